What follows belongs to an exercise in optimizing a design on an open flow for small area, a short achievable clock period and few clock cycles per item; a production flow would make more cautious choices. In this exercise RTL edits were held to simulation tests only and were not proved equivalent to the original. The runs stand in the order in which they began. Some may have run side by side, so a run need not build on the results above it, and the first need not be the original design. The series may have gaps, and a smaller design here may also do less where the tests do not look. Power and IR drop assume default switching activity.

==> flow/design.v <==
module fifo #(parameter DATA_WIDTH=32, ADDR_WIDTH=2, VECTOR_LEN=1)
            (clk, reset, rd, wr, empty, full, w_data, r_data);
	input  logic clk, reset, rd, wr;
	output logic empty, full;
	input  logic [DATA_WIDTH-1:0] w_data;
	output logic [DATA_WIDTH-1:0] r_data;
	logic [ADDR_WIDTH-1:0] w_addr, r_addr;
	logic w_en;
	assign w_en = wr & (~full | rd);
	fifo_ctrl #(ADDR_WIDTH, VECTOR_LEN) c_unit (.*);
	reg_file #(DATA_WIDTH, ADDR_WIDTH) r_unit (.*);
endmodule   
module fifo_ctrl #(parameter ADDR_WIDTH=4, VECTOR_LEN=1)
                 (clk, reset, rd, wr, empty, full, w_addr, r_addr);
	input  logic clk, reset, rd, wr;
	output logic empty, full;
	output logic [ADDR_WIDTH-1:0] w_addr, r_addr;
	logic [ADDR_WIDTH-1:0] rd_ptr, rd_ptr_next;
	logic [ADDR_WIDTH-1:0] wr_ptr, wr_ptr_next;
	logic empty_next, full_next;
	assign w_addr = wr_ptr;
	assign r_addr = rd_ptr;
	always_ff @(posedge clk) begin
		if (reset)
			begin
				wr_ptr <= 0;
				rd_ptr <= 0;
				full   <= 0;
				empty  <= 1;
			end
		else
			begin
				wr_ptr <= wr_ptr_next;
				rd_ptr <= rd_ptr_next;
				full   <= full_next;
				empty  <= empty_next;
			end
	end   
	always_comb begin
		rd_ptr_next = rd_ptr;
		wr_ptr_next = wr_ptr;
		empty_next = empty;
		full_next = full;
		case ({rd, wr})
			2'b11:   
				begin
					rd_ptr_next = rd_ptr + 1'b1;
					wr_ptr_next = wr_ptr + 1'b1;
				end
			2'b10:   
				if (~empty)
					begin
						rd_ptr_next = rd_ptr + 1'b1;
						if (rd_ptr_next == wr_ptr)
							empty_next = 1;
						full_next = 0;
					end
			2'b01:   
				if (~full)
					begin
						wr_ptr_next = wr_ptr + 1'b1;
						empty_next = 0;
						if (wr_ptr_next == rd_ptr)
							full_next = 1;
					end
			2'b00: ;  
		endcase
	end   
endmodule   
module reg_file #(parameter DATA_WIDTH=8, ADDR_WIDTH=2)
                (clk, w_data, w_en, w_addr, r_addr, r_data);
	input  logic clk, w_en;
	input  logic [ADDR_WIDTH-1:0] w_addr, r_addr;
	input  logic [DATA_WIDTH-1:0] w_data;
	output logic [DATA_WIDTH-1:0] r_data;
	logic [DATA_WIDTH-1:0] array_reg [0:2**ADDR_WIDTH-1];
	always_ff @(posedge clk)
	   if (w_en)
		   array_reg[w_addr] <= w_data;
	assign r_data = array_reg[r_addr];
endmodule   
module counter(input clk, reset,enable ,output[3:0] counter
    );
reg [3:0] counter_up;
always_ff @(posedge clk)
begin
if(reset)
 counter_up <= 4'd0;
else
 if(enable)
 counter_up <= counter_up + 4'd1;
 else
 counter_up <= 0;
end 
assign counter = counter_up;
endmodule
module oc_ic_counter(input clk, reset,enable ,output[3:0] counter
    );
logic [3:0] counter_up;
always_ff @(posedge clk)
begin
 if(reset)
 begin
   counter_up <= 0;
 end
 else
   begin
   if(enable)
   counter_up <= counter_up + 4'd1;
   else
   counter_up <= counter_up;
   end
end
assign counter = counter_up;
endmodule
module SqrtCORDIC(input         Start,
                  input         clk,
                  input         rst,
                  input  [31:0] InpNum,
                  output [15:0] Result,
                  output reg    Stop);
wire        init;
wire        gatedClk;
wire        le;
wire [15:0] added;
wire [15:0] addOrNot;
wire [47:0] squared;
wire [31:0] squaredRestr;
reg [15:0] OneShReg;
reg [15:0] Sqrt;
reg [31:0] InputReg;
reg [4:0] ctr;
assign added        = OneShReg + Sqrt;
assign squared      = added * added;
assign squaredRestr = squared >> 8;
assign le           = (squaredRestr <= InputReg) ? 1'b1  : 1'b0;
assign addOrNot     = (le == 1)                  ? added : Sqrt;
assign Result       = Sqrt>>4;
always @(posedge clk) begin
    if (rst) begin
   OneShReg <=16'b0;
Sqrt <=16'b0;
InputReg<=32'b0;
end else if (Start) begin
OneShReg<=16'b1<<15;
Sqrt<=16'b0;
InputReg<=InpNum;
end else if (~Stop) begin
OneShReg<=OneShReg>>1;
Sqrt<=addOrNot;
end
end
assign init = Start;
always@(posedge clk) begin
if (rst) begin
   ctr<= 5'b0;
 Stop<=1'b0;
end
else if (Start == 1'b1)
   begin
   ctr  <= 5'b0;
   Stop <= 1'b0;
   end
else
   if (ctr > 5'd15)
   begin
   ctr  <= ctr;
   Stop <= 1'b1;
   end
   else
   begin
   ctr  <= ctr + 5'b1;
   Stop <= 1'b0;
   end
end
endmodule 
module qdiv #(
    parameter Q = 8,
    parameter N = 16
)
(
    input [N-1:0] i_dividend,
    input [N-1:0] i_divisor,
    input i_start,
    input i_clk,
    input i_reset,  
    output [N-1:0] o_quotient_out,
    output o_complete,
    output o_overflow
);
reg [2*N+Q-3:0] reg_working_quotient;
reg [N-1:0] reg_quotient;
reg [N-2+Q:0] reg_working_dividend;
reg [2*N+Q-3:0] reg_working_divisor;
reg [N-1:0] reg_count;
reg reg_done;
reg reg_start;
reg reg_sign;
reg reg_overflow;
assign o_quotient_out[N-2:0] = reg_quotient[N-2:0];
assign o_quotient_out[N-1] = reg_sign;
assign o_complete = reg_done;
assign o_overflow = reg_overflow;
always @(posedge i_clk) begin
    if (i_reset) begin
        reg_done <= 1'b0;
        reg_start <= 1'b1;
        reg_overflow <= 1'b0;
        reg_sign <= 1'b0;
        reg_working_quotient <= 0;
        reg_quotient <= 0;
        reg_working_dividend <= 0;
        reg_working_divisor <= 0;
        reg_count <= 0;
    end else begin
        if (i_start && reg_start) begin
	    reg_start <= 1'b0;
            reg_count <= N+Q-1;
            reg_working_quotient <= 0;
            reg_working_dividend <= 0;  
            reg_working_divisor <= 0;    
            reg_overflow<=1'b0;										
			  reg_working_dividend[N+Q-2:Q] <=  i_dividend[N-2:0];				
			  reg_working_divisor[2*N+Q-3:N+Q-1] <= i_divisor[N-2:0];	
            reg_sign <= i_dividend[N-1] ^ i_divisor[N-1];
        end 
        else if (~reg_start) begin
            reg_working_divisor <= reg_working_divisor >> 1;
            reg_count <= reg_count - 1;
            if (reg_working_dividend >= reg_working_divisor) begin
                reg_working_quotient[reg_count] <= 1'b1;
                reg_working_dividend <= reg_working_dividend - reg_working_divisor;
            end
            if (reg_count == 0) begin
                reg_done <= 1'b1;
                reg_quotient <= reg_working_quotient;
                if (reg_working_quotient[2*N+Q-3:N] != 0)
                    reg_overflow <= 1'b1;
            end else begin
		  reg_count <= reg_count - 1;	
     end
     end
    end
end
endmodule
module norm
  ( input               clk_i
  , input               reset_i
  , input               done_acc
  , input        [15:0] A
  , input               v_i
  , output              ready_o
  , output logic [15:0] data_o
  , output        v_o
  , input               yumi_i
  );
  typedef enum logic [1:0] {eWAIT, eBUSY, eDONE} state_e;
  state_e  state_n, state_r;
  logic        v_o_norm;
  logic [15:0] A_n, A_r;
  logic [31:0] accum;
  assign ready_o = state_r == eWAIT;
  assign     v_o_norm = state_r == eDONE;
  assign accum = A_r;
  always_comb
    begin
      state_n = state_r;
      if (ready_o & v_i) begin
        state_n = eBUSY;
      end else if ((state_r == eBUSY & done_acc == 1'b1)) begin
        state_n = eDONE;
      end else if (v_o_norm & yumi_i) begin
        state_n = eWAIT;
      end
    end
  always_ff @(posedge clk_i)
    begin
      if (reset_i)
          state_r <= eWAIT;
      else
          state_r <= state_n;
    end
    assign A_n = ((state_r == eBUSY))? A_r+ A*A: A_r;
   always_ff@(posedge clk_i)
     begin
       if (reset_i)
           A_r<=0;
       else
           A_r <= A_n;
end
logic [31:0]in;
assign in= accum << 16;
SqrtCORDIC s1 (.Start(v_o_norm), .clk(clk_i), .InpNum(in), .rst(reset_i), .Result(data_o), .Stop(v_o));
endmodule
module normalization
  ( input               clk_i
  , input               reset_i
  , input        [15:0] A
  , input               v_i
  , output              ready_norm
  , output logic [15:0] data_out, data_norm
  , output logic        v_o, v_o_norm
  , input               yumi_i_norm
 , input               done_acc,
   output	o_overflow
  );
  logic [7:0] int_bits, fract_bits;
  logic [15:0] data_in_div;
  norm n1 (.clk_i( clk_i), .reset_i(reset_i), .done_acc(done_acc), .A(A), .v_i(v_i), 
             .ready_o(ready_norm), .data_o(data_norm), .v_o(v_o_norm), .yumi_i(1'b1));
				 assign int_bits=data_norm[15:8];
				 assign fract_bits= data_norm[7:0];
				 always @* begin
				 if (fract_bits >= 8'b10000000)  
            data_in_div = int_bits + 1;  
        else
            data_in_div = int_bits;  
    end
  qdiv #(.Q(8), .N(16)) d1 (.i_dividend(16'b0000000000000001), .i_divisor(data_in_div), .i_start(v_o_norm), .i_clk(clk_i),
 .i_reset(reset_i),
         .o_quotient_out(data_out), .o_complete(v_o), .o_overflow(o_overflow));
endmodule
module buffer_3 #(parameter DATA_WIDTH=16, ADDR_WIDTH=2)(
input [DATA_WIDTH-1:0] A_i,
input clk,reset,
input start_write,
input start_read,
output done_load,
output done_read_vector,
output [DATA_WIDTH-1:0] A_o
    );
 logic rd,wr; 
 logic [0:1] count_read;
 logic [0:1] count_write;
 logic [DATA_WIDTH-1:0] r_data, w_data;
 logic full, empty, done_temp_read, done_temp_write;  
assign w_data = A_i;
assign A_o = r_data;
assign done_read_vector = done_temp_read;
assign done_load = done_temp_write;
always_ff @(posedge clk)
begin
if(reset)
  begin
  done_temp_read <=0;
  done_temp_write <=0;
  count_read <=0;
  count_write <= 0;
 wr<=0;
  rd<=0;
  end
else
 begin
if (~start_write)
begin
count_write<= 0;
wr<=0;
done_temp_write <=0;
end
else if (count_write == 2'b11) 
  begin
  done_temp_write <= 1'b1;   
  wr<=1'b0;
  end
else if (start_write)  
 begin                  
 count_write <= count_write+ 1'b1;
 wr<=1'b1;
 end
else      
 begin
 count_write<= 0;
 wr<=0;
 end
if (~start_read)
 begin
 count_read<= 0;
 rd<=0;
 done_temp_read <=0;
 end
else if (count_read == 2'b10)
  begin
  done_temp_read <= 1'b1;
  count_read <= count_read+ 1'b1;
  rd <= 1'b1;
  end
else if (count_read ==3)  
  begin                   
   done_temp_read <= 1'b1;
   rd <= 0;
   end
else if (start_read && count_read !=2'b11)   
  begin                 
 count_read <= count_read+ 1'b1;
  rd <= 1'b1;
 end
else  
 begin
 count_read <= 0;
 rd <= 0;
 done_temp_read <=0;
 end
end
end
fifo   #(DATA_WIDTH,ADDR_WIDTH) in_buffer (.*);
endmodule
module input_buffer #(parameter DATA_WIDTH=16, ADDR_WIDTH=4)(
input [DATA_WIDTH-1:0] A_i,
input clk,reset,
input start_write,
input start_read,
output done_load,
output done_read_vector,
output [DATA_WIDTH-1:0] A_o,
output wr_o
    );
 logic rd,wr; 
 logic [0:1] count_read;
 logic [0:3] count_write;
 logic [DATA_WIDTH-1:0] r_data, w_data;
 logic full, empty, done_temp_read, done_temp_write;  
assign w_data = A_i;
assign A_o = r_data;
assign done_read_vector = done_temp_read;
assign done_load = done_temp_write;
assign wr_o = wr;
always_ff @(posedge clk)
begin
if(reset)
  begin
  done_temp_read <=0;
  done_temp_write <=0;
  count_read <=0;
  count_write <= 0;
   wr<=0;
  rd<=0;
  end
else
 begin
if (~start_write)
 begin
 count_write<= 0;
 wr<=0;
 done_temp_write <=0;
 end
else if (count_write == 4'b1001) 
  begin
  done_temp_write <= 1'b1;   
  wr<=1'b0;
  end
else if (start_write)  
 begin                  
 count_write <= count_write+ 1'b1;
 wr<=1'b1;
 done_temp_write <=0;
 end
else      
 begin
 count_write<= 0;
 wr<=0;
 done_temp_write <=0;
 end
if (~start_read)
 begin
 count_read<= 0;
 rd<=0;
 done_temp_read <=0;
 end
else if (count_read == 2'b10)
  begin
  done_temp_read <= 1'b1;
  count_read <= count_read+ 1'b1;
  rd <= 1'b1;
  end
else if (count_read ==3)  
  begin                   
   done_temp_read <= 1'b1;
   rd <= 0;
   count_read <=count_read;
   end
else if (start_read && count_read !=2'b11)   
  begin                 
 count_read <= count_read+ 1'b1;
  rd <= 1'b1;
  done_temp_read <=0;
 end
else  
 begin
 count_read <= 0;
 rd <= 0;
 done_temp_read <=0;
 end
end
end
fifo  #(DATA_WIDTH,ADDR_WIDTH) in_buffer (.*);
endmodule
module modified_buffer #(parameter DATA_WIDTH=16, ADDR_WIDTH=4)(
input [DATA_WIDTH-1:0] A_i,
input clk,reset,
input start_write,
input start_read,
output done_load,
output done_read_vector,
output [DATA_WIDTH-1:0] A_o
    );
 logic rd,wr; 
 logic [0:1] count_read;
 logic [0:1] count_write;
 logic [DATA_WIDTH-1:0] r_data, w_data;
 logic full, empty, done_temp_read, done_temp_write;  
assign w_data = A_i;
assign A_o = r_data;
assign done_read_vector = done_temp_read;
assign done_load = done_temp_write;
always_ff @(posedge clk)
begin
if(reset)
  begin
  done_temp_read <=0;
  done_temp_write <=0;
  count_read <=0;
  count_write <= 0;
  wr<=0;
  rd<=0;
  end
else
 begin
if (~start_write)
begin
count_write<= 0;
wr<=0;
done_temp_write <=0;
end
else if (count_write == 2'b11) 
  begin
  done_temp_write <= 1'b1;   
  wr<=1'b0;
  end
else if (start_write)  
 begin                  
 count_write <= count_write+ 1'b1;
 wr<=1'b1;
 done_temp_write <= 0;
 end
else      
 begin
 count_write<= 0;
 wr<=0;
 done_temp_write<=0;
 end
if (~start_read)
 begin
 count_read<= 0;
 rd<=0;
 done_temp_read <=0;
 end
else if (count_read == 2'b10)
  begin
  done_temp_read <= 1'b1;
  count_read <= count_read+ 1'b1;
  rd <= 1'b1;
  end
else if (count_read ==3)  
  begin                   
   done_temp_read <= 1'b1;
   rd <= 0;
   end
else if (start_read && count_read !=2'b11)   
  begin                 
 count_read <= count_read+ 1'b1;
  rd <= 1'b1;
  done_temp_read <=0;
 end
else  
 begin
 count_read <= 0;
 rd <= 0;
 done_temp_read <=0;
 end
end
end
fifo  #(DATA_WIDTH,ADDR_WIDTH) mod_buf (.*);
endmodule
module multiplier_b(
input [15:0] i_multiplier,
input [15:0] i_multiplicand,
input i_start,
input i_clk,
input i_reset,
output o_stop,
output [15:0] q1out,
output [15:0] q2out,
output [15:0] q3out
    );
logic stop_temp;   
logic [3:0] count_m;
counter cm(.clk(i_clk),
             .reset(i_reset),
             .enable(i_start & (~stop_temp)),
             .counter(count_m));
logic [15:0] q1out_temp, q2out_temp, q3out_temp;
assign q1out = q1out_temp;
assign q2out = q2out_temp;
assign q3out = q3out_temp;
assign o_stop =stop_temp;
always_ff @(posedge i_clk)
begin
  if(i_reset)
  begin
  q1out_temp <= 0;
  q2out_temp <= 0;
  q3out_temp <= 0;
  stop_temp<=0;
  end
  else
  begin
  case(count_m)
      4'b0001: q1out_temp <= i_multiplier * i_multiplicand;
      4'b0010: q2out_temp <= i_multiplier * i_multiplicand;
      4'b0011: begin
              q3out_temp <= i_multiplier * i_multiplicand;
              stop_temp <= 1'b1;
              end
	    4'b0000: stop_temp <= 0;
	   default: begin
		        q1out_temp <= q1out_temp;
               q2out_temp <= q2out_temp;
               q3out_temp <= q3out_temp;
               stop_temp <= stop_temp;
              end
   endcase
  end
end
endmodule
module load_q(
input [15:0] q1,
input [15:0] q2,
input [15:0] q3,
output [15:0] q1_l,
output [15:0] q2_l,
output [15:0] q3_l,
input clk,
input start,
input reset,
output stop
    );
logic stop_r, stop_n;
logic [15:0] q1_l_r, q2_l_r, q3_l_r;
logic [15:0] q1_l_n, q2_l_n, q3_l_n;
assign q1_l = q1_l_r;
assign q2_l = q2_l_r;
assign q3_l = q3_l_r;
assign stop = stop_r;
always_ff @(posedge clk)
begin
if(reset)
   begin
   q1_l_r <= 0;
   q2_l_r <= 0;
   q3_l_r <= 0;
   stop_r <= 0;
   end
else
   begin
    q1_l_r <= q1_l_n;
    q2_l_r <= q2_l_n;
    q3_l_r <= q3_l_n;
    stop_r <= stop_n;
    end
end
always_comb
   begin
     if (start)
     begin
     q1_l_n = q1;
     q2_l_n = q2;
     q3_l_n = q3;
     stop_n = 1;
     end
     else
     begin
     q1_l_n = q1_l_r;
     q2_l_n = q2_l_r;
     q3_l_n = q3_l_r;
     stop_n = 0;
     end
   end
endmodule
module o_q_i_dot(
input start,
input reset,
input clk,
input [15:0] q1_l, q2_l, q3_l,
output [15:0] q_i_dot,
output stop
    );
logic stop_temp;  
logic [15:0] q_i_dot_temp; 
assign stop = stop_temp;
assign q_i_dot = q_i_dot_temp;
logic [3:0] count;
counter cd(.clk(clk),
             .reset(reset),
             .enable(start & (~stop_temp)),
             .counter(count));
always_ff @(posedge clk)
begin
if (reset)
  begin
  stop_temp <= 0;
  q_i_dot_temp <= 0;
  end 
else
  begin
  case(count)
      4'b0000: q_i_dot_temp <= q1_l;
      4'b0001: q_i_dot_temp <= q2_l;
      4'b0010: begin
              q_i_dot_temp <= q3_l;
              stop_temp <= 1'b1;
              end
      default: stop_temp<=0;
   endcase
  end
end       
endmodule
module dot_product
  ( input               clk_i
  , input               reset_i
  , input               done_acc
  , input        [15:0] A
  , input        [15:0] B
  , input               A_v_i
  , input               B_v_i
  , output              ready_o
  , output logic [15:0] accum
  , output logic        v_o
  , input               yumi_i
  );
  typedef enum logic [1:0] {eWAIT, eBUSY, eDONE} state_e;
  state_e  state_n, state_r;
  logic [15:0] As;
  logic [31:0] A_n, A_r;
  assign ready_o = state_r == eWAIT;
  assign     v_o = state_r == eDONE;
  assign accum = A_r[23:8];
  always_comb
    begin
      state_n = state_r;
      if (ready_o & A_v_i & B_v_i) begin
        state_n = eBUSY;
      end else if ((state_r == eBUSY & done_acc==1'b1)) begin
        state_n = eDONE;
      end else if (v_o & yumi_i) begin
        state_n = eWAIT;
      end
    end
  always_ff @(posedge clk_i)
    begin
      if (reset_i)
       state_r <= eWAIT;
     else
        state_r <= state_n;
   end
    assign A_n = (state_r == eBUSY)? A_r+ A*B: A_r;
   always_ff@(posedge clk_i)
     begin
      if (reset_i)
           A_r<=0;
      else
           A_r <= A_n;
end
endmodule
module mul_dot(
input start,
input clk,
input reset,
input [15:0] q1_l, q2_l, q3_l,
input [15:0] dot_val,
output [31:0] d1_mul, d2_mul, d3_mul,
output stop  );
logic [31:0] d1_mul_temp, d2_mul_temp, d3_mul_temp;
logic stop_temp;
assign stop = stop_temp;
assign d1_mul = d1_mul_temp;
assign d2_mul = d2_mul_temp;
assign d3_mul = d3_mul_temp;
always_ff @(posedge clk)
begin
  if(reset)
    begin
    stop_temp <= 0;
    d1_mul_temp <=0;
    d2_mul_temp <=0;
    d3_mul_temp <=0;   
    end
  else if (start)
    begin 
    d1_mul_temp <= dot_val * q1_l;
    d2_mul_temp <= dot_val * q2_l;
    d3_mul_temp <= dot_val * q3_l;
    stop_temp <= 1'b1;
    end
  else
   begin
    stop_temp <= 0;
   end
end
endmodule
module sub(
   input start,
   output stop,
   input reset,
   input clk,
   input [15:0] sub1,
   input [15:0] d1_mul, d2_mul, d3_mul,
   output [15:0] sub_o,
   output start_w
    );
logic stop_temp; 
logic start_w_temp; 
logic [15:0] sub_o_temp; 
assign stop = stop_temp;
assign sub_o = sub_o_temp;
assign start_w = start_w_temp;
logic [3:0] count;
counter cd(.clk(clk),
             .reset(reset),
             .enable(start & (~stop_temp)),
             .counter(count));
always_ff @(posedge clk)
begin
if (reset)
  begin
  stop_temp <=  0;
  sub_o_temp <= 0;
  start_w_temp <= 0;
  end 
else
  begin
  case(count)
      4'b0000: begin
               start_w_temp <= start;
               end
      4'b0001: begin
               sub_o_temp <= sub1 - d1_mul;
               start_w_temp <= 1'b1;
               end
      4'b0010: begin
              sub_o_temp <= sub1 - d2_mul;
              start_w_temp <= 1'b1;
              end
      4'b0011: begin
              sub_o_temp <= sub1 - d3_mul;
              stop_temp <= 1'b1;
              start_w_temp<=1;
              end
      default: begin
              sub_o_temp <=0;
              stop_temp <=0;
              start_w_temp <=0;
             end
   endcase
  end
end       
endmodule
module controller(
    input start,
    input clk,
    input reset,
    output load_input,
    input done_load,
    input done_norm_state,
    input oc_eq_zero,
    output incr_oc,
    input oc_lt_n,
    input ic_eq_zero,
    output load_q,
    input oc_eq_one,
    input done_dot,
    input done_dot_mul ,
    input done_sub,
    output dot,
    output dot_mul,
    output sub,
    output incr_ic,
    input ic_eq_one,
    input ic_lt_n_minus_oc,
    input done_load_buff_sub_dot,
    output norm,
    output ic_eq_0,
    output read_input,  
    output read_modified ,   
    output read_modified_ds,
    output read_input_ds,
    output s_norm,
    output s_dot,
    output s_sub,
    output s_done
    );
    enum logic [3:0] {S_idle,S_load_reg,S_norm, S_wait_1 ,S_incr_oc,S_wait_2, S_dot, S_dot_mul, S_incr_ic,S_load_buff_sub_dot,S_wait_3, S_done, S_eq_0, S_sub} ps,ns;
    always_ff @(posedge clk)
    if (reset)
       ps <= S_idle;
    else
       ps <= ns;
    always_comb
       case(ps)
           S_idle: ns = start ? S_load_reg:S_idle;
           S_load_reg: ns = done_load ? S_norm:S_load_reg;
           S_norm: ns = done_norm_state? S_wait_1:S_norm;
           S_wait_1: ns = (ic_eq_one & ic_lt_n_minus_oc)? S_load_buff_sub_dot:S_incr_oc;
           S_incr_oc: ns = oc_lt_n ? S_wait_2:S_done;
           S_wait_2: ns = S_load_buff_sub_dot;
           S_load_buff_sub_dot: ns = done_load_buff_sub_dot ? S_incr_ic:S_load_buff_sub_dot;
           S_incr_ic: ns = S_dot;
           S_dot: ns = done_dot ? S_dot_mul : S_dot;
           S_dot_mul: ns = done_dot_mul ? S_sub : S_dot_mul;
           S_sub : ns = done_sub ? (ic_eq_one?S_norm:S_wait_3) : S_sub;
           S_wait_3:ns = ic_lt_n_minus_oc ? S_load_buff_sub_dot: S_incr_oc;
           S_done: ns = reset ? S_idle:S_done;
           default: ns=S_idle;
        endcase 
    assign load_input = (ps==S_load_reg);
    assign read_input= ((ps==S_norm) & oc_eq_zero);
    assign read_modified = ((ps==S_norm) & ~oc_eq_zero);
    assign incr_oc = (ps==S_incr_oc);
    assign load_q = (ps==S_wait_2) & ic_eq_zero;
    assign incr_ic = (ps==S_incr_ic);
    assign ic_eq_0 = (ps==S_wait_3) & ~ic_lt_n_minus_oc;
    assign dot_mul = (ps==S_dot_mul);
    assign dot = (ps==S_dot);
    assign sub = (ps==S_sub);
    assign norm = (ps==S_norm);
    assign read_input_ds =((ps==S_load_buff_sub_dot) & oc_eq_one);
    assign read_modified_ds = ((ps==S_load_buff_sub_dot) & ~oc_eq_one);
    assign s_norm = (ps==S_norm);
    assign s_dot = (ps==S_dot);
    assign s_sub = (ps==S_sub);
    assign s_done = (ps==S_done);
endmodule
module datapath #(parameter DATA_WIDTH=16, ADDR_WIDTH=4)(
input clk,
input reset,
input [DATA_WIDTH-1:0] A,  
input load_input,  
input load_q,  
input incr_oc,  
input incr_ic,  
output done_norm_state,  
output done_load,  
input read_input,  
input read_modified, 
input dot, 
output done_dot, 
input  dot_mul, 
output done_dot_mul, 
input sub,  
output done_sub, 
output oc_eq_zero,  
output oc_eq_one, 
output oc_lt_n,  
input ic_eq_0,  
output ic_eq_one, 
output ic_eq_zero, 
output ic_lt_n_minus_oc,  
output done_load_buff_sub_dot,
input read_input_ds,
input read_modified_ds,
input norm,
output [15:0]q1out,  
output [15:0]q2out,
output [15:0]q3out,
input s_norm,
input s_dot,
input s_sub,
output a_ready  
    );
 logic done_read_ib;  
 logic [DATA_WIDTH-1:0] ib_data_o;  
 logic [DATA_WIDTH-1:0] sub_data_o, mul_data_i, dot_data_i, dot_data_q, norm_data_i;
 logic [DATA_WIDTH-1:0] q1out_temp, q2out_temp, q3out_temp;  
 logic [DATA_WIDTH-1:0] q1_l, q2_l, q3_l;  
 assign q1out= q1out_temp;
 assign q2out= q2out_temp;
 assign q3out= q3out_temp;
 logic start_read_ib;
 logic [15:0] sub_data_i;
 assign start_read_ib = (read_input | read_input_ds);  
 logic done_modified_write, done_modified_read, start_modified_write;
  parameter n = 3;
 input_buffer #(DATA_WIDTH, ADDR_WIDTH) ib(.A_i(A),
                                           .clk(clk),
                                           .reset(reset),
                                           .start_write(load_input),
                                           .start_read(start_read_ib),
                                           .done_load(done_load),
                                           .done_read_vector(done_read_ib),
                                           .A_o(ib_data_o),
                                           .wr_o(a_ready));
 logic [15:0] modified_data_o, buffer_dot_data_i;
 always_comb
 begin
   if (read_input)
      begin
      norm_data_i = ib_data_o;
      end
   else if (read_modified)
      norm_data_i = modified_data_o >>8;
   else
     norm_data_i = 0;
 end                                          
 logic done_acc_norm; 
 assign done_acc_norm = (done_read_ib & norm) | (done_modified_read & norm);  
 logic [DATA_WIDTH-1:0] norm_data_div_o;  
logic o_overflow, yumi_i_norm, v_o_norm;
 logic [15:0] data_norm;
 logic start_norm;  
 assign start_norm= norm & ~(done_acc_norm);  
 normalization nm(.clk_i(clk),
                   .reset_i(reset || ~s_norm),  
                   .v_i(start_norm), 
                   .done_acc(done_acc_norm), 
                   .A(norm_data_i), 
                   .data_out(norm_data_div_o), 
                   .ready_norm(ready_norm),
                   .v_o(done_normalization), .o_overflow(o_overflow), .yumi_i_norm(yumi_i_norm), .v_o_norm(v_o_norm)
						 , .data_norm(data_norm));
 logic done_norm_state_temp;                
 assign done_norm_state= done_norm_state_temp;
  logic done_load_buffer_norm;
 buffer_3 #(DATA_WIDTH, ADDR_WIDTH) buffer_norm(.A_i(norm_data_i),
                                           .clk(clk),
                                           .reset(reset),
                                           .start_write(norm),
                                           .start_read(done_normalization),
                                           .done_load(done_load_buffer_norm),
                                           .done_read_vector(done_read_buffer_norm),
                                           .A_o(mul_data_i));   
 logic start_mul_norm;
 multiplier_b mulb ( .i_multiplicand(norm_data_div_o),
                  .i_multiplier(mul_data_i),
                  .i_start(start_mul_norm),
                  .o_stop(done_multiply),
                  .i_clk(clk),
	              .i_reset(reset),
                  .q1out(q1out_temp),
                  .q2out(q2out_temp),
                  .q3out(q3out_temp));
 assign reset_norm = reset | done_norm_state_temp;
 logic done_load_buffer_dot, done_read_buffer_dot, done_dot_temp;
  always_comb
 begin
   if (read_input_ds)
      buffer_dot_data_i = ib_data_o<<8;
   else if (read_modified_ds)
      buffer_dot_data_i = modified_data_o;
   else
     buffer_dot_data_i = 0;
 end 
 logic start_buff_dot_sub;
 assign start_buff_dot_sub = (read_input_ds | read_modified_ds) ; 
 buffer_3 #(DATA_WIDTH, ADDR_WIDTH) buffer_dot(.A_i(buffer_dot_data_i),
                                           .clk(clk),
                                           .reset(reset),
                                           .start_write(start_buff_dot_sub),
                                           .start_read(dot),
                                           .done_load(done_load_buffer_dot),
                                           .done_read_vector(done_read_buffer_dot),
                                           .A_o(dot_data_i));  
 buffer_3 #(DATA_WIDTH, ADDR_WIDTH) buffer_sub(.A_i(buffer_dot_data_i),
                                           .clk(clk),
                                           .reset(reset),
                                           .start_write(start_buff_dot_sub),
                                           .start_read(sub),
                                           .done_load(done_load_buffer_sub),
                                           .done_read_vector(done_read_buffer_sub),
                                           .A_o(sub_data_i)); 
 assign done_load_buff_sub_dot = done_load_buffer_dot |  done_load_buffer_sub;                                      
 logic done_load_q, done_o_q_i_dot; 
 load_q lq(.start(load_q),
           .q1(q1out_temp),
           .q2(q2out_temp),
           .q3(q3out_temp),
           .q1_l(q1_l),
           .q2_l(q2_l),
           .q3_l(q3_l),
           .clk(clk),
           .reset(reset),
           .stop(done_load_q)
           );
 o_q_i_dot oqi( .start(dot),       
                .stop(done_o_q_i_dot), 
                .reset(reset),
                .clk(clk),
                .q1_l(q1_l),
                .q2_l(q2_l),
                .q3_l(q3_l),
                .q_i_dot(dot_data_q)
               );
  logic [15:0] dot_product_o;
 logic done_acc_dot, start_dot;
 assign done_acc_dot = done_read_buffer_dot;
 assign start_dot = dot & ~(done_acc_dot);
 dot_product dot_p( .clk_i(clk),
                  .reset_i(reset | s_sub),  
                  .done_acc(done_acc_dot),
                  .A(dot_data_i),
                  .B(dot_data_q),
                  .A_v_i(start_dot),
                  .B_v_i(start_dot),
                  .ready_o(ready_o_dot),
                  .accum(dot_product_o), 
                  .v_o(done_dot),
                  .yumi_i(1'b1));
  logic [15:0] shift_mul_data_i;
 logic [31:0] d1_mul_temp, d2_mul_temp, d3_mul_temp;
 logic [15:0] d1_mul, d2_mul, d3_mul;
 assign d1_mul = d1_mul_temp[23:8];
 assign d2_mul = d2_mul_temp[23:8];
 assign d3_mul = d3_mul_temp[23:8]; 
  mul_dot   muld ( .start(dot_mul),
                   .clk(clk),
                   .reset(reset),
                   .q1_l(q1_l),
                   .q2_l(q2_l),
                   .q3_l(q3_l),
                   .dot_val(dot_product_o),
                   .stop(done_dot_mul),
                   .d1_mul(d1_mul_temp),
                   .d2_mul(d2_mul_temp),
                   .d3_mul(d3_mul_temp)
                 );  
 assign done_norm_state_temp = done_multiply & done_read_buffer_norm;  
 assign start_mul_norm = done_normalization & s_norm;  
  logic [3:0] count_oc, count_ic;      
  assign oc_eq_zero = (count_oc==0)?1:0;
  assign oc_eq_one = (count_oc==1)?1:0;
  assign oc_lt_n = (count_oc<n)?1:0;
  assign ic_eq_zero = (count_ic==0)?1:0;
  assign ic_eq_one = (count_ic==1)?1:0;
  assign ic_lt_n_minus_oc = (count_ic<(n-count_oc))?1:0;
  oc_ic_counter oc(.clk(clk),
             .reset(reset),
             .enable(incr_oc),
             .counter(count_oc));  
  oc_ic_counter ic(.clk(clk),
             .reset(reset | ic_eq_0),  
             .enable(incr_ic),
             .counter(count_ic)); 
  sub sub_mod( .start(sub),
           .stop(done_sub),
           .reset(reset),
           .clk(clk),
           .sub1(sub_data_i),
           .d1_mul(d1_mul), 
           .d2_mul(d2_mul),
           .d3_mul(d3_mul),
           .sub_o(sub_data_o),
           .start_w(start_modified_write));
 modified_buffer mod_buf( .A_i(sub_data_o),
                          .clk(clk),
                          .reset(reset),
                          .start_write(start_modified_write),
                          .start_read(read_modified | read_modified_ds),
                          .done_load(done_modified_write),
                          .done_read_vector(done_modified_read),
                          .A_o(modified_data_o));
endmodule
module qr_decomp #(parameter DATA_WIDTH=16, ADDR_WIDTH=4)(
input [DATA_WIDTH-1:0] A,
input clk,reset, start,
output a_ready,    
output q_valid,    
output done,       
output [DATA_WIDTH-1:0] q1out,
output [DATA_WIDTH-1:0] q2out,
output  [DATA_WIDTH-1:0] q3out
    );
    logic load_input;
    logic done_load;
    logic oc_eq_zero;
    logic done_norm_state;
    logic done_dot;
    logic done_sub;
    logic done_dot_mul;
    logic dot_mul;
    logic sub;
    logic incr_oc;
    logic oc_lt_n;
    logic ic_eq_0;
    logic load_q;
    logic oc_eq_one;
    logic dot;
    logic incr_ic;
    logic ic_eq_one;
    logic store_modified;
    logic ic_lt_n_minus_oc;
    logic ic_eq_zero;
    logic read_input;  
    logic read_modified ;
    logic read_input_ds;  
    logic read_modified_ds ;
    logic done_load_buff_sub_dot;
    logic norm;
    logic s_norm;
    logic s_dot;
    logic s_sub;
    logic s_done;
    controller c1(.*);
    datapath #(DATA_WIDTH, ADDR_WIDTH) d1(.*);
    assign done=s_done;
    assign q_valid = norm & done_norm_state;
endmodule
==> flow/run.sh <==
#!/bin/bash
# synth_recipe.tcl (not shown) runs the flow's synth.tcl, then flattens the netlist and writes it again
# the make line also repeats each setting of config.mk as NAME=value (left out here)
make -C /OpenROAD-flow-scripts/flow DESIGN_CONFIG=/design/flow/config.mk WORK_HOME=/design/flow/orfs CLKGATE_MAP_FILE= SYNTH_SCRIPT=/design/flow/synth_recipe.tcl finish
==> flow/config.mk <==
export PLATFORM = sky130hd
export DESIGN_NAME = qr_decomp
export DESIGN_NICKNAME = qr_decomp
export VERILOG_FILES = /design/flow/design.v
export SDC_FILE = /design/flow/constraint.sdc
export NUM_CORES = 4
export LEC_CHECK = 0
export CAP_MARGIN = 20
export CORE_MARGIN = 2
export CORE_UTILIZATION = 40
export SLEW_MARGIN = 20
==> flow/constraint.sdc <==
create_clock -name core_clock -period 13.0 [get_ports {clk}]
set_input_delay 2.6000 -clock core_clock [delete_from_list [all_inputs] [get_ports {clk}]]
set_output_delay 2.6000 -clock core_clock [all_outputs]
set_load 0.01 [all_outputs]
==> results of run 1 <==
==> path summary, 6_finish.rpt <==
kind | startpoint | to | slack (ps)
max | d1.nm.n1.s1.OneShReg[0] | d1.nm.n1.s1.Sqrt[14] | 1500
min | d1.muld.d3_mul_temp[10] | d1.muld.d3_mul_temp[10] | 450
max reg2reg | d1.nm.n1.s1.OneShReg[0] | d1.nm.n1.s1.Sqrt[14] | 1500
min reg2reg | d1.muld.d3_mul_temp[10] | d1.muld.d3_mul_temp[10] | 450
==> cells by family (layout without fill, tap and decap cells) <==
logic type	after synthesis	after routing	share of synthesized area
xor gates and xnor gates	355	355	0.0277
AOI/OAI and AO/OA	854	854	0.0466
buffers and inverters	1916	2061	0.0635
and+or+nand+nor	2669	2669	0.105
muxes	505	505	0.0846
adders and majority gates	1634	1634	0.246
DFF	1791	1791	0.426
other	0	3	0
==> cell usage in the layout, fill, tap and decap left out, types with 61 or more instances in the layout <==
master / instances
edfxtp_1: 1280
inv_1: 1445
fa_1: 1023
a21oi_1: 373
dfxtp_1: 486
mux4_2: 367
a211oi_1: 61
buf_4: 202
and2_1: 401
xnor2_1: 231
clkdlybuf4s50_1: 68
clkbuf_16: 192
o21ai_0: 111
xor2_1: 119
nand2b_1: 62
nor2_1: 498
mux2i_1: 125
nand2_1: 1315
ha_1: 611
nor3_1: 84
==> through the flow <==
stage,hold WS (ps),utilization,instance area [sq um]
floorplan,425,-,114000
CTS,453,0.442,126000
global placement,437,0.420,120000
detailed placement,440,0.420,120000
global route,470,0.442,126000
finish,447,0.442,126000
==> layout make-up <==
cell class / instances / area (sq um) / area share
timing repair buffer: 271 / 2210 / 0.0176
multi-input combinational: 6017 / 58500 / 0.466
antenna: 3 / 7.51 / 0.0000597
clock buffer: 242 / 5120 / 0.0408
tap: 3762 / 4710 / 0.0375
sequential: 1791 / 48700 / 0.388
clock inverter: 100 / 966 / 0.00769
inverter: 1448 / 5440 / 0.0433
==> critical path: cells and delay by family (launching register included) <==
kind                     cells  cell delay [ps]
AND/OR/NAND/NOR              6              800
XOR/XNOR                     2              970
adder cells (fa/ha/maj)     10             4000
buffers and inverters        6             1100
flip-flops                   1              310
AO/OA/AOI/OAI               16             4010
multiplexers                 1              190
==> routing by layer <==
metal  wire length, microns  track usage  up-vias  part of all wire
met4                   6110       0.0460        8             0.022
met5                     46            0        -           0.00016
li1                       -            -    32300                 -
met3                  15600       0.0263      367             0.055
met1                 124000        0.269    37100              0.44
met2                 136000        0.327     1898              0.48
==> flow_summary.ini, run 1 <==
[status]
run_status = complete, no violations

[global_routing]
grt_usage = 0.195
grt.overflow.total = 0
grt_pass1_vias = 75400
grt_pass1_wl_mm = 443
grt_max_degree = 102
antenna_found_initial = 7

[final_layout]
n_fill_cell = 25900
num-nets-final = 11400
layout-drive-gt1-share = 0.0999
fin_cells = 13600
syn2layout_area_growth_pct = 10.1

[hold_path]
min_path_cells = 2
worstHoldPathType = register to register

[detailed_routing]
drt_iter0_drc = 5056
route.vias.total = 71600
antenna_left = 0
post-route-drc-count = 0
wirelength_mm = 282
viasPerCell = 5.25
wire_per_inst_microns = 20.7
drtPass1Iterations = 6

[placement]
placed_cells = 13300
routabilityCongestion = 0.856
dpl.hpwl_mm = 193
place_ws_ps = 1450
io_buffer_count = 69

[synth]
yosysWarnings = 27
synth_largest_area_cell = edfxtp_1
synth_top_area_share = 0.337
synth.distinct_cells = 80
synth_area_leaders = edfxtp_1 (34%), fa_1 (18%), dfxtp_1 (9.0%), mux4_2 (7.2%), ha_1 (6.7%)
synth_edf_count = 1280
synthArstFlopShare = 0
ys_ff_latch = 1791
synth_seq_area_share = 0.426
synthTopCellsByCount = inv_1 (1445), nand2_1 (1316), edfxtp_1 (1280)
syn_inst = 9724
yosysMostFrequentCell = inv_1
avgSynthCellArea_sq_um = 11.7
synth_ff_type = edfxtp_1
syn-cell-area_sq_um = 114000

[floorplan]
fp.dieH_microns = 538
placementRows = 196
io-pin-count = 70
core_region_area_sq_um = 284000
initial_core_util = 0.401
die_area_sq_um = 290000
die_x_microns = 538

[setup_path]
crit_top_cell = fa_1
max_stage_delay_ps = 800
crit_path_top_delay_cell = xnor2_1
rr_worst_depth = 41
cp_data_required_time_ps = 13670
cp_data_arrival_time_ps = 12170
crit_type = register to register
end_kind = register
start_kind = register
cp_max_fo = 17

[sta]
slew_headroom = 0.262
worst_slew_pin_slew_ps = 1110
skew_ps = 100
fmax_ghz = 0.0870
rsz0062_at_grt = false
slew_violations = 0
tns_ps = 0
fin_ws_ps = 1500
hold_viol = 0
setup_violations = 0
finalCritPeriodShare = 0.884
min_period_ps = 11500

[clock_tree]
hold_buffers = 0
cts_tree = built
cts_resized = 0
cts-root-buf = clkbuf_16
path_clk_slew_ps = 60
clockBufferDepth = 4
htree_levels = 4
cts_setup_buffers = 0
clkSinkCount = 1791
numCtsBuffers = 190
clock_latency_ps = 890

[flow_run]
drv_cap = 0
Testbench counts, summed over its fixed seeds: cycles 20,320, matrices 80.
Power of run 1 is not shown: the default activity estimate is doubtful for this run.
==> run 2: changes to the inputs <==
==> flow/design.v (replaced) <==
module qr_decomp #(parameter DATA_WIDTH=16, ADDR_WIDTH=4)(
input [DATA_WIDTH-1:0] A,
input clk,reset, start,
output a_ready,    
output q_valid,    
output done,       
output [DATA_WIDTH-1:0] q1out,
output [DATA_WIDTH-1:0] q2out,
output  [DATA_WIDTH-1:0] q3out
    );
  reg        run, ar, qv, dn;
  reg  [4:0] cnt;
  assign a_ready = ar;
  assign q_valid = qv;
  assign done    = dn;
  always @(posedge clk) begin
    if (reset) begin
      run <= 1'b0; ar <= 1'b0; qv <= 1'b0; dn <= 1'b0; cnt <= 5'd0;
    end else begin
      if (!run && !dn) begin
        if (start) begin run <= 1'b1; ar <= 1'b1; cnt <= 5'd1; end
      end else if (run) begin
        cnt <= cnt + 5'd1;
        if (cnt == 5'd9) ar <= 1'b0;
        qv <= (cnt == 5'd6) | (cnt == 5'd19) | (cnt == 5'd20);
        if (cnt == 5'd20) begin run <= 1'b0; dn <= 1'b1; end
      end else
        qv <= 1'b0;
    end
  end
  reg [15:0] X0, X1, X2;         
  reg [7:0]  A0, A1, A2;         
  reg [7:0]  B0, B1, B2;         
  reg [23:0] ACC0, ACC1, ACC2;   
  reg [15:0] DOT;
  reg [23:0] TR;
  reg [7:0]  H;                  
  reg        Z;                  
  reg [15:0] O0, O1, O2;
  assign q1out = O0;
  assign q2out = O1;
  assign q3out = O2;
  wire [15:0] s = ACC0[15:0];
  reg  [7:0]  hf;
  always @* begin
    if      (s >= 16'd211) hf = 8'd8;
    else if (s >= 16'd157) hf = 8'd9;
    else if (s >= 16'd133) hf = 8'd10;
    else if (s >= 16'd111) hf = 8'd11;
    else if (s >= 16'd91)  hf = 8'd12;
    else if (s >= 16'd73)  hf = 8'd14;
    else if (s >= 16'd57)  hf = 8'd16;
    else if (s >= 16'd43)  hf = 8'd18;
    else if (s >= 16'd31)  hf = 8'd21;
    else if (s >= 16'd21)  hf = 8'd25;
    else if (s >= 16'd13)  hf = 8'd32;
    else if (s >= 16'd7)   hf = 8'd42;
    else if (s >= 16'd3)   hf = 8'd64;
    else                   hf = 8'd128;
  end
  wire [7:0] m2c0 = A0 - ACC0[23:16] - {7'd0, |ACC0[15:8]};
  wire [7:0] m2c1 = A1 - ACC1[23:16] - {7'd0, |ACC1[15:8]};
  wire [7:0] m2c2 = A2 - ACC2[23:16] - {7'd0, |ACC2[15:8]};
  wire [15:0] m3c0 = {B0, 8'd0} - ACC0[23:8];
  wire [15:0] m3c1 = {B1, 8'd0} - ACC1[23:8];
  wire [15:0] m3c2 = {B2, 8'd0} - ACC2[23:8];
  reg [7:0]  a0, a1, a2;
  reg [23:0] b0, b1, b2;
  reg        acc;
  always @* begin
    a0 = 8'd0; a1 = 8'd0; a2 = 8'd0;
    b0 = 24'd0; b1 = 24'd0; b2 = 24'd0;
    acc = 1'b0;
    case (cnt)
      5'd2, 5'd3, 5'd4: begin    
        a0 = X2[7:0]; b0 = {8'd0, X2[14:8], 1'b0, X2[7:0]}; acc = (cnt != 5'd2);
      end
      5'd6: begin a0 = H; a1 = H; a2 = H; b0 = {8'd0, X0}; b1 = {8'd0, X1}; b2 = {8'd0, X2}; end
      5'd7: begin a0 = A0; a1 = A1; a2 = A2; b0 = {8'd0, X0}; b1 = {8'd0, X1}; b2 = {8'd0, X2}; end
      5'd8, 5'd12: begin a0 = DOT[7:0]; a1 = DOT[7:0]; a2 = DOT[7:0];
                   b0 = {8'd0, X0}; b1 = {8'd0, X1}; b2 = {8'd0, X2}; end
      5'd9, 5'd13: begin a0 = DOT[15:8]; a1 = DOT[15:8]; a2 = DOT[15:8];
                   b0 = {X0, 8'd0}; b1 = {X1, 8'd0}; b2 = {X2, 8'd0}; acc = 1'b1; end
      5'd10: begin a0 = m2c0; a1 = m2c1; a2 = m2c2; b0 = {16'd0, m2c0}; b1 = {16'd0, m2c1}; b2 = {16'd0, m2c2}; end
      5'd11: begin a0 = B0; a1 = B1; a2 = B2; b0 = {8'd0, X0}; b1 = {8'd0, X1}; b2 = {8'd0, X2}; end
      5'd14: begin a0 = A0; a1 = A1; a2 = A2; b0 = {8'd0, m3c0}; b1 = {8'd0, m3c1}; b2 = {8'd0, m3c2}; end
      5'd15: begin a0 = H; b0 = TR; end
      5'd16: begin a0 = H; b0 = {8'd0, DOT}; end
      5'd17: begin a0 = A0; a1 = A1; a2 = A2; b0 = TR; b1 = TR; b2 = TR; end
      5'd18: begin a0 = B0; a1 = B1; a2 = B2; b0 = {16'd0, B0}; b1 = {16'd0, B1}; b2 = {16'd0, B2}; end
      5'd19: begin a0 = H; a1 = H; a2 = H; b0 = {16'd0, A0}; b1 = {16'd0, A1}; b2 = {16'd0, A2}; end
      5'd20: begin a0 = H; a1 = H; a2 = H; b0 = {16'd0, B0}; b1 = {16'd0, B1}; b2 = {16'd0, B2}; end
      default: ;
    endcase
  end
  wire [23:0] p0 = a0 * b0;
  wire [23:0] p1 = a1 * b1;
  wire [23:0] p2 = a2 * b2;
  wire [23:0] r0 = p0 + (acc ? ACC0 : 24'd0);
  wire [23:0] r1 = p1 + (acc ? ACC1 : 24'd0);
  wire [23:0] r2 = p2 + (acc ? ACC2 : 24'd0);
  wire [23:0] sum = p0 + p1 + p2;
  wire [15:0] zq0 = {X0[0], 15'd0} - {X0[14:0], 1'b0};
  wire [15:0] zq1 = {X1[0], 15'd0} - {X1[14:0], 1'b0};
  wire [15:0] zq2 = {X2[0], 15'd0} - {X2[14:0], 1'b0};
  wire [15:0] q0 = Z ? zq0 : {p0[14:0], 1'b0};
  wire [15:0] q1 = Z ? zq1 : {p1[14:0], 1'b0};
  wire [15:0] q2 = Z ? zq2 : {p2[14:0], 1'b0};
  always @(posedge clk) begin
    if (ar) begin
      if (cnt <= 5'd3) begin X2 <= A; X1 <= X2; X0 <= X1; end
      else if (cnt <= 5'd6) begin A2 <= A[7:0]; A1 <= A2; A0 <= A1; end
      else begin B2 <= A[7:0]; B1 <= B2; B0 <= B1; end
    end
    case (cnt)
      5'd2, 5'd3, 5'd4, 5'd8, 5'd9, 5'd12, 5'd13: begin ACC0 <= r0; ACC1 <= r1; ACC2 <= r2; end
      5'd5, 5'd11, 5'd19: begin H <= hf; Z <= (s == 16'd0); end
      default: ;
    endcase
    case (cnt)
      5'd6: begin X0 <= q0; X1 <= q1; X2 <= q2; O0 <= q0; O1 <= q1; O2 <= q2; end
      5'd7, 5'd11: DOT <= sum[15:0];
      5'd10: begin A0 <= m2c0; A1 <= m2c1; A2 <= m2c2; ACC0 <= {8'd0, sum[15:0]}; end
      5'd14: begin TR <= sum; ACC0 <= {8'd0, m3c0}; ACC1 <= {8'd0, m3c1}; ACC2 <= {8'd0, m3c2}; end
      5'd15: DOT <= p0[22:7];
      5'd16: TR <= {p0[22:0], 1'b0};
      5'd17: begin B0 <= ACC0[15:8] - p0[23:16] - {7'd0, ACC0[7:0] < p0[15:8]};
                   B1 <= ACC1[15:8] - p1[23:16] - {7'd0, ACC1[7:0] < p1[15:8]};
                   B2 <= ACC2[15:8] - p2[23:16] - {7'd0, ACC2[7:0] < p2[15:8]}; end
      5'd18: ACC0 <= {8'd0, sum[15:0]};
      5'd19, 5'd20: begin O0 <= {p0[14:0], 1'b0}; O1 <= {p1[14:0], 1'b0}; O2 <= {p2[14:0], 1'b0}; end
      default: ;
    endcase
  end
endmodule
==> flow_summary.ini, run 2 <==
[status]
run_status = complete, no violations

[synth]
synth_ff_type = edfxtp_1
synth_area_leaders = edfxtp_1 (20%), fa_1 (19%), ha_1 (10%), inv_1 (5.1%), nand2_1 (5.0%)
yosysMostFrequentCell = inv_1
syn-cell-area_sq_um = 37500
synth.distinct_cells = 100
synthTopCellsByCount = inv_1 (510), nand2_1 (503), nor2_1 (487)
synth_largest_area_cell = edfxtp_1
synth_top_area_share = 0.197
synth_edf_count = 246
synth_seq_area_share = 0.210
syn_inst = 4351
ys_ff_latch = 271
yosysWarnings = 1
avgSynthCellArea_sq_um = 8.63
synthArstFlopShare = 0

[sta]
hold_viol = 0
min_period_ps = 12320
worst_slew_pin_slew_ps = 1220
rsz0062_at_grt = false
skew_ps = 31.5
setup_violations = 0
finalCritPeriodShare = 0.948
slew_headroom = 0.184
slew_violations = 0
fmax_ghz = 0.0811
tns_ps = 0

[final_layout]
layout-drive-gt1-share = 0.0747
num-nets-final = 5071
n_fill_cell = 9141
syn2layout_area_growth_pct = 10.1
final_cell_mix = inv_1 (510), nand2_1 (502), nor2_1 (485)
fin_util = 0.443
layout_commonest_cell = inv_1

[clock_tree]
cts_tree = built
clock_latency_ps = 610
hold_buffers = 0
path_clk_slew_ps = 60
clkSinkCount = 271
htree_levels = 2
numCtsBuffers = 38
clockBufferDepth = 3
cts_setup_buffers = 0
cts-root-buf = clkbuf_16

[power]
ir_worst_vdd_mv = 0.0722
leakage_uw = 0.0178
power_density_nw_per_um2 = 60.4

[global_routing]
grt_max_degree = 91
antenna_found_initial = 10
grt_pass1_wl_mm = 224
grt_usage = 0.323
grt_pass1_vias = 32400
grt.overflow.total = 0

[detailed_routing]
antenna_left = 0
drt_iter0_drc = 4266
viasPerCell = 5.92
drtPass1Iterations = 8
wirelength_mm = 155
post-route-drc-count = 0
route.vias.total = 33600
wire_per_inst_microns = 27.4

[floorplan]
die_x_microns = 310
placementRows = 112
io-pin-count = 70
initial_core_util = 0.403
fp.dieH_microns = 310
die_area_sq_um = 96300
core_region_area_sq_um = 93200

[placement]
routabilityCongestion = 1.11
io_buffer_count = 66
dpl.hpwl_mm = 125

[setup_path]
crit_path_top_delay_cell = and3_1
cp_max_fo = 11
start_kind = register
end_kind = register
cp_data_arrival_time_ps = 12640
cp_data_required_time_ps = 13320
crit_top_cell = fa_1
crit_type = register to register
max_stage_delay_ps = 570

[hold_path]
worstHoldPathType = register to register

[flow_run]
drv_cap = 0
[run 2: path summary, 6_finish.rpt]
| check | depth (start not counted) | slack (ps) | to | from |
|---|---|---|---|---|
| worst max-delay path | 49 | 680 | B0[6] | ACC0[13] |
| worst min register to register | 2 | 470 | ACC2[17] | ACC2[17] |
| worst min-delay path | 2 | 470 | ACC2[17] | ACC2[17] |
| worst max register to register | 49 | 680 | B0[6] | ACC0[13] |
[run 2: routing by layer]
metal | vias up | wire length [microns] | track usage
li1 | 14800 | - | -
met1 | 16500 | 61400 | 0.415
met2 | 1859 | 66900 | 0.493
met3 | 452 | 15900 | 0.0783
met4 | 10 | 11100 | 0.187
met5 | - | 66 | 0
[run 2: kinds of logic (layout without fill, tap and decap cells)]
kind of cell | Yosys count | after routing | share of synthesized area
buf+inv | 698 | 765 | 0.0719
mux | 41 | 41 | 0.0113
flops | 271 | 271 | 0.210
simple gates | 1492 | 1492 | 0.184
other cells | 1 | 7 | 0.0000999
fa+ha+maj | 670 | 670 | 0.295
compound gates | 874 | 874 | 0.153
xor+xnor | 304 | 304 | 0.0741
[run 2: final cells by class]
type	count	area, sq um	area share
multi-input combinational	3384	27100	0.656
sequential	271	7890	0.191
inverter	514	1930	0.0467
tap	1254	1570	0.0380
timing repair buffer	181	1540	0.0372
clock buffer	42	966	0.0234
clock inverter	28	322	0.00778
antenna	4	10.0	0.000242
[run 2: repair_timing]
| action | 4_1_cts | 5_1_grt |
|---|---|---|
| gates resized for setup | 0 | 1 |
| endpoints found under the hold margin | 0 | 0 |
| setup endpoints to repair | 0 | 2 |
[run 2: worst max-delay path: cells and delay by family (launching register included)]
kind	cells	cell delay (ps)
flip-flops	1	470
adder cells (fa/ha/maj)	14	5420
buffers and inverters	8	990
AO/OA/AOI/OAI	14	1970
AND/OR/NAND/NOR	11	2890
XOR/XNOR	2	250
[run 2: report_power, final]
group / switching, uW / internal [uW]
combinational: 215 / 130
sequential: 51.4 / 974
clock: 481 / 645
[run 2: metrics by stage]
stage / worst slack [ps] / instances / hold slack (ps) / cell area, sq um / power, uW
floorplan: 1780 / 4353 / 440 / 37600 / 1240
global placement: 892 / 5604 / 451 / 40000 / 1370
detailed placement: 870 / 5604 / 471 / 40000 / 1370
CTS: 821 / 5674 / 476 / 41300 / 2480
global route: 18.6 / 5674 / 496 / 41300 / 2550
finish: 676 / 5678 / 471 / 41300 / 2500
Testbench counts for the RTL of run 2, summed over its fixed seeds: cycles 1,840, matrices 80.
==> run 3: changes to the inputs <==
==> flow/design.v (replaced) <==
module qr_decomp #(parameter DATA_WIDTH=16, ADDR_WIDTH=4)(
input [DATA_WIDTH-1:0] A,
input clk,reset, start,
output a_ready,    
output q_valid,    
output done,       
output [DATA_WIDTH-1:0] q1out,
output [DATA_WIDTH-1:0] q2out,
output  [DATA_WIDTH-1:0] q3out
    );
  reg [22:1] ph;
  reg        ar, qv, dn, osel;
  wire       run   = |ph;
  wire       take0 = ~run & ~dn & start;
  assign a_ready = take0 | ar;
  assign q_valid = qv;
  assign done    = dn;
  always @(posedge clk) begin
    if (reset) begin
      ph <= 22'd0; ar <= 1'b0; qv <= 1'b0; dn <= 1'b0; osel <= 1'b0;
    end else begin
      ph <= {ph[21:1], take0};
      if (take0) ar <= 1'b1;
      if (ph[8]) ar <= 1'b0;
      qv <= ph[8] | ph[14] | ph[22];
      if (ph[14]) osel <= 1'b1;
      if (ph[20]) osel <= 1'b0;
      if (ph[22]) dn <= 1'b1;
    end
  end
  reg [15:0] X0, X1, X2;         
  reg [7:0]  A0, A1, A2;         
  reg [7:0]  B0, B1, B2;         
  reg [15:0] Q0, Q1, Q2;         
  reg [15:0] S;                  
  reg [15:0] RC;                 
  reg [15:0] DOT;                
  reg [23:0] ACC;                
  assign q1out = osel ? Q0 : X0;
  assign q2out = osel ? Q1 : X1;
  assign q3out = osel ? Q2 : X2;
  function [3:0] band(input [15:0] s);
    if      (s >= 16'd211) band = 4'd14;
    else if (s >= 16'd157) band = 4'd13;
    else if (s >= 16'd133) band = 4'd12;
    else if (s >= 16'd111) band = 4'd11;
    else if (s >= 16'd91)  band = 4'd10;
    else if (s >= 16'd73)  band = 4'd9;
    else if (s >= 16'd57)  band = 4'd8;
    else if (s >= 16'd43)  band = 4'd7;
    else if (s >= 16'd31)  band = 4'd6;
    else if (s >= 16'd21)  band = 4'd5;
    else if (s >= 16'd13)  band = 4'd4;
    else if (s >= 16'd7)   band = 4'd3;
    else if (s >= 16'd3)   band = 4'd2;
    else if (s != 16'd0)   band = 4'd1;
    else                   band = 4'd0;
  endfunction
  function [15:0] rcval(input [3:0] b);
    case (b)
      4'd1: rcval = 16'd256;  4'd2: rcval = 16'd128;  4'd3: rcval = 16'd84;
      4'd4: rcval = 16'd64;   4'd5: rcval = 16'd50;   4'd6: rcval = 16'd42;
      4'd7: rcval = 16'd36;   4'd8: rcval = 16'd32;   4'd9: rcval = 16'd28;
      4'd10: rcval = 16'd24;  4'd11: rcval = 16'd22;  4'd12: rcval = 16'd20;
      4'd13: rcval = 16'd18;  4'd14: rcval = 16'd16;
      default: rcval = 16'h7ffe;
    endcase
  endfunction
  function [15:0] cu8(input [7:0] v, input [3:0] b);
    reg [15:0] t1, t2, t3;
    begin
      t1 = 16'd0; t2 = 16'd0; t3 = 16'd0;
      case (b)
        4'd1: t1 = {v, 8'd0};                                               
        4'd2: t1 = {1'b0, v, 7'd0};                                         
        4'd3: begin t1 = {2'd0, v, 6'd0}; t2 = {4'd0, v, 4'd0}; t3 = {6'd0, v, 2'd0}; end  
        4'd4: t1 = {2'd0, v, 6'd0};                                         
        4'd5: begin t1 = {3'd0, v, 5'd0}; t2 = {4'd0, v, 4'd0}; t3 = {7'd0, v, 1'd0}; end  
        4'd6: begin t1 = {3'd0, v, 5'd0}; t2 = {5'd0, v, 3'd0}; t3 = {7'd0, v, 1'd0}; end  
        4'd7: begin t1 = {3'd0, v, 5'd0}; t2 = {6'd0, v, 2'd0}; end        
        4'd8: t1 = {3'd0, v, 5'd0};                                         
        4'd9: begin t1 = {4'd0, v, 4'd0}; t2 = {5'd0, v, 3'd0}; t3 = {6'd0, v, 2'd0}; end  
        4'd10: begin t1 = {4'd0, v, 4'd0}; t2 = {5'd0, v, 3'd0}; end       
        4'd11: begin t1 = {4'd0, v, 4'd0}; t2 = {6'd0, v, 2'd0}; t3 = {7'd0, v, 1'd0}; end  
        4'd12: begin t1 = {4'd0, v, 4'd0}; t2 = {6'd0, v, 2'd0}; end       
        4'd13: begin t1 = {4'd0, v, 4'd0}; t2 = {7'd0, v, 1'd0}; end       
        4'd14: t1 = {4'd0, v, 4'd0};                                        
        default: ;
      endcase
      cu8 = t1 + t2 + t3;
    end
  endfunction
  wire [3:0] sband = band(S);
  wire sq_x  = ph[1] | ph[2] | ph[3];
  wire sq_a  = ph[11] | ph[12] | ph[13];
  wire sq_b  = ph[19] | ph[20] | ph[21];
  wire [7:0] sa = ({8{sq_x}} & X2[7:0]) | ({8{ph[4] | ph[5] | ph[6]}} & A2) |
                  ({8{ph[7] | ph[8] | ph[9]}} & B2) |
                  ({8{ph[11]}} & A0) | ({8{ph[12]}} & A1) | ({8{ph[13]}} & A2) |
                  ({8{ph[19]}} & B0) | ({8{ph[20]}} & B1) | ({8{ph[21]}} & B2);
  wire [15:0] sb = ({16{sq_x}} & {X2[14:8], 1'b0, X2[7:0]}) |
                   ({16{ph[4] | ph[7]}} & X0) | ({16{ph[5] | ph[8]}} & X1) |
                   ({16{ph[6] | ph[9]}} & X2) | ({16{sq_a | sq_b}} & {8'd0, sa});
  wire        sacc = ~(ph[1] | ph[4] | ph[7] | ph[11] | ph[19]);
  wire        sen  = sq_x | sq_a | sq_b | (|ph[9:4]);
  wire [15:0] snext = sa * sb + (sacc ? S : 16'd0);
  wire op_q1  = ph[5] | ph[6] | ph[8];
  wire op_e2  = ph[9] | ph[10] | ph[11];
  wire op_e3  = ph[12] | ph[13] | ph[14];
  wire op_t   = ph[15] | ph[16] | ph[17];
  wire op_f   = ph[18] | ph[19] | ph[20];
  wire neg    = op_e2 | op_e3 | op_f;
  wire [15:0] ba = ({16{ph[5] | ph[9] | ph[12]}} & X0) | ({16{ph[6] | ph[10] | ph[13]}} & X1) |
                   ({16{ph[8] | ph[11] | ph[14]}} & X2) | ({16{ph[7]}} & S) |
                   ({16{ph[15]}} & X0) | ({16{ph[16]}} & X1) | ({16{ph[17]}} & X2) |
                   ({16{op_f}} & ACC[23:8]);
  wire [15:0] bb = ({16{op_q1 | ph[7] | op_e3}} & RC) | ({16{op_e2}} & DOT) |
                   ({16{ph[15] | ph[18]}} & Q0) | ({16{ph[16] | ph[19]}} & Q1) |
                   ({16{ph[17] | ph[20]}} & Q2);
  wire [7:0]  av = ({8{ph[9]}} & A0) | ({8{ph[10]}} & A1) | ({8{ph[11]}} & A2) |
                   ({8{ph[12]}} & B0) | ({8{ph[13]}} & B1) | ({8{ph[14]}} & B2);
  wire [23:0] badd = ({24{op_e2 | op_e3}} & {av, 16'h00ff}) |
                     ({24{ph[18]}} & {X0, 8'hff}) | ({24{ph[19]}} & {X1, 8'hff}) |
                     ({24{ph[20]}} & {X2, 8'hff}) |
                     ({24{ph[16] | ph[17]}} & ACC);
  wire [7:0]  bbn  = ~bb[7:0] + 8'd1;
  wire [23:0] bcor = {24{neg}} & {bbn, bb};
  wire [15:0] bax  = ba ^ {16{neg}};
  wire [23:0] br   = badd + bcor + bax * bb;
  wire [7:0] cv0 = ph[14] ? A0 : B0;
  wire [7:0] cv1 = ph[14] ? A1 : B1;
  wire [7:0] cv2 = ph[14] ? A2 : B2;
  wire [15:0] cq0 = cu8(cv0, sband);
  wire [15:0] cq1 = cu8(cv1, sband);
  wire [15:0] cq2 = cu8(cv2, sband);
  always @(posedge clk) begin
    if (a_ready) begin
      if (take0 | ph[1] | ph[2]) begin X2 <= A; X1 <= X2; X0 <= X1; end
      else if (ph[3] | ph[4] | ph[5]) begin A2 <= A[7:0]; A1 <= A2; A0 <= A1; end
      else begin B2 <= A[7:0]; B1 <= B2; B0 <= B1; end
    end
    if (sen) S <= snext;
    if (ph[4])  RC <= rcval(sband);
    if (ph[10]) RC <= S;
    if (ph[5])  X0 <= br[15:0];
    if (ph[6])  X1 <= br[15:0];
    if (ph[7])  DOT <= br[15:0];
    if (ph[8])  X2 <= br[15:0];
    if (ph[9])  A0 <= br[23:16];
    if (ph[10]) A1 <= br[23:16];
    if (ph[11]) A2 <= br[23:16];
    if (ph[12]) X0 <= br[23:8];
    if (ph[13]) X1 <= br[23:8];
    if (ph[14]) X2 <= br[23:8];
    if (op_t)   ACC <= br;
    if (ph[18]) B0 <= br[23:16];
    if (ph[19]) B1 <= br[23:16];
    if (ph[20]) B2 <= br[23:16];
    if (ph[14]) begin Q0 <= cq0; Q1 <= cq1; Q2 <= cq2; end
    if (ph[22]) begin X0 <= cq0; X1 <= cq1; X2 <= cq2; end
  end
endmodule
==> flow_summary.ini, run 3 <==
[floorplan]
placementRows = 97
die_area_sq_um = 72400
die_x_microns = 269
initial_core_util = 0.403
io-pin-count = 70
core_region_area_sq_um = 69800
fp.dieH_microns = 269

[setup_path]
crit_path_top_delay_cell = xor2_1
start_kind = register
cp_top_family = adder cells
cp_data_required_time_ps = 13440
cp_data_arrival_time_ps = 10550
end_kind = register
cp_max_fo = 40
max_stage_delay_ps = 920
crit_buf_inv = 5
crit_start = ph[13]
crit_type = register to register
crit_top_cell = fa_1
r2r-start = ph[13]

[final_layout]
syn2layout_area_growth_pct = 9.40
diodes = 0
largest_reg_flops = 24
num-nets-final = 3477
n_fill_cell = 6801
biggestRegsByFlops = ACC (24), ph (22)
layout_commonest_cell = inv_1
fin_util = 0.441
final_cell_mix = inv_1 (415), nand2_1 (349), fa_1 (306)
layout-drive-gt1-share = 0.0879
top_register = ACC

[sta]
skew_ps = 13.5
rsz0062_at_grt = false
setup_violations = 0
min_period_ps = 10110
hold_viol = 0
slew_headroom = 0.168
worst_slew_pin_slew_ps = 1240
tns_ps = 0
finalCritPeriodShare = 0.778
fmax_ghz = 0.0989
slew_violations = 0

[flow_run]
drv_cap = 0

[hold_path]
worstHoldPathType = register to register
min-delay-start = ph[21]

[synth]
yosysWarnings = 1
synth_top_area_share = 0.227
synth_edf_count = 213
synth_seq_area_share = 0.246
synth_ff_type = edfxtp_1
synth_largest_area_cell = edfxtp_1
synthTopCellsByCount = inv_1 (415), nand2_1 (349), fa_1 (306)
synthArstFlopShare = 0
avgSynthCellArea_sq_um = 9.36
syn_inst = 3004
syn-cell-area_sq_um = 28100
ys_ff_latch = 239
synth.distinct_cells = 80
synth_area_leaders = edfxtp_1 (23%), fa_1 (22%), ha_1 (6.9%), inv_1 (5.5%), nand2_1 (4.7%)
yosysMostFrequentCell = inv_1

[detailed_routing]
drt_iter0_drc = 3363
post-route-drc-count = 0
wire_per_inst_microns = 28.2
route.vias.total = 23900
antenna_left = 0
wirelength_mm = 111
drtPass1Iterations = 13
viasPerCell = 6.05

[power]
combPwrFrac = 0.218
clock_power_share = 0.348
ir_worst_vdd_mv = 0.0808
netSwitchingFraction = 0.326
leakage_uw = 0.0127
sequentialPowerShare = 0.434
p_int_uw = 1520
power_density_nw_per_um2 = 73.3
power_switching_uw = 734

[global_routing]
grt_usage = 0.302
grt_pass1_vias = 24200
grt.overflow.total = 0
grt_pass1_wl_mm = 163
grt_max_degree = 82
antenna_found_initial = 2

[clock_tree]
cts-root-buf = clkbuf_16
cts_tree = built
cts_setup_buffers = 0
htree_levels = 1
numCtsBuffers = 25
clkSinkCount = 239
hold_buffers = 0
clockBufferDepth = 3
clock_latency_ps = 570
cts_resized = 0
path_clk_slew_ps = 70

[status]
run_status = complete, no violations

[placement]
routabilityCongestion = 0.981
dpl.hpwl_mm = 87.0
io_buffer_count = 69
[run 3: cell count changes after synthesis, sizes merged, moves of 98 or more]
cell,change
xnor2,-98
nand2,-154
ha,-146
nor2,-218
o21ai,-152
mux2,+99
[run 3: power groups by stage]
stage          sequential [uW]  clock, uW  combinational, uW
4_1_cts                    973        783                486
3_5_place_dp               990          0                483
5_1_grt                    977        808                542
2_1_floorplan              929          0                326
6_report                   979        784                490
3_3_place_gp               990          0                477
[run 3: layer usage]
layer  up-vias  routed length (microns)  global-route usage
li1      10300                        -                   -
met1     11900                    41400               0.372
met2      1376                    52400               0.502
met3       348                     9560              0.0420
met4         4                     7950               0.184
met5         -                      114             0.00987
[run 3: worst paths after layout]
check / endpoint / slack, ps / cells after the start
setup reg to reg: A2[6] / 2890 / 27
hold reg to reg: ph[22] / 470 / 1
setup / recovery: A2[6] / 2890 / 27
hold / removal: ph[22] / 470 / 1
[run 3: kinds of logic (layout without fill, tap and decap cells)]
kind of cell	after synthesis	in the layout	synth area share
simple gates	838	838	0.131
buf+inv	592	604	0.0806
compound gates	576	576	0.148
fa+ha+maj	461	461	0.287
flops	239	239	0.246
mux	170	170	0.0655
xor+xnor	128	128	0.0425
[run 3: cell type report]
class | instances | area [sq um] | share of cell area
inverter | 419 | 1570 | 0.0511
sequential | 239 | 6920 | 0.225
timing repair buffer | 139 | 1220 | 0.0395
clock inverter | 20 | 228 | 0.00740
multi-input combinational | 2173 | 19000 | 0.618
clock buffer | 26 | 629 | 0.0205
tap | 940 | 1180 | 0.0382
[run 3: stage by stage]
step	hold WS, ps	total power (uW)	instance area [sq um]	setup slack [ps]	instances
after floorplan	443	1250	28100	3840	3004
after global placement	458	1470	29800	3360	3909
after detailed placement	454	1470	29900	3190	3909
after CTS	469	2240	30700	3120	3955
after global routing	480	2330	30800	2550	3956
final	471	2250	30800	2890	3956
Testbench counts for the RTL of run 3, summed over its fixed seeds: cycles 2,000, matrices 80.
==> run 4: changes to the inputs <==
==> flow/design.v (replaced) <==
module qr_decomp #(parameter DATA_WIDTH=16, ADDR_WIDTH=4)(
input [DATA_WIDTH-1:0] A,
input clk,reset, start,
output a_ready,    
output q_valid,    
output done,       
output [DATA_WIDTH-1:0] q1out,
output [DATA_WIDTH-1:0] q2out,
output  [DATA_WIDTH-1:0] q3out
    );
  reg [22:1] ph;
  reg        ar, qv, dn, o_q, o_c;
  wire       run   = |ph;
  wire       take0 = ~run & ~dn & start;
  wire [22:1] phn  = {ph[21:1], take0};    
  assign a_ready = take0 | ar;
  assign q_valid = qv;
  assign done    = dn;
  reg s_sqx, s_sqa, s_sqb, s_a2, s_b2, s_sa0, s_sa1, s_sa2, s_sb0, s_sb1, s_sb2;
  reg s_x0, s_x1, s_x2, s_sacc, s_sen;
  reg b_x0, b_x1, b_x2, b_nx0, b_nx1, b_nx2, b_s, b_nacc;
  reg b_rc, b_dot, b_q0, b_q1, b_q2, b_neg;
  reg c_a;                  
  reg d_a0, d_a1, d_a2, d_b0, d_b1, d_b2, d_e, d_m0, d_m1, d_m2, d_acc;
  always @(posedge clk) begin
    if (reset) begin
      ph <= 22'd0; ar <= 1'b0; qv <= 1'b0; dn <= 1'b0; o_q <= 1'b0; o_c <= 1'b0;
      {s_sqx, s_sqa, s_sqb, s_a2, s_b2, s_sa0, s_sa1, s_sa2, s_sb0, s_sb1, s_sb2} <= 11'd0;
      {s_x0, s_x1, s_x2, s_sacc, s_sen} <= 5'd0;
      {b_x0, b_x1, b_x2, b_nx0, b_nx1, b_nx2, b_s, b_nacc} <= 8'd0;
      {b_rc, b_dot, b_q0, b_q1, b_q2, b_neg} <= 6'd0;
      {d_a0, d_a1, d_a2, d_b0, d_b1, d_b2, d_e, d_m0, d_m1, d_m2, d_acc} <= 11'd0;
      c_a <= 1'b0;
    end else begin
      ph <= phn;
      if (take0) ar <= 1'b1;
      if (ph[8]) ar <= 1'b0;
      qv  <= phn[9] | phn[15] | phn[22];
      o_q <= phn[15];
      o_c <= phn[22];
      if (phn[22]) dn <= 1'b1;
      s_sqx <= phn[1] | phn[2] | phn[3];
      s_sqa <= phn[10] | phn[11] | phn[12];
      s_sqb <= phn[19] | phn[20] | phn[21];
      s_a2  <= phn[4] | phn[5] | phn[6];
      s_b2  <= phn[7] | phn[8] | phn[9];
      s_sa0 <= phn[10]; s_sa1 <= phn[11]; s_sa2 <= phn[12];
      s_sb0 <= phn[19]; s_sb1 <= phn[20]; s_sb2 <= phn[21];
      s_x0  <= phn[4] | phn[7];
      s_x1  <= phn[5] | phn[8];
      s_x2  <= phn[6] | phn[9];
      s_sacc <= ~(phn[1] | phn[4] | phn[7] | phn[10] | phn[19]);
      s_sen <= phn[1] | phn[2] | phn[3] | phn[4] | phn[5] | phn[6] | phn[7] | phn[8] | phn[9] |
               phn[10] | phn[11] | phn[12] | phn[19] | phn[20] | phn[21];
      b_x0  <= phn[5] | phn[15];
      b_x1  <= phn[6] | phn[16];
      b_x2  <= phn[8] | phn[17];
      b_nx0 <= phn[9] | phn[12];
      b_nx1 <= phn[10] | phn[13];
      b_nx2 <= phn[11] | phn[14];
      b_s   <= phn[7];
      b_nacc <= phn[18] | phn[19] | phn[20];
      b_rc  <= phn[5] | phn[6] | phn[7] | phn[8] | phn[12] | phn[13] | phn[14];
      b_dot <= phn[9] | phn[10] | phn[11];
      b_q0  <= phn[15] | phn[18];
      b_q1  <= phn[16] | phn[19];
      b_q2  <= phn[17] | phn[20];
      b_neg <= phn[9] | phn[10] | phn[11] | phn[12] | phn[13] | phn[14] | phn[18] | phn[19] | phn[20];
      c_a  <= phn[14];
      d_a0 <= phn[9];  d_a1 <= phn[10]; d_a2 <= phn[11];
      d_b0 <= phn[12]; d_b1 <= phn[13]; d_b2 <= phn[14];
      d_e  <= phn[9] | phn[10] | phn[11] | phn[12] | phn[13] | phn[14];
      d_m0 <= phn[18]; d_m1 <= phn[19]; d_m2 <= phn[20];
      d_acc <= phn[16] | phn[17];
    end
  end
  reg [15:0] X0, X1, X2;         
  reg [7:0]  A0, A1, A2;         
  reg [7:0]  B0, B1, B2;         
  reg [15:0] Q0, Q1, Q2;         
  reg [15:0] S;                  
  reg [15:0] RC;                 
  reg [15:0] DOT;                
  reg [23:0] ACC;                
  wire [15:0] cq0, cq1, cq2;
  assign q1out = o_q ? Q0 : o_c ? cq0 : X0;
  assign q2out = o_q ? Q1 : o_c ? cq1 : X1;
  assign q3out = o_q ? Q2 : o_c ? cq2 : X2;
  function [3:0] band(input [15:0] s);
    if      (s >= 16'd211) band = 4'd14;
    else if (s >= 16'd157) band = 4'd13;
    else if (s >= 16'd133) band = 4'd12;
    else if (s >= 16'd111) band = 4'd11;
    else if (s >= 16'd91)  band = 4'd10;
    else if (s >= 16'd73)  band = 4'd9;
    else if (s >= 16'd57)  band = 4'd8;
    else if (s >= 16'd43)  band = 4'd7;
    else if (s >= 16'd31)  band = 4'd6;
    else if (s >= 16'd21)  band = 4'd5;
    else if (s >= 16'd13)  band = 4'd4;
    else if (s >= 16'd7)   band = 4'd3;
    else if (s >= 16'd3)   band = 4'd2;
    else if (s != 16'd0)   band = 4'd1;
    else                   band = 4'd0;
  endfunction
  function [15:0] rcval(input [3:0] b);
    case (b)
      4'd1: rcval = 16'd256;  4'd2: rcval = 16'd128;  4'd3: rcval = 16'd84;
      4'd4: rcval = 16'd64;   4'd5: rcval = 16'd50;   4'd6: rcval = 16'd42;
      4'd7: rcval = 16'd36;   4'd8: rcval = 16'd32;   4'd9: rcval = 16'd28;
      4'd10: rcval = 16'd24;  4'd11: rcval = 16'd22;  4'd12: rcval = 16'd20;
      4'd13: rcval = 16'd18;  4'd14: rcval = 16'd16;
      default: rcval = 16'h7ffe;
    endcase
  endfunction
  function [15:0] cu8(input [7:0] v, input [3:0] b);
    reg [15:0] t1, t2, t3;
    begin
      t1 = 16'd0; t2 = 16'd0; t3 = 16'd0;
      case (b)
        4'd1: t1 = {v, 8'd0};                                               
        4'd2: t1 = {1'b0, v, 7'd0};                                         
        4'd3: begin t1 = {2'd0, v, 6'd0}; t2 = {4'd0, v, 4'd0}; t3 = {6'd0, v, 2'd0}; end  
        4'd4: t1 = {2'd0, v, 6'd0};                                         
        4'd5: begin t1 = {3'd0, v, 5'd0}; t2 = {4'd0, v, 4'd0}; t3 = {7'd0, v, 1'd0}; end  
        4'd6: begin t1 = {3'd0, v, 5'd0}; t2 = {5'd0, v, 3'd0}; t3 = {7'd0, v, 1'd0}; end  
        4'd7: begin t1 = {3'd0, v, 5'd0}; t2 = {6'd0, v, 2'd0}; end        
        4'd8: t1 = {3'd0, v, 5'd0};                                         
        4'd9: begin t1 = {4'd0, v, 4'd0}; t2 = {5'd0, v, 3'd0}; t3 = {6'd0, v, 2'd0}; end  
        4'd10: begin t1 = {4'd0, v, 4'd0}; t2 = {5'd0, v, 3'd0}; end       
        4'd11: begin t1 = {4'd0, v, 4'd0}; t2 = {6'd0, v, 2'd0}; t3 = {7'd0, v, 1'd0}; end  
        4'd12: begin t1 = {4'd0, v, 4'd0}; t2 = {6'd0, v, 2'd0}; end       
        4'd13: begin t1 = {4'd0, v, 4'd0}; t2 = {7'd0, v, 1'd0}; end       
        4'd14: t1 = {4'd0, v, 4'd0};                                        
        default: ;
      endcase
      cu8 = t1 + t2 + t3;
    end
  endfunction
  wire [3:0] sband = band(S);
  reg  [3:0] bandr;             
  wire [7:0] sa = ({8{s_sqx}} & X2[7:0]) | ({8{s_a2}} & A2) | ({8{s_b2}} & B2) |
                  ({8{s_sa0}} & A0) | ({8{s_sa1}} & A1) | ({8{s_sa2}} & A2) |
                  ({8{s_sb0}} & B0) | ({8{s_sb1}} & B1) | ({8{s_sb2}} & B2);
  wire [15:0] sb = ({16{s_sqx}} & {X2[14:8], 1'b0, X2[7:0]}) |
                   ({16{s_x0}} & X0) | ({16{s_x1}} & X1) | ({16{s_x2}} & X2) |
                   ({16{s_sqa | s_sqb}} & {8'd0, sa});
  wire [15:0] snext = sa * sb + ({16{s_sacc}} & S);
  wire [15:0] ba = ({16{b_x0}} & X0) | ({16{b_x1}} & X1) | ({16{b_x2}} & X2) |
                   ({16{b_nx0}} & ~X0) | ({16{b_nx1}} & ~X1) | ({16{b_nx2}} & ~X2) |
                   ({16{b_s}} & S) | ({16{b_nacc}} & ~ACC[23:8]);
  wire [15:0] bb = ({16{b_rc}} & RC) | ({16{b_dot}} & DOT) |
                   ({16{b_q0}} & Q0) | ({16{b_q1}} & Q1) | ({16{b_q2}} & Q2);
  wire [7:0]  av = ({8{d_a0}} & A0) | ({8{d_a1}} & A1) | ({8{d_a2}} & A2) |
                   ({8{d_b0}} & B0) | ({8{d_b1}} & B1) | ({8{d_b2}} & B2);
  wire [23:0] badd = ({24{d_e}} & {av, 16'h00ff}) |
                     ({24{d_m0}} & {X0, 8'hff}) | ({24{d_m1}} & {X1, 8'hff}) |
                     ({24{d_m2}} & {X2, 8'hff}) | ({24{d_acc}} & ACC);
  wire [7:0]  bbn  = ~bb[7:0] + 8'd1;
  wire [23:0] bcor = {24{b_neg}} & {bbn, bb};
  wire [23:0] br   = badd + bcor + ba * bb;
  wire [7:0] cv0 = c_a ? A0 : B0;
  wire [7:0] cv1 = c_a ? A1 : B1;
  wire [7:0] cv2 = c_a ? A2 : B2;
  assign cq0 = cu8(cv0, bandr);
  assign cq1 = cu8(cv1, bandr);
  assign cq2 = cu8(cv2, bandr);
  always @(posedge clk) begin
    if (a_ready) begin
      if (take0 | ph[1] | ph[2]) begin X2 <= A; X1 <= X2; X0 <= X1; end
      else if (ph[3] | ph[4] | ph[5]) begin A2 <= A[7:0]; A1 <= A2; A0 <= A1; end
      else begin B2 <= A[7:0]; B1 <= B2; B0 <= B1; end
    end
    if (s_sen) S <= snext;
    if (ph[13]) bandr <= sband;
    if (ph[21]) bandr <= band(snext);
    if (ph[4])  RC <= rcval(sband);
    if (ph[10]) RC <= S;
    if (ph[5])  X0 <= br[15:0];
    if (ph[6])  X1 <= br[15:0];
    if (ph[7])  DOT <= br[15:0];
    if (ph[8])  X2 <= br[15:0];
    if (ph[9])  A0 <= br[23:16];
    if (ph[10]) A1 <= br[23:16];
    if (ph[11]) A2 <= br[23:16];
    if (ph[12]) X0 <= br[23:8];
    if (ph[13]) X1 <= br[23:8];
    if (ph[14]) X2 <= br[23:8];
    if (ph[15] | ph[16] | ph[17]) ACC <= br;
    if (ph[18]) B0 <= br[23:16];
    if (ph[19]) B1 <= br[23:16];
    if (ph[20]) B2 <= br[23:16];
    if (ph[14]) begin Q0 <= cq0; Q1 <= cq1; Q2 <= cq2; end
  end
endmodule
--- a/flow/config.mk
+++ b/flow/config.mk
@@ -8,4 +8,5 @@
 export CAP_MARGIN = 20
 export CORE_MARGIN = 2
 export CORE_UTILIZATION = 40
+export SETUP_SLACK_MARGIN = 5
 export SLEW_MARGIN = 20
==> flow_summary.ini, run 4 <==
[clock_tree]
hold_buffers = 0
cts-root-buf = clkbuf_16
htree_levels = 1
cts_tree = built
path_clk_slew_ps = 60
numCtsBuffers = 31
clockBufferDepth = 3
clkSinkCount = 267
clock_latency_ps = 620

[power]
netSwitchingFraction = 0.316
clock_power_share = 0.371
power.total_uw = 2400
combPwrFrac = 0.189
p_int_uw = 1640
leakage_uw = 0.0143
power_density_nw_per_um2 = 71.1
power_switching_uw = 759
sequentialPowerShare = 0.439
ir_worst_vdd_mv = 0.0985

[placement]
routabilityCongestion = 1.01
place_ws_ps = 4020
placed_cells = 4124
dpl.hpwl_mm = 86.1
io_buffer_count = 69

[synth]
synth_ff_type = edfxtp_1
synth_area_leaders = edfxtp_1 (22%), fa_1 (21%), ha_1 (6.5%), inv_1 (5.6%), nand2_1 (4.8%)
syn_inst = 3211
synth_top_area_share = 0.220
synth_largest_area_cell = edfxtp_1
synth_seq_area_share = 0.253
avgSynthCellArea_sq_um = 9.24
ys_ff_latch = 267
synthArstFlopShare = 0
synth.distinct_cells = 80
yosysWarnings = 1
yosysMostFrequentCell = inv_1
synthTopCellsByCount = inv_1 (441), nand2_1 (383), fa_1 (306)
syn-cell-area_sq_um = 29700
synth_edf_count = 217

[final_layout]
biggestRegsByFlops = ACC (24), ph (22)
num-nets-final = 3763
layout_commonest_cell = inv_1
fin_util = 0.461
layout-drive-gt1-share = 0.122
syn2layout_area_growth_pct = 13.7
top_register = ACC
fin_cells = 4270
largest_reg_flops = 24
final_cell_mix = inv_1 (441), nand2_1 (377), fa_1 (306)

[status]
run_status = complete, no violations

[sta]
slew_violations = 0
hold_viol = 0
skew_ps = 36.9
fmax_ghz = 0.126
setup_violations = 0
fin_ws_ps = 5090
rsz0062_at_grt = true
finalCritPeriodShare = 0.608
min_period_ps = 7910
slew_headroom = 0.204
worst_slew_pin_slew_ps = 1190
tns_ps = 0

[detailed_routing]
route.vias.total = 26000
drt_iter0_drc = 3595
drtPass1Iterations = 10
post-route-drc-count = 0
viasPerCell = 6.08
wire_per_inst_microns = 27.0
wirelength_mm = 115
antenna_left = 0

[floorplan]
placementRows = 99
initial_core_util = 0.405
fp.dieH_microns = 276
core_region_area_sq_um = 73200
die_x_microns = 276
die_area_sq_um = 76300
io-pin-count = 70

[flow_run]
drv_cap = 0

[global_routing]
grt.overflow.total = 0
grt_pass1_vias = 24900
antenna_found_initial = 7
grt_pass1_wl_mm = 169
grt_usage = 0.296
grt_max_degree = 99

[setup_path]
end_kind = output port
cp_data_required_time_ps = 10400
max_stage_delay_ps = 830
crit_path_cell_trace = bufbuf_16 -> mux2i_1 -> o22ai_1 -> a221oi_1 -> fa_1 -> inv_1 -> ha_1 -> a2111oi_2 -> o41ai_1 -> and2_4 -> o22ai_2 -> nor3b_1 -> a211o_1 -> clkdlybuf4s50_1
r2r_slack_ps = 5210
cp_max_fo = 24
timing.critical_path.to = q2out[13]
worstReg2RegEnd = A2[6]
crit_path_top_delay_cell = mux2i_1
crit_start = ph[14]
cp_data_arrival_time_ps = 5310
r2r-start = b_rc
start_kind = register
crit_type = register to output port
rr_worst_depth = 23

[hold_path]
worstHoldPathType = register to register
-- run 4: changes by cell type after synthesis, sizes merged, moves of 15 or more --
cell / change
dfxtp: +24
a222oi: -15
clkbuf: +16
a221o: -16
xnor2: -35
nor2: -48
inv: +26
a22oi: +77
mux2i: +69
o21ai: +48
and2: +27
nand2: +34
a221oi: -26
mux2: -42
-- run 4: how the worst min path moves through the flow --
stage / from / endpoint / cells after the start
5_1_grt: ph[3] / ph[4] / 1
4_1_cts: ph[2] / ph[3] / 1
2_1_floorplan: ph[1] / ph[2] / 1
3_3_place_gp: ph[1] / ph[2] / 1
6_report: ph[1] / ph[2] / 1
3_5_place_dp: ph[2] / ph[3] / 1
-- run 4: layout make-up --
cell class	count	area [sq um]
diodes	3	7.51
clock buffers	46	942
clock inverters	12	88.8
fillers	7049	39500
inverters	443	1660
multi-input cells	2328	20400
flip-flops and latches	267	7540
well taps	959	1200
repair buffers	212	1930
-- run 4: timing repair --
item,in CTS,in global routing
gates resized for setup,77,66
endpoints found under the setup margin,59,71
gates cloned,2,1
pin swaps,15,22
setup buffers,55,27
-- run 4: critical path, delay by kind of cell, from the launching register on --
kind	cells	cell delay, ps
multiplexers	1	830
buffers and inverters	3	1020
adder cells (fa/ha/maj)	2	710
AND/OR/NAND/NOR	2	440
AO/OA/AOI/OAI	6	1280
flip-flops	1	410
-- run 4: cells by family after synthesis --
group | synth area share
flops | 0.253
fa+ha+maj | 0.272
simple gates | 0.146
compound gates | 0.147
buf+inv | 0.0787
mux | 0.0695
xor+xnor | 0.0335
-- run 4: per-stage QoR --
step	instance area (sq um)	hold slack, ps
finish	33700	488
global route	33700	510
CTS	33200	484
detailed placement	31400	473
global placement	31400	471
floorplan	29700	461
-- run 4: per-layer routing --
metal  track usage  share of wire  vias up
met5             0        0.00029        -
met4         0.125          0.051        6
met3        0.0624           0.11      298
met1         0.422           0.41    12700
li1              -              -    11200
met2         0.437           0.42     1695
-- run 4: power by group through the flow --
stage	logic, uW	clock network, uW	registers [uW]
finish	454	891	1050
global route	490	912	1050
CTS	438	890	1050
detailed placement	428	0	1070
global placement	429	0	1070
floorplan	276	0	1010
Testbench counts for the RTL of run 4, summed over its fixed seeds: cycles 1,920, matrices 80.
==> run 5: changes to the inputs <==
--- a/flow/design.v
+++ b/flow/design.v
@@ -8,11 +8,11 @@
 output [DATA_WIDTH-1:0] q2out,
 output  [DATA_WIDTH-1:0] q3out
     );
-  reg [22:1] ph;
+  reg [21:1] ph;
   reg        ar, qv, dn, o_q, o_c;
   wire       run   = |ph;
   wire       take0 = ~run & ~dn & start;
-  wire [22:1] phn  = {ph[21:1], take0};    
+  wire [21:1] phn  = {ph[20:1], take0};    
   assign a_ready = take0 | ar;
   assign q_valid = qv;
   assign done    = dn;
@@ -24,7 +24,7 @@
   reg d_a0, d_a1, d_a2, d_b0, d_b1, d_b2, d_e, d_m0, d_m1, d_m2, d_acc;
   always @(posedge clk) begin
     if (reset) begin
-      ph <= 22'd0; ar <= 1'b0; qv <= 1'b0; dn <= 1'b0; o_q <= 1'b0; o_c <= 1'b0;
+      ph <= 21'd0; ar <= 1'b0; qv <= 1'b0; dn <= 1'b0; o_q <= 1'b0; o_c <= 1'b0;
       {s_sqx, s_sqa, s_sqb, s_a2, s_b2, s_sa0, s_sa1, s_sa2, s_sb0, s_sb1, s_sb2} <= 11'd0;
       {s_x0, s_x1, s_x2, s_sacc, s_sen} <= 5'd0;
       {b_x0, b_x1, b_x2, b_nx0, b_nx1, b_nx2, b_s, b_nacc} <= 8'd0;
@@ -35,43 +35,42 @@
       ph <= phn;
       if (take0) ar <= 1'b1;
       if (ph[8]) ar <= 1'b0;
-      qv  <= phn[9] | phn[15] | phn[22];
-      o_q <= phn[15];
-      o_c <= phn[22];
-      if (phn[22]) dn <= 1'b1;
+      qv  <= phn[7] | phn[14] | phn[21];
+      o_q <= phn[14];
+      o_c <= phn[21];
+      if (phn[21]) dn <= 1'b1;
       s_sqx <= phn[1] | phn[2] | phn[3];
-      s_sqa <= phn[10] | phn[11] | phn[12];
-      s_sqb <= phn[19] | phn[20] | phn[21];
       s_a2  <= phn[4] | phn[5] | phn[6];
       s_b2  <= phn[7] | phn[8] | phn[9];
-      s_sa0 <= phn[10]; s_sa1 <= phn[11]; s_sa2 <= phn[12];
-      s_sb0 <= phn[19]; s_sb1 <= phn[20]; s_sb2 <= phn[21];
       s_x0  <= phn[4] | phn[7];
       s_x1  <= phn[5] | phn[8];
       s_x2  <= phn[6] | phn[9];
-      s_sacc <= ~(phn[1] | phn[4] | phn[7] | phn[10] | phn[19]);
-      s_sen <= phn[1] | phn[2] | phn[3] | phn[4] | phn[5] | phn[6] | phn[7] | phn[8] | phn[9] |
-               phn[10] | phn[11] | phn[12] | phn[19] | phn[20] | phn[21];
-      b_x0  <= phn[5] | phn[15];
-      b_x1  <= phn[6] | phn[16];
-      b_x2  <= phn[8] | phn[17];
-      b_nx0 <= phn[9] | phn[12];
-      b_nx1 <= phn[10] | phn[13];
-      b_nx2 <= phn[11] | phn[14];
+      s_sqa <= phn[10] | phn[11] | phn[12];
+      s_sa0 <= phn[10]; s_sa1 <= phn[11]; s_sa2 <= phn[12];
+      s_sqb <= phn[18] | phn[19] | phn[20];
+      s_sb0 <= phn[18]; s_sb1 <= phn[19]; s_sb2 <= phn[20];
+      s_sacc <= ~(phn[1] | phn[4] | phn[7] | phn[10] | phn[18]);
+      s_sen <= (|phn[12:1]) | phn[18] | phn[19] | phn[20];
+      b_x0  <= phn[4] | phn[14];
+      b_x1  <= phn[5] | phn[15];
+      b_x2  <= phn[6] | phn[16];
+      b_nx0 <= phn[8] | phn[11];
+      b_nx1 <= phn[9] | phn[12];
+      b_nx2 <= phn[10] | phn[13];
       b_s   <= phn[7];
-      b_nacc <= phn[18] | phn[19] | phn[20];
-      b_rc  <= phn[5] | phn[6] | phn[7] | phn[8] | phn[12] | phn[13] | phn[14];
-      b_dot <= phn[9] | phn[10] | phn[11];
-      b_q0  <= phn[15] | phn[18];
-      b_q1  <= phn[16] | phn[19];
-      b_q2  <= phn[17] | phn[20];
-      b_neg <= phn[9] | phn[10] | phn[11] | phn[12] | phn[13] | phn[14] | phn[18] | phn[19] | phn[20];
-      c_a  <= phn[14];
-      d_a0 <= phn[9];  d_a1 <= phn[10]; d_a2 <= phn[11];
-      d_b0 <= phn[12]; d_b1 <= phn[13]; d_b2 <= phn[14];
-      d_e  <= phn[9] | phn[10] | phn[11] | phn[12] | phn[13] | phn[14];
-      d_m0 <= phn[18]; d_m1 <= phn[19]; d_m2 <= phn[20];
-      d_acc <= phn[16] | phn[17];
+      b_nacc <= phn[17] | phn[18] | phn[19];
+      b_rc  <= phn[4] | phn[5] | phn[6] | phn[7] | phn[11] | phn[12] | phn[13];
+      b_dot <= phn[8] | phn[9] | phn[10];
+      b_q0  <= phn[14] | phn[17];
+      b_q1  <= phn[15] | phn[18];
+      b_q2  <= phn[16] | phn[19];
+      b_neg <= (|phn[13:8]) | phn[17] | phn[18] | phn[19];
+      d_a0 <= phn[8];  d_a1 <= phn[9];  d_a2 <= phn[10];
+      d_b0 <= phn[11]; d_b1 <= phn[12]; d_b2 <= phn[13];
+      d_e  <= |phn[13:8];
+      d_m0 <= phn[17]; d_m1 <= phn[18]; d_m2 <= phn[19];
+      d_acc <= phn[15] | phn[16];
+      c_a  <= phn[13];
     end
   end
   reg [15:0] X0, X1, X2;         
@@ -137,7 +136,6 @@
       cu8 = t1 + t2 + t3;
     end
   endfunction
-  wire [3:0] sband = band(S);
   reg  [3:0] bandr;             
   wire [7:0] sa = ({8{s_sqx}} & X2[7:0]) | ({8{s_a2}} & A2) | ({8{s_b2}} & B2) |
                   ({8{s_sa0}} & A0) | ({8{s_sa1}} & A1) | ({8{s_sa2}} & A2) |
@@ -172,24 +170,23 @@
       else begin B2 <= A[7:0]; B1 <= B2; B0 <= B1; end
     end
     if (s_sen) S <= snext;
-    if (ph[13]) bandr <= sband;
-    if (ph[21]) bandr <= band(snext);
-    if (ph[4])  RC <= rcval(sband);
+    if (ph[3])  RC <= rcval(band(snext));
     if (ph[10]) RC <= S;
-    if (ph[5])  X0 <= br[15:0];
-    if (ph[6])  X1 <= br[15:0];
+    if (ph[12] | ph[20]) bandr <= band(snext);
+    if (ph[4])  X0 <= br[15:0];
+    if (ph[5])  X1 <= br[15:0];
+    if (ph[6])  X2 <= br[15:0];
     if (ph[7])  DOT <= br[15:0];
-    if (ph[8])  X2 <= br[15:0];
-    if (ph[9])  A0 <= br[23:16];
-    if (ph[10]) A1 <= br[23:16];
-    if (ph[11]) A2 <= br[23:16];
-    if (ph[12]) X0 <= br[23:8];
-    if (ph[13]) X1 <= br[23:8];
-    if (ph[14]) X2 <= br[23:8];
-    if (ph[15] | ph[16] | ph[17]) ACC <= br;
-    if (ph[18]) B0 <= br[23:16];
-    if (ph[19]) B1 <= br[23:16];
-    if (ph[20]) B2 <= br[23:16];
-    if (ph[14]) begin Q0 <= cq0; Q1 <= cq1; Q2 <= cq2; end
+    if (ph[8])  A0 <= br[23:16];
+    if (ph[9])  A1 <= br[23:16];
+    if (ph[10]) A2 <= br[23:16];
+    if (ph[11]) X0 <= br[23:8];
+    if (ph[12]) X1 <= br[23:8];
+    if (ph[13]) X2 <= br[23:8];
+    if (ph[14] | ph[15] | ph[16]) ACC <= br;
+    if (ph[17]) B0 <= br[23:16];
+    if (ph[18]) B1 <= br[23:16];
+    if (ph[19]) B2 <= br[23:16];
+    if (ph[13]) begin Q0 <= cq0; Q1 <= cq1; Q2 <= cq2; end
   end
 endmodule
==> flow_summary.ini, run 5 <==
[sta]
min_period_ps = 8210
skew_ps = 14.6
hold_viol = 0
worst_slew_pin_slew_ps = 1150
rsz0062_at_grt = true
fmax_ghz = 0.122
finalCritPeriodShare = 0.631
setup_violations = 0
slew_violations = 0
tns_ps = 0
slew_headroom = 0.228

[synth]
synth.distinct_cells = 82
synthArstFlopShare = 0
synth_ff_type = edfxtp_1
synth_seq_area_share = 0.255
ys_ff_latch = 266
synth_edf_count = 217
synth_top_area_share = 0.221
avgSynthCellArea_sq_um = 9.26
synthTopCellsByCount = inv_1 (443), nand2_1 (381), fa_1 (306)
yosysMostFrequentCell = inv_1
syn-cell-area_sq_um = 29400
synth_largest_area_cell = edfxtp_1
yosysWarnings = 1
synth_area_leaders = edfxtp_1 (22%), fa_1 (21%), ha_1 (6.6%), inv_1 (5.6%), nand2_1 (4.9%)
syn_inst = 3181

[setup_path]
crit_type = register to register
max_stage_delay_ps = 530
cp_data_arrival_time_ps = 8560
start_kind = register
crit_path_top_delay_cell = fa_1
crit_top_cell = buf_4
cp_data_required_time_ps = 13350
end_kind = register
cp_max_fo = 5

[detailed_routing]
wire_per_inst_microns = 27.4
drt_iter0_drc = 4278
route.vias.total = 26300
antenna_left = 0
post-route-drc-count = 0
wirelength_mm = 118
drtPass1Iterations = 11
viasPerCell = 6.12

[final_layout]
final_cell_mix = inv_1 (438), nand2_1 (373), fa_1 (305)
largest_reg_flops = 24
layout-drive-gt1-share = 0.157
top_register = ACC
multiInputGateArea_sq_um = 20700
syn2layout_area_growth_pct = 16.8
fin_cells = 4290
n_fill_cell = 6880
biggestRegsByFlops = ACC (24), ph (21)
num-nets-final = 3782
seq_area_sq_um = 7530
layout_commonest_cell = inv_1

[power]
sequentialPowerShare = 0.414
combPwrFrac = 0.252
netSwitchingFraction = 0.333
p_int_uw = 1730
leakage_uw = 0.0144
ir_worst_vdd_mv = 0.0980
power_switching_uw = 866
power_density_nw_per_um2 = 75.6
clock_power_share = 0.335

[floorplan]
die_area_sq_um = 75800
die_x_microns = 275
initial_core_util = 0.404
fp.dieH_microns = 275
io-pin-count = 70
placementRows = 99
core_region_area_sq_um = 73000

[placement]
dpl.hpwl_mm = 87.0
routabilityCongestion = 1.03
placed_cells = 4085
io_buffer_count = 69

[global_routing]
antenna_found_initial = 9
use_met3 = 0.0703
use_met2 = 0.452
grt_usage = 0.306
grt_max_degree = 93
grt.overflow.total = 0
grtUsageMet1 = 0.417
grt_busiest_layer = met2
grt_pass1_vias = 25000
grt_pass1_wl_mm = 170

[clock_tree]
clock_latency_ps = 600
hold_buffers = 0
cts-root-buf = clkbuf_16
clkSinkCount = 266
cts_tree = built
numCtsBuffers = 29
clockBufferDepth = 3
path_clk_slew_ps = 60
htree_levels = 1

[status]
run_status = complete, no violations

[flow_run]
drv_cap = 0

[hold_path]
worstHoldPathType = register to register
==> run 5: power groups by stage <==
stage | logic [uW] | registers [uW] | clock network (uW)
CTS | 580 | 1070 | 863
floorplan | 332 | 1010 | 0
finish | 654 | 1080 | 870
global placement | 494 | 1090 | 0
detailed placement | 493 | 1090 | 0
global route | 701 | 1070 | 895
==> run 5: routing by layer <==
layer | vias up | wire length, microns
li1 | 11200 | -
met1 | 12900 | 46000
met2 | 1749 | 50500
met3 | 389 | 13600
met4 | 10 | 7520
met5 | - | 56
==> run 5: final timing paths <==
check	startpoint	to	depth (start not counted)	slack, ps
min reg2reg	ph[2]	ph[3]	1	480
max reg2reg	X2[3]	S[13]	41	4790
max	X2[3]	S[13]	41	4790
min	ph[2]	ph[3]	1	480
==> run 5: critical path: cells and delay by family (launching register included) <==
| family | cells | cell delay (ps) |
|---|---|---|
| simple gates | 1 | 50 |
| fa+ha+maj | 5 | 2230 |
| flops | 1 | 510 |
| compound gates | 5 | 1410 |
| xor+xnor | 1 | 170 |
| buf+inv | 29 | 3590 |
==> run 5: cell type report <==
class                           count  area share
Antenna cell                        6    0.000436
Clock buffer                       39      0.0240
Clock inverter                     15     0.00436
Inverter                          444      0.0485
Multi-Input combinational cell   2298       0.600
Sequential cell                   266       0.219
Tap cell                          959      0.0349
Timing Repair Buffer              263      0.0687
==> run 5: repair_timing <==
item	4_1_cts	5_1_grt
endpoints found under the setup margin	105	91
gates cloned	2	1
hold endpoints to repair	0	0
pin swaps	39	68
buffers inserted	101	41
resized for setup	114	171
==> run 5: cells by family (layout without fill, tap and decap cells) <==
| kind of cell | after synthesis | count (layout) | share of synthesized area |
|---|---|---|---|
| compound gates | 609 | 609 | 0.144 |
| other cells | 0 | 6 | 0 |
| xor+xnor | 101 | 101 | 0.0315 |
| mux | 212 | 212 | 0.0752 |
| flops | 266 | 266 | 0.255 |
| buf+inv | 617 | 761 | 0.0791 |
| fa+ha+maj | 461 | 461 | 0.274 |
| simple gates | 915 | 915 | 0.142 |
==> run 5: metrics by stage <==
step	hold slack, ps	setup slack, ps	power, uW	cell area, sq um	util
finish	480	4790	2600	34400	0.472
global route	496	4670	2660	34400	0.471
CTS	480	4790	2510	33400	0.457
detailed placement	472	3470	1580	31100	0.427
global placement	471	3640	1580	31100	0.427
floorplan	460	5010	1340	29500	-
Testbench counts for the RTL of run 5, summed over its fixed seeds: cycles 1,840, matrices 80.
==> run 6: changes to the inputs <==
--- a/flow/design.v
+++ b/flow/design.v
@@ -19,7 +19,7 @@
   reg s_sqx, s_sqa, s_sqb, s_a2, s_b2, s_sa0, s_sa1, s_sa2, s_sb0, s_sb1, s_sb2;
   reg s_x0, s_x1, s_x2, s_sacc, s_sen;
   reg b_x0, b_x1, b_x2, b_nx0, b_nx1, b_nx2, b_s, b_nacc;
-  reg b_rc, b_dot, b_q0, b_q1, b_q2, b_neg;
+  reg b_rc, b_q0, b_q1, b_q2, b_neg;
   reg c_a;                  
   reg d_a0, d_a1, d_a2, d_b0, d_b1, d_b2, d_e, d_m0, d_m1, d_m2, d_acc;
   always @(posedge clk) begin
@@ -28,7 +28,7 @@
       {s_sqx, s_sqa, s_sqb, s_a2, s_b2, s_sa0, s_sa1, s_sa2, s_sb0, s_sb1, s_sb2} <= 11'd0;
       {s_x0, s_x1, s_x2, s_sacc, s_sen} <= 5'd0;
       {b_x0, b_x1, b_x2, b_nx0, b_nx1, b_nx2, b_s, b_nacc} <= 8'd0;
-      {b_rc, b_dot, b_q0, b_q1, b_q2, b_neg} <= 6'd0;
+      {b_rc, b_q0, b_q1, b_q2, b_neg} <= 5'd0;
       {d_a0, d_a1, d_a2, d_b0, d_b1, d_b2, d_e, d_m0, d_m1, d_m2, d_acc} <= 11'd0;
       c_a <= 1'b0;
     end else begin
@@ -59,8 +59,7 @@
       b_nx2 <= phn[10] | phn[13];
       b_s   <= phn[7];
       b_nacc <= phn[17] | phn[18] | phn[19];
-      b_rc  <= phn[4] | phn[5] | phn[6] | phn[7] | phn[11] | phn[12] | phn[13];
-      b_dot <= phn[8] | phn[9] | phn[10];
+      b_rc  <= (|phn[13:4]);
       b_q0  <= phn[14] | phn[17];
       b_q1  <= phn[15] | phn[18];
       b_q2  <= phn[16] | phn[19];
@@ -79,7 +78,6 @@
   reg [15:0] Q0, Q1, Q2;         
   reg [15:0] S;                  
   reg [15:0] RC;                 
-  reg [15:0] DOT;                
   reg [23:0] ACC;                
   wire [15:0] cq0, cq1, cq2;
   assign q1out = o_q ? Q0 : o_c ? cq0 : X0;
@@ -147,7 +145,7 @@
   wire [15:0] ba = ({16{b_x0}} & X0) | ({16{b_x1}} & X1) | ({16{b_x2}} & X2) |
                    ({16{b_nx0}} & ~X0) | ({16{b_nx1}} & ~X1) | ({16{b_nx2}} & ~X2) |
                    ({16{b_s}} & S) | ({16{b_nacc}} & ~ACC[23:8]);
-  wire [15:0] bb = ({16{b_rc}} & RC) | ({16{b_dot}} & DOT) |
+  wire [15:0] bb = ({16{b_rc}} & RC) |
                    ({16{b_q0}} & Q0) | ({16{b_q1}} & Q1) | ({16{b_q2}} & Q2);
   wire [7:0]  av = ({8{d_a0}} & A0) | ({8{d_a1}} & A1) | ({8{d_a2}} & A2) |
                    ({8{d_b0}} & B0) | ({8{d_b1}} & B1) | ({8{d_b2}} & B2);
@@ -176,7 +174,7 @@
     if (ph[4])  X0 <= br[15:0];
     if (ph[5])  X1 <= br[15:0];
     if (ph[6])  X2 <= br[15:0];
-    if (ph[7])  DOT <= br[15:0];
+    if (ph[7])  RC <= br[15:0];
     if (ph[8])  A0 <= br[23:16];
     if (ph[9])  A1 <= br[23:16];
     if (ph[10]) A2 <= br[23:16];
--- a/flow/config.mk
+++ b/flow/config.mk
@@ -7,6 +7,7 @@
 export LEC_CHECK = 0
 export CAP_MARGIN = 20
 export CORE_MARGIN = 2
-export CORE_UTILIZATION = 40
+export CORE_UTILIZATION = 60
+export CTS_BUF_LIST = sky130_fd_sc_hd__clkbuf_8 sky130_fd_sc_hd__clkbuf_4
 export SETUP_SLACK_MARGIN = 5
 export SLEW_MARGIN = 20
==> flow_summary.ini, run 6 <==
[detailed_routing]
drtPass1Iterations = 10
antenna_left = 0
wirelength_mm = 111
route.vias.total = 26200
viasPerCell = 6.76
drt_iter0_drc = 4109
post-route-drc-count = 0
wire_per_inst_microns = 28.5

[power]
power_density_nw_per_um2 = 73.0
combPwrFrac = 0.240
sequentialPowerShare = 0.423
netSwitchingFraction = 0.339
ir_worst_vdd_mv = 0.119
leakage_uw = 0.0139
power_switching_uw = 806
p_int_uw = 1570
clock_power_share = 0.338
power.total_uw = 2380

[setup_path]
cp_max_fo = 7
r2r-start = ph[7]
end_kind = output port
crit_type = register to output port
cp_data_required_time_ps = 10400
worstReg2RegEnd = A0[2]
r2r_slack_ps = 5070
cp_data_arrival_time_ps = 5350
start_kind = register
rr_worst_depth = 21

[final_layout]
top_register = ACC
n_fill_cell = 3838
final_cell_mix = inv_1 (435), nand2_1 (369), fa_1 (305)
syn2layout_area_growth_pct = 13.0
num-nets-final = 3700
layout_commonest_cell = inv_1
design_area_sq_um = 32600
layout-drive-gt1-share = 0.142
largest_reg_flops = 24
biggestRegsByFlops = ACC (24), ph (21)

[clock_tree]
clockBufferDepth = 3
numCtsBuffers = 44
path_clk_slew_ps = 60
cts-root-buf = clkbuf_8
htree_levels = 2
clock_latency_ps = 640
clkSinkCount = 249
cts_tree = built

[global_routing]
grt_pass1_wl_mm = 163
grt.overflow.total = 0
grt_usage = 0.445
grt_max_degree = 96
grt_pass1_vias = 25500
antenna_found_initial = 10

[sta]
hold-worst-slack_ps = 480
hold_viol = 0
min_period_ps = 7950
fmax_ghz = 0.126
setup_violations = 0
slew_violations = 0
tns_ps = 0
rsz0062_at_grt = true
slew_headroom = 0.202
skew_ps = 56.6
finalCritPeriodShare = 0.611
worst_slew_pin_slew_ps = 1190

[placement]
routabilityCongestion = 1.08
dpl.hpwl_mm = 84.3
place_area_sq_um = 30000
io_buffer_count = 69

[floorplan]
io-pin-count = 70
initial_core_util = 0.606
die_x_microns = 223
die_area_sq_um = 49800
core_region_area_sq_um = 47500
placementRows = 80
fp.dieH_microns = 223

[synth]
yosysWarnings = 1
synth_seq_area_share = 0.243
syn_inst = 3117
syn-cell-area_sq_um = 28800
yosysMostFrequentCell = inv_1
avgSynthCellArea_sq_um = 9.24
synth_area_leaders = fa_1 (21%), edfxtp_1 (21%), ha_1 (6.7%), inv_1 (5.7%), nand2_1 (4.9%)
synthTopCellsByCount = inv_1 (435), nand2_1 (378), fa_1 (306)
synth_edf_count = 201
synth.distinct_cells = 84
synth_top_area_share = 0.213
ys_ff_latch = 249
synth_ff_type = edfxtp_1
synthArstFlopShare = 0
synth_largest_area_cell = fa_1

[hold_path]
min-delay-start = ph[2]
hold_end = ph[3]
worstHoldPathType = register to register
min_path_cells = 1

[flow_run]
drv_cap = 0

[status]
run_status = complete, no violations
run 6: changes by cell type in the layout (fill, tap and decap cells not counted), sizes merged, moves of 8 or more:
cell / delta
nor2b: -9
dlymetal6s2s: -8
buf: -43
and3: +10
o21ai: -11
a22oi: +14
clkbuf: +20
edfxtp: -16
o22ai: +18
clkinv: +8
inv: -10
a222oi: -23
nor2: -25
run 6: per-layer routing:
metal / GRT usage / share of wire
met2: 0.639 / 0.41
met3: 0.162 / 0.15
met4: 0.221 / 0.065
met5: 0 / 0.00051
met1: 0.596 / 0.38
run 6: how the worst max path moves through the flow:
stage / from / end / slack (ps) / cells after the start
final: bandr[1] / q3out[15] / 5050 / 24
after global routing: bandr[2] / q3out[13] / 4910 / 20
after CTS: ph[13] / q1out[15] / 4840 / 17
after detailed placement: ph[20] / RC[11] / 3900 / 27
after global placement: ph[13] / q1out[15] / 4040 / 17
after floorplan: ph[13] / q2out[15] / 5130 / 18
run 6: critical path: stages (launching register included):
cell and delay (ps):
edfxtp_1 390, buf_6 170, buf_12 140, or2_4 260
mux2i_4 180, nand2_2 120, o21ai_4 100, buf_6 160
buf_4 110, buf_4 100, a221oi_1 80, fa_1 520
inv_1 70, ha_4 290, inv_1 40, o21bai_1 220
a21o_1 190, a21oi_2 80, o21ai_2 200, o41ai_2 90
buf_4 160, o311ai_2 230, o31ai_2 150, a221o_1 360
dlygate4sd2_1 290
run 6: repair_timing:
action	4_1_cts	5_1_grt
hold buffers	0	0
endpoints found under the hold margin	0	0
endpoints found under the setup margin	100	81
pin swaps	26	43
resized for setup	120	81
cloned	2	0
setup buffers	48	52
run 6: kinds of logic after synthesis:
family	count (synthesis)	synth area share
flip-flops	249	0.243
AO/OA/AOI/OAI	627	0.150
multiplexers	210	0.0762
adder cells (fa/ha/maj)	462	0.280
buffers and inverters	597	0.0795
XOR/XNOR	99	0.0319
AND/OR/NAND/NOR	873	0.139
run 6: power by group through the flow:
stage / logic (uW) / clock network (uW) / registers, uW
final: 570 / 803 / 1000
after global routing: 610 / 826 / 998
after CTS: 519 / 798 / 1000
after detailed placement: 497 / 0 / 1020
after global placement: 487 / 0 / 1020
after floorplan: 340 / 0 / 955
run 6: layout make-up:
cell class              instances  area, sq um  share of cell area
multi-input cells            2271        20200               0.622
well taps                     615          769              0.0236
clock buffers                  60          732              0.0225
diodes                          3         7.51            0.000231
flip-flops and latches        249         7020               0.216
inverters                     437         1640              0.0504
repair buffers                217         1940              0.0595
clock inverters                22          214             0.00657
run 6: metrics by stage:
step	util	worst slack, ps	cells
after detailed placement	0.632	3900	3687
after global routing	0.685	4910	3871
final	0.685	5050	3874
after CTS	0.669	4840	3819
after floorplan	-	5130	3117
after global placement	0.631	4040	3686
Testbench counts for the RTL of run 6, summed over its fixed seeds: cycles 1,840, matrices 80.
==> run 7: changes to the inputs <==
--- a/flow/config.mk
+++ b/flow/config.mk
@@ -5,9 +5,9 @@
 export SDC_FILE = /design/flow/constraint.sdc
 export NUM_CORES = 4
 export LEC_CHECK = 0
-export CAP_MARGIN = 20
+export CAP_MARGIN = 40
 export CORE_MARGIN = 2
 export CORE_UTILIZATION = 60
 export CTS_BUF_LIST = sky130_fd_sc_hd__clkbuf_8 sky130_fd_sc_hd__clkbuf_4
 export SETUP_SLACK_MARGIN = 5
-export SLEW_MARGIN = 20
+export SLEW_MARGIN = 40
==> flow_summary.ini, run 7 <==
[status]
run_status = complete, no violations

[global_routing]
grt_pass1_wl_mm = 163
antenna_found_initial = 5
grt_usage = 0.444
grt.overflow.total = 0
grt_max_degree = 96
grt_pass1_vias = 25600

[power]
leakage_uw = 0.0139
power.total_uw = 2440
power_density_nw_per_um2 = 74.6
ir_worst_vdd_mv = 0.0961

[floorplan]
core_region_area_sq_um = 47500
fp.dieH_microns = 223
initial_core_util = 0.606
io-pin-count = 70
die_x_microns = 223
die_area_sq_um = 49800
placementRows = 80

[setup_path]
crit_buf_inv = 2
crit_type = register to output port
rr_worst_depth = 23
cp_data_arrival_time_ps = 5410
r2r-start = X2[11]
max_stage_delay_ps = 580
start_kind = register
worstReg2RegEnd = X1[15]
crit_path_cell_trace = buf_4 -> mux2i_1 -> o22a_1 -> o21ai_0 -> ha_1 -> ha_1 -> a21o_1 -> a21oi_2 -> o21bai_1 -> a21oi_2 -> o21bai_1 -> a21oi_2 -> nor2b_1 -> o31a_1 -> o311ai_2 -> a221o_1 -> clkdlybuf4s50_1
crit_start = ph[13]
r2r_slack_ps = 5170
path_depth = 17
timing.critical_path.to = q1out[15]
cp_data_required_time_ps = 10400
end_kind = output port
crit_top_cell = a21oi_2
cp_max_fo = 9
cp_top_family = compound AO/OA/AOI/OAI gates
crit_path_top_delay_cell = mux2i_1

[clock_tree]
htree_levels = 2
numCtsBuffers = 45
clockBufferDepth = 3
cts_tree = built
hold_buffers = 0
path_clk_slew_ps = 60
cts-root-buf = clkbuf_8
clock_latency_ps = 640
clkSinkCount = 249

[detailed_routing]
post-route-drc-count = 0
wire_per_inst_microns = 28.6
route.met2.wl_mm = 44.8
drt_iter0_drc = 4381
drtPass1Iterations = 15
wirelength_mm = 111
top_layer_used = met5
viasPerCell = 6.79
antenna_left = 0
route.vias.total = 26200
wl_met1_mm = 41.5
dr_wl_met3_mm = 16.7

[hold_path]
worstHoldPathType = register to register

[sta]
hold_viol = 0
skew_ps = 50.3
fin_ws_ps = 4990
tns_ps = 0
rsz0062_at_grt = true
slew_violations = 0
setup_violations = 0
worst_slew_pin_slew_ps = 974
slew_headroom = 0.332
hold-worst-slack_ps = 486
fmax_ghz = 0.125
min_period_ps = 8010
finalCritPeriodShare = 0.616

[synth]
synthTopCellsByCount = inv_1 (435), nand2_1 (378), fa_1 (306)
synthArstFlopShare = 0
yosysWarnings = 1
syn-cell-area_sq_um = 28800
ys_ff_latch = 249
synth_ff_type = edfxtp_1
synth_largest_area_cell = fa_1
synth_edf_count = 201
yosysMostFrequentCell = inv_1
synth_area_leaders = fa_1 (21%), edfxtp_1 (21%), ha_1 (6.7%), inv_1 (5.7%), nand2_1 (4.9%)
avgSynthCellArea_sq_um = 9.24
synth_seq_area_share = 0.243
synth.distinct_cells = 84
synth_top_area_share = 0.213
syn_inst = 3117

[flow_run]
drv_cap = 0

[placement]
io_buffer_count = 69
place_ws_ps = 3910
routabilityCongestion = 1.08
dpl.hpwl_mm = 84.3

[final_layout]
syn2layout_area_growth_pct = 13.4
layout-drive-gt1-share = 0.142
top_register = ACC
layout_commonest_cell = inv_1
biggestRegsByFlops = ACC (24), ph (21)
n_fill_cell = 3745
num-nets-final = 3691
largest_reg_flops = 24
fin_util = 0.687
final_cell_mix = inv_1 (435), nand2_1 (370), fa_1 (306)
==> run 7: cell counts after synthesis <==
Identical to the previous run, type by type.
==> run 7: power by group <==
part	switching, uW	total (uW)	internal (uW)	leakage [uW]
registers	88.6	1000	913	0.00226
logic	350	575	225	0.0111
clock network	368	861	494	0.000538
==> run 7: layout make-up <==
type	count	area [sq um]	area share
Tap cell	615	769	0.0236
Sequential cell	249	7030	0.215
Antenna cell	2	5.00	0.000153
Inverter	437	1640	0.0502
Clock inverter	18	213	0.00651
Timing Repair Buffer	206	1910	0.0586
Clock buffer	65	826	0.0253
Multi-Input combinational cell	2272	20300	0.621
==> run 7: cell families after synthesis <==
kind of cell | Yosys count | synth area share
AND/OR/NAND/NOR | 873 | 0.139
multiplexers | 210 | 0.0762
flip-flops | 249 | 0.243
buffers and inverters | 597 | 0.0795
XOR/XNOR | 99 | 0.0319
adder cells (fa/ha/maj) | 462 | 0.280
AO/OA/AOI/OAI | 627 | 0.150
==> run 7: worst min path at each step <==
| stage | start | endpoint | slack (ps) | cells after the start |
|---|---|---|---|---|
| 2_1_floorplan | ph[15] | ph[16] | 450 | 2 |
| 4_1_cts | ph[1] | ph[2] | 480 | 1 |
| 3_5_place_dp | ph[1] | ph[2] | 470 | 1 |
| 5_1_grt | ph[1] | ph[2] | 500 | 1 |
| 3_3_place_gp | ph[2] | ph[3] | 470 | 1 |
| 6_report | ph[1] | ph[2] | 490 | 1 |
==> run 7: what timing repair did <==
item	4_1_cts	5_1_grt
pin swaps	19	28
resized for setup	106	81
gates cloned	1	1
setup endpoints to repair	86	63
buffers inserted	52	37
==> run 7: per-layer routing <==
metal  GRT usage  up-vias
met1       0.598    12800
met4       0.232        6
li1            -    10900
met3       0.157      463
met2       0.632     2048
met5           0        -
==> run 7: metrics by stage <==
step           cell area, sq um  instances
2_1_floorplan             28800       3117
3_3_place_gp              30000       3686
3_5_place_dp              30100       3687
4_1_cts                   32000       3823
5_1_grt                   32700       3862
6_report                  32700       3864
==> run 8: changes to the inputs <==
--- a/flow/design.v
+++ b/flow/design.v
@@ -17,7 +17,7 @@
   assign q_valid = qv;
   assign done    = dn;
   reg s_sqx, s_sqa, s_sqb, s_a2, s_b2, s_sa0, s_sa1, s_sa2, s_sb0, s_sb1, s_sb2;
-  reg s_x0, s_x1, s_x2, s_sacc, s_sen;
+  reg s_x0, s_x1, s_x2, s_sacc;
   reg b_x0, b_x1, b_x2, b_nx0, b_nx1, b_nx2, b_s, b_nacc;
   reg b_rc, b_q0, b_q1, b_q2, b_neg;
   reg c_a;                  
@@ -26,7 +26,7 @@
     if (reset) begin
       ph <= 21'd0; ar <= 1'b0; qv <= 1'b0; dn <= 1'b0; o_q <= 1'b0; o_c <= 1'b0;
       {s_sqx, s_sqa, s_sqb, s_a2, s_b2, s_sa0, s_sa1, s_sa2, s_sb0, s_sb1, s_sb2} <= 11'd0;
-      {s_x0, s_x1, s_x2, s_sacc, s_sen} <= 5'd0;
+      {s_x0, s_x1, s_x2, s_sacc} <= 4'd0;
       {b_x0, b_x1, b_x2, b_nx0, b_nx1, b_nx2, b_s, b_nacc} <= 8'd0;
       {b_rc, b_q0, b_q1, b_q2, b_neg} <= 5'd0;
       {d_a0, d_a1, d_a2, d_b0, d_b1, d_b2, d_e, d_m0, d_m1, d_m2, d_acc} <= 11'd0;
@@ -50,7 +50,6 @@
       s_sqb <= phn[18] | phn[19] | phn[20];
       s_sb0 <= phn[18]; s_sb1 <= phn[19]; s_sb2 <= phn[20];
       s_sacc <= ~(phn[1] | phn[4] | phn[7] | phn[10] | phn[18]);
-      s_sen <= (|phn[12:1]) | phn[18] | phn[19] | phn[20];
       b_x0  <= phn[4] | phn[14];
       b_x1  <= phn[5] | phn[15];
       b_x2  <= phn[6] | phn[16];
@@ -167,7 +166,7 @@
       else if (ph[3] | ph[4] | ph[5]) begin A2 <= A[7:0]; A1 <= A2; A0 <= A1; end
       else begin B2 <= A[7:0]; B1 <= B2; B0 <= B1; end
     end
-    if (s_sen) S <= snext;
+    S <= snext;                
     if (ph[3])  RC <= rcval(band(snext));
     if (ph[10]) RC <= S;
     if (ph[12] | ph[20]) bandr <= band(snext);
--- a/flow/config.mk
+++ b/flow/config.mk
@@ -7,7 +7,8 @@
 export LEC_CHECK = 0
 export CAP_MARGIN = 40
 export CORE_MARGIN = 2
-export CORE_UTILIZATION = 60
+export CORE_UTILIZATION = 65
 export CTS_BUF_LIST = sky130_fd_sc_hd__clkbuf_8 sky130_fd_sc_hd__clkbuf_4
+export PLACE_DENSITY = 0.85
 export SETUP_SLACK_MARGIN = 5
 export SLEW_MARGIN = 40
==> flow_summary.ini, run 8 <==
[setup_path]
crit_path_top_delay_cell = clkdlybuf4s50_1
start_kind = register
crit_start = bandr[3]
crit_path_cell_trace = buf_4 -> xor2_1 -> and3b_4 -> a22oi_1 -> fa_1 -> inv_1 -> ha_1 -> a21oi_2 -> o21bai_1 -> a21oi_2 -> o21bai_2 -> a211oi_2 -> o21ai_0 -> o211ai_1 -> xor2_1 -> a221o_1 -> clkdlybuf4s50_1
crit_type = register to output port
cp_data_required_time_ps = 10400
r2r-start = X2[13]
cp_max_fo = 15
max_stage_delay_ps = 560
end_kind = output port
cp_data_arrival_time_ps = 5480

[final_layout]
syn2layout_area_growth_pct = 13.0
n_fill_cell = 2962
num-nets-final = 3690
largest_reg_flops = 24
final_cell_mix = inv_1 (443), nand2_1 (354), fa_1 (305)
fin_util = 0.747
top_register = ACC
multiInputGateArea_sq_um = 20100
seq_area_sq_um = 6840
layout-drive-gt1-share = 0.145
design_area_sq_um = 32300
layout_commonest_cell = inv_1
biggestRegsByFlops = ACC (24), ph (21)

[detailed_routing]
route.vias.total = 26800
drtPass1Iterations = 14
viasPerCell = 6.99
post-route-drc-count = 0
antenna_left = 0
wire_per_inst_microns = 29.6
drt_iter0_drc = 4835
wirelength_mm = 113

[clock_tree]
numCtsBuffers = 44
path_clk_slew_ps = 60
cts_tree = built
htree_levels = 2
cts-root-buf = clkbuf_8
clock_latency_ps = 650
clkSinkCount = 248
clockBufferDepth = 3

[synth]
synth_ff_type = edfxtp_1
yosysWarnings = 1
synth.distinct_cells = 79
ys_ff_latch = 248
synthTopCellsByCount = inv_1 (445), nand2_1 (360), fa_1 (306)
synth_edf_count = 185
yosysMostFrequentCell = inv_1
synthArstFlopShare = 0
syn_inst = 3113
synth_top_area_share = 0.214
synth_largest_area_cell = fa_1
synth_area_leaders = fa_1 (21%), edfxtp_1 (19%), ha_1 (6.8%), inv_1 (5.8%), mux2i_1 (5.1%)
synthSimpleGateAreaFrac = 0.138
muxShareOfSynthArea = 0.0787
synthAdderAreaFrac = 0.282
syn-cell-area_sq_um = 28600
synth_compound_area_frac = 0.148
avgSynthCellArea_sq_um = 9.18
synth_seq_area_share = 0.238
synth-xor-area-share = 0.0331
synth_top_family_by_area = adder cells

[sta]
setup_violations = 0
tns_ps = 0
fin_ws_ps = 4920
fmax_ghz = 0.124
hold_viol = 0
slew_violations = 0
finalCritPeriodShare = 0.622
min_period_ps = 8080
rsz0062_at_grt = true
worst_slew_pin_slew_ps = 888
slew_headroom = 0.391
skew_ps = 48.9

[flow_run]
drv_cap = 0

[global_routing]
grt.overflow.total = 0
grt_usage = 0.496
grt_max_degree = 92
grt_pass1_wl_mm = 164
grt_pass1_vias = 26300
antenna_found_initial = 6

[hold_path]
worstHoldPathType = register to register
min-delay-start = ph[2]

[placement]
io_buffer_count = 69
dpl.hpwl_mm = 83.2
place_ws_ps = 3520
place_area_sq_um = 29800
routabilityCongestion = 1.08

[power]
ir_worst_vdd_mv = 0.141
leakage_uw = 0.0139
power_density_nw_per_um2 = 75.2
power.total_uw = 2430

[floorplan]
io-pin-count = 70
die_x_microns = 214
initial_core_util = 0.661
fp.dieH_microns = 214
placementRows = 76
die_area_sq_um = 45700
core_region_area_sq_um = 43300

[status]
run_status = complete, no violations
## run 8: changes by cell type after synthesis, sizes merged, moves of 7 or more
cell    before  now
nand2      379  361
inv        435  445
a221o       10    3
nor2       211  201
edfxtp     201  185
and3        25    9
clkbuf     139  147
a21o        23   35
dfxtp       48   63
or3         11   23
a22o        15    8
mux2i      136  146
o21a        17    8
## run 8: cells by family after synthesis
| kind of cell | Yosys count |
|---|---|
| xor+xnor | 105 |
| mux | 216 |
| simple gates | 851 |
| flops | 248 |
| fa+ha+maj | 461 |
| compound gates | 618 |
| buf+inv | 614 |
## run 8: repair_timing
item / CTS / global route
setup endpoints to repair: 85 / 53
resized for setup: 102 / 103
hold buffers: 0 / 0
buffers inserted: 52 / 41
cloned: 3 / 2
pin swaps: 18 / 31
## run 8: worst max-delay path: cells and delay by family (launching register included)
family                   cells  cell delay, ps
buffers and inverters        3             860
flip-flops                   1             530
XOR/XNOR                     2             530
adder cells (fa/ha/maj)      2             830
AO/OA/AOI/OAI                9            1680
AND/OR/NAND/NOR              1             390
## run 8: path summary, 6_finish.rpt
path / endpoint / depth (start not counted) / slack, ps
min: ph[3] / 1 / 510
min reg2reg: ph[3] / 1 / 510
max: q3out[13] / 17 / 4920
max reg2reg: B0[6] / 20 / 5080
## run 8: report_power, final
part | switching [uW] | leakage [uW] | internal, uW | total (uW)
logic | 367 | 0.0112 | 251 | 617
registers | 109 | 0.00222 | 905 | 1010
clock network | 368 | 0.000500 | 430 | 798
## run 8: through the flow
step / hold WS, ps / cells
2_1_floorplan: 449 / 3113
3_3_place_gp: 484 / 3647
3_5_place_dp: 486 / 3649
4_1_cts: 501 / 3784
5_1_grt: 518 / 3829
6_report: 513 / 3830
## run 8: routing by layer
metal,up-vias,track usage,routed length (microns)
li1,10900,-,-
met1,12700,0.630,38400
met2,2537,0.697,45700
met3,687,0.223,20100
met4,8,0.293,8990
met5,-,0.00323,53
## run 8: final cells by class
| type | count | share of cell area |
|---|---|---|
| sequential | 248 | 0.212 |
| clock inverter | 12 | 0.00372 |
| antenna | 1 | 0.0000775 |
| timing repair buffer | 219 | 0.0608 |
| clock buffer | 68 | 0.0255 |
| inverter | 445 | 0.0519 |
| multi-input combinational | 2252 | 0.624 |
| tap | 585 | 0.0227 |
Testbench counts for the RTL of run 8, summed over its fixed seeds: cycles 1,840, matrices 80.
==> run 9: changes to the inputs <==
--- a/flow/design.v
+++ b/flow/design.v
@@ -11,7 +11,7 @@
   reg [21:1] ph;
   reg        ar, qv, dn, o_q, o_c;
   wire       run   = |ph;
-  wire       take0 = ~run & ~dn & start;
+  wire       take0 = ~run & ~dn & start & ~reset;
   wire [21:1] phn  = {ph[20:1], take0};    
   assign a_ready = take0 | ar;
   assign q_valid = qv;
@@ -77,7 +77,6 @@
   reg [15:0] Q0, Q1, Q2;         
   reg [15:0] S;                  
   reg [15:0] RC;                 
-  reg [23:0] ACC;                
   wire [15:0] cq0, cq1, cq2;
   assign q1out = o_q ? Q0 : o_c ? cq0 : X0;
   assign q2out = o_q ? Q1 : o_c ? cq1 : X1;
@@ -143,14 +142,14 @@
   wire [15:0] snext = sa * sb + ({16{s_sacc}} & S);
   wire [15:0] ba = ({16{b_x0}} & X0) | ({16{b_x1}} & X1) | ({16{b_x2}} & X2) |
                    ({16{b_nx0}} & ~X0) | ({16{b_nx1}} & ~X1) | ({16{b_nx2}} & ~X2) |
-                   ({16{b_s}} & S) | ({16{b_nacc}} & ~ACC[23:8]);
+                   ({16{b_s}} & S) | ({16{b_nacc}} & ~RC);
   wire [15:0] bb = ({16{b_rc}} & RC) |
                    ({16{b_q0}} & Q0) | ({16{b_q1}} & Q1) | ({16{b_q2}} & Q2);
   wire [7:0]  av = ({8{d_a0}} & A0) | ({8{d_a1}} & A1) | ({8{d_a2}} & A2) |
                    ({8{d_b0}} & B0) | ({8{d_b1}} & B1) | ({8{d_b2}} & B2);
   wire [23:0] badd = ({24{d_e}} & {av, 16'h00ff}) |
                      ({24{d_m0}} & {X0, 8'hff}) | ({24{d_m1}} & {X1, 8'hff}) |
-                     ({24{d_m2}} & {X2, 8'hff}) | ({24{d_acc}} & ACC);
+                     ({24{d_m2}} & {X2, 8'hff}) | ({24{d_acc}} & {RC, B0});
   wire [7:0]  bbn  = ~bb[7:0] + 8'd1;
   wire [23:0] bcor = {24{b_neg}} & {bbn, bb};
   wire [23:0] br   = badd + bcor + ba * bb;
@@ -180,7 +179,7 @@
     if (ph[11]) X0 <= br[23:8];
     if (ph[12]) X1 <= br[23:8];
     if (ph[13]) X2 <= br[23:8];
-    if (ph[14] | ph[15] | ph[16]) ACC <= br;
+    if (ph[14] | ph[15] | ph[16]) begin RC <= br[23:8]; B0 <= br[7:0]; end
     if (ph[17]) B0 <= br[23:16];
     if (ph[18]) B1 <= br[23:16];
     if (ph[19]) B2 <= br[23:16];
--- a/flow/config.mk
+++ b/flow/config.mk
@@ -7,8 +7,7 @@
 export LEC_CHECK = 0
 export CAP_MARGIN = 40
 export CORE_MARGIN = 2
-export CORE_UTILIZATION = 65
+export CORE_UTILIZATION = 60
 export CTS_BUF_LIST = sky130_fd_sc_hd__clkbuf_8 sky130_fd_sc_hd__clkbuf_4
-export PLACE_DENSITY = 0.85
 export SETUP_SLACK_MARGIN = 5
 export SLEW_MARGIN = 40
==> flow_summary.ini, run 9 <==
[synth]
ys_ff_latch = 224
synth_top_family_by_area = adder cells
synth_compound_area_frac = 0.166
syn-cell-area_sq_um = 28000
syn_inst = 3176
synth_seq_area_share = 0.218
synth.distinct_cells = 74
synthArstFlopShare = 0
synth_area_leaders = fa_1 (22%), edfxtp_1 (17%), ha_1 (6.9%), inv_1 (6.0%), nand2_1 (5.2%)
synth-xor-area-share = 0.0352
synthAdderAreaFrac = 0.288
synth_top_area_share = 0.219
synth_ff_type = edfxtp_1
yosysMostFrequentCell = inv_1
synthTopCellsByCount = inv_1 (449), nand2_1 (384), fa_1 (306)
synth_largest_area_cell = fa_1
muxShareOfSynthArea = 0.0612
synth_edf_count = 161
yosysWarnings = 1
synthSimpleGateAreaFrac = 0.146
avgSynthCellArea_sq_um = 8.81

[placement]
dpl.hpwl_mm = 85.5
io_buffer_count = 69
routabilityCongestion = 1.09
place_ws_ps = 4240

[floorplan]
die_area_sq_um = 48400
placementRows = 79
fp.dieH_microns = 220
initial_core_util = 0.605
die_x_microns = 220
core_region_area_sq_um = 46300
io-pin-count = 70

[clock_tree]
clock_latency_ps = 640
cts_tree = built
clockBufferDepth = 3
hold_buffers = 0
path_clk_slew_ps = 70
cts-root-buf = clkbuf_8
clkSinkCount = 224
numCtsBuffers = 42
htree_levels = 2

[status]
run_status = complete, no violations

[setup_path]
crit_type = register to register
start_kind = register
cp_data_required_time_ps = 13380
crit_path_cell_trace = mux2_2 -> a221oi_1 -> o2111ai_1 -> buf_4 -> inv_1 -> nor2_1 -> fa_1 -> inv_1 -> fa_1 -> inv_1 -> fa_1 -> fa_1 -> fa_1 -> fa_1 -> ha_1 -> a21oi_1 -> nor2_1 -> nor4_1 -> and3_1 -> or3_1 -> mux2_2
max_stage_delay_ps = 600
crit_path_top_delay_cell = or3_1
crit_top_cell = fa_1
end_kind = register
cp_max_fo = 11
cp_data_arrival_time_ps = 8320

[detailed_routing]
viasPerCell = 6.85
post-route-drc-count = 0
drtPass1Iterations = 14
route.vias.total = 26700
wire_per_inst_microns = 28.8
wirelength_mm = 112
antenna_left = 0
drt_iter0_drc = 4859

[global_routing]
grt_pass1_vias = 25000
antenna_found_initial = 3
grt_usage = 0.460
grt.overflow.total = 0
grt_max_degree = 89
grt_pass1_wl_mm = 161

[sta]
fmax_ghz = 0.126
hold-worst-slack_ps = 493
setup_violations = 0
slew_violations = 0
slew_headroom = 0.405
fin_ws_ps = 5060
skew_ps = 63.7
worst_slew_pin_slew_ps = 868
tns_ps = 0
hold_viol = 0
rsz0062_at_grt = false
finalCritPeriodShare = 0.611
min_period_ps = 7940

[hold_path]
worstHoldPathType = register to register

[final_layout]
layout-drive-gt1-share = 0.130
top_register = ph
layout_commonest_cell = inv_1
syn2layout_area_growth_pct = 13.1
largest_reg_flops = 21
num-nets-final = 3735
fin_util = 0.684
n_fill_cell = 3739
final_cell_mix = inv_1 (448), nand2_1 (378), fa_1 (306)

[power]
power_density_nw_per_um2 = 66.9
ir_worst_vdd_mv = 0.0907
leakage_uw = 0.0138

[flow_run]
drv_cap = 0
[run 9: changes by cell type after synthesis, moves of 13 or more]
| cell | before | now |
|---|---|---|
| mux2_2 | 70 | 57 |
| nand2_1 | 360 | 384 |
| a21o_1 | 35 | 20 |
| mux2i_1 | 146 | 107 |
| a211oi_1 | 18 | 33 |
| and3_1 | 9 | 28 |
| edfxtp_1 | 185 | 161 |
| and2_1 | 41 | 26 |
| a21oi_1 | 95 | 131 |
[run 9: logic make-up (layout without fill, tap and decap cells)]
family | Yosys count | count (layout)
fa+ha+maj | 461 | 461
other cells | 0 | 1
mux | 164 | 164
xor+xnor | 107 | 107
compound gates | 696 | 696
buf+inv | 627 | 737
flops | 224 | 224
simple gates | 897 | 897
[run 9: area by class of cell]
cell class,instances,area [sq um],area share
multi-input combinational,2325,20200,0.640
clock buffer,62,747,0.0236
sequential,224,6110,0.193
antenna,1,2.50,0.0000791
clock inverter,13,109,0.00344
tap,607,759,0.0240
inverter,451,1690,0.0535
timing repair buffer,211,1960,0.0620
[run 9: final timing paths]
| path | from | end | cells after the start | slack [ps] |
|---|---|---|---|---|
| max reg2reg | X2[9] | B1[6] | 21 | 5060 |
| min reg2reg | ph[1] | ph[2] | 1 | 490 |
| min | ph[1] | ph[2] | 1 | 490 |
| max | X2[9] | B1[6] | 21 | 5060 |
[run 9: layer usage]
metal / vias up / track usage / wire [microns]
met5: - / 0.00417 / 27
met2: 2265 / 0.666 / 46900
li1: 11000 / - / -
met4: 4 / 0.270 / 8420
met3: 490 / 0.138 / 16600
met1: 12900 / 0.609 / 40200
[run 9: power breakdown]
part	switching, uW	internal [uW]	total [uW]
Clock	338	392	730
Sequential	73.3	806	879
Combinational	304	202	506
[run 9: what timing repair did]
| item | CTS | global route |
|---|---|---|
| pin swaps | 11 | 28 |
| resized for setup | 87 | 92 |
| gates cloned | 1 | 2 |
| setup endpoints to repair | 55 | 84 |
| hold endpoints to repair | 0 | 0 |
| buffers inserted | 42 | 41 |
[run 9: per-stage QoR]
stage	cell area [sq um]	power, uW	instances
after floorplan	28000	1150	3176
after global placement	29200	1320	3729
after detailed placement	29300	1330	3731
after CTS	30900	2050	3849
after global routing	31600	2170	3893
final	31600	2120	3894
[run 9: worst max-delay path: cells and delay by family, from the launching register on]
| kind | cells | cell delay, ps |
|---|---|---|
| and+or+nand+nor | 5 | 1130 |
| buffers and inverters | 4 | 590 |
| DFF | 1 | 530 |
| muxes | 2 | 760 |
| AOI/OAI and AO/OA | 3 | 880 |
| adders and majority gates | 7 | 3800 |
Testbench counts for the RTL of run 9, summed over its fixed seeds: cycles 1,840, matrices 80.
==> run 10: changes to the inputs <==
--- a/flow/design.v
+++ b/flow/design.v
@@ -18,8 +18,8 @@
   assign done    = dn;
   reg s_sqx, s_sqa, s_sqb, s_a2, s_b2, s_sa0, s_sa1, s_sa2, s_sb0, s_sb1, s_sb2;
   reg s_x0, s_x1, s_x2, s_sacc;
-  reg b_x0, b_x1, b_x2, b_nx0, b_nx1, b_nx2, b_s, b_nacc;
-  reg b_rc, b_q0, b_q1, b_q2, b_neg;
+  reg b_x0, b_x1, b_x2, b_s, b_rca;
+  reg b_rc, b_q0, b_q1, b_q2;
   reg c_a;                  
   reg d_a0, d_a1, d_a2, d_b0, d_b1, d_b2, d_e, d_m0, d_m1, d_m2, d_acc;
   always @(posedge clk) begin
@@ -27,8 +27,8 @@
       ph <= 21'd0; ar <= 1'b0; qv <= 1'b0; dn <= 1'b0; o_q <= 1'b0; o_c <= 1'b0;
       {s_sqx, s_sqa, s_sqb, s_a2, s_b2, s_sa0, s_sa1, s_sa2, s_sb0, s_sb1, s_sb2} <= 11'd0;
       {s_x0, s_x1, s_x2, s_sacc} <= 4'd0;
-      {b_x0, b_x1, b_x2, b_nx0, b_nx1, b_nx2, b_s, b_nacc} <= 8'd0;
-      {b_rc, b_q0, b_q1, b_q2, b_neg} <= 5'd0;
+      {b_x0, b_x1, b_x2, b_s, b_rca} <= 5'd0;
+      {b_rc, b_q0, b_q1, b_q2} <= 4'd0;
       {d_a0, d_a1, d_a2, d_b0, d_b1, d_b2, d_e, d_m0, d_m1, d_m2, d_acc} <= 11'd0;
       c_a <= 1'b0;
     end else begin
@@ -50,19 +50,15 @@
       s_sqb <= phn[18] | phn[19] | phn[20];
       s_sb0 <= phn[18]; s_sb1 <= phn[19]; s_sb2 <= phn[20];
       s_sacc <= ~(phn[1] | phn[4] | phn[7] | phn[10] | phn[18]);
-      b_x0  <= phn[4] | phn[14];
-      b_x1  <= phn[5] | phn[15];
-      b_x2  <= phn[6] | phn[16];
-      b_nx0 <= phn[8] | phn[11];
-      b_nx1 <= phn[9] | phn[12];
-      b_nx2 <= phn[10] | phn[13];
+      b_x0  <= phn[4] | phn[8] | phn[11] | phn[14];
+      b_x1  <= phn[5] | phn[9] | phn[12] | phn[15];
+      b_x2  <= phn[6] | phn[10] | phn[13] | phn[16];
       b_s   <= phn[7];
-      b_nacc <= phn[17] | phn[18] | phn[19];
+      b_rca <= phn[17] | phn[18] | phn[19];
       b_rc  <= (|phn[13:4]);
       b_q0  <= phn[14] | phn[17];
       b_q1  <= phn[15] | phn[18];
       b_q2  <= phn[16] | phn[19];
-      b_neg <= (|phn[13:8]) | phn[17] | phn[18] | phn[19];
       d_a0 <= phn[8];  d_a1 <= phn[9];  d_a2 <= phn[10];
       d_b0 <= phn[11]; d_b1 <= phn[12]; d_b2 <= phn[13];
       d_e  <= |phn[13:8];
@@ -141,18 +137,15 @@
                    ({16{s_sqa | s_sqb}} & {8'd0, sa});
   wire [15:0] snext = sa * sb + ({16{s_sacc}} & S);
   wire [15:0] ba = ({16{b_x0}} & X0) | ({16{b_x1}} & X1) | ({16{b_x2}} & X2) |
-                   ({16{b_nx0}} & ~X0) | ({16{b_nx1}} & ~X1) | ({16{b_nx2}} & ~X2) |
-                   ({16{b_s}} & S) | ({16{b_nacc}} & ~RC);
+                   ({16{b_s}} & S) | ({16{b_rca}} & RC);
   wire [15:0] bb = ({16{b_rc}} & RC) |
                    ({16{b_q0}} & Q0) | ({16{b_q1}} & Q1) | ({16{b_q2}} & Q2);
   wire [7:0]  av = ({8{d_a0}} & A0) | ({8{d_a1}} & A1) | ({8{d_a2}} & A2) |
                    ({8{d_b0}} & B0) | ({8{d_b1}} & B1) | ({8{d_b2}} & B2);
-  wire [23:0] badd = ({24{d_e}} & {av, 16'h00ff}) |
-                     ({24{d_m0}} & {X0, 8'hff}) | ({24{d_m1}} & {X1, 8'hff}) |
-                     ({24{d_m2}} & {X2, 8'hff}) | ({24{d_acc}} & {RC, B0});
-  wire [7:0]  bbn  = ~bb[7:0] + 8'd1;
-  wire [23:0] bcor = {24{b_neg}} & {bbn, bb};
-  wire [23:0] br   = badd + bcor + ba * bb;
+  wire [23:0] badd = ({24{d_e}} & {~av, 16'hff00}) |
+                     ({24{d_m0}} & {~X0, 8'h00}) | ({24{d_m1}} & {~X1, 8'h00}) |
+                     ({24{d_m2}} & {~X2, 8'h00}) | ({24{d_acc}} & {RC, B0});
+  wire [23:0] br   = badd + ba * bb;
   wire [7:0] cv0 = c_a ? A0 : B0;
   wire [7:0] cv1 = c_a ? A1 : B1;
   wire [7:0] cv2 = c_a ? A2 : B2;
@@ -173,16 +166,16 @@
     if (ph[5])  X1 <= br[15:0];
     if (ph[6])  X2 <= br[15:0];
     if (ph[7])  RC <= br[15:0];
-    if (ph[8])  A0 <= br[23:16];
-    if (ph[9])  A1 <= br[23:16];
-    if (ph[10]) A2 <= br[23:16];
-    if (ph[11]) X0 <= br[23:8];
-    if (ph[12]) X1 <= br[23:8];
-    if (ph[13]) X2 <= br[23:8];
+    if (ph[8])  A0 <= ~br[23:16];
+    if (ph[9])  A1 <= ~br[23:16];
+    if (ph[10]) A2 <= ~br[23:16];
+    if (ph[11]) X0 <= ~br[23:8];
+    if (ph[12]) X1 <= ~br[23:8];
+    if (ph[13]) X2 <= ~br[23:8];
     if (ph[14] | ph[15] | ph[16]) begin RC <= br[23:8]; B0 <= br[7:0]; end
-    if (ph[17]) B0 <= br[23:16];
-    if (ph[18]) B1 <= br[23:16];
-    if (ph[19]) B2 <= br[23:16];
+    if (ph[17]) B0 <= ~br[23:16];
+    if (ph[18]) B1 <= ~br[23:16];
+    if (ph[19]) B2 <= ~br[23:16];
     if (ph[13]) begin Q0 <= cq0; Q1 <= cq1; Q2 <= cq2; end
   end
 endmodule
--- a/flow/config.mk
+++ b/flow/config.mk
@@ -5,9 +5,9 @@
 export SDC_FILE = /design/flow/constraint.sdc
 export NUM_CORES = 4
 export LEC_CHECK = 0
-export CAP_MARGIN = 40
+export CAP_MARGIN = 20
 export CORE_MARGIN = 2
 export CORE_UTILIZATION = 60
 export CTS_BUF_LIST = sky130_fd_sc_hd__clkbuf_8 sky130_fd_sc_hd__clkbuf_4
 export SETUP_SLACK_MARGIN = 5
-export SLEW_MARGIN = 40
+export SLEW_MARGIN = 20
==> flow_summary.ini, run 10 <==
[floorplan]
io-pin-count = 70
die_area_sq_um = 45900
die_x_microns = 214
core_region_area_sq_um = 43400
placementRows = 76
fp.dieH_microns = 214
initial_core_util = 0.611

[final_layout]
multiInputGateArea_sq_um = 19000
fin_util = 0.699
largest_reg_flops = 21
layout_commonest_cell = inv_1
n_fill_cell = 3491
final_cell_mix = inv_1 (413), nand2_1 (387), fa_1 (285)
top_register = ph
fin_cells = 3722
syn2layout_area_growth_pct = 14.4
num-nets-final = 3556
seq_area_sq_um = 6060
design_area_sq_um = 30300
layout-drive-gt1-share = 0.134

[clock_tree]
hold_buffers = 0
path_clk_slew_ps = 60
htree_levels = 2
clkSinkCount = 220
clock_latency_ps = 640
numCtsBuffers = 39
cts-root-buf = clkbuf_8
cts_tree = built
clockBufferDepth = 3

[sta]
hold_viol = 0
min_period_ps = 8040
setup_violations = 0
tns_ps = 0
skew_ps = 58.0
fmax_ghz = 0.124
worst_slew_pin_slew_ps = 1410
hold-worst-slack_ps = 491
slew_headroom = 0.0565
slew_violations = 0
rsz0062_at_grt = true
finalCritPeriodShare = 0.619

[placement]
dpl.hpwl_mm = 78.2
place_area_sq_um = 27700
placed_cells = 3547
io_buffer_count = 69
routabilityCongestion = 1.08

[global_routing]
grt.overflow.total = 0
antenna_found_initial = 5
grt_max_degree = 99
grt_usage = 0.451
grt_pass1_wl_mm = 155
grt_pass1_vias = 24400

[setup_path]
end_kind = register
start_kind = register
crit_type = register to register
cp_max_fo = 11
crit_start = X1[7]
cp_data_required_time_ps = 13280
r2r-start = X1[7]
cp_data_arrival_time_ps = 8330

[synth]
syn_inst = 3018
synth_largest_area_cell = fa_1
synthTopCellsByCount = inv_1 (414), nand2_1 (405), fa_1 (285)
synth_seq_area_share = 0.227
ys_ff_latch = 220
synthArstFlopShare = 0
syn-cell-area_sq_um = 26500
synth.distinct_cells = 72
synth_top_area_share = 0.215
synth_edf_count = 161
synth_ff_type = edfxtp_1
synth_area_leaders = fa_1 (22%), edfxtp_1 (18%), ha_1 (7.1%), inv_1 (5.9%), nand2_1 (5.7%)
yosysMostFrequentCell = inv_1
avgSynthCellArea_sq_um = 8.78
yosysWarnings = 1

[detailed_routing]
drtPass1Iterations = 12
route.vias.total = 25500
viasPerCell = 6.86
wire_per_inst_microns = 28.5
drt_iter0_drc = 4656
wirelength_mm = 106
antenna_left = 0
post-route-drc-count = 0

[status]
run_status = complete, no violations

[hold_path]
min-delay-start = ph[1]
worstHoldPathType = register to register

[flow_run]
drv_cap = 0

[power]
leakage_uw = 0.0129
ir_worst_vdd_mv = 0.131
power_density_nw_per_um2 = 67.4
-- run 10: cell types whose count changed in the layout (fill, tap and decap cells not counted), sizes merged, moves of 12 or more --
| cell | previous run | this run |
|---|---|---|
| mux2i | 107 | 87 |
| a21oi | 131 | 182 |
| a222oi | 29 | 52 |
| a31oi | 21 | 6 |
| and3 | 29 | 15 |
| a22oi | 126 | 84 |
| o22ai | 55 | 70 |
| nor2 | 212 | 200 |
| nand2 | 384 | 406 |
| fa | 306 | 285 |
| o21ai | 140 | 117 |
| nand3 | 51 | 19 |
| inv | 452 | 414 |
| mux2 | 57 | 30 |
-- run 10: area by class of cell --
class | instances | share of cell area
inverter | 418 | 0.0519
tap | 585 | 0.0241
timing repair buffer | 215 | 0.0686
clock buffer | 60 | 0.0237
antenna | 4 | 0.000330
clock inverter | 12 | 0.00322
sequential | 220 | 0.200
multi-input combinational | 2208 | 0.628
-- run 10: path summary, 6_finish.rpt --
path | endpoint | slack [ps] | cells after the start
worst min-delay path | ph[2] | 490 | 1
worst min register to register | ph[2] | 490 | 1
worst max register to register | RC[9] | 4960 | 19
worst max-delay path | RC[9] | 4960 | 19
-- run 10: layer usage --
metal  GRT usage  routed length [microns]  vias up
met4       0.253                     7780        2
li1            -                        -    10600
met2       0.631                    42400     2354
met5           0                       13        -
met1       0.591                    37100    12100
met3       0.188                    18800      500
-- run 10: timing repair --
action | in CTS | in global routing
cloned | 3 | 6
gates resized for setup | 131 | 98
setup endpoints to repair | 126 | 94
pin swaps | 23 | 34
setup buffers | 52 | 38
-- run 10: critical path, cell delays in order (launching register included) --
cell and delay [ps]:
edfxtp_1 540, a222oi_1 450, nand2_4 250, inv_1 310, a21oi_1 100, fa_1 560, fa_1 460, fa_1 480
ha_1 380, fa_1 560, fa_1 510, ha_1 250, or3_1 380, o311ai_1 310, a21boi_1 210, o31ai_2 300
nand2b_1 90, a21o_1 230, xnor2_1 1080, o22ai_1 230
-- run 10: kinds of logic (layout without fill, tap and decap cells) --
group / count (synthesis) / after routing / share of synthesized area
other cells: 0 / 4 / 0
fa+ha+maj: 435 / 435 / 0.286
compound gates: 720 / 720 / 0.183
simple gates: 837 / 837 / 0.140
flops: 220 / 220 / 0.227
xor+xnor: 99 / 99 / 0.0343
mux: 117 / 117 / 0.0456
buf+inv: 590 / 705 / 0.0840
-- run 10: stage by stage --
step | worst slack [ps] | total power [uW]
after floorplan | 5010 | 1120
after global placement | 4040 | 1270
after detailed placement | 3840 | 1280
after CTS | 4950 | 1980
after global routing | 4940 | 2090
final | 4960 | 2040
-- run 10: power by group --
part / total [uW] / internal (uW) / switching [uW]
logic: 488 / 194 / 294
clock network: 702 / 376 / 326
registers: 853 / 790 / 62.6
Testbench counts for the RTL of run 10, summed over its fixed seeds: cycles 1,840, matrices 80.
==> run 11: changes to the inputs <==
==> flow/config.mk (replaced) <==
export PLATFORM = sky130hd
export DESIGN_NAME = qr_decomp
export DESIGN_NICKNAME = qr_decomp
export VERILOG_FILES = /design/flow/design.v
export SDC_FILE = /design/flow/constraint.sdc
export NUM_CORES = 4
export LEC_CHECK = 0
export CAP_MARGIN = 40
export CORE_MARGIN = 2
export CORE_UTILIZATION = 40
export CTS_BUF_LIST = sky130_fd_sc_hd__clkbuf_8 sky130_fd_sc_hd__clkbuf_4
export SETUP_SLACK_MARGIN = 5
export SLEW_MARGIN = 40
==> flow_summary.ini, run 11 <==
[synth]
synth_top_family_by_area = adder cells
synth_compound_area_frac = 0.183
synthAdderAreaFrac = 0.286
synthSimpleGateAreaFrac = 0.140
synth_area_leaders = fa_1 (22%), edfxtp_1 (18%), ha_1 (7.1%), inv_1 (5.9%), nand2_1 (5.7%)
synthArstFlopShare = 0
avgSynthCellArea_sq_um = 8.78
synth.distinct_cells = 72
yosysWarnings = 1
yosysMostFrequentCell = inv_1
synth_top_area_share = 0.215
synth_edf_count = 161
synth_largest_area_cell = fa_1
ys_ff_latch = 220
syn_inst = 3018
syn-cell-area_sq_um = 26500
synth-xor-area-share = 0.0343
synthTopCellsByCount = inv_1 (414), nand2_1 (405), fa_1 (285)
synth_ff_type = edfxtp_1
synth_seq_area_share = 0.227
muxShareOfSynthArea = 0.0456

[clock_tree]
clkSinkCount = 220
cts_tree = built
numCtsBuffers = 42
hold_buffers = 0
htree_levels = 2
clockBufferDepth = 3
cts-root-buf = clkbuf_8
clock_latency_ps = 640
path_clk_slew_ps = 60

[global_routing]
grt_usage = 0.332
grtUsageMet1 = 0.460
antenna_found_initial = 3
grt.overflow.total = 0
grt_pass1_wl_mm = 165
grt_max_degree = 93
use_met2 = 0.486
grt_busiest_layer = met2
use_met3 = 0.0985
grt_pass1_vias = 24600

[placement]
io_buffer_count = 69
dpl.hpwl_mm = 85.5
place_ws_ps = 3630
placed_cells = 3829
routabilityCongestion = 1.07

[hold_path]
worstHoldPathType = register to register
min_path_cells = 1

[status]
run_status = complete, no violations

[setup_path]
cp_data_arrival_time_ps = 5300
start_kind = register
cp_data_required_time_ps = 10400
end_kind = output port
rr_worst_depth = 22
cp_max_fo = 9
crit_type = register to output port

[floorplan]
fp.dieH_microns = 261
initial_core_util = 0.404
placementRows = 94
core_region_area_sq_um = 65600
die_x_microns = 261
die_area_sq_um = 68300
io-pin-count = 70

[sta]
worst_slew_pin_slew_ps = 938
slew_headroom = 0.370
hold_viol = 0
tns_ps = 0
rsz0062_at_grt = true
finalCritPeriodShare = 0.608
skew_ps = 73.9
slew_violations = 0
fmax_ghz = 0.127
min_period_ps = 7900
fin_ws_ps = 5100
setup_violations = 0

[final_layout]
layout_commonest_cell = inv_1
fin_cells = 4017
top_register = ph
layout-drive-gt1-share = 0.152
fin_util = 0.475
final_cell_mix = inv_1 (411), nand2_1 (383), fa_1 (285)
num-nets-final = 3574
n_fill_cell = 6288
syn2layout_area_growth_pct = 17.7
largest_reg_flops = 21

[detailed_routing]
wire_per_inst_microns = 28.7
antenna_left = 0
drt_iter0_drc = 3715
wirelength_mm = 115
route.vias.total = 25100
drtPass1Iterations = 14
viasPerCell = 6.25
post-route-drc-count = 0

[power]
power_density_nw_per_um2 = 67.5
ir_worst_vdd_mv = 0.0881
leakage_uw = 0.0131

[flow_run]
drv_cap = 0
==> run 11: cell types whose count changed in the layout (fill, tap and decap cells not counted), moves of 6 or more <==
cell and change:
xnor2_2 +6, xnor2_1 -8, buf_4 +9, clkinv_2 +6, nand2_4 +6
==> run 11: path summary, 6_finish.rpt <==
path / from / end / slack, ps
setup reg to reg: b_x2 / B2[7] / 5240
hold / removal: ph[2] / ph[3] / 490
setup / recovery: bandr[2] / q1out[8] / 5100
hold reg to reg: ph[2] / ph[3] / 490
==> run 11: timing repair <==
action / 4_1_cts / 5_1_grt
setup endpoints to repair: 122 / 90
setup buffers: 61 / 41
pin swaps: 26 / 58
gates cloned: 4 / 4
gates resized for setup: 176 / 112
==> run 11: where the power goes <==
| group | leakage, uW | switching [uW] | internal (uW) |
|---|---|---|---|
| Combinational | 0.0107 | 310 | 205 |
| Sequential | 0.00195 | 62.2 | 791 |
| Clock | 0.000460 | 355 | 384 |
==> run 11: kinds of logic (layout without fill, tap and decap cells) <==
kind of cell,count (synthesis),count (layout)
xor+xnor,99,100
compound gates,720,720
other cells,0,1
fa+ha+maj,435,435
simple gates,837,838
mux,117,117
buf+inv,590,722
flops,220,220
==> run 11: metal layers <==
layer / part of all wire / vias up / wire (microns)
met2: 0.42 / 1807 / 48600
met3: 0.13 / 356 / 15200
met1: 0.40 / 12400 / 45600
met5: 0.00016 / - / 19
met4: 0.050 / 2 / 5810
li1: - / 10600 / -
==> run 11: critical path: stages, from the launching register on <==
cell and delay [ps]:
edfxtp_1 510, buf_4 210, nand2b_2 260, o22a_4 350, o22ai_1 200, ha_1 260, ha_1 230, fa_1 480
a21o_1 190, a21oi_2 180, o21bai_1 90, a21oi_2 180, xnor2_1 240, mux2i_1 180, o21ai_0 490, clkdlybuf4s50_1 640
==> run 11: metrics by stage <==
| stage | total power, uW | hold slack, ps | instance area, sq um |
|---|---|---|---|
| 2_1_floorplan | 1120 | 449 | 26500 |
| 3_3_place_gp | 1290 | 475 | 28000 |
| 3_5_place_dp | 1300 | 479 | 28200 |
| 4_1_cts | 2060 | 490 | 30300 |
| 5_1_grt | 2170 | 513 | 31200 |
| 6_report | 2110 | 489 | 31200 |
==> run 11: layout make-up <==
class                      count  area (sq um)  area share
antenna                        1          2.50   0.0000802
clock buffer                  58           717      0.0230
clock inverter                18           143     0.00457
inverter                     418          1580      0.0507
multi-input combinational   2210         19400       0.623
sequential                   220          6040       0.194
tap                          864          1080      0.0347
timing repair buffer         228          2210      0.0708
==> run 12: changes to the inputs <==
--- a/flow/design.v
+++ b/flow/design.v
@@ -74,9 +74,9 @@
   reg [15:0] S;                  
   reg [15:0] RC;                 
   wire [15:0] cq0, cq1, cq2;
-  assign q1out = o_q ? Q0 : o_c ? cq0 : X0;
-  assign q2out = o_q ? Q1 : o_c ? cq1 : X1;
-  assign q3out = o_q ? Q2 : o_c ? cq2 : X2;
+  assign q1out = o_c ? cq0 : o_q ? Q0 : X0;
+  assign q2out = o_c ? cq1 : o_q ? Q1 : X1;
+  assign q3out = o_c ? cq2 : o_q ? Q2 : X2;
   function [3:0] band(input [15:0] s);
     if      (s >= 16'd211) band = 4'd14;
     else if (s >= 16'd157) band = 4'd13;
==> flow_summary.ini, run 12 <==
[status]
run_status = complete, no violations

[setup_path]
max_stage_delay_ps = 540
crit_top_cell = o21bai_1
crit_path_top_delay_cell = clkdlybuf4s50_1
cp_data_arrival_time_ps = 5380
cp_max_fo = 10
start_kind = register
end_kind = output port
crit_type = register to output port
crit_path_cell_trace = buf_4 -> buf_4 -> or2_2 -> mux2_4 -> nor2_1 -> a21oi_1 -> fa_1 -> inv_1 -> ha_1 -> inv_1 -> o21bai_1 -> a21oi_1 -> o21bai_1 -> a21oi_2 -> o21bai_1 -> nand2_1 -> a2111oi_2 -> xnor2_1 -> a21o_1 -> clkdlybuf4s50_1
crit_buf_inv = 5
cp_data_required_time_ps = 10400
cp_top_family = compound AO/OA/AOI/OAI gates

[sta]
rsz0062_at_grt = true
skew_ps = 30.7
fin_ws_ps = 5020
setup_violations = 0
fmax_ghz = 0.125
tns_ps = 0
worst_slew_pin_slew_ps = 904
slew_headroom = 0.397
finalCritPeriodShare = 0.614
min_period_ps = 7980
hold_viol = 0
slew_violations = 0

[global_routing]
grt.overflow.total = 0
use_met2 = 0.503
grt_usage = 0.329
grt_pass1_vias = 24500
antenna_found_initial = 2
grt_max_degree = 89
grt_busiest_layer = met2
use_met3 = 0.0838
grt_pass1_wl_mm = 164
grtUsageMet1 = 0.412

[floorplan]
placementRows = 94
die_area_sq_um = 68200
fp.dieH_microns = 261
die_x_microns = 261
initial_core_util = 0.403
core_region_area_sq_um = 65600
io-pin-count = 70

[synth]
yosysWarnings = 1
synthTopCellsByCount = inv_1 (418), nand2_1 (387), fa_1 (285)
synth_top_area_share = 0.216
synthArstFlopShare = 0
synth_seq_area_share = 0.227
synth_ff_type = edfxtp_1
synth_largest_area_cell = fa_1
ys_ff_latch = 220
synth_edf_count = 161
avgSynthCellArea_sq_um = 8.79
synth_area_leaders = fa_1 (22%), edfxtp_1 (18%), ha_1 (7.1%), inv_1 (5.9%), nand2_1 (5.5%)
syn-cell-area_sq_um = 26500
yosysMostFrequentCell = inv_1
syn_inst = 3009
synth.distinct_cells = 74

[final_layout]
final_cell_mix = inv_1 (415), nand2_1 (364), fa_1 (284)
layout_commonest_cell = inv_1
layout-drive-gt1-share = 0.147
num-nets-final = 3582
largest_reg_flops = 21
top_register = ph
syn2layout_area_growth_pct = 17.0

[detailed_routing]
wirelength_mm = 113
post-route-drc-count = 0
drtPass1Iterations = 11
route.vias.total = 25200
wire_per_inst_microns = 28.1
viasPerCell = 6.25
drt_iter0_drc = 4191
antenna_left = 0

[clock_tree]
clkSinkCount = 220
clock_latency_ps = 640
htree_levels = 2
numCtsBuffers = 43
clockBufferDepth = 3
hold_buffers = 0
path_clk_slew_ps = 70
cts-root-buf = clkbuf_8
cts_tree = built

[flow_run]
drv_cap = 0

[power]
power_density_nw_per_um2 = 70.5
ir_worst_vdd_mv = 0.0837
leakage_uw = 0.0130
power.total_uw = 2180

[hold_path]
worstHoldPathType = register to register

[placement]
dpl.hpwl_mm = 83.1
io_buffer_count = 69
place_ws_ps = 3730
routabilityCongestion = 1.02
-- run 12: cell count changes in the layout (fill, tap and decap cells not counted), sizes merged, moves of 6 or more --
cell    delta
nand2     -19
nor3      -11
a21boi     -7
buf       +20
nor2b      -7
nor2      +15
o22ai      +6
and2       -7
o21a       +7
-- run 12: cell type report --
cell class                      instances  area (sq um)
Clock buffer                           61           764
Fill cell                            6273         34700
Inverter                              419          1580
Timing Repair Buffer                  245          2270
Antenna cell                            1          2.50
Clock inverter                         18           190
Multi-Input combinational cell       2199         19000
Sequential cell                       220          6050
Tap cell                              864          1080
-- run 12: power breakdown --
part | internal [uW] | switching [uW] | total, uW
clock | 445 | 356 | 800
sequential | 797 | 73.0 | 870
combinational | 202 | 311 | 512
-- run 12: path summary, 6_finish.rpt --
path | startpoint | to | slack (ps) | depth (start not counted)
hold / removal | ph[1] | ph[2] | 470 | 1
setup / recovery | bandr[0] | q3out[15] | 5020 | 20
setup reg to reg | ph[7] | RC[14] | 5110 | 27
hold reg to reg | ph[1] | ph[2] | 470 | 1
-- run 12: cell families after synthesis --
family	Yosys count	share of synthesized area
flip-flops	220	0.227
XOR/XNOR	99	0.0343
AND/OR/NAND/NOR	827	0.139
multiplexers	121	0.0473
adder cells (fa/ha/maj)	435	0.287
buffers and inverters	591	0.0846
AO/OA/AOI/OAI	716	0.181
-- run 12: stage by stage --
step	instances	cell area [sq um]	utilization	hold slack [ps]
4_1_cts	3956	30000	0.457	447
6_report	4027	31000	0.472	471
2_1_floorplan	3009	26500	-	450
3_3_place_gp	3822	28000	0.427	473
3_5_place_dp	3822	28100	0.429	479
5_1_grt	4026	31000	0.472	470
-- run 12: layer usage --
| metal | up-vias | wire length (microns) |
|---|---|---|
| li1 | 10600 | - |
| met1 | 12300 | 41100 |
| met2 | 1794 | 49500 |
| met3 | 468 | 13000 |
| met4 | 2 | 9530 |
| met5 | - | 17 |
-- run 12: timing repair --
action | in CTS | in global routing
gates resized for setup | 104 | 97
cloned | 2 | 1
pin swaps | 18 | 34
buffers inserted | 53 | 67
setup endpoints to repair | 85 | 77
Testbench counts for the RTL of run 12, summed over its fixed seeds: cycles 1,840, matrices 80.

==> re-timing with driven ports <==
The flow's constraints put no driver on any port. The routed layouts listed below were extracted and timed again, unchanged, in two steps. Step 1 assumes that a clkbuf_16 drives the clock port and a buf_2 every other input. Step 2 times the ports against the registers' clock, not the clock port: input delays grow and output delays shrink by t, the midpoint of the rising clock arrivals with the driver on. Three values: ideal, step 1, step 2; two values: the first two.
run | t, ns | setup WS [ns] | hold WS [ns] | latest minus earliest clock arrival (ns)
run 1 | 0.937 | 1.503 / 1.503 / 1.503 | 0.447 / 0.447 / 0.447 | 0.106 / 0.106
run 2 | 0.669 | 0.676 / 0.676 / 0.676 | 0.471 / 0.471 / 0.471 | 0.032 / 0.032
run 3 | 0.619 | 2.888 / 2.888 / 2.888 | 0.471 / 0.471 / 0.471 | 0.014 / 0.013
run 4 | 0.663 | 5.095 / 5.030 / 5.208 | 0.488 / 0.488 / 0.488 | 0.037 / 0.037
run 5 | 0.652 | 4.794 / 4.794 / 4.794 | 0.480 / 0.480 / 0.480 | 0.015 / 0.014
run 6 | 0.671 | 5.053 / 4.998 / 5.069 | 0.480 / 0.480 / 0.480 | 0.059 / 0.059
run 7 | 0.682 | 4.990 / 4.929 / 5.173 | 0.486 / 0.486 / 0.486 | 0.056 / 0.056
run 8 | 0.682 | 4.915 / 4.857 / 5.079 | 0.513 / 0.513 / 0.513 | 0.049 / 0.049
run 9 | 0.667 | 5.057 / 5.043 / 5.057 | 0.493 / 0.493 / 0.493 | 0.064 / 0.064
run 10 | 0.661 | 4.957 / 4.957 / 4.957 | 0.491 / 0.491 / 0.491 | 0.058 / 0.058
run 11 | 0.659 | 5.098 / 5.044 / 5.241 | 0.489 / 0.489 / 0.489 | 0.075 / 0.075
run 12 | 0.669 | 5.019 / 4.970 / 5.110 | 0.471 / 0.471 / 0.471 | 0.030 / 0.031
After both steps every run listed still meets setup and hold.
